From an optimization exercise on the open Yosys and OpenROAD flow, aimed at small area; shortcuts taken in it are not production practice. RTL that was checked went through simulation tests only; none was proved equivalent to the original. Order is by start time. A run may have started before the one above it ended, and the first run may already hold edits. Some runs may be left out. An edit can pass the tests and still lose a function that they never use. The RTL of run 4 was laid out without a check of its function.

--- design/flow/config.mk ---
export PLATFORM = sky130hd
export DESIGN_NAME = STDPmodel
export DESIGN_NICKNAME = STDPmodel
export VERILOG_FILES = /design/flow/design.v
export SDC_FILE = /design/flow/constraint.sdc
export NUM_CORES = 4
export LEC_CHECK = 0
export CAP_MARGIN = 20
export CORE_MARGIN = 2
export CORE_UTILIZATION = 40
export SLEW_MARGIN = 20
--- design/flow/run.sh ---
#!/bin/bash
# synth_recipe.tcl (not shown) runs the flow's synth.tcl, then flattens the netlist and writes it again
# the make line also repeats each setting of config.mk as NAME=value (left out here)
make -C /OpenROAD-flow-scripts/flow DESIGN_CONFIG=/design/flow/config.mk WORK_HOME=/design/flow/orfs CLKGATE_MAP_FILE= SYNTH_SCRIPT=/design/flow/synth_recipe.tcl finish
--- design/flow/design.v ---
module STDP_multiplier 
#(parameter n = 3)(a, b, result);
        input  [n-1:0]  a;
        input  [n-1:0]  b;
        output [n-1:0] result;
		  wire    [2*n-1:0] res;
           assign res = a * b;
			  assign result = res[n/2 +: n];
 endmodule
module STDPmodel
( reset,clk, T_pre,T_post,W_previous, W_new);   
	parameter buffer_size=32;
	parameter buffer_Time=32;
	parameter A_PLUS      = 16'b0000000000000011;   
	parameter A_MINUS     = 16'b0000000011110000;   
	input reset;
	input clk;
	input [buffer_Time-1:0] T_pre;
	input [buffer_Time-1:0] T_post;	
	input [buffer_size-1:0] W_previous;
   	output [buffer_size-1:0] W_new;
	reg  	[buffer_Time-1:0] DeltaT;
	wire 	[buffer_Time-1:0] DeltaW;
	wire 	[buffer_Time-1:0] DeltaW1;
	reg  	AdaptW;
	wire 	[buffer_size-1:0] W;	
	wire 	[buffer_size-1:0] W_B;	
	wire  	[buffer_size-1:0] Z1;
	wire  	[buffer_size-1:0] Z2;
	wire 	[buffer_size-1:0] res1;
	wire 	[buffer_size-1:0] res2;
	wire 	[buffer_size-1:0] res3;
	wire  	[buffer_size-1:0] DELTA;
	wire [buffer_size-1:0] m_minus   = 32'b00000000000000000000000000011111; 
	wire [buffer_size-1:0] m_plus   = 32'b00000000000000000000000001011100; 
	wire [buffer_size-1:0] margin_t= 32'b00000000001010000000000000000000; 
	wire [buffer_size-1:0] W_min   = 32'b00000000000000000000000000000000; 
	wire [buffer_size-1:0] W_max   = 32'b00000000000000010000000000000000; 
	assign W={{buffer_size/2-1{1'b0}},W_previous[buffer_size-1 -: buffer_size/2],1'b0};
	always @(posedge clk)
		begin	
		if (reset)begin
				DeltaT={buffer_Time{1'b0}};
				AdaptW  =1'b0;
				end
		else
				if (T_pre) begin 
								DeltaT=(T_post)?(T_post-T_pre):{buffer_Time{1'b0}};
								AdaptW  =(T_post)?1'b1:1'b0;
						  end
				else    begin
								DeltaT={buffer_Time{1'b0}};
								AdaptW  =1'b0;
							end
		end
		assign DELTA =AdaptW ?(( DeltaT[buffer_Time-1]) ? (~DeltaT)+32'b00000000000000000000000000000001 : DeltaT ):{buffer_Time{1'b0}}; 
		assign Z1    =AdaptW ?((DeltaT[buffer_Time-1])  ?  W	  : W_max-W ):{buffer_Time{1'b0}}; 
		assign Z2    =AdaptW ?((DeltaT[buffer_Time-1])  ?  m_minus : m_plus   ):{buffer_Time{1'b0}}; 
		assign res1=margin_t-DELTA;
			STDP_multiplier 
			  #(.n(buffer_size))
			  mult1
			 (.a(Z2), 
			  .b(res1),
			  .result(res2));  
	      	STDP_multiplier 
			  #(.n(buffer_size))
			  mult2
			 (.a(Z1), 
			  .b(res2),
			  .result(res3));
			 assign DeltaW1 = (DeltaT[buffer_Time-1]) ? (~res3 +32'b00000000000000000000000000000001) : res3 ;
			 assign DeltaW =  (DeltaT[buffer_Time-1]? (DeltaW1[buffer_Time-1]?DeltaW1:{buffer_Time{1'b0}}): (DeltaW1[buffer_Time-1]?{buffer_Time{1'b0}}:DeltaW1));
   	assign W_B = (AdaptW && Z1>={buffer_size{1'b0}})? (W + DeltaW ): W;
	assign W_new= {W_B[buffer_size/2:0],{buffer_size/2-1{1'b0}}};
endmodule
--- design/flow/constraint.sdc ---
create_clock -name core_clock -period 25.0 [get_ports {clk}]
set_input_delay 5.0000 -clock core_clock [delete_from_list [all_inputs] [get_ports {clk}]]
set_output_delay 5.0000 -clock core_clock [all_outputs]
set_load 0.01 [all_outputs]
==> flow_metrics.tcl, run 1 <==
set metrics [dict create \
    root_buffer "clkbuf_16" \
    cts_tree "yes" \
    clock.fmax_ghz 0.04145 \
    die-area_um2 71760 \
    whs_ns 5.406 \
    vias 22050 \
    worst_setup_path_end_kind "output pin" \
    die_w_um 267.9 \
    maxCapViolations 0 \
    ys_ff_latch 33 \
    start_util_pct 40.54 \
    netlist_instances 3276 \
    finalCritPeriodShare_pct 96.51 \
    clockBufferDepth 2 \
    slew_viol_final 0 \
    grtUsageTotal_pct 22.23 \
    slew_headroom_pct 30.16 \
    setup_violations 0 \
    min_period_ns 24.13 \
    row_count 96 \
    antenna_found_initial 2 \
    grt_max_degree 73 \
    synth_area_per_cell_um2 8.502 \
    final_cell_mix "inv_1, fa_1, nand2_1" \
    hp-class "primary input to flop" \
    async_flop_share_pct 0 \
    synth_edf_count 0 \
    numCtsBuffers 5 \
    wl_per_cell_um 17.50 \
    critPathMaxStageDelay_ns 0.57 \
    ant_nets 0 \
    final_common_cell "inv_1" \
    synth_area_leader_cell "fa_1" \
    dr.pass1.iters 5 \
    clkTransAtPathRegs_ns 0.05 \
    wirelength_um 76580 \
    final-hold-violation-count 0 \
    coreArea_um2 68710 \
    grt_pass1_wl_um 124300 \
    clock_sinks 33 \
    ioPinCount 130 \
    io_buffers 98 \
    rsz0062_at_grt "yes" \
    drtIter0Drc 1461 \
    tightest_slew_ns 1.047 \
    critPathSlowestCell "fa_1" \
    nNetsFinal 4399 \
    cp_data_required_time_ns 20.00 \
    h-tree-depth 2 \
    crit_family "adder cells" \
    crit_arrival_ns 19.13 \
    area_delta_synth_final_pct 12.29 \
    drive_above_1_share_pct 8.745 \
    setup_ws_ns 0.8726 \
    ys_types 102 \
    finalSetupTns_ns 0 \
    vias_per_cell 5.040 \
    drc 0 \
    syn-cell-area_um2 27850 \
    grt_pass1_vias 23090 \
    critPathBufInv 11 \
    grt_remaining_overflow 0 \
    synth.area.top_cells "fa_1, ha_1, inv_1" \
    dp_hpwl_um 65590 \
    synth_seq_area_share_pct 2.372 \
    crit_fanout 7 \
    critPathLaunchType "flop" \
    status "timing/DRC/antenna clean" \
    dpl_worst_slack_ns -0.2688 \
    synth.top_cell.area_share_pct 41.76 \
    critical_path_class "flop to output pin" \
    fp.dieH_um 267.9 \
    ys.flop_type "dfxtp_1" \
    ys_warn_count 1 \
    crit_top_cell "fa_1" \
    routabilityCongestion 0.9216 \
]
## logic make-up (layout without fill, tap and decap cells)
| logic type | Yosys count | count (layout) | share of synthesized area [%] |
|---|---|---|---|
| other cells | 1 | 18 | 0.01346 |
| fa+ha+maj | 860 | 860 | 54.29 |
| xor+xnor | 181 | 181 | 5.809 |
| buf+inv | 831 | 983 | 11.55 |
| mux | 20 | 20 | 0.8266 |
| compound gates | 370 | 370 | 8.940 |
| simple gates | 980 | 980 | 16.19 |
| flops | 33 | 33 | 2.372 |
## cell usage after synthesis, drive strengths merged, types with 7 or more instances
library cell,count
inv,727
fa,581
nand2,384
nor2,284
ha,279
a21oi,99
xnor2,97
xor2,83
clkbuf,78
o21ai,75
and2,69
a21o,55
nor3,41
dfxtp,33
nand2b,31
nand3,29
and3,26
buf,25
nor4,22
or3,19
a211oi,17
nand4,17
nor2b,15
mux2,14
o21a,14
o31ai,13
a31oi,12
o21bai,11
or2,10
nand3b,8
nor3b,7
## final timing paths
path / start / to / slack [ns] / cells past startpoint
worst max-delay path: DeltaT[3] / W_new[30] / 0.87 / 77
worst min-delay path: T_post[0] / DeltaT[0] / 5.41 / 4
## timing repair
action                     CTS  global route
pin swaps                    7            27
setup endpoints to repair    2             6
hold endpoints to repair     0             0
resized for setup           17            69
hold buffers                 0             0
gates cloned                 0             1
buffers inserted             1            15
## stage by stage
stage                     util [%]  cell area, um^2  cells
after floorplan                  -            27900   3290
after CTS                    44.94            30880   4357
after global routing         45.51            31270   4374
after detailed placement     44.53            30600   4348
final                        45.52            31270   4376
after global placement       44.52            30590   4348
## registers in the layout, indices dropped and copies added, names as in the netlist
register and cells:
DeltaT 32, AdaptW 1
## final cells by class
cell class | count | area [um^2]
diodes | 3 | 7.507
clock buffers | 7 | 142.6
clock inverters | 1 | 30.03
fillers | 6930 | 37430
inverters | 728 | 2733
multi-input cells | 2426 | 24400
flip-flops and latches | 33 | 665.6
well taps | 931 | 1165
repair buffers | 247 | 2127
## layer usage
layer	track usage (%)	vias up	routed length, um
met5	0	-	0
met1	31.71	10960	35250
met3	2.969	72	4776
li1	-	10420	-
met2	35.94	604	34450
met4	5.119	0	2110
Power of run 1 is left out: the tool's default activity adds up to more than one toggle a clock period on the data nets, which glitch-free logic cannot reach.
==> run 2: changes to the inputs <==
==> design/flow/design.v (replaced) <==
module FA (a, b, c, s, co);
  input a, b, c;
  output s, co;
  assign s = a ^ b ^ c;
  assign co = (a & b) | (c & (a ^ b));
endmodule
module HA (a, b, s, co);
  input a, b;
  output s, co;
  assign s = a ^ b;
  assign co = a & b;
endmodule
module STDP_multiplier
#(parameter n = 3)(a, b, result);
  input  [n-1:0] a;
  input  [n-1:0] b;
  output [n-1:0] result;
  wire [2*n-1:0] res = a * b;
  assign result = res[n/2 +: n];
endmodule
module STDPmodel (reset, clk, T_pre, T_post, W_previous, W_new);
  input reset;
  input clk;
  input [31:0] T_pre;
  input [31:0] T_post;
  input [31:0] W_previous;
  output [31:0] W_new;
  reg [22:0] r2;
  reg s;
  reg A;
  wire a0 = T_post[0] & ~T_pre[0];
  wire a1 = ~(T_post[0] ^ T_pre[0]);
  wire a2 = T_post[1] & ~T_pre[1];
  wire a3 = ~(T_post[1] ^ T_pre[1]);
  wire a4 = T_post[2] & ~T_pre[2];
  wire a5 = ~(T_post[2] ^ T_pre[2]);
  wire a6 = T_post[3] & ~T_pre[3];
  wire a7 = ~(T_post[3] ^ T_pre[3]);
  wire a8 = T_post[4] & ~T_pre[4];
  wire a9 = ~(T_post[4] ^ T_pre[4]);
  wire a10 = T_post[5] & ~T_pre[5];
  wire a11 = ~(T_post[5] ^ T_pre[5]);
  wire a12 = T_post[6] & ~T_pre[6];
  wire a13 = ~(T_post[6] ^ T_pre[6]);
  wire a14 = T_post[7] & ~T_pre[7];
  wire a15 = ~(T_post[7] ^ T_pre[7]);
  wire a16 = T_post[8] & ~T_pre[8];
  wire a17 = ~(T_post[8] ^ T_pre[8]);
  wire a18 = T_post[9] & ~T_pre[9];
  wire a19 = ~(T_post[9] ^ T_pre[9]);
  wire a20 = T_post[10] & ~T_pre[10];
  wire a21 = ~(T_post[10] ^ T_pre[10]);
  wire a22 = T_post[11] & ~T_pre[11];
  wire a23 = ~(T_post[11] ^ T_pre[11]);
  wire a24 = T_post[12] & ~T_pre[12];
  wire a25 = ~(T_post[12] ^ T_pre[12]);
  wire a26 = T_post[13] & ~T_pre[13];
  wire a27 = ~(T_post[13] ^ T_pre[13]);
  wire a28 = T_post[14] & ~T_pre[14];
  wire a29 = ~(T_post[14] ^ T_pre[14]);
  wire a30 = T_post[15] & ~T_pre[15];
  wire a31 = ~(T_post[15] ^ T_pre[15]);
  wire a32 = T_post[16] & ~T_pre[16];
  wire a33 = ~(T_post[16] ^ T_pre[16]);
  wire a34 = T_post[17] & ~T_pre[17];
  wire a35 = ~(T_post[17] ^ T_pre[17]);
  wire a36 = T_post[18] & ~T_pre[18];
  wire a37 = ~(T_post[18] ^ T_pre[18]);
  wire a38 = T_post[19] & ~T_pre[19];
  wire a39 = ~(T_post[19] ^ T_pre[19]);
  wire a40 = T_post[20] & ~T_pre[20];
  wire a41 = ~(T_post[20] ^ T_pre[20]);
  wire a42 = T_post[21] & ~T_pre[21];
  wire a43 = ~(T_post[21] ^ T_pre[21]);
  wire a44 = T_post[22] & ~T_pre[22];
  wire a45 = ~(T_post[22] ^ T_pre[22]);
  wire a46 = T_post[23] & ~T_pre[23];
  wire a47 = ~(T_post[23] ^ T_pre[23]);
  wire a48 = T_post[24] & ~T_pre[24];
  wire a49 = ~(T_post[24] ^ T_pre[24]);
  wire a50 = T_post[25] & ~T_pre[25];
  wire a51 = ~(T_post[25] ^ T_pre[25]);
  wire a52 = T_post[26] & ~T_pre[26];
  wire a53 = ~(T_post[26] ^ T_pre[26]);
  wire a54 = T_post[27] & ~T_pre[27];
  wire a55 = ~(T_post[27] ^ T_pre[27]);
  wire a56 = T_post[28] & ~T_pre[28];
  wire a57 = ~(T_post[28] ^ T_pre[28]);
  wire a58 = T_post[29] & ~T_pre[29];
  wire a59 = ~(T_post[29] ^ T_pre[29]);
  wire a60 = T_post[30] & ~T_pre[30];
  wire a61 = ~(T_post[30] ^ T_pre[30]);
  wire a62 = T_post[31] & ~T_pre[31];
  wire a63 = ~(T_post[31] ^ T_pre[31]);
  wire a64 = a3 & a0;
  wire a65 = a2 | a64;
  wire a66 = a3 & a1;
  wire a67 = a7 & a4;
  wire a68 = a6 | a67;
  wire a69 = a7 & a5;
  wire a70 = a11 & a8;
  wire a71 = a10 | a70;
  wire a72 = a11 & a9;
  wire a73 = a15 & a12;
  wire a74 = a14 | a73;
  wire a75 = a15 & a13;
  wire a76 = a19 & a16;
  wire a77 = a18 | a76;
  wire a78 = a19 & a17;
  wire a79 = a23 & a20;
  wire a80 = a22 | a79;
  wire a81 = a23 & a21;
  wire a82 = a27 & a24;
  wire a83 = a26 | a82;
  wire a84 = a27 & a25;
  wire a85 = a31 & a28;
  wire a86 = a30 | a85;
  wire a87 = a31 & a29;
  wire a88 = a35 & a32;
  wire a89 = a34 | a88;
  wire a90 = a35 & a33;
  wire a91 = a39 & a36;
  wire a92 = a38 | a91;
  wire a93 = a39 & a37;
  wire a94 = a43 & a40;
  wire a95 = a42 | a94;
  wire a96 = a43 & a41;
  wire a97 = a47 & a44;
  wire a98 = a46 | a97;
  wire a99 = a47 & a45;
  wire a100 = a51 & a48;
  wire a101 = a50 | a100;
  wire a102 = a51 & a49;
  wire a103 = a55 & a52;
  wire a104 = a54 | a103;
  wire a105 = a55 & a53;
  wire a106 = a59 & a56;
  wire a107 = a58 | a106;
  wire a108 = a59 & a57;
  wire a109 = a63 & a60;
  wire a110 = a62 | a109;
  wire a111 = a63 & a61;
  wire a112 = a69 & a65;
  wire a113 = a68 | a112;
  wire a114 = a69 & a66;
  wire a115 = a75 & a71;
  wire a116 = a74 | a115;
  wire a117 = a75 & a72;
  wire a118 = a81 & a77;
  wire a119 = a80 | a118;
  wire a120 = a81 & a78;
  wire a121 = a87 & a83;
  wire a122 = a86 | a121;
  wire a123 = a87 & a84;
  wire a124 = a93 & a89;
  wire a125 = a92 | a124;
  wire a126 = a93 & a90;
  wire a127 = a99 & a95;
  wire a128 = a98 | a127;
  wire a129 = a99 & a96;
  wire a130 = a105 & a101;
  wire a131 = a104 | a130;
  wire a132 = a105 & a102;
  wire a133 = a111 & a107;
  wire a134 = a110 | a133;
  wire a135 = a111 & a108;
  wire a136 = a117 & a113;
  wire a137 = a116 | a136;
  wire a138 = a117 & a114;
  wire a139 = a123 & a119;
  wire a140 = a122 | a139;
  wire a141 = a123 & a120;
  wire a142 = a129 & a125;
  wire a143 = a128 | a142;
  wire a144 = a129 & a126;
  wire a145 = a135 & a131;
  wire a146 = a134 | a145;
  wire a147 = a135 & a132;
  wire a148 = a141 & a137;
  wire a149 = a140 | a148;
  wire a150 = a141 & a138;
  wire a151 = a147 & a143;
  wire a152 = a146 | a151;
  wire a153 = a147 & a144;
  wire a154 = a153 & a149;
  wire a155 = a152 | a154;
  wire a156 = a153 & a150;
  wire a157 = a144 & a149;
  wire a158 = a143 | a157;
  wire a159 = a144 & a150;
  wire a160 = a120 & a137;
  wire a161 = a119 | a160;
  wire a162 = a120 & a138;
  wire a163 = a126 & a149;
  wire a164 = a125 | a163;
  wire a165 = a126 & a150;
  wire a166 = a132 & a158;
  wire a167 = a131 | a166;
  wire a168 = a132 & a159;
  wire a169 = a72 & a113;
  wire a170 = a71 | a169;
  wire a171 = a72 & a114;
  wire a172 = a78 & a137;
  wire a173 = a77 | a172;
  wire a174 = a78 & a138;
  wire a175 = a84 & a161;
  wire a176 = a83 | a175;
  wire a177 = a84 & a162;
  wire a178 = a90 & a149;
  wire a179 = a89 | a178;
  wire a180 = a90 & a150;
  wire a181 = a96 & a164;
  wire a182 = a95 | a181;
  wire a183 = a96 & a165;
  wire a184 = a102 & a158;
  wire a185 = a101 | a184;
  wire a186 = a102 & a159;
  wire a187 = a108 & a167;
  wire a188 = a107 | a187;
  wire a189 = a108 & a168;
  wire a190 = a5 & a65;
  wire a191 = a4 | a190;
  wire a192 = a5 & a66;
  wire a193 = a9 & a113;
  wire a194 = a8 | a193;
  wire a195 = a9 & a114;
  wire a196 = a13 & a170;
  wire a197 = a12 | a196;
  wire a198 = a13 & a171;
  wire a199 = a17 & a137;
  wire a200 = a16 | a199;
  wire a201 = a17 & a138;
  wire a202 = a21 & a173;
  wire a203 = a20 | a202;
  wire a204 = a21 & a174;
  wire a205 = a25 & a161;
  wire a206 = a24 | a205;
  wire a207 = a25 & a162;
  wire a208 = a29 & a176;
  wire a209 = a28 | a208;
  wire a210 = a29 & a177;
  wire a211 = a33 & a149;
  wire a212 = a32 | a211;
  wire a213 = a33 & a150;
  wire a214 = a37 & a179;
  wire a215 = a36 | a214;
  wire a216 = a37 & a180;
  wire a217 = a41 & a164;
  wire a218 = a40 | a217;
  wire a219 = a41 & a165;
  wire a220 = a45 & a182;
  wire a221 = a44 | a220;
  wire a222 = a45 & a183;
  wire a223 = a49 & a158;
  wire a224 = a48 | a223;
  wire a225 = a49 & a159;
  wire a226 = a53 & a185;
  wire a227 = a52 | a226;
  wire a228 = a53 & a186;
  wire a229 = a57 & a167;
  wire a230 = a56 | a229;
  wire a231 = a57 & a168;
  wire a232 = a61 & a188;
  wire a233 = a60 | a232;
  wire a234 = a61 & a189;
  wire a235 = a233 | a234;
  wire a236 = a63 ^ a235;
  wire a237 = ~a236;
  wire a238 = ~a1;
  wire a239 = a0 | a1;
  wire a240 = ~a0;
  wire a241 = a236 ? a239 : a240;
  wire a242 = a3 ^ a241;
  wire a243 = a65 | a66;
  wire a244 = ~a65;
  wire a245 = a236 ? a243 : a244;
  wire a246 = a5 ^ a245;
  wire a247 = a191 | a192;
  wire a248 = ~a191;
  wire a249 = a236 ? a247 : a248;
  wire a250 = a7 ^ a249;
  wire a251 = a113 | a114;
  wire a252 = ~a113;
  wire a253 = a236 ? a251 : a252;
  wire a254 = a9 ^ a253;
  wire a255 = a194 | a195;
  wire a256 = ~a194;
  wire a257 = a236 ? a255 : a256;
  wire a258 = a11 ^ a257;
  wire a259 = a170 | a171;
  wire a260 = ~a170;
  wire a261 = a236 ? a259 : a260;
  wire a262 = a13 ^ a261;
  wire a263 = a197 | a198;
  wire a264 = ~a197;
  wire a265 = a236 ? a263 : a264;
  wire a266 = a15 ^ a265;
  wire a267 = a137 | a138;
  wire a268 = ~a137;
  wire a269 = a236 ? a267 : a268;
  wire a270 = a17 ^ a269;
  wire a271 = a200 | a201;
  wire a272 = ~a200;
  wire a273 = a236 ? a271 : a272;
  wire a274 = a19 ^ a273;
  wire a275 = a173 | a174;
  wire a276 = ~a173;
  wire a277 = a236 ? a275 : a276;
  wire a278 = a21 ^ a277;
  wire a279 = a203 | a204;
  wire a280 = ~a203;
  wire a281 = a236 ? a279 : a280;
  wire a282 = a23 ^ a281;
  wire a283 = a161 | a162;
  wire a284 = ~a161;
  wire a285 = a236 ? a283 : a284;
  wire a286 = a25 ^ a285;
  wire a287 = a206 | a207;
  wire a288 = ~a206;
  wire a289 = a236 ? a287 : a288;
  wire a290 = a27 ^ a289;
  wire a291 = a176 | a177;
  wire a292 = ~a176;
  wire a293 = a236 ? a291 : a292;
  wire a294 = a29 ^ a293;
  wire a295 = a209 | a210;
  wire a296 = ~a209;
  wire a297 = a236 ? a295 : a296;
  wire a298 = a31 ^ a297;
  wire a299 = a149 | a150;
  wire a300 = ~a149;
  wire a301 = a236 ? a299 : a300;
  wire a302 = a33 ^ a301;
  wire a303 = a212 | a213;
  wire a304 = ~a212;
  wire a305 = a236 ? a303 : a304;
  wire a306 = a35 ^ a305;
  wire a307 = a179 | a180;
  wire a308 = ~a179;
  wire a309 = a236 ? a307 : a308;
  wire a310 = a37 ^ a309;
  wire a311 = a215 | a216;
  wire a312 = ~a215;
  wire a313 = a236 ? a311 : a312;
  wire a314 = a39 ^ a313;
  wire a315 = a164 | a165;
  wire a316 = ~a164;
  wire a317 = a236 ? a315 : a316;
  wire a318 = a41 ^ a317;
  wire a319 = a218 | a219;
  wire a320 = ~a218;
  wire a321 = a236 ? a319 : a320;
  wire a322 = a43 ^ a321;
  wire a323 = a182 | a183;
  wire a324 = ~a182;
  wire a325 = a236 ? a323 : a324;
  wire a326 = a45 ^ a325;
  wire a327 = a221 | a222;
  wire a328 = ~a221;
  wire a329 = a236 ? a327 : a328;
  wire a330 = a47 ^ a329;
  wire a331 = a158 | a159;
  wire a332 = ~a158;
  wire a333 = a236 ? a331 : a332;
  wire a334 = a49 ^ a333;
  wire a335 = a224 | a225;
  wire a336 = ~a224;
  wire a337 = a236 ? a335 : a336;
  wire a338 = a51 ^ a337;
  wire a339 = a185 | a186;
  wire a340 = ~a185;
  wire a341 = a236 ? a339 : a340;
  wire a342 = a53 ^ a341;
  wire a343 = a227 | a228;
  wire a344 = ~a227;
  wire a345 = a236 ? a343 : a344;
  wire a346 = a55 ^ a345;
  wire a347 = a167 | a168;
  wire a348 = ~a167;
  wire a349 = a236 ? a347 : a348;
  wire a350 = a57 ^ a349;
  wire a351 = a230 | a231;
  wire a352 = ~a230;
  wire a353 = a236 ? a351 : a352;
  wire a354 = a59 ^ a353;
  wire a355 = a188 | a189;
  wire a356 = ~a188;
  wire a357 = a236 ? a355 : a356;
  wire a358 = a61 ^ a357;
  wire a359 = a233 | a234;
  wire a360 = ~a233;
  wire a361 = a236 ? a359 : a360;
  wire a362 = a63 ^ a361;
  wire a363 = ~a314;
  wire a364;
  wire a365;
  HA aha366 (a318, a314, a364, a365);
  wire a367 = ~(a322 ^ a365);
  wire a368 = a322 | a365;
  wire a369;
  wire a370;
  HA aha371 (a326, a368, a369, a370);
  wire a372;
  wire a373;
  HA aha374 (a330, a370, a372, a373);
  wire a375;
  wire a376;
  HA aha377 (a334, a373, a375, a376);
  wire a378;
  wire a379;
  HA aha380 (a338, a376, a378, a379);
  wire a381;
  wire a382;
  HA aha383 (a342, a379, a381, a382);
  wire a384;
  wire a385;
  HA aha386 (a346, a382, a384, a385);
  wire a387;
  wire a388;
  HA aha389 (a350, a385, a387, a388);
  wire a390;
  wire a391;
  HA aha392 (a354, a388, a390, a391);
  wire a393;
  wire a394;
  HA aha395 (a358, a391, a393, a394);
  wire a396;
  wire a397;
  HA aha398 (a362, a394, a396, a397);
  wire a399 = ~a238;
  wire a400 = a236 & a399;
  wire a401 = ~a242;
  wire a402 = a236 & a401;
  wire a403 = ~a246;
  wire a404 = a236 & a403;
  wire a405 = ~a238;
  wire a406 = a237 & a405;
  wire a407 = ~a250;
  wire a408 = a236 & a407;
  wire a409 = ~a242;
  wire a410 = a237 & a409;
  wire a411 = ~a254;
  wire a412 = a236 & a411;
  wire a413 = ~a246;
  wire a414 = a237 & a413;
  wire a415 = ~a258;
  wire a416 = a236 & a415;
  wire a417 = ~a250;
  wire a418 = a237 & a417;
  wire a419 = ~a262;
  wire a420 = a236 ? a419 : a238;
  wire a421 = ~a254;
  wire a422 = a237 & a421;
  wire a423 = ~a266;
  wire a424 = a236 ? a423 : a242;
  wire a425 = ~a258;
  wire a426 = a237 & a425;
  wire a427 = ~a270;
  wire a428 = a236 ? a427 : a246;
  wire a429 = ~a262;
  wire a430 = a237 & a429;
  wire a431 = ~a274;
  wire a432 = a236 ? a431 : a250;
  wire a433 = ~a266;
  wire a434 = a237 & a433;
  wire a435 = ~a278;
  wire a436 = a236 ? a435 : a254;
  wire a437 = ~a270;
  wire a438 = a237 & a437;
  wire a439 = ~a282;
  wire a440 = a236 ? a439 : a258;
  wire a441 = ~a274;
  wire a442 = a237 & a441;
  wire a443 = ~a286;
  wire a444 = a236 ? a443 : a262;
  wire a445 = ~a278;
  wire a446 = a237 & a445;
  wire a447 = ~a290;
  wire a448 = a236 ? a447 : a266;
  wire a449 = ~a282;
  wire a450 = a237 & a449;
  wire a451 = ~a294;
  wire a452 = a236 ? a451 : a270;
  wire a453 = ~a286;
  wire a454 = a237 & a453;
  wire a455 = ~a298;
  wire a456 = a236 ? a455 : a274;
  wire a457 = ~a290;
  wire a458 = a237 & a457;
  wire a459 = ~a302;
  wire a460 = a236 ? a459 : a278;
  wire a461 = ~a294;
  wire a462 = a237 & a461;
  wire a463 = ~a306;
  wire a464 = a236 ? a463 : a282;
  wire a465 = ~a298;
  wire a466 = a237 & a465;
  wire a467 = ~a310;
  wire a468 = a236 ? a467 : a286;
  wire a469 = ~a302;
  wire a470 = a237 & a469;
  wire a471 = ~a363;
  wire a472 = a236 ? a471 : a290;
  wire a473 = ~a306;
  wire a474 = a237 & a473;
  wire a475 = ~a364;
  wire a476 = a236 ? a475 : a294;
  wire a477 = ~a310;
  wire a478 = a237 & a477;
  wire a479 = ~a367;
  wire a480 = a236 ? a479 : a298;
  wire a481 = ~a363;
  wire a482 = a237 & a481;
  wire a483 = ~a369;
  wire a484 = a236 ? a483 : a302;
  wire a485 = ~a364;
  wire a486 = a237 & a485;
  wire a487 = ~a372;
  wire a488 = a236 ? a487 : a306;
  wire a489 = ~a367;
  wire a490 = a237 & a489;
  wire a491 = ~a375;
  wire a492 = a236 ? a491 : a310;
  wire a493 = ~a369;
  wire a494 = a237 & a493;
  wire a495 = ~a378;
  wire a496 = a236 ? a495 : a363;
  wire a497 = ~a372;
  wire a498 = a237 & a497;
  wire a499 = ~a381;
  wire a500 = a236 ? a499 : a364;
  wire a501 = ~a375;
  wire a502 = a237 & a501;
  wire a503 = ~a384;
  wire a504 = a236 ? a503 : a367;
  wire a505 = ~a378;
  wire a506 = a237 & a505;
  wire a507 = ~a387;
  wire a508 = a236 ? a507 : a369;
  wire a509 = ~a381;
  wire a510 = a237 & a509;
  wire a511 = ~a390;
  wire a512 = a236 ? a511 : a372;
  wire a513 = ~a384;
  wire a514 = a237 & a513;
  wire a515 = ~a393;
  wire a516 = a236 ? a515 : a375;
  wire a517 = ~a387;
  wire a518 = a237 & a517;
  wire a519 = ~a396;
  wire a520 = a236 ? a519 : a378;
  wire a521 = ~a390;
  wire a522 = a237 & a521;
  wire a523 = a236 ? 1'b1 : a381;
  wire a524 = ~a393;
  wire a525 = a237 & a524;
  wire a526 = a236 ? 1'b1 : a384;
  wire a527 = ~a396;
  wire a528 = a237 & a527;
  wire a529 = a236 ? 1'b1 : a387;
  wire a530 = a236 ? 1'b1 : a390;
  wire a531 = a236 ? 1'b1 : a393;
  wire a532 = a236 ? 1'b1 : a396;
  wire a533 = ~(a237 ^ a400);
  wire a534 = a237 | a400;
  wire a535;
  wire a536;
  FA afa537 (a237, a534, a402, a535, a536);
  wire a538;
  wire a539;
  FA afa540 (a406, a404, a536, a538, a539);
  wire a541;
  wire a542;
  FA afa543 (a408, a410, a539, a541, a542);
  wire a544;
  wire a545;
  FA afa546 (a412, a414, a542, a544, a545);
  wire a547;
  wire a548;
  FA afa549 (a238, a416, a418, a547, a548);
  wire a550;
  wire a551;
  FA afa552 (a242, a422, a420, a550, a551);
  wire a553;
  wire a554;
  FA afa555 (a246, a426, a424, a553, a554);
  wire a556;
  wire a557;
  FA afa558 (a250, a430, a428, a556, a557);
  wire a559;
  wire a560;
  FA afa561 (a254, a434, a432, a559, a560);
  wire a562;
  wire a563;
  FA afa564 (a258, a438, a436, a562, a563);
  wire a565;
  wire a566;
  FA afa567 (a262, a442, a440, a565, a566);
  wire a568;
  wire a569;
  FA afa570 (a266, a446, a444, a568, a569);
  wire a571;
  wire a572;
  FA afa573 (a270, a450, a448, a571, a572);
  wire a574;
  wire a575;
  FA afa576 (a274, a454, a452, a574, a575);
  wire a577;
  wire a578;
  FA afa579 (a278, a458, a456, a577, a578);
  wire a580;
  wire a581;
  FA afa582 (a282, a462, a460, a580, a581);
  wire a583;
  wire a584;
  FA afa585 (a286, a466, a464, a583, a584);
  wire a586;
  wire a587;
  FA afa588 (a290, a470, a468, a586, a587);
  wire a589;
  wire a590;
  FA afa591 (a294, a474, a472, a589, a590);
  wire a592;
  wire a593;
  FA afa594 (a298, a478, a476, a592, a593);
  wire a595;
  wire a596;
  FA afa597 (a302, a482, a480, a595, a596);
  wire a598;
  wire a599;
  FA afa600 (a306, a486, a484, a598, a599);
  wire a601;
  wire a602;
  FA afa603 (a310, a490, a488, a601, a602);
  wire a604;
  wire a605;
  FA afa606 (a363, a494, a492, a604, a605);
  wire a607;
  wire a608;
  FA afa609 (a364, a498, a496, a607, a608);
  wire a610;
  wire a611;
  FA afa612 (a367, a502, a500, a610, a611);
  wire a613;
  wire a614;
  FA afa615 (a369, a506, a504, a613, a614);
  wire a616;
  wire a617;
  FA afa618 (a372, a510, a508, a616, a617);
  wire a619;
  wire a620;
  FA afa621 (a375, a514, a512, a619, a620);
  wire a622;
  wire a623;
  FA afa624 (a378, a518, a516, a622, a623);
  wire a625;
  wire a626;
  FA afa627 (a381, a522, a520, a625, a626);
  wire a628;
  wire a629;
  FA afa630 (a384, a523, a525, a628, a629);
  wire a631;
  wire a632;
  FA afa633 (a387, a526, a528, a631, a632);
  wire a634;
  wire a635;
  FA afa636 (a237, a390, a529, a634, a635);
  wire a637;
  wire a638;
  FA afa639 (a237, a393, a530, a637, a638);
  wire a640;
  wire a641;
  FA afa642 (a237, a396, a531, a640, a641);
  wire a643;
  wire a644;
  FA afa645 (a237, a532, a641, a643, a644);
  wire a646;
  wire a647;
  FA afa648 (a236, a237, a644, a646, a647);
  wire a649 = a547 & a545;
  wire a650 = a547 | a545;
  wire a651 = a550 & a548;
  wire a652 = a550 | a548;
  wire a653 = a553 & a551;
  wire a654 = a553 | a551;
  wire a655 = a556 & a554;
  wire a656 = a556 | a554;
  wire a657 = a559 & a557;
  wire a658 = a559 | a557;
  wire a659 = a562 & a560;
  wire a660 = a562 | a560;
  wire a661 = a565 & a563;
  wire a662 = a565 | a563;
  wire a663 = a568 & a566;
  wire a664 = a568 | a566;
  wire a665 = a571 & a569;
  wire a666 = a571 | a569;
  wire a667 = a574 & a572;
  wire a668 = a574 | a572;
  wire a669 = a577 & a575;
  wire a670 = a577 | a575;
  wire a671 = a538 & a535;
  wire a672 = a544 & a541;
  wire a673 = a652 & a649;
  wire a674 = a651 | a673;
  wire a675 = a652 & a650;
  wire a676 = a656 & a653;
  wire a677 = a655 | a676;
  wire a678 = a656 & a654;
  wire a679 = a660 & a657;
  wire a680 = a659 | a679;
  wire a681 = a660 & a658;
  wire a682 = a664 & a661;
  wire a683 = a663 | a682;
  wire a684 = a664 & a662;
  wire a685 = a668 & a665;
  wire a686 = a667 | a685;
  wire a687 = a668 & a666;
  wire a688 = a675 & a672;
  wire a689 = a681 & a677;
  wire a690 = a680 | a689;
  wire a691 = a681 & a678;
  wire a692 = a687 & a683;
  wire a693 = a686 | a692;
  wire a694 = a687 & a684;
  wire a695 = a694 & a690;
  wire a696 = a693 | a695;
  wire a697 = a694 & a691;
  wire a698 = a697 & a674;
  wire a699 = a696 | a698;
  wire a700 = a670 & a699;
  wire a701 = a669 | a700;
  wire a702;
  wire a703;
  FA afa704 (a580, a578, a701, a702, a703);
  wire a705;
  wire a706;
  FA afa707 (a583, a581, a703, a705, a706);
  wire a708;
  wire a709;
  FA afa710 (a586, a584, a706, a708, a709);
  wire a711;
  wire a712;
  FA afa713 (a589, a587, a709, a711, a712);
  wire a714;
  wire a715;
  FA afa716 (a592, a590, a712, a714, a715);
  wire a717;
  wire a718;
  FA afa719 (a595, a593, a715, a717, a718);
  wire a720;
  wire a721;
  FA afa722 (a598, a596, a718, a720, a721);
  wire a723;
  wire a724;
  FA afa725 (a601, a599, a721, a723, a724);
  wire a726;
  wire a727;
  FA afa728 (a604, a602, a724, a726, a727);
  wire a729;
  wire a730;
  FA afa731 (a607, a605, a727, a729, a730);
  wire a732;
  wire a733;
  FA afa734 (a610, a608, a730, a732, a733);
  wire a735;
  wire a736;
  FA afa737 (a613, a611, a733, a735, a736);
  wire a738;
  wire a739;
  FA afa740 (a616, a614, a736, a738, a739);
  wire a741;
  wire a742;
  FA afa743 (a619, a617, a739, a741, a742);
  wire a744;
  wire a745;
  FA afa746 (a622, a620, a742, a744, a745);
  wire a747;
  wire a748;
  FA afa749 (a625, a623, a745, a747, a748);
  wire a750;
  wire a751;
  FA afa752 (a628, a626, a748, a750, a751);
  wire a753;
  wire a754;
  FA afa755 (a631, a629, a751, a753, a754);
  wire a756;
  wire a757;
  FA afa758 (a634, a632, a754, a756, a757);
  wire a759;
  wire a760;
  FA afa761 (a637, a635, a757, a759, a760);
  wire a762;
  wire a763;
  FA afa764 (a640, a638, a760, a762, a763);
  wire a765;
  wire a766;
  HA aha767 (a643, a763, a765, a766);
  wire a768;
  wire a769;
  HA aha770 (a646, a766, a768, a769);
  wire a771 = T_pre[0] | T_pre[1];
  wire a772 = T_pre[2] | T_pre[3];
  wire a773 = T_pre[4] | T_pre[5];
  wire a774 = T_pre[6] | T_pre[7];
  wire a775 = T_pre[8] | T_pre[9];
  wire a776 = T_pre[10] | T_pre[11];
  wire a777 = T_pre[12] | T_pre[13];
  wire a778 = T_pre[14] | T_pre[15];
  wire a779 = T_pre[16] | T_pre[17];
  wire a780 = T_pre[18] | T_pre[19];
  wire a781 = T_pre[20] | T_pre[21];
  wire a782 = T_pre[22] | T_pre[23];
  wire a783 = T_pre[24] | T_pre[25];
  wire a784 = T_pre[26] | T_pre[27];
  wire a785 = T_pre[28] | T_pre[29];
  wire a786 = T_pre[30] | T_pre[31];
  wire a787 = a786 | a785;
  wire a788 = a784 | a783;
  wire a789 = a782 | a781;
  wire a790 = a780 | a779;
  wire a791 = a778 | a777;
  wire a792 = a776 | a775;
  wire a793 = a774 | a773;
  wire a794 = a772 | a771;
  wire a795 = a794 | a793;
  wire a796 = a792 | a791;
  wire a797 = a790 | a789;
  wire a798 = a788 | a787;
  wire a799 = a798 | a797;
  wire a800 = a796 | a795;
  wire a801 = a800 | a799;
  wire a802 = T_post[0] | T_post[1];
  wire a803 = T_post[2] | T_post[3];
  wire a804 = T_post[4] | T_post[5];
  wire a805 = T_post[6] | T_post[7];
  wire a806 = T_post[8] | T_post[9];
  wire a807 = T_post[10] | T_post[11];
  wire a808 = T_post[12] | T_post[13];
  wire a809 = T_post[14] | T_post[15];
  wire a810 = T_post[16] | T_post[17];
  wire a811 = T_post[18] | T_post[19];
  wire a812 = T_post[20] | T_post[21];
  wire a813 = T_post[22] | T_post[23];
  wire a814 = T_post[24] | T_post[25];
  wire a815 = T_post[26] | T_post[27];
  wire a816 = T_post[28] | T_post[29];
  wire a817 = T_post[30] | T_post[31];
  wire a818 = a817 | a816;
  wire a819 = a815 | a814;
  wire a820 = a813 | a812;
  wire a821 = a811 | a810;
  wire a822 = a809 | a808;
  wire a823 = a807 | a806;
  wire a824 = a805 | a804;
  wire a825 = a803 | a802;
  wire a826 = a825 | a824;
  wire a827 = a823 | a822;
  wire a828 = a821 | a820;
  wire a829 = a819 | a818;
  wire a830 = a829 | a828;
  wire a831 = a827 | a826;
  wire a832 = a831 | a830;
  wire a833 = a801 & a832;
  wire [22:0] r2_next = {a768, a765, a762, a759, a756, a753, a750, a747, a744, a741, a738, a735, a732, a729, a726, a723, a720, a717, a714, a711, a708, a705, a702};
  wire s_next = a236;
  wire both = a833;
  always @(posedge clk) begin
    r2 <= r2_next;
    s <= s_next;
    A <= both & ~reset;
  end
  wire b0 = ~s;
  wire b1 = ~(W_previous[16] & r2[0]);
  wire b2 = ~(W_previous[16] & r2[1]);
  wire b3 = ~(W_previous[16] & r2[2]);
  wire b4 = ~(W_previous[16] & r2[3]);
  wire b5 = ~(W_previous[16] & r2[4]);
  wire b6 = ~(W_previous[16] & r2[5]);
  wire b7 = ~(W_previous[16] & r2[6]);
  wire b8 = ~(W_previous[16] & r2[7]);
  wire b9 = ~(W_previous[16] & r2[8]);
  wire b10 = ~(W_previous[16] & r2[9]);
  wire b11 = ~(W_previous[16] & r2[10]);
  wire b12 = ~(W_previous[16] & r2[11]);
  wire b13 = ~(W_previous[16] & r2[12]);
  wire b14 = ~(W_previous[16] & r2[13]);
  wire b15 = ~(W_previous[16] & r2[14]);
  wire b16 = ~(W_previous[16] & r2[15]);
  wire b17 = ~(W_previous[16] & r2[16]);
  wire b18 = ~(W_previous[16] & r2[17]);
  wire b19 = ~(W_previous[16] & r2[18]);
  wire b20 = ~(W_previous[16] & r2[19]);
  wire b21 = ~(W_previous[16] & r2[20]);
  wire b22 = ~(W_previous[16] & r2[21]);
  wire b23 = ~(W_previous[16] & r2[22]);
  wire b24 = ~(W_previous[17] & r2[0]);
  wire b25 = ~(W_previous[17] & r2[1]);
  wire b26 = ~(W_previous[17] & r2[2]);
  wire b27 = ~(W_previous[17] & r2[3]);
  wire b28 = ~(W_previous[17] & r2[4]);
  wire b29 = ~(W_previous[17] & r2[5]);
  wire b30 = ~(W_previous[17] & r2[6]);
  wire b31 = ~(W_previous[17] & r2[7]);
  wire b32 = ~(W_previous[17] & r2[8]);
  wire b33 = ~(W_previous[17] & r2[9]);
  wire b34 = ~(W_previous[17] & r2[10]);
  wire b35 = ~(W_previous[17] & r2[11]);
  wire b36 = ~(W_previous[17] & r2[12]);
  wire b37 = ~(W_previous[17] & r2[13]);
  wire b38 = ~(W_previous[17] & r2[14]);
  wire b39 = ~(W_previous[17] & r2[15]);
  wire b40 = ~(W_previous[17] & r2[16]);
  wire b41 = ~(W_previous[17] & r2[17]);
  wire b42 = ~(W_previous[17] & r2[18]);
  wire b43 = ~(W_previous[17] & r2[19]);
  wire b44 = ~(W_previous[17] & r2[20]);
  wire b45 = ~(W_previous[17] & r2[21]);
  wire b46 = ~(W_previous[17] & r2[22]);
  wire b47 = ~(W_previous[18] & r2[0]);
  wire b48 = ~(W_previous[18] & r2[1]);
  wire b49 = ~(W_previous[18] & r2[2]);
  wire b50 = ~(W_previous[18] & r2[3]);
  wire b51 = ~(W_previous[18] & r2[4]);
  wire b52 = ~(W_previous[18] & r2[5]);
  wire b53 = ~(W_previous[18] & r2[6]);
  wire b54 = ~(W_previous[18] & r2[7]);
  wire b55 = ~(W_previous[18] & r2[8]);
  wire b56 = ~(W_previous[18] & r2[9]);
  wire b57 = ~(W_previous[18] & r2[10]);
  wire b58 = ~(W_previous[18] & r2[11]);
  wire b59 = ~(W_previous[18] & r2[12]);
  wire b60 = ~(W_previous[18] & r2[13]);
  wire b61 = ~(W_previous[18] & r2[14]);
  wire b62 = ~(W_previous[18] & r2[15]);
  wire b63 = ~(W_previous[18] & r2[16]);
  wire b64 = ~(W_previous[18] & r2[17]);
  wire b65 = ~(W_previous[18] & r2[18]);
  wire b66 = ~(W_previous[18] & r2[19]);
  wire b67 = ~(W_previous[18] & r2[20]);
  wire b68 = ~(W_previous[18] & r2[21]);
  wire b69 = ~(W_previous[18] & r2[22]);
  wire b70 = ~(W_previous[19] & r2[0]);
  wire b71 = ~(W_previous[19] & r2[1]);
  wire b72 = ~(W_previous[19] & r2[2]);
  wire b73 = ~(W_previous[19] & r2[3]);
  wire b74 = ~(W_previous[19] & r2[4]);
  wire b75 = ~(W_previous[19] & r2[5]);
  wire b76 = ~(W_previous[19] & r2[6]);
  wire b77 = ~(W_previous[19] & r2[7]);
  wire b78 = ~(W_previous[19] & r2[8]);
  wire b79 = ~(W_previous[19] & r2[9]);
  wire b80 = ~(W_previous[19] & r2[10]);
  wire b81 = ~(W_previous[19] & r2[11]);
  wire b82 = ~(W_previous[19] & r2[12]);
  wire b83 = ~(W_previous[19] & r2[13]);
  wire b84 = ~(W_previous[19] & r2[14]);
  wire b85 = ~(W_previous[19] & r2[15]);
  wire b86 = ~(W_previous[19] & r2[16]);
  wire b87 = ~(W_previous[19] & r2[17]);
  wire b88 = ~(W_previous[19] & r2[18]);
  wire b89 = ~(W_previous[19] & r2[19]);
  wire b90 = ~(W_previous[19] & r2[20]);
  wire b91 = ~(W_previous[19] & r2[21]);
  wire b92 = ~(W_previous[19] & r2[22]);
  wire b93 = ~(W_previous[20] & r2[0]);
  wire b94 = ~(W_previous[20] & r2[1]);
  wire b95 = ~(W_previous[20] & r2[2]);
  wire b96 = ~(W_previous[20] & r2[3]);
  wire b97 = ~(W_previous[20] & r2[4]);
  wire b98 = ~(W_previous[20] & r2[5]);
  wire b99 = ~(W_previous[20] & r2[6]);
  wire b100 = ~(W_previous[20] & r2[7]);
  wire b101 = ~(W_previous[20] & r2[8]);
  wire b102 = ~(W_previous[20] & r2[9]);
  wire b103 = ~(W_previous[20] & r2[10]);
  wire b104 = ~(W_previous[20] & r2[11]);
  wire b105 = ~(W_previous[20] & r2[12]);
  wire b106 = ~(W_previous[20] & r2[13]);
  wire b107 = ~(W_previous[20] & r2[14]);
  wire b108 = ~(W_previous[20] & r2[15]);
  wire b109 = ~(W_previous[20] & r2[16]);
  wire b110 = ~(W_previous[20] & r2[17]);
  wire b111 = ~(W_previous[20] & r2[18]);
  wire b112 = ~(W_previous[20] & r2[19]);
  wire b113 = ~(W_previous[20] & r2[20]);
  wire b114 = ~(W_previous[20] & r2[21]);
  wire b115 = ~(W_previous[20] & r2[22]);
  wire b116 = ~(W_previous[21] & r2[0]);
  wire b117 = ~(W_previous[21] & r2[1]);
  wire b118 = ~(W_previous[21] & r2[2]);
  wire b119 = ~(W_previous[21] & r2[3]);
  wire b120 = ~(W_previous[21] & r2[4]);
  wire b121 = ~(W_previous[21] & r2[5]);
  wire b122 = ~(W_previous[21] & r2[6]);
  wire b123 = ~(W_previous[21] & r2[7]);
  wire b124 = ~(W_previous[21] & r2[8]);
  wire b125 = ~(W_previous[21] & r2[9]);
  wire b126 = ~(W_previous[21] & r2[10]);
  wire b127 = ~(W_previous[21] & r2[11]);
  wire b128 = ~(W_previous[21] & r2[12]);
  wire b129 = ~(W_previous[21] & r2[13]);
  wire b130 = ~(W_previous[21] & r2[14]);
  wire b131 = ~(W_previous[21] & r2[15]);
  wire b132 = ~(W_previous[21] & r2[16]);
  wire b133 = ~(W_previous[21] & r2[17]);
  wire b134 = ~(W_previous[21] & r2[18]);
  wire b135 = ~(W_previous[21] & r2[19]);
  wire b136 = ~(W_previous[21] & r2[20]);
  wire b137 = ~(W_previous[21] & r2[21]);
  wire b138 = ~(W_previous[21] & r2[22]);
  wire b139 = ~(W_previous[22] & r2[0]);
  wire b140 = ~(W_previous[22] & r2[1]);
  wire b141 = ~(W_previous[22] & r2[2]);
  wire b142 = ~(W_previous[22] & r2[3]);
  wire b143 = ~(W_previous[22] & r2[4]);
  wire b144 = ~(W_previous[22] & r2[5]);
  wire b145 = ~(W_previous[22] & r2[6]);
  wire b146 = ~(W_previous[22] & r2[7]);
  wire b147 = ~(W_previous[22] & r2[8]);
  wire b148 = ~(W_previous[22] & r2[9]);
  wire b149 = ~(W_previous[22] & r2[10]);
  wire b150 = ~(W_previous[22] & r2[11]);
  wire b151 = ~(W_previous[22] & r2[12]);
  wire b152 = ~(W_previous[22] & r2[13]);
  wire b153 = ~(W_previous[22] & r2[14]);
  wire b154 = ~(W_previous[22] & r2[15]);
  wire b155 = ~(W_previous[22] & r2[16]);
  wire b156 = ~(W_previous[22] & r2[17]);
  wire b157 = ~(W_previous[22] & r2[18]);
  wire b158 = ~(W_previous[22] & r2[19]);
  wire b159 = ~(W_previous[22] & r2[20]);
  wire b160 = ~(W_previous[22] & r2[21]);
  wire b161 = ~(W_previous[22] & r2[22]);
  wire b162 = ~(W_previous[23] & r2[0]);
  wire b163 = ~(W_previous[23] & r2[1]);
  wire b164 = ~(W_previous[23] & r2[2]);
  wire b165 = ~(W_previous[23] & r2[3]);
  wire b166 = ~(W_previous[23] & r2[4]);
  wire b167 = ~(W_previous[23] & r2[5]);
  wire b168 = ~(W_previous[23] & r2[6]);
  wire b169 = ~(W_previous[23] & r2[7]);
  wire b170 = ~(W_previous[23] & r2[8]);
  wire b171 = ~(W_previous[23] & r2[9]);
  wire b172 = ~(W_previous[23] & r2[10]);
  wire b173 = ~(W_previous[23] & r2[11]);
  wire b174 = ~(W_previous[23] & r2[12]);
  wire b175 = ~(W_previous[23] & r2[13]);
  wire b176 = ~(W_previous[23] & r2[14]);
  wire b177 = ~(W_previous[23] & r2[15]);
  wire b178 = ~(W_previous[23] & r2[16]);
  wire b179 = ~(W_previous[23] & r2[17]);
  wire b180 = ~(W_previous[23] & r2[18]);
  wire b181 = ~(W_previous[23] & r2[19]);
  wire b182 = ~(W_previous[23] & r2[20]);
  wire b183 = ~(W_previous[23] & r2[21]);
  wire b184 = ~(W_previous[23] & r2[22]);
  wire b185 = ~(W_previous[24] & r2[0]);
  wire b186 = ~(W_previous[24] & r2[1]);
  wire b187 = ~(W_previous[24] & r2[2]);
  wire b188 = ~(W_previous[24] & r2[3]);
  wire b189 = ~(W_previous[24] & r2[4]);
  wire b190 = ~(W_previous[24] & r2[5]);
  wire b191 = ~(W_previous[24] & r2[6]);
  wire b192 = ~(W_previous[24] & r2[7]);
  wire b193 = ~(W_previous[24] & r2[8]);
  wire b194 = ~(W_previous[24] & r2[9]);
  wire b195 = ~(W_previous[24] & r2[10]);
  wire b196 = ~(W_previous[24] & r2[11]);
  wire b197 = ~(W_previous[24] & r2[12]);
  wire b198 = ~(W_previous[24] & r2[13]);
  wire b199 = ~(W_previous[24] & r2[14]);
  wire b200 = ~(W_previous[24] & r2[15]);
  wire b201 = ~(W_previous[24] & r2[16]);
  wire b202 = ~(W_previous[24] & r2[17]);
  wire b203 = ~(W_previous[24] & r2[18]);
  wire b204 = ~(W_previous[24] & r2[19]);
  wire b205 = ~(W_previous[24] & r2[20]);
  wire b206 = ~(W_previous[24] & r2[21]);
  wire b207 = ~(W_previous[24] & r2[22]);
  wire b208 = ~(W_previous[25] & r2[0]);
  wire b209 = ~(W_previous[25] & r2[1]);
  wire b210 = ~(W_previous[25] & r2[2]);
  wire b211 = ~(W_previous[25] & r2[3]);
  wire b212 = ~(W_previous[25] & r2[4]);
  wire b213 = ~(W_previous[25] & r2[5]);
  wire b214 = ~(W_previous[25] & r2[6]);
  wire b215 = ~(W_previous[25] & r2[7]);
  wire b216 = ~(W_previous[25] & r2[8]);
  wire b217 = ~(W_previous[25] & r2[9]);
  wire b218 = ~(W_previous[25] & r2[10]);
  wire b219 = ~(W_previous[25] & r2[11]);
  wire b220 = ~(W_previous[25] & r2[12]);
  wire b221 = ~(W_previous[25] & r2[13]);
  wire b222 = ~(W_previous[25] & r2[14]);
  wire b223 = ~(W_previous[25] & r2[15]);
  wire b224 = ~(W_previous[25] & r2[16]);
  wire b225 = ~(W_previous[25] & r2[17]);
  wire b226 = ~(W_previous[25] & r2[18]);
  wire b227 = ~(W_previous[25] & r2[19]);
  wire b228 = ~(W_previous[25] & r2[20]);
  wire b229 = ~(W_previous[25] & r2[21]);
  wire b230 = ~(W_previous[25] & r2[22]);
  wire b231 = ~(W_previous[26] & r2[0]);
  wire b232 = ~(W_previous[26] & r2[1]);
  wire b233 = ~(W_previous[26] & r2[2]);
  wire b234 = ~(W_previous[26] & r2[3]);
  wire b235 = ~(W_previous[26] & r2[4]);
  wire b236 = ~(W_previous[26] & r2[5]);
  wire b237 = ~(W_previous[26] & r2[6]);
  wire b238 = ~(W_previous[26] & r2[7]);
  wire b239 = ~(W_previous[26] & r2[8]);
  wire b240 = ~(W_previous[26] & r2[9]);
  wire b241 = ~(W_previous[26] & r2[10]);
  wire b242 = ~(W_previous[26] & r2[11]);
  wire b243 = ~(W_previous[26] & r2[12]);
  wire b244 = ~(W_previous[26] & r2[13]);
  wire b245 = ~(W_previous[26] & r2[14]);
  wire b246 = ~(W_previous[26] & r2[15]);
  wire b247 = ~(W_previous[26] & r2[16]);
  wire b248 = ~(W_previous[26] & r2[17]);
  wire b249 = ~(W_previous[26] & r2[18]);
  wire b250 = ~(W_previous[26] & r2[19]);
  wire b251 = ~(W_previous[26] & r2[20]);
  wire b252 = ~(W_previous[26] & r2[21]);
  wire b253 = ~(W_previous[26] & r2[22]);
  wire b254 = ~(W_previous[27] & r2[0]);
  wire b255 = ~(W_previous[27] & r2[1]);
  wire b256 = ~(W_previous[27] & r2[2]);
  wire b257 = ~(W_previous[27] & r2[3]);
  wire b258 = ~(W_previous[27] & r2[4]);
  wire b259 = ~(W_previous[27] & r2[5]);
  wire b260 = ~(W_previous[27] & r2[6]);
  wire b261 = ~(W_previous[27] & r2[7]);
  wire b262 = ~(W_previous[27] & r2[8]);
  wire b263 = ~(W_previous[27] & r2[9]);
  wire b264 = ~(W_previous[27] & r2[10]);
  wire b265 = ~(W_previous[27] & r2[11]);
  wire b266 = ~(W_previous[27] & r2[12]);
  wire b267 = ~(W_previous[27] & r2[13]);
  wire b268 = ~(W_previous[27] & r2[14]);
  wire b269 = ~(W_previous[27] & r2[15]);
  wire b270 = ~(W_previous[27] & r2[16]);
  wire b271 = ~(W_previous[27] & r2[17]);
  wire b272 = ~(W_previous[27] & r2[18]);
  wire b273 = ~(W_previous[27] & r2[19]);
  wire b274 = ~(W_previous[27] & r2[20]);
  wire b275 = ~(W_previous[27] & r2[21]);
  wire b276 = ~(W_previous[27] & r2[22]);
  wire b277 = ~(W_previous[28] & r2[0]);
  wire b278 = ~(W_previous[28] & r2[1]);
  wire b279 = ~(W_previous[28] & r2[2]);
  wire b280 = ~(W_previous[28] & r2[3]);
  wire b281 = ~(W_previous[28] & r2[4]);
  wire b282 = ~(W_previous[28] & r2[5]);
  wire b283 = ~(W_previous[28] & r2[6]);
  wire b284 = ~(W_previous[28] & r2[7]);
  wire b285 = ~(W_previous[28] & r2[8]);
  wire b286 = ~(W_previous[28] & r2[9]);
  wire b287 = ~(W_previous[28] & r2[10]);
  wire b288 = ~(W_previous[28] & r2[11]);
  wire b289 = ~(W_previous[28] & r2[12]);
  wire b290 = ~(W_previous[28] & r2[13]);
  wire b291 = ~(W_previous[28] & r2[14]);
  wire b292 = ~(W_previous[28] & r2[15]);
  wire b293 = ~(W_previous[28] & r2[16]);
  wire b294 = ~(W_previous[28] & r2[17]);
  wire b295 = ~(W_previous[28] & r2[18]);
  wire b296 = ~(W_previous[28] & r2[19]);
  wire b297 = ~(W_previous[28] & r2[20]);
  wire b298 = ~(W_previous[28] & r2[21]);
  wire b299 = ~(W_previous[28] & r2[22]);
  wire b300 = ~(W_previous[29] & r2[0]);
  wire b301 = ~(W_previous[29] & r2[1]);
  wire b302 = ~(W_previous[29] & r2[2]);
  wire b303 = ~(W_previous[29] & r2[3]);
  wire b304 = ~(W_previous[29] & r2[4]);
  wire b305 = ~(W_previous[29] & r2[5]);
  wire b306 = ~(W_previous[29] & r2[6]);
  wire b307 = ~(W_previous[29] & r2[7]);
  wire b308 = ~(W_previous[29] & r2[8]);
  wire b309 = ~(W_previous[29] & r2[9]);
  wire b310 = ~(W_previous[29] & r2[10]);
  wire b311 = ~(W_previous[29] & r2[11]);
  wire b312 = ~(W_previous[29] & r2[12]);
  wire b313 = ~(W_previous[29] & r2[13]);
  wire b314 = ~(W_previous[29] & r2[14]);
  wire b315 = ~(W_previous[29] & r2[15]);
  wire b316 = ~(W_previous[29] & r2[16]);
  wire b317 = ~(W_previous[29] & r2[17]);
  wire b318 = ~(W_previous[29] & r2[18]);
  wire b319 = ~(W_previous[29] & r2[19]);
  wire b320 = ~(W_previous[29] & r2[20]);
  wire b321 = ~(W_previous[29] & r2[21]);
  wire b322 = ~(W_previous[29] & r2[22]);
  wire b323 = ~(W_previous[30] & r2[0]);
  wire b324 = ~(W_previous[30] & r2[1]);
  wire b325 = ~(W_previous[30] & r2[2]);
  wire b326 = ~(W_previous[30] & r2[3]);
  wire b327 = ~(W_previous[30] & r2[4]);
  wire b328 = ~(W_previous[30] & r2[5]);
  wire b329 = ~(W_previous[30] & r2[6]);
  wire b330 = ~(W_previous[30] & r2[7]);
  wire b331 = ~(W_previous[30] & r2[8]);
  wire b332 = ~(W_previous[30] & r2[9]);
  wire b333 = ~(W_previous[30] & r2[10]);
  wire b334 = ~(W_previous[30] & r2[11]);
  wire b335 = ~(W_previous[30] & r2[12]);
  wire b336 = ~(W_previous[30] & r2[13]);
  wire b337 = ~(W_previous[30] & r2[14]);
  wire b338 = ~(W_previous[30] & r2[15]);
  wire b339 = ~(W_previous[30] & r2[16]);
  wire b340 = ~(W_previous[30] & r2[17]);
  wire b341 = ~(W_previous[30] & r2[18]);
  wire b342 = ~(W_previous[30] & r2[19]);
  wire b343 = ~(W_previous[30] & r2[20]);
  wire b344 = ~(W_previous[30] & r2[21]);
  wire b345 = ~(W_previous[30] & r2[22]);
  wire b346 = ~W_previous[31];
  wire b347 = b0 & b346;
  wire b348 = s & W_previous[31];
  wire b349 = r2[0] ? b347 : b348;
  wire b350 = r2[1] ? b347 : b348;
  wire b351 = r2[2] ? b347 : b348;
  wire b352 = r2[3] ? b347 : b348;
  wire b353 = r2[4] ? b347 : b348;
  wire b354 = r2[5] ? b347 : b348;
  wire b355 = r2[6] ? b347 : b348;
  wire b356 = r2[7] ? b347 : b348;
  wire b357 = r2[8] ? b347 : b348;
  wire b358 = r2[9] ? b347 : b348;
  wire b359 = r2[10] ? b347 : b348;
  wire b360 = r2[11] ? b347 : b348;
  wire b361 = r2[12] ? b347 : b348;
  wire b362 = r2[13] ? b347 : b348;
  wire b363 = r2[14] ? b347 : b348;
  wire b364 = r2[15] ? b347 : b348;
  wire b365 = r2[16] ? b347 : b348;
  wire b366 = ~(b2 ^ b24);
  wire b367 = b2 | b24;
  wire b368 = ~(b3 ^ b25);
  wire b369 = b3 | b25;
  wire b370;
  wire b371;
  FA bfa372 (b47, b367, b368, b370, b371);
  wire b373 = ~(b4 ^ b26);
  wire b374 = b4 | b26;
  wire b375;
  wire b376;
  FA bfa377 (b48, b70, b369, b375, b376);
  wire b378;
  wire b379;
  FA bfa380 (b373, b375, b371, b378, b379);
  wire b381 = ~(b5 ^ b27);
  wire b382 = b5 | b27;
  wire b383;
  wire b384;
  FA bfa385 (b49, b71, b93, b383, b384);
  wire b386;
  wire b387;
  FA bfa388 (b374, b381, b383, b386, b387);
  wire b389;
  wire b390;
  FA bfa391 (b376, b386, b379, b389, b390);
  wire b392 = ~(b6 ^ b28);
  wire b393 = b6 | b28;
  wire b394;
  wire b395;
  FA bfa396 (b50, b72, b94, b394, b395);
  wire b397;
  wire b398;
  FA bfa399 (b116, b382, b392, b397, b398);
  wire b400;
  wire b401;
  FA bfa402 (b384, b394, b397, b400, b401);
  wire b403;
  wire b404;
  FA bfa405 (b387, b400, b390, b403, b404);
  wire b406 = ~(b7 ^ b29);
  wire b407 = b7 | b29;
  wire b408;
  wire b409;
  FA bfa410 (b51, b73, b95, b408, b409);
  wire b411;
  wire b412;
  FA bfa413 (b117, b139, b393, b411, b412);
  wire b414;
  wire b415;
  FA bfa416 (b406, b395, b408, b414, b415);
  wire b417;
  wire b418;
  FA bfa419 (b411, b398, b414, b417, b418);
  wire b420;
  wire b421;
  FA bfa422 (b401, b417, b404, b420, b421);
  wire b423 = ~(b8 ^ b30);
  wire b424 = b8 | b30;
  wire b425;
  wire b426;
  FA bfa427 (b52, b74, b96, b425, b426);
  wire b428;
  wire b429;
  FA bfa430 (b118, b140, b162, b428, b429);
  wire b431;
  wire b432;
  FA bfa433 (b407, b423, b409, b431, b432);
  wire b434;
  wire b435;
  FA bfa436 (b428, b425, b412, b434, b435);
  wire b437;
  wire b438;
  FA bfa439 (b431, b415, b434, b437, b438);
  wire b440;
  wire b441;
  FA bfa442 (b418, b437, b421, b440, b441);
  wire b443 = ~(b9 ^ b31);
  wire b444 = b9 | b31;
  wire b445;
  wire b446;
  FA bfa447 (b53, b75, b97, b445, b446);
  wire b448;
  wire b449;
  FA bfa450 (b119, b141, b163, b448, b449);
  wire b451;
  wire b452;
  FA bfa453 (b185, b424, b443, b451, b452);
  wire b454;
  wire b455;
  FA bfa456 (b426, b429, b448, b454, b455);
  wire b457;
  wire b458;
  FA bfa459 (b445, b451, b432, b457, b458);
  wire b460;
  wire b461;
  FA bfa462 (b454, b435, b457, b460, b461);
  wire b463;
  wire b464;
  FA bfa465 (b438, b460, b441, b463, b464);
  wire b466 = ~(b10 ^ b32);
  wire b467 = b10 | b32;
  wire b468;
  wire b469;
  FA bfa470 (b54, b76, b98, b468, b469);
  wire b471;
  wire b472;
  FA bfa473 (b120, b142, b164, b471, b472);
  wire b474;
  wire b475;
  FA bfa476 (b186, b208, b444, b474, b475);
  wire b477;
  wire b478;
  FA bfa479 (b466, b446, b449, b477, b478);
  wire b480;
  wire b481;
  FA bfa482 (b471, b468, b474, b480, b481);
  wire b483;
  wire b484;
  FA bfa485 (b452, b455, b477, b483, b484);
  wire b486;
  wire b487;
  FA bfa488 (b480, b458, b483, b486, b487);
  wire b489;
  wire b490;
  FA bfa491 (b461, b486, b464, b489, b490);
  wire b492 = ~(b11 ^ b33);
  wire b493 = b11 | b33;
  wire b494;
  wire b495;
  FA bfa496 (b55, b77, b99, b494, b495);
  wire b497;
  wire b498;
  FA bfa499 (b121, b143, b165, b497, b498);
  wire b500;
  wire b501;
  FA bfa502 (b187, b209, b231, b500, b501);
  wire b503;
  wire b504;
  FA bfa505 (b467, b492, b469, b503, b504);
  wire b506;
  wire b507;
  FA bfa508 (b472, b500, b497, b506, b507);
  wire b509;
  wire b510;
  FA bfa511 (b494, b475, b503, b509, b510);
  wire b512;
  wire b513;
  FA bfa514 (b478, b481, b506, b512, b513);
  wire b515;
  wire b516;
  FA bfa517 (b509, b484, b512, b515, b516);
  wire b518;
  wire b519;
  FA bfa520 (b487, b515, b490, b518, b519);
  wire b521 = ~(b12 ^ b34);
  wire b522 = b12 | b34;
  wire b523;
  wire b524;
  FA bfa525 (b56, b78, b100, b523, b524);
  wire b526;
  wire b527;
  FA bfa528 (b122, b144, b166, b526, b527);
  wire b529;
  wire b530;
  FA bfa531 (b188, b210, b232, b529, b530);
  wire b532;
  wire b533;
  FA bfa534 (b254, b493, b521, b532, b533);
  wire b535;
  wire b536;
  FA bfa537 (b495, b498, b501, b535, b536);
  wire b538;
  wire b539;
  FA bfa540 (b529, b526, b523, b538, b539);
  wire b541;
  wire b542;
  FA bfa543 (b532, b504, b535, b541, b542);
  wire b544;
  wire b545;
  FA bfa546 (b507, b538, b510, b544, b545);
  wire b547;
  wire b548;
  FA bfa549 (b541, b513, b544, b547, b548);
  wire b550;
  wire b551;
  FA bfa552 (b516, b547, b519, b550, b551);
  wire b553 = ~(b13 ^ b35);
  wire b554 = b13 | b35;
  wire b555;
  wire b556;
  FA bfa557 (b57, b79, b101, b555, b556);
  wire b558;
  wire b559;
  FA bfa560 (b123, b145, b167, b558, b559);
  wire b561;
  wire b562;
  FA bfa563 (b189, b211, b233, b561, b562);
  wire b564;
  wire b565;
  FA bfa566 (b255, b277, b522, b564, b565);
  wire b567;
  wire b568;
  FA bfa569 (b553, b524, b527, b567, b568);
  wire b570;
  wire b571;
  FA bfa572 (b530, b561, b558, b570, b571);
  wire b573;
  wire b574;
  FA bfa575 (b555, b564, b533, b573, b574);
  wire b576;
  wire b577;
  FA bfa578 (b536, b567, b539, b576, b577);
  wire b579;
  wire b580;
  FA bfa581 (b570, b573, b542, b579, b580);
  wire b582;
  wire b583;
  FA bfa584 (b576, b545, b579, b582, b583);
  wire b585;
  wire b586;
  FA bfa587 (b548, b582, b551, b585, b586);
  wire b588 = ~(b14 ^ b36);
  wire b589 = b14 | b36;
  wire b590;
  wire b591;
  FA bfa592 (b58, b80, b102, b590, b591);
  wire b593;
  wire b594;
  FA bfa595 (b124, b146, b168, b593, b594);
  wire b596;
  wire b597;
  FA bfa598 (b190, b212, b234, b596, b597);
  wire b599;
  wire b600;
  FA bfa601 (b256, b278, b300, b599, b600);
  wire b602;
  wire b603;
  FA bfa604 (b554, b588, b556, b602, b603);
  wire b605;
  wire b606;
  FA bfa607 (b559, b562, b599, b605, b606);
  wire b608;
  wire b609;
  FA bfa610 (b596, b593, b590, b608, b609);
  wire b611;
  wire b612;
  FA bfa613 (b565, b602, b568, b611, b612);
  wire b614;
  wire b615;
  FA bfa616 (b605, b571, b608, b614, b615);
  wire b617;
  wire b618;
  FA bfa619 (b574, b611, b577, b617, b618);
  wire b620;
  wire b621;
  FA bfa622 (b614, b580, b617, b620, b621);
  wire b623;
  wire b624;
  FA bfa625 (b583, b620, b586, b623, b624);
  wire b626 = ~(b15 ^ b37);
  wire b627 = b15 | b37;
  wire b628;
  wire b629;
  FA bfa630 (b59, b81, b103, b628, b629);
  wire b631;
  wire b632;
  FA bfa633 (b125, b147, b169, b631, b632);
  wire b634;
  wire b635;
  FA bfa636 (b191, b213, b235, b634, b635);
  wire b637;
  wire b638;
  FA bfa639 (b257, b279, b301, b637, b638);
  wire b640;
  wire b641;
  FA bfa642 (b323, b589, b626, b640, b641);
  wire b643;
  wire b644;
  FA bfa645 (b591, b594, b597, b643, b644);
  wire b646;
  wire b647;
  FA bfa648 (b600, b637, b634, b646, b647);
  wire b649;
  wire b650;
  FA bfa651 (b631, b628, b640, b649, b650);
  wire b652;
  wire b653;
  FA bfa654 (b603, b606, b643, b652, b653);
  wire b655;
  wire b656;
  FA bfa657 (b609, b646, b649, b655, b656);
  wire b658;
  wire b659;
  FA bfa660 (b612, b652, b615, b658, b659);
  wire b661;
  wire b662;
  FA bfa663 (b655, b618, b658, b661, b662);
  wire b664;
  wire b665;
  FA bfa666 (b621, b661, b624, b664, b665);
  wire b667;
  wire b668;
  FA bfa669 (s, b16, b38, b667, b668);
  wire b670;
  wire b671;
  FA bfa672 (b60, b82, b104, b670, b671);
  wire b673;
  wire b674;
  FA bfa675 (b126, b148, b170, b673, b674);
  wire b676;
  wire b677;
  FA bfa678 (b192, b214, b236, b676, b677);
  wire b679;
  wire b680;
  FA bfa681 (b258, b280, b302, b679, b680);
  wire b682;
  wire b683;
  FA bfa684 (b324, b348, b627, b682, b683);
  wire b685;
  wire b686;
  FA bfa687 (b629, b632, b635, b685, b686);
  wire b688;
  wire b689;
  FA bfa690 (b638, b679, b676, b688, b689);
  wire b691;
  wire b692;
  FA bfa693 (b673, b670, b667, b691, b692);
  wire b694;
  wire b695;
  FA bfa696 (b349, b682, b641, b694, b695);
  wire b697;
  wire b698;
  FA bfa699 (b644, b685, b647, b697, b698);
  wire b700;
  wire b701;
  FA bfa702 (b691, b688, b650, b700, b701);
  wire b703;
  wire b704;
  FA bfa705 (b694, b653, b697, b703, b704);
  wire b706;
  wire b707;
  FA bfa708 (b656, b700, b659, b706, b707);
  wire b709;
  wire b710;
  FA bfa711 (b703, b706, b662, b709, b710);
  wire b712;
  wire b713;
  FA bfa714 (b17, b39, b61, b712, b713);
  wire b715;
  wire b716;
  FA bfa717 (b83, b105, b127, b715, b716);
  wire b718;
  wire b719;
  FA bfa720 (b149, b171, b193, b718, b719);
  wire b721;
  wire b722;
  FA bfa723 (b215, b237, b259, b721, b722);
  wire b724;
  wire b725;
  FA bfa726 (b281, b303, b325, b724, b725);
  wire b727;
  wire b728;
  FA bfa729 (b668, b671, b674, b727, b728);
  wire b730;
  wire b731;
  FA bfa732 (b677, b680, b724, b730, b731);
  wire b733;
  wire b734;
  FA bfa735 (b721, b718, b715, b733, b734);
  wire b736;
  wire b737;
  FA bfa738 (b712, b350, b683, b736, b737);
  wire b739;
  wire b740;
  FA bfa741 (b686, b730, b727, b739, b740);
  wire b742;
  wire b743;
  FA bfa744 (b689, b692, b736, b742, b743);
  wire b745;
  wire b746;
  FA bfa747 (b733, b695, b698, b745, b746);
  wire b748;
  wire b749;
  FA bfa750 (b742, b739, b701, b748, b749);
  wire b751;
  wire b752;
  FA bfa753 (b745, b704, b748, b751, b752);
  wire b754;
  wire b755;
  FA bfa756 (b707, b751, b710, b754, b755);
  wire b757;
  wire b758;
  FA bfa759 (b18, b40, b62, b757, b758);
  wire b760;
  wire b761;
  FA bfa762 (b84, b106, b128, b760, b761);
  wire b763;
  wire b764;
  FA bfa765 (b150, b172, b194, b763, b764);
  wire b766;
  wire b767;
  FA bfa768 (b216, b238, b260, b766, b767);
  wire b769;
  wire b770;
  FA bfa771 (b282, b304, b326, b769, b770);
  wire b772;
  wire b773;
  FA bfa774 (b713, b716, b719, b772, b773);
  wire b775;
  wire b776;
  FA bfa777 (b722, b725, b769, b775, b776);
  wire b778;
  wire b779;
  FA bfa780 (b766, b763, b760, b778, b779);
  wire b781;
  wire b782;
  FA bfa783 (b757, b351, b728, b781, b782);
  wire b784;
  wire b785;
  FA bfa786 (b731, b775, b772, b784, b785);
  wire b787;
  wire b788;
  FA bfa789 (b734, b737, b778, b787, b788);
  wire b790;
  wire b791;
  FA bfa792 (b781, b740, b743, b790, b791);
  wire b793;
  wire b794;
  FA bfa795 (b784, b787, b746, b793, b794);
  wire b796;
  wire b797;
  FA bfa798 (b790, b749, b793, b796, b797);
  wire b799;
  wire b800;
  FA bfa801 (b752, b796, b755, b799, b800);
  wire b802;
  wire b803;
  FA bfa804 (b19, b41, b63, b802, b803);
  wire b805;
  wire b806;
  FA bfa807 (b85, b107, b129, b805, b806);
  wire b808;
  wire b809;
  FA bfa810 (b151, b173, b195, b808, b809);
  wire b811;
  wire b812;
  FA bfa813 (b217, b239, b261, b811, b812);
  wire b814;
  wire b815;
  FA bfa816 (b283, b305, b327, b814, b815);
  wire b817;
  wire b818;
  FA bfa819 (b758, b761, b764, b817, b818);
  wire b820;
  wire b821;
  FA bfa822 (b767, b770, b814, b820, b821);
  wire b823;
  wire b824;
  FA bfa825 (b811, b808, b805, b823, b824);
  wire b826;
  wire b827;
  FA bfa828 (b802, b352, b773, b826, b827);
  wire b829;
  wire b830;
  FA bfa831 (b776, b820, b817, b829, b830);
  wire b832;
  wire b833;
  FA bfa834 (b779, b823, b782, b832, b833);
  wire b835;
  wire b836;
  FA bfa837 (b826, b785, b788, b835, b836);
  wire b838;
  wire b839;
  FA bfa840 (b829, b832, b791, b838, b839);
  wire b841;
  wire b842;
  FA bfa843 (b835, b794, b838, b841, b842);
  wire b844;
  wire b845;
  FA bfa846 (b797, b841, b800, b844, b845);
  wire b847;
  wire b848;
  FA bfa849 (b20, b42, b64, b847, b848);
  wire b850;
  wire b851;
  FA bfa852 (b86, b108, b130, b850, b851);
  wire b853;
  wire b854;
  FA bfa855 (b152, b174, b196, b853, b854);
  wire b856;
  wire b857;
  FA bfa858 (b218, b240, b262, b856, b857);
  wire b859;
  wire b860;
  FA bfa861 (b284, b306, b328, b859, b860);
  wire b862;
  wire b863;
  FA bfa864 (b803, b806, b809, b862, b863);
  wire b865;
  wire b866;
  FA bfa867 (b812, b815, b859, b865, b866);
  wire b868;
  wire b869;
  FA bfa870 (b856, b853, b850, b868, b869);
  wire b871;
  wire b872;
  FA bfa873 (b847, b353, b818, b871, b872);
  wire b874;
  wire b875;
  FA bfa876 (b821, b865, b862, b874, b875);
  wire b877;
  wire b878;
  FA bfa879 (b824, b868, b827, b877, b878);
  wire b880;
  wire b881;
  FA bfa882 (b871, b830, b874, b880, b881);
  wire b883;
  wire b884;
  FA bfa885 (b833, b877, b836, b883, b884);
  wire b886;
  wire b887;
  FA bfa888 (b880, b839, b883, b886, b887);
  wire b889;
  wire b890;
  FA bfa891 (b842, b886, b845, b889, b890);
  wire b892;
  wire b893;
  FA bfa894 (b21, b43, b65, b892, b893);
  wire b895;
  wire b896;
  FA bfa897 (b87, b109, b131, b895, b896);
  wire b898;
  wire b899;
  FA bfa900 (b153, b175, b197, b898, b899);
  wire b901;
  wire b902;
  FA bfa903 (b219, b241, b263, b901, b902);
  wire b904;
  wire b905;
  FA bfa906 (b285, b307, b329, b904, b905);
  wire b907;
  wire b908;
  FA bfa909 (b848, b851, b854, b907, b908);
  wire b910;
  wire b911;
  FA bfa912 (b857, b860, b904, b910, b911);
  wire b913;
  wire b914;
  FA bfa915 (b901, b898, b895, b913, b914);
  wire b916;
  wire b917;
  FA bfa918 (b892, b354, b863, b916, b917);
  wire b919;
  wire b920;
  FA bfa921 (b866, b910, b907, b919, b920);
  wire b922;
  wire b923;
  FA bfa924 (b869, b913, b872, b922, b923);
  wire b925;
  wire b926;
  FA bfa927 (b916, b875, b919, b925, b926);
  wire b928;
  wire b929;
  FA bfa930 (b878, b922, b881, b928, b929);
  wire b931;
  wire b932;
  FA bfa933 (b925, b884, b928, b931, b932);
  wire b934;
  wire b935;
  FA bfa936 (b887, b931, b890, b934, b935);
  wire b937;
  wire b938;
  FA bfa939 (b22, b44, b66, b937, b938);
  wire b940;
  wire b941;
  FA bfa942 (b88, b110, b132, b940, b941);
  wire b943;
  wire b944;
  FA bfa945 (b154, b176, b198, b943, b944);
  wire b946;
  wire b947;
  FA bfa948 (b220, b242, b264, b946, b947);
  wire b949;
  wire b950;
  FA bfa951 (b286, b308, b330, b949, b950);
  wire b952;
  wire b953;
  FA bfa954 (b893, b896, b899, b952, b953);
  wire b955;
  wire b956;
  FA bfa957 (b902, b905, b949, b955, b956);
  wire b958;
  wire b959;
  FA bfa960 (b946, b943, b940, b958, b959);
  wire b961;
  wire b962;
  FA bfa963 (b937, b355, b908, b961, b962);
  wire b964;
  wire b965;
  FA bfa966 (b911, b955, b952, b964, b965);
  wire b967;
  wire b968;
  FA bfa969 (b914, b958, b917, b967, b968);
  wire b970;
  wire b971;
  FA bfa972 (b961, b920, b964, b970, b971);
  wire b973;
  wire b974;
  FA bfa975 (b923, b967, b926, b973, b974);
  wire b976;
  wire b977;
  FA bfa978 (b970, b929, b973, b976, b977);
  wire b979;
  wire b980;
  FA bfa981 (b932, b976, b935, b979, b980);
  wire b982;
  wire b983;
  FA bfa984 (b23, b45, b67, b982, b983);
  wire b985;
  wire b986;
  FA bfa987 (b89, b111, b133, b985, b986);
  wire b988;
  wire b989;
  FA bfa990 (b155, b177, b199, b988, b989);
  wire b991;
  wire b992;
  FA bfa993 (b221, b243, b265, b991, b992);
  wire b994;
  wire b995;
  FA bfa996 (b287, b309, b331, b994, b995);
  wire b997;
  wire b998;
  FA bfa999 (b938, b941, b944, b997, b998);
  wire b1000;
  wire b1001;
  FA bfa1002 (b947, b950, b994, b1000, b1001);
  wire b1003;
  wire b1004;
  FA bfa1005 (b991, b988, b985, b1003, b1004);
  wire b1006;
  wire b1007;
  FA bfa1008 (b982, b356, b953, b1006, b1007);
  wire b1009;
  wire b1010;
  FA bfa1011 (b956, b1000, b997, b1009, b1010);
  wire b1012;
  wire b1013;
  FA bfa1014 (b959, b1003, b962, b1012, b1013);
  wire b1015;
  wire b1016;
  FA bfa1017 (b1006, b965, b1009, b1015, b1016);
  wire b1018;
  wire b1019;
  FA bfa1020 (b968, b1012, b971, b1018, b1019);
  wire b1021;
  wire b1022;
  FA bfa1023 (b1015, b974, b1018, b1021, b1022);
  wire b1024;
  wire b1025;
  FA bfa1026 (b977, b1021, b980, b1024, b1025);
  wire b1027 = ~(b46 ^ b68);
  wire b1028 = b46 | b68;
  wire b1029;
  wire b1030;
  FA bfa1031 (b90, b112, b134, b1029, b1030);
  wire b1032;
  wire b1033;
  FA bfa1034 (b156, b178, b200, b1032, b1033);
  wire b1035;
  wire b1036;
  FA bfa1037 (b222, b244, b266, b1035, b1036);
  wire b1038;
  wire b1039;
  FA bfa1040 (b288, b310, b332, b1038, b1039);
  wire b1041;
  wire b1042;
  FA bfa1043 (b1027, b983, b986, b1041, b1042);
  wire b1044;
  wire b1045;
  FA bfa1046 (b989, b992, b995, b1044, b1045);
  wire b1047;
  wire b1048;
  FA bfa1049 (b1038, b1035, b1032, b1047, b1048);
  wire b1050;
  wire b1051;
  FA bfa1052 (b1029, b357, b998, b1050, b1051);
  wire b1053;
  wire b1054;
  FA bfa1055 (b1001, b1044, b1041, b1053, b1054);
  wire b1056;
  wire b1057;
  FA bfa1058 (b1004, b1047, b1007, b1056, b1057);
  wire b1059;
  wire b1060;
  FA bfa1061 (b1050, b1010, b1053, b1059, b1060);
  wire b1062;
  wire b1063;
  FA bfa1064 (b1013, b1056, b1016, b1062, b1063);
  wire b1065;
  wire b1066;
  FA bfa1067 (b1059, b1019, b1062, b1065, b1066);
  wire b1068;
  wire b1069;
  FA bfa1070 (b1022, b1065, b1025, b1068, b1069);
  wire b1071;
  wire b1072;
  FA bfa1073 (b69, b91, b113, b1071, b1072);
  wire b1074;
  wire b1075;
  FA bfa1076 (b135, b157, b179, b1074, b1075);
  wire b1077;
  wire b1078;
  FA bfa1079 (b201, b223, b245, b1077, b1078);
  wire b1080;
  wire b1081;
  FA bfa1082 (b267, b289, b311, b1080, b1081);
  wire b1083;
  wire b1084;
  FA bfa1085 (b333, b1028, b1030, b1083, b1084);
  wire b1086;
  wire b1087;
  FA bfa1088 (b1033, b1036, b1039, b1086, b1087);
  wire b1089;
  wire b1090;
  FA bfa1091 (b1080, b1077, b1074, b1089, b1090);
  wire b1092;
  wire b1093;
  FA bfa1094 (b1071, b358, b1083, b1092, b1093);
  wire b1095;
  wire b1096;
  FA bfa1097 (b1042, b1045, b1086, b1095, b1096);
  wire b1098;
  wire b1099;
  FA bfa1100 (b1048, b1089, b1051, b1098, b1099);
  wire b1101;
  wire b1102;
  FA bfa1103 (b1092, b1095, b1054, b1101, b1102);
  wire b1104;
  wire b1105;
  FA bfa1106 (b1057, b1098, b1060, b1104, b1105);
  wire b1107;
  wire b1108;
  FA bfa1109 (b1101, b1063, b1104, b1107, b1108);
  wire b1110;
  wire b1111;
  FA bfa1112 (b1066, b1107, b1069, b1110, b1111);
  wire b1113;
  wire b1114;
  FA bfa1115 (b92, b114, b136, b1113, b1114);
  wire b1116;
  wire b1117;
  FA bfa1118 (b158, b180, b202, b1116, b1117);
  wire b1119;
  wire b1120;
  FA bfa1121 (b224, b246, b268, b1119, b1120);
  wire b1122;
  wire b1123;
  FA bfa1124 (b290, b312, b334, b1122, b1123);
  wire b1125;
  wire b1126;
  FA bfa1127 (b1072, b1075, b1078, b1125, b1126);
  wire b1128;
  wire b1129;
  FA bfa1130 (b1081, b1122, b1119, b1128, b1129);
  wire b1131;
  wire b1132;
  FA bfa1133 (b1116, b1113, b359, b1131, b1132);
  wire b1134;
  wire b1135;
  FA bfa1136 (b1084, b1087, b1125, b1134, b1135);
  wire b1137;
  wire b1138;
  FA bfa1139 (b1090, b1131, b1128, b1137, b1138);
  wire b1140;
  wire b1141;
  FA bfa1142 (b1093, b1096, b1134, b1140, b1141);
  wire b1143;
  wire b1144;
  FA bfa1145 (b1137, b1099, b1102, b1143, b1144);
  wire b1146;
  wire b1147;
  FA bfa1148 (b1140, b1105, b1143, b1146, b1147);
  wire b1149;
  wire b1150;
  FA bfa1151 (b1108, b1146, b1111, b1149, b1150);
  wire b1152;
  wire b1153;
  FA bfa1154 (b115, b137, b159, b1152, b1153);
  wire b1155;
  wire b1156;
  FA bfa1157 (b181, b203, b225, b1155, b1156);
  wire b1158;
  wire b1159;
  FA bfa1160 (b247, b269, b291, b1158, b1159);
  wire b1161;
  wire b1162;
  FA bfa1163 (b313, b335, b1114, b1161, b1162);
  wire b1164;
  wire b1165;
  FA bfa1166 (b1117, b1120, b1123, b1164, b1165);
  wire b1167;
  wire b1168;
  FA bfa1169 (b1158, b1155, b1152, b1167, b1168);
  wire b1170;
  wire b1171;
  FA bfa1172 (b360, b1161, b1126, b1170, b1171);
  wire b1173;
  wire b1174;
  FA bfa1175 (b1164, b1129, b1132, b1173, b1174);
  wire b1176;
  wire b1177;
  FA bfa1178 (b1167, b1135, b1170, b1176, b1177);
  wire b1179;
  wire b1180;
  FA bfa1181 (b1173, b1138, b1141, b1179, b1180);
  wire b1182;
  wire b1183;
  FA bfa1184 (b1176, b1179, b1144, b1182, b1183);
  wire b1185;
  wire b1186;
  FA bfa1187 (b1147, b1182, b1150, b1185, b1186);
  wire b1188;
  wire b1189;
  FA bfa1190 (b138, b160, b182, b1188, b1189);
  wire b1191;
  wire b1192;
  FA bfa1193 (b204, b226, b248, b1191, b1192);
  wire b1194;
  wire b1195;
  FA bfa1196 (b270, b292, b314, b1194, b1195);
  wire b1197;
  wire b1198;
  FA bfa1199 (b336, b1153, b1156, b1197, b1198);
  wire b1200;
  wire b1201;
  FA bfa1202 (b1159, b1194, b1191, b1200, b1201);
  wire b1203;
  wire b1204;
  FA bfa1205 (b1188, b361, b1162, b1203, b1204);
  wire b1206;
  wire b1207;
  FA bfa1208 (b1165, b1197, b1168, b1206, b1207);
  wire b1209;
  wire b1210;
  FA bfa1211 (b1200, b1203, b1171, b1209, b1210);
  wire b1212;
  wire b1213;
  FA bfa1214 (b1174, b1206, b1209, b1212, b1213);
  wire b1215;
  wire b1216;
  FA bfa1217 (b1177, b1180, b1212, b1215, b1216);
  wire b1218;
  wire b1219;
  FA bfa1220 (b1183, b1215, b1186, b1218, b1219);
  wire b1221;
  wire b1222;
  FA bfa1223 (b161, b183, b205, b1221, b1222);
  wire b1224;
  wire b1225;
  FA bfa1226 (b227, b249, b271, b1224, b1225);
  wire b1227;
  wire b1228;
  FA bfa1229 (b293, b315, b337, b1227, b1228);
  wire b1230;
  wire b1231;
  FA bfa1232 (b1189, b1192, b1195, b1230, b1231);
  wire b1233;
  wire b1234;
  FA bfa1235 (b1227, b1224, b1221, b1233, b1234);
  wire b1236;
  wire b1237;
  FA bfa1238 (b362, b1198, b1230, b1236, b1237);
  wire b1239;
  wire b1240;
  FA bfa1241 (b1201, b1233, b1204, b1239, b1240);
  wire b1242;
  wire b1243;
  FA bfa1244 (b1236, b1207, b1239, b1242, b1243);
  wire b1245;
  wire b1246;
  FA bfa1247 (b1210, b1242, b1213, b1245, b1246);
  wire b1248;
  wire b1249;
  FA bfa1250 (b1245, b1216, b1219, b1248, b1249);
  wire b1251;
  wire b1252;
  FA bfa1253 (b184, b206, b228, b1251, b1252);
  wire b1254;
  wire b1255;
  FA bfa1256 (b250, b272, b294, b1254, b1255);
  wire b1257;
  wire b1258;
  FA bfa1259 (b316, b338, b1222, b1257, b1258);
  wire b1260;
  wire b1261;
  FA bfa1262 (b1225, b1228, b1254, b1260, b1261);
  wire b1263;
  wire b1264;
  FA bfa1265 (b1251, b363, b1257, b1263, b1264);
  wire b1266;
  wire b1267;
  FA bfa1268 (b1231, b1260, b1234, b1266, b1267);
  wire b1269;
  wire b1270;
  FA bfa1271 (b1263, b1237, b1266, b1269, b1270);
  wire b1272;
  wire b1273;
  FA bfa1274 (b1240, b1269, b1243, b1272, b1273);
  wire b1275;
  wire b1276;
  FA bfa1277 (b1272, b1246, b1249, b1275, b1276);
  wire b1278;
  wire b1279;
  FA bfa1280 (b207, b229, b251, b1278, b1279);
  wire b1281;
  wire b1282;
  FA bfa1283 (b273, b295, b317, b1281, b1282);
  wire b1284;
  wire b1285;
  FA bfa1286 (b339, b1252, b1255, b1284, b1285);
  wire b1287;
  wire b1288;
  FA bfa1289 (b1281, b1278, b364, b1287, b1288);
  wire b1290;
  wire b1291;
  FA bfa1292 (b1258, b1261, b1284, b1290, b1291);
  wire b1293;
  wire b1294;
  FA bfa1295 (b1287, b1264, b1267, b1293, b1294);
  wire b1296;
  wire b1297;
  FA bfa1298 (b1290, b1293, b1270, b1296, b1297);
  wire b1299;
  wire b1300;
  FA bfa1301 (b1296, b1273, b1276, b1299, b1300);
  wire b1302;
  wire b1303;
  FA bfa1304 (b230, b252, b274, b1302, b1303);
  wire b1305;
  wire b1306;
  FA bfa1307 (b296, b318, b340, b1305, b1306);
  wire b1308;
  wire b1309;
  FA bfa1310 (b1279, b1282, b1305, b1308, b1309);
  wire b1311;
  wire b1312;
  FA bfa1313 (b1302, b365, b1285, b1311, b1312);
  wire b1314;
  wire b1315;
  FA bfa1316 (b1308, b1288, b1311, b1314, b1315);
  wire b1317;
  wire b1318;
  FA bfa1319 (b1291, b1314, b1294, b1317, b1318);
  wire b1320;
  wire b1321;
  FA bfa1322 (b1317, b1297, b1300, b1320, b1321);
  wire b1323;
  wire b1324;
  FA bfa1325 (b253, b275, b297, b1323, b1324);
  wire b1326;
  wire b1327;
  FA bfa1328 (b319, b341, b1303, b1326, b1327);
  wire b1329;
  wire b1330;
  FA bfa1331 (b1306, b1323, b1326, b1329, b1330);
  wire b1332;
  wire b1333;
  FA bfa1334 (b1309, b1312, b1329, b1332, b1333);
  wire b1335;
  wire b1336;
  FA bfa1337 (b1315, b1332, b1318, b1335, b1336);
  wire b1338;
  wire b1339;
  FA bfa1340 (b276, b298, b320, b1338, b1339);
  wire b1341;
  wire b1342;
  FA bfa1343 (b342, b1324, b1338, b1341, b1342);
  wire b1344;
  wire b1345;
  FA bfa1346 (b1327, b1341, b1330, b1344, b1345);
  wire b1347;
  wire b1348;
  FA bfa1349 (b1344, b1333, b1336, b1347, b1348);
  wire b1350;
  wire b1351;
  FA bfa1352 (b299, b321, b343, b1350, b1351);
  wire b1353;
  wire b1354;
  FA bfa1355 (b1339, b1350, b1342, b1353, b1354);
  wire b1356;
  wire b1357;
  FA bfa1358 (b1353, b1345, b1348, b1356, b1357);
  wire b1359;
  wire b1360;
  FA bfa1361 (b322, b344, b1351, b1359, b1360);
  wire b1362;
  wire b1363;
  FA bfa1364 (b1359, b1354, b1357, b1362, b1363);
  wire b1365;
  wire b1366;
  FA bfa1367 (b345, b1360, b1363, b1365, b1366);
  wire b1368 = b1 & b0;
  wire b1369 = b1 | b0;
  wire b1370 = b370 & b366;
  wire b1371 = b389 & b378;
  wire b1372 = b420 & b403;
  wire b1373 = b463 & b440;
  wire b1374 = b518 & b489;
  wire b1375 = b585 & b550;
  wire b1376 = b664 & b623;
  wire b1377 = b1370 & b1368;
  wire b1378 = b1372 & b1371;
  wire b1379 = b1374 & b1373;
  wire b1380 = b1376 & b1375;
  wire b1381 = b1378 & b1377;
  wire b1382 = b1380 & b1379;
  wire b1383 = b1382 & b1381;
  wire b1384;
  wire b1385;
  FA bfa1386 (b709, b665, b1383, b1384, b1385);
  wire b1387;
  wire b1388;
  HA bha1389 (b754, b1385, b1387, b1388);
  wire b1390;
  wire b1391;
  HA bha1392 (b799, b1388, b1390, b1391);
  wire b1393;
  wire b1394;
  HA bha1395 (b844, b1391, b1393, b1394);
  wire b1396;
  wire b1397;
  HA bha1398 (b889, b1394, b1396, b1397);
  wire b1399;
  wire b1400;
  HA bha1401 (b934, b1397, b1399, b1400);
  wire b1402;
  wire b1403;
  HA bha1404 (b979, b1400, b1402, b1403);
  wire b1405;
  wire b1406;
  HA bha1407 (b1024, b1403, b1405, b1406);
  wire b1408;
  wire b1409;
  HA bha1410 (b1068, b1406, b1408, b1409);
  wire b1411;
  wire b1412;
  HA bha1413 (b1110, b1409, b1411, b1412);
  wire b1414;
  wire b1415;
  HA bha1416 (b1149, b1412, b1414, b1415);
  wire b1417;
  wire b1418;
  HA bha1419 (b1185, b1415, b1417, b1418);
  wire b1420;
  wire b1421;
  HA bha1422 (b1218, b1418, b1420, b1421);
  wire b1423;
  wire b1424;
  HA bha1425 (b1248, b1421, b1423, b1424);
  wire b1426;
  wire b1427;
  HA bha1428 (b1275, b1424, b1426, b1427);
  wire b1429;
  wire b1430;
  HA bha1431 (b1299, b1427, b1429, b1430);
  wire b1432;
  wire b1433;
  HA bha1434 (b1320, b1430, b1432, b1433);
  wire b1435;
  wire b1436;
  HA bha1437 (b1335, b1321, b1435, b1436);
  wire b1438;
  wire b1439;
  HA bha1440 (b1347, b1436, b1438, b1439);
  wire b1441;
  wire b1442;
  HA bha1443 (b1356, b1439, b1441, b1442);
  wire b1444;
  wire b1445;
  HA bha1446 (b1362, b1442, b1444, b1445);
  wire b1447;
  wire b1448;
  HA bha1449 (b1365, b1445, b1447, b1448);
  wire b1450;
  wire b1451;
  HA bha1452 (b1366, b1448, b1450, b1451);
  wire b1453 = b1320 & r2[0];
  wire b1454 = b1320 | r2[0];
  wire b1455 = b1435 & r2[1];
  wire b1456 = b1435 | r2[1];
  wire b1457 = b1438 & r2[2];
  wire b1458 = b1438 | r2[2];
  wire b1459 = b1441 & r2[3];
  wire b1460 = b1441 | r2[3];
  wire b1461 = b1444 & r2[4];
  wire b1462 = b1444 | r2[4];
  wire b1463 = b1447 & r2[5];
  wire b1464 = b1447 | r2[5];
  wire b1465 = b1450 & r2[6];
  wire b1466 = b1450 | r2[6];
  wire b1467 = b1456 & b1453;
  wire b1468 = b1455 | b1467;
  wire b1469 = b1456 & b1454;
  wire b1470 = b1458 & b1468;
  wire b1471 = b1457 | b1470;
  wire b1472 = b1458 & b1469;
  wire b1473 = b1460 & b1471;
  wire b1474 = b1459 | b1473;
  wire b1475 = b1460 & b1472;
  wire b1476 = b1462 & b1474;
  wire b1477 = b1461 | b1476;
  wire b1478 = b1462 & b1475;
  wire b1479 = b1464 & b1477;
  wire b1480 = b1463 | b1479;
  wire b1481 = b1464 & b1478;
  wire b1482 = b1466 & b1480;
  wire b1483 = b1465 | b1482;
  wire b1484 = b1466 & b1481;
  wire b1485 = b1430 & b1484;
  wire b1486 = b1483 | b1485;
  wire b1487 = r2[7] | r2[8];
  wire b1488 = r2[9] | r2[10];
  wire b1489 = r2[11] | r2[12];
  wire b1490 = r2[13] | r2[14];
  wire b1491 = b1490 | b1489;
  wire b1492 = b1488 | b1487;
  wire b1493 = b1492 | b1491;
  wire b1494 = b1493 | b1486;
  wire b1495 = W_previous[16] | W_previous[17];
  wire b1496 = W_previous[18] | W_previous[19];
  wire b1497 = W_previous[20] | W_previous[21];
  wire b1498 = W_previous[22] | W_previous[23];
  wire b1499 = W_previous[24] | W_previous[25];
  wire b1500 = W_previous[26] | W_previous[27];
  wire b1501 = W_previous[28] | W_previous[29];
  wire b1502 = W_previous[30] | b1501;
  wire b1503 = b1500 | b1499;
  wire b1504 = b1498 | b1497;
  wire b1505 = b1496 | b1495;
  wire b1506 = b1505 | b1504;
  wire b1507 = b1503 | b1502;
  wire b1508 = b1507 | b1506;
  wire b1509 = r2[15] ^ b1494;
  wire b1510 = b1508 & b1509;
  wire b1511 = ~b1510;
  wire b1512 = b0 & W_previous[31];
  wire b1513 = b1512 & b1511;
  wire b1514 = ~b1513;
  wire b1515 = A & b1514;
  wire b1516 = b0 & W_previous[31];
  wire b1517 = r2[0] & b1516;
  wire b1518 = b1432 ^ b1517;
  wire b1519;
  wire b1520;
  HA bha1521 (W_previous[16], b1387, b1519, b1520);
  wire b1522;
  wire b1523;
  FA bfa1524 (W_previous[17], b1390, b1520, b1522, b1523);
  wire b1525;
  wire b1526;
  FA bfa1527 (W_previous[18], b1393, b1523, b1525, b1526);
  wire b1528;
  wire b1529;
  FA bfa1530 (W_previous[19], b1396, b1526, b1528, b1529);
  wire b1531;
  wire b1532;
  FA bfa1533 (W_previous[20], b1399, b1529, b1531, b1532);
  wire b1534;
  wire b1535;
  FA bfa1536 (W_previous[21], b1402, b1532, b1534, b1535);
  wire b1537;
  wire b1538;
  FA bfa1539 (W_previous[22], b1405, b1535, b1537, b1538);
  wire b1540;
  wire b1541;
  FA bfa1542 (W_previous[23], b1408, b1538, b1540, b1541);
  wire b1543;
  wire b1544;
  FA bfa1545 (W_previous[24], b1411, b1541, b1543, b1544);
  wire b1546;
  wire b1547;
  FA bfa1548 (W_previous[25], b1414, b1544, b1546, b1547);
  wire b1549;
  wire b1550;
  FA bfa1551 (W_previous[26], b1417, b1547, b1549, b1550);
  wire b1552;
  wire b1553;
  FA bfa1554 (W_previous[27], b1420, b1550, b1552, b1553);
  wire b1555;
  wire b1556;
  FA bfa1557 (W_previous[28], b1423, b1553, b1555, b1556);
  wire b1558;
  wire b1559;
  FA bfa1560 (W_previous[29], b1426, b1556, b1558, b1559);
  wire b1561;
  wire b1562;
  FA bfa1563 (W_previous[30], b1429, b1559, b1561, b1562);
  wire b1564;
  wire b1565;
  FA bfa1566 (W_previous[31], b1518, b1562, b1564, b1565);
  wire b1567 = b1515 & b1384;
  wire b1568 = b1515 ? b1519 : W_previous[16];
  wire b1569 = b1515 ? b1522 : W_previous[17];
  wire b1570 = b1515 ? b1525 : W_previous[18];
  wire b1571 = b1515 ? b1528 : W_previous[19];
  wire b1572 = b1515 ? b1531 : W_previous[20];
  wire b1573 = b1515 ? b1534 : W_previous[21];
  wire b1574 = b1515 ? b1537 : W_previous[22];
  wire b1575 = b1515 ? b1540 : W_previous[23];
  wire b1576 = b1515 ? b1543 : W_previous[24];
  wire b1577 = b1515 ? b1546 : W_previous[25];
  wire b1578 = b1515 ? b1549 : W_previous[26];
  wire b1579 = b1515 ? b1552 : W_previous[27];
  wire b1580 = b1515 ? b1555 : W_previous[28];
  wire b1581 = b1515 ? b1558 : W_previous[29];
  wire b1582 = b1515 ? b1561 : W_previous[30];
  wire b1583 = b1515 ? b1564 : W_previous[31];
  assign W_new = {b1583, b1582, b1581, b1580, b1579, b1578, b1577, b1576, b1575, b1574, b1573, b1572, b1571, b1570, b1569, b1568, b1567, 15'd0};
endmodule
--- a/design/flow/config.mk
+++ b/design/flow/config.mk
@@ -7,5 +7,7 @@
 export LEC_CHECK = 0
 export CAP_MARGIN = 20
 export CORE_MARGIN = 2
-export CORE_UTILIZATION = 40
+export CORE_UTILIZATION = 60
 export SLEW_MARGIN = 20
+export SYNTH_HIERARCHICAL = 1
+export SYNTH_MINIMUM_KEEP_SIZE = 0
==> run 2 against run 1 <==
Compared with the run above: wire length decreased by 50%; synthesized cell count down 54%; first-iteration DRC count decreased by 57%; clock-buffer cell count down 4; critical endpoint is now W_new[31].
==> flow_metrics.tcl, run 2 <==
set metrics [dict create \
    numCtsBuffers 3 \
    maxCapViolations 0 \
    routabilityCongestion 0.8597 \
    slew_headroom_pct 40.33 \
    slew_viol_final 0 \
    wl_per_cell_um 20.60 \
    grt_max_degree 61 \
    cts_tree "yes" \
    rsz0062_at_grt "no" \
    dr.max_layer_used "met4" \
    syn-cell-area_um2 14850 \
    clock_sinks 25 \
    drc 0 \
    crit_arrival_ns 19.47 \
    antenna_cells 0 \
    postCtsHoldBufs 0 \
    cp_data_required_time_ns 20.00 \
    critical_path_class "primary input to output pin" \
    crit_cells 40 \
    ioPinCount 130 \
    finalCritPeriodShare_pct 97.88 \
    netlist_instances 1522 \
    grt_pass1_wl_um 63850 \
    finalSetupTns_ns 0 \
    grt_pass1_vias 12340 \
    largest_reg_flops 23 \
    async_flop_share_pct 0 \
    dp_hpwl_um 30450 \
    synth.top_cell.area_share_pct 53.79 \
    crit_family "adder cells" \
    ys_warn_count 7 \
    ys_types 60 \
    start_util_pct 61.06 \
    synth_area_leader_cell "fa_1" \
    dr.pass1.iters 5 \
    wl_met1_um 15260 \
    ys.flop_type "dfxtp_1" \
    h-tree-depth 1 \
    tightest_slew_ns 0.8938 \
    vias 11040 \
    grtUsageTotal_pct 31.38 \
    ant_nets 0 \
    final_cell_mix "fa_1, nand2_1, clkdlybuf4s50_1" \
    coreArea_um2 24320 \
    crit_top_cell "fa_1" \
    synth_seq_area_share_pct 3.370 \
    die-area_um2 26020 \
    grt_remaining_overflow 0 \
    critPathMaxStageDelay_ns 0.64 \
    clock.fmax_ghz 0.04087 \
    nNetsFinal 2121 \
    worstSetupEndpoint "W_new[31]" \
    netlist_top_cells_count "fa_1, nand2_1, inv_1" \
    setup_violations 0 \
    synth_area_per_cell_um2 9.756 \
    fillCellCount 2015 \
    startpoint "W_previous[17]" \
    min_period_ns 24.47 \
    final_common_cell "fa_1" \
    io_buffers 98 \
    status "timing/DRC/antenna clean" \
    ys_ff_latch 25 \
    synth.area.top_cells "fa_1, nand2_1, ha_1" \
    root_buffer "clkbuf_16" \
    antenna_found_initial 0 \
    clkTransAtPathRegs_ns 0.06 \
    row_count 57 \
    clockBufferDepth 2 \
    worst_setup_path_end_kind "output pin" \
    critPathBufInv 4 \
    final-hold-violation-count 0 \
    synth_most_common_cell "fa_1" \
    synth_edf_count 0 \
    drtIter0Drc 629 \
    drive_above_1_share_pct 4.873 \
    critPathLaunchType "primary input" \
    area_delta_synth_final_pct 7.533 \
    crit_fanout 14 \
    wirelength_um 38380 \
    die_w_um 161.3 \
    fp.dieH_um 161.3 \
    hp-class "primary input to flop" \
    wl_met2_um 19020 \
    critPathSlowestCell "clkdlybuf4s50_1" \
    vias_per_cell 5.928 \
    wl_met3_um 2931 \
]
-- run 2: cell count changes after synthesis, sizes merged, moves of 34 or more --
cell / previous run / this run
xnor2: 97 / 41
o21ai: 75 / 35
ha: 279 / 84
xor2: 83 / 21
fa: 581 / 399
a21o: 55 / 21
inv: 727 / 88
a21oi: 99 / 62
nor2: 284 / 47
-- run 2: area by class of cell --
cell class              instances  area, um^2  share of cell area, %
clock buffers                   3       75.07                 0.4701
multi-input cells            1282       13350                  83.61
flip-flops and latches         25       500.5                  3.134
clock inverters                 1       5.005                0.03134
well taps                     324       405.4                  2.539
repair buffers                140        1299                  8.134
inverters                      88       332.8                  2.084
-- run 2: cells by family (layout without fill, tap and decap cells) --
| family | Yosys count | after routing | share of synthesized area, % |
|---|---|---|---|
| other | 1 | 15 | 0.02525 |
| AND/OR/NAND/NOR | 504 | 504 | 14.45 |
| multiplexers | 43 | 43 | 3.042 |
| buffers and inverters | 229 | 232 | 7.086 |
| AO/OA/AOI/OAI | 173 | 173 | 7.364 |
| adder cells (fa/ha/maj) | 485 | 485 | 61.00 |
| XOR/XNOR | 62 | 62 | 3.657 |
| flip-flops | 25 | 25 | 3.370 |
-- run 2: worst min path at each step --
stage	start	end	slack [ns]	cells past startpoint
after floorplan	reset	A	5.08	1
after global placement	reset	A	5.61	2
after detailed placement	reset	A	5.61	2
after CTS	reset	A	5.33	2
after global routing	reset	A	5.36	2
final	reset	A	5.34	2
-- run 2: routing by layer --
layer	track usage (%)	vias to the layer above
li1	-	4821
met1	42.04	5658
met2	54.18	496
met3	4.135	69
met4	8.847	0
met5	0	-
-- run 2: timing repair --
item                       in CTS  in global routing
gates resized for setup         0                  1
setup endpoints to repair       0                  1
setup buffers                   0                  0
-- run 2: metrics by stage --
stage / utilization (%) / area [um^2] / setup WS, ns / std cells / hold WS [ns]
floorplan: - / 14900 / 2.076 / 1536 / 5.079
global placement: 65.32 / 15890 / 0.5795 / 1859 / 5.614
detailed placement: 65.32 / 15890 / 0.4673 / 1859 / 5.609
CTS: 65.65 / 15970 / 0.4611 / 1863 / 5.331
global route: 65.66 / 15970 / 0.08786 / 1863 / 5.356
finish: 65.66 / 15970 / 0.5310 / 1863 / 5.339
-- run 2: per-module statistics from Yosys (local to each module, per instance) --
module | flip-flops and latches | area (um^2)
FA | 0 | 20.02
STDPmodel | 25 | 6411
HA | 0 | 12.51
Power of run 2 is left out for the same reason.
==> run 3: changes to the inputs <==
--- a/design/flow/config.mk
+++ b/design/flow/config.mk
@@ -7,7 +7,7 @@
 export LEC_CHECK = 0
 export CAP_MARGIN = 20
 export CORE_MARGIN = 2
-export CORE_UTILIZATION = 60
+export CORE_UTILIZATION = 40
 export SLEW_MARGIN = 20
 export SYNTH_HIERARCHICAL = 1
 export SYNTH_MINIMUM_KEEP_SIZE = 0
==> run 3 against run 2 <==
Compared with the run above: critical path type unchanged; cell area is 1.1% higher; die area is 49% higher; still clean; fmax hardly changed.
==> flow_metrics.tcl, run 3 <==
set metrics [dict create \
    dp_hpwl_um 30820 \
    setup_ws_ns 0.5434 \
    grt_util_met3_pct 2.173 \
    hp-start "reset" \
    grt_pass1_wl_um 63550 \
    row_count 70 \
    min_period_ns 24.46 \
    crit_top_cell "fa_1" \
    hold_depth 2 \
    drive_above_1_share_pct 4.876 \
    drc 0 \
    ant_nets 0 \
    largest_reg_flops 23 \
    antenna_cells 0 \
    finalCritPeriodShare_pct 97.83 \
    clock_sinks 25 \
    netlist_instances 1522 \
    setup_violations 0 \
    synth_seq_area_share_pct 3.370 \
    ys_ff_latch 25 \
    final_cell_mix "fa_1, nand2_1, clkdlybuf4s50_1" \
    synth.area.top_cells "fa_1, nand2_1, ha_1" \
    hp-class "primary input to flop" \
    instances_no_fill 2006 \
    h-tree-depth 1 \
    coreArea_um2 36610 \
    routabilityCongestion 0.8729 \
    async_flop_share_pct 0 \
    die-area_um2 38680 \
    crit_arrival_ns 19.46 \
    min_to "A" \
    ys.flop_type "dfxtp_1" \
    area_delta_synth_final_pct 8.704 \
    critPathBufInv 3 \
    critPathLaunchType "primary input" \
    post-cts-setup-buffers 0 \
    grt.busiest_layer "met2" \
    seq_area_um2 500.5 \
    use_met2_pct 35.30 \
    fillCellCount 3569 \
    grt_max_degree 61 \
    netlist_top_cells_count "fa_1, nand2_1, inv_1" \
    final_common_cell "fa_1" \
    synth_edf_count 0 \
    drtIter0Drc 752 \
    critPathMaxStageDelay_ns 0.60 \
    final-hold-violation-count 0 \
    crit_family "adder cells" \
    finalSetupTns_ns 0 \
    antenna_found_initial 1 \
    wirelength_um 38540 \
    synth_most_common_cell "fa_1" \
    synth_area_leader_cell "fa_1" \
    root_buffer "clkbuf_16" \
    io_buffers 98 \
    fp.dieH_um 196.7 \
    nNetsFinal 2120 \
    fin_util_pct 44.09 \
    synth.top_cell.area_share_pct 53.79 \
    ioPinCount 130 \
    rsz0062_at_grt "no" \
    clkTransAtPathRegs_ns 0.06 \
    ys_types 60 \
    tightest_slew_ns 0.9521 \
    numCtsBuffers 3 \
    ys_warn_count 7 \
    wl_per_cell_um 19.21 \
    maxCapViolations 0 \
    critPathSlowestCell "clkdlybuf4s50_1" \
    dpl_worst_slack_ns 0.3123 \
    slew_headroom_pct 36.44 \
    synth_area_per_cell_um2 9.756 \
    status "timing/DRC/antenna clean" \
    critical_path_class "primary input to output pin" \
    grt_use_met1_pct 28.96 \
    vias 10850 \
    grtUsageTotal_pct 20.87 \
    slew_viol_final 0 \
    clockBufferDepth 2 \
    grt_pass1_vias 12070 \
    die_w_um 196.7 \
    start_util_pct 40.56 \
    multiInputGateArea_um2 13350 \
    crit_fanout 8 \
    grt_remaining_overflow 0 \
    worst_setup_path_end_kind "output pin" \
    cts_tree "yes" \
    cp_data_required_time_ns 20.00 \
    dr.pass1.iters 5 \
    vias_per_cell 5.407 \
    clock.fmax_ghz 0.04089 \
    place_inst 2002 \
    syn-cell-area_um2 14850 \
]
-- run 3: cell counts after synthesis --
No cell type changed its count.
-- run 3: cell families after synthesis --
kind of cell	count (synthesis)	synth area share (%)
simple gates	504	14.45
fa+ha+maj	485	61.00
buf+inv	229	7.086
compound gates	173	7.364
xor+xnor	62	3.657
mux	43	3.042
flops	25	3.370
other cells	1	0.02525
-- run 3: worst max-delay path by stage --
stage | start | endpoint | slack, ns | cells past startpoint
after floorplan | W_previous[18] | W_new[31] | 2.08 | 38
after global placement | W_previous[17] | W_new[31] | 0.46 | 39
after detailed placement | W_previous[17] | W_new[31] | 0.31 | 39
after CTS | W_previous[17] | W_new[31] | 0.31 | 39
after global routing | W_previous[17] | W_new[31] | 0.04 | 39
final | W_previous[17] | W_new[31] | 0.54 | 39
-- run 3: per-module statistics from Yosys, one instance, submodules excluded --
module     copies in the design  area (um^2)  flip-flops and latches
FA                          399        20.02                       0
HA                           36        12.51                       0
STDPmodel                     1         6411                      25
-- run 3: timing repair --
action | in CTS | in global routing
gates resized for setup | 0 | 2
endpoints found under the hold margin | 0 | 0
hold buffers | 0 | 0
endpoints found under the setup margin | 0 | 1
-- run 3: stage by stage --
| stage | hold slack [ns] | area, um^2 |
|---|---|---|
| after floorplan | 5.079 | 14900 |
| after global placement | 5.620 | 16060 |
| after detailed placement | 5.632 | 16060 |
| after CTS | 5.368 | 16140 |
| after global routing | 5.402 | 16140 |
| final | 5.367 | 16140 |
-- run 3: area by class of cell --
| type | instances | area share [%] |
|---|---|---|
| Sequential cell | 25 | 3.101 |
| Timing Repair Buffer | 139 | 7.984 |
| Clock inverter | 1 | 0.03101 |
| Multi-Input combinational cell | 1282 | 82.73 |
| Clock buffer | 3 | 0.4651 |
| Inverter | 88 | 2.062 |
| Tap cell | 468 | 3.628 |
-- run 3: per-layer routing --
| layer | wire length, um | vias to the layer above |
|---|---|---|
| li1 | - | 4808 |
| met1 | 16590 | 5536 |
| met2 | 18330 | 443 |
| met3 | 2653 | 58 |
| met4 | 957 | 2 |
| met5 | 8 | - |
Power of run 3 is left out for the same reason.
==> run 4: changes to the inputs <==
==> design/flow/design.v (replaced) <==
module FA (a, b, c, s, co);
  input a, b, c;
  output s, co;
  assign s = a ^ b ^ c;
  assign co = (a & b) | (c & (a ^ b));
endmodule
module HA (a, b, s, co);
  input a, b;
  output s, co;
  assign s = a ^ b;
  assign co = a & b;
endmodule
module STDP_multiplier
#(parameter n = 3)(a, b, result);
  input  [n-1:0] a;
  input  [n-1:0] b;
  output [n-1:0] result;
  wire [2*n-1:0] res = a * b;
  assign result = res[n/2 +: n];
endmodule
module STDPmodel (reset, clk, T_pre, T_post, W_previous, W_new);
  input reset;
  input clk;
  input [31:0] T_pre;
  input [31:0] T_post;
  input [31:0] W_previous;
  output [31:0] W_new;
  reg [22:0] r2;
  reg s;
  reg A;
  wire a0 = T_post[0] & ~T_pre[0];
  wire a1 = ~(T_post[0] ^ T_pre[0]);
  wire a2 = T_post[1] & ~T_pre[1];
  wire a3 = ~(T_post[1] ^ T_pre[1]);
  wire a4 = T_post[2] & ~T_pre[2];
  wire a5 = ~(T_post[2] ^ T_pre[2]);
  wire a6 = T_post[3] & ~T_pre[3];
  wire a7 = ~(T_post[3] ^ T_pre[3]);
  wire a8 = T_post[4] & ~T_pre[4];
  wire a9 = ~(T_post[4] ^ T_pre[4]);
  wire a10 = T_post[5] & ~T_pre[5];
  wire a11 = ~(T_post[5] ^ T_pre[5]);
  wire a12 = T_post[6] & ~T_pre[6];
  wire a13 = ~(T_post[6] ^ T_pre[6]);
  wire a14 = T_post[7] & ~T_pre[7];
  wire a15 = ~(T_post[7] ^ T_pre[7]);
  wire a16 = T_post[8] & ~T_pre[8];
  wire a17 = ~(T_post[8] ^ T_pre[8]);
  wire a18 = T_post[9] & ~T_pre[9];
  wire a19 = ~(T_post[9] ^ T_pre[9]);
  wire a20 = T_post[10] & ~T_pre[10];
  wire a21 = ~(T_post[10] ^ T_pre[10]);
  wire a22 = T_post[11] & ~T_pre[11];
  wire a23 = ~(T_post[11] ^ T_pre[11]);
  wire a24 = T_post[12] & ~T_pre[12];
  wire a25 = ~(T_post[12] ^ T_pre[12]);
  wire a26 = T_post[13] & ~T_pre[13];
  wire a27 = ~(T_post[13] ^ T_pre[13]);
  wire a28 = T_post[14] & ~T_pre[14];
  wire a29 = ~(T_post[14] ^ T_pre[14]);
  wire a30 = T_post[15] & ~T_pre[15];
  wire a31 = ~(T_post[15] ^ T_pre[15]);
  wire a32 = T_post[16] & ~T_pre[16];
  wire a33 = ~(T_post[16] ^ T_pre[16]);
  wire a34 = T_post[17] & ~T_pre[17];
  wire a35 = ~(T_post[17] ^ T_pre[17]);
  wire a36 = T_post[18] & ~T_pre[18];
  wire a37 = ~(T_post[18] ^ T_pre[18]);
  wire a38 = T_post[19] & ~T_pre[19];
  wire a39 = ~(T_post[19] ^ T_pre[19]);
  wire a40 = T_post[20] & ~T_pre[20];
  wire a41 = ~(T_post[20] ^ T_pre[20]);
  wire a42 = T_post[21] & ~T_pre[21];
  wire a43 = ~(T_post[21] ^ T_pre[21]);
  wire a44 = T_post[22] & ~T_pre[22];
  wire a45 = ~(T_post[22] ^ T_pre[22]);
  wire a46 = T_post[23] & ~T_pre[23];
  wire a47 = ~(T_post[23] ^ T_pre[23]);
  wire a48 = T_post[24] & ~T_pre[24];
  wire a49 = ~(T_post[24] ^ T_pre[24]);
  wire a50 = T_post[25] & ~T_pre[25];
  wire a51 = ~(T_post[25] ^ T_pre[25]);
  wire a52 = T_post[26] & ~T_pre[26];
  wire a53 = ~(T_post[26] ^ T_pre[26]);
  wire a54 = T_post[27] & ~T_pre[27];
  wire a55 = ~(T_post[27] ^ T_pre[27]);
  wire a56 = T_post[28] & ~T_pre[28];
  wire a57 = ~(T_post[28] ^ T_pre[28]);
  wire a58 = T_post[29] & ~T_pre[29];
  wire a59 = ~(T_post[29] ^ T_pre[29]);
  wire a60 = T_post[30] & ~T_pre[30];
  wire a61 = ~(T_post[30] ^ T_pre[30]);
  wire a62 = T_post[31] & ~T_pre[31];
  wire a63 = ~(T_post[31] ^ T_pre[31]);
  wire a64 = a3 & a0;
  wire a65 = a2 | a64;
  wire a66 = a3 & a1;
  wire a67 = a7 & a4;
  wire a68 = a6 | a67;
  wire a69 = a7 & a5;
  wire a70 = a11 & a8;
  wire a71 = a10 | a70;
  wire a72 = a11 & a9;
  wire a73 = a15 & a12;
  wire a74 = a14 | a73;
  wire a75 = a15 & a13;
  wire a76 = a19 & a16;
  wire a77 = a18 | a76;
  wire a78 = a19 & a17;
  wire a79 = a23 & a20;
  wire a80 = a22 | a79;
  wire a81 = a23 & a21;
  wire a82 = a27 & a24;
  wire a83 = a26 | a82;
  wire a84 = a27 & a25;
  wire a85 = a31 & a28;
  wire a86 = a30 | a85;
  wire a87 = a31 & a29;
  wire a88 = a35 & a32;
  wire a89 = a34 | a88;
  wire a90 = a35 & a33;
  wire a91 = a39 & a36;
  wire a92 = a38 | a91;
  wire a93 = a39 & a37;
  wire a94 = a43 & a40;
  wire a95 = a42 | a94;
  wire a96 = a43 & a41;
  wire a97 = a47 & a44;
  wire a98 = a46 | a97;
  wire a99 = a47 & a45;
  wire a100 = a51 & a48;
  wire a101 = a50 | a100;
  wire a102 = a51 & a49;
  wire a103 = a55 & a52;
  wire a104 = a54 | a103;
  wire a105 = a55 & a53;
  wire a106 = a59 & a56;
  wire a107 = a58 | a106;
  wire a108 = a59 & a57;
  wire a109 = a63 & a60;
  wire a110 = a62 | a109;
  wire a111 = a63 & a61;
  wire a112 = a69 & a65;
  wire a113 = a68 | a112;
  wire a114 = a69 & a66;
  wire a115 = a75 & a71;
  wire a116 = a74 | a115;
  wire a117 = a75 & a72;
  wire a118 = a81 & a77;
  wire a119 = a80 | a118;
  wire a120 = a81 & a78;
  wire a121 = a87 & a83;
  wire a122 = a86 | a121;
  wire a123 = a87 & a84;
  wire a124 = a93 & a89;
  wire a125 = a92 | a124;
  wire a126 = a93 & a90;
  wire a127 = a99 & a95;
  wire a128 = a98 | a127;
  wire a129 = a99 & a96;
  wire a130 = a105 & a101;
  wire a131 = a104 | a130;
  wire a132 = a105 & a102;
  wire a133 = a111 & a107;
  wire a134 = a110 | a133;
  wire a135 = a111 & a108;
  wire a136 = a117 & a113;
  wire a137 = a116 | a136;
  wire a138 = a117 & a114;
  wire a139 = a123 & a119;
  wire a140 = a122 | a139;
  wire a141 = a123 & a120;
  wire a142 = a129 & a125;
  wire a143 = a128 | a142;
  wire a144 = a129 & a126;
  wire a145 = a135 & a131;
  wire a146 = a134 | a145;
  wire a147 = a135 & a132;
  wire a148 = a141 & a137;
  wire a149 = a140 | a148;
  wire a150 = a141 & a138;
  wire a151 = a147 & a143;
  wire a152 = a146 | a151;
  wire a153 = a147 & a144;
  wire a154 = a153 & a149;
  wire a155 = a152 | a154;
  wire a156 = a153 & a150;
  wire a157 = a144 & a149;
  wire a158 = a143 | a157;
  wire a159 = a144 & a150;
  wire a160 = a120 & a137;
  wire a161 = a119 | a160;
  wire a162 = a120 & a138;
  wire a163 = a126 & a149;
  wire a164 = a125 | a163;
  wire a165 = a126 & a150;
  wire a166 = a132 & a158;
  wire a167 = a131 | a166;
  wire a168 = a132 & a159;
  wire a169 = a72 & a113;
  wire a170 = a71 | a169;
  wire a171 = a72 & a114;
  wire a172 = a78 & a137;
  wire a173 = a77 | a172;
  wire a174 = a78 & a138;
  wire a175 = a84 & a161;
  wire a176 = a83 | a175;
  wire a177 = a84 & a162;
  wire a178 = a90 & a149;
  wire a179 = a89 | a178;
  wire a180 = a90 & a150;
  wire a181 = a96 & a164;
  wire a182 = a95 | a181;
  wire a183 = a96 & a165;
  wire a184 = a102 & a158;
  wire a185 = a101 | a184;
  wire a186 = a102 & a159;
  wire a187 = a108 & a167;
  wire a188 = a107 | a187;
  wire a189 = a108 & a168;
  wire a190 = a5 & a65;
  wire a191 = a4 | a190;
  wire a192 = a5 & a66;
  wire a193 = a9 & a113;
  wire a194 = a8 | a193;
  wire a195 = a9 & a114;
  wire a196 = a13 & a170;
  wire a197 = a12 | a196;
  wire a198 = a13 & a171;
  wire a199 = a17 & a137;
  wire a200 = a16 | a199;
  wire a201 = a17 & a138;
  wire a202 = a21 & a173;
  wire a203 = a20 | a202;
  wire a204 = a21 & a174;
  wire a205 = a25 & a161;
  wire a206 = a24 | a205;
  wire a207 = a25 & a162;
  wire a208 = a29 & a176;
  wire a209 = a28 | a208;
  wire a210 = a29 & a177;
  wire a211 = a33 & a149;
  wire a212 = a32 | a211;
  wire a213 = a33 & a150;
  wire a214 = a37 & a179;
  wire a215 = a36 | a214;
  wire a216 = a37 & a180;
  wire a217 = a41 & a164;
  wire a218 = a40 | a217;
  wire a219 = a41 & a165;
  wire a220 = a45 & a182;
  wire a221 = a44 | a220;
  wire a222 = a45 & a183;
  wire a223 = a49 & a158;
  wire a224 = a48 | a223;
  wire a225 = a49 & a159;
  wire a226 = a53 & a185;
  wire a227 = a52 | a226;
  wire a228 = a53 & a186;
  wire a229 = a57 & a167;
  wire a230 = a56 | a229;
  wire a231 = a57 & a168;
  wire a232 = a61 & a188;
  wire a233 = a60 | a232;
  wire a234 = a61 & a189;
  wire a235 = a233 | a234;
  wire a236 = a63 ^ a235;
  wire a237 = ~a236;
  wire a238 = ~a1;
  wire a239 = a0 | a1;
  wire a240 = ~a0;
  wire a241 = a236 ? a239 : a240;
  wire a242 = a3 ^ a241;
  wire a243 = a65 | a66;
  wire a244 = ~a65;
  wire a245 = a236 ? a243 : a244;
  wire a246 = a5 ^ a245;
  wire a247 = a191 | a192;
  wire a248 = ~a191;
  wire a249 = a236 ? a247 : a248;
  wire a250 = a7 ^ a249;
  wire a251 = a113 | a114;
  wire a252 = ~a113;
  wire a253 = a236 ? a251 : a252;
  wire a254 = a9 ^ a253;
  wire a255 = a194 | a195;
  wire a256 = ~a194;
  wire a257 = a236 ? a255 : a256;
  wire a258 = a11 ^ a257;
  wire a259 = a170 | a171;
  wire a260 = ~a170;
  wire a261 = a236 ? a259 : a260;
  wire a262 = a13 ^ a261;
  wire a263 = a197 | a198;
  wire a264 = ~a197;
  wire a265 = a236 ? a263 : a264;
  wire a266 = a15 ^ a265;
  wire a267 = a137 | a138;
  wire a268 = ~a137;
  wire a269 = a236 ? a267 : a268;
  wire a270 = a17 ^ a269;
  wire a271 = a200 | a201;
  wire a272 = ~a200;
  wire a273 = a236 ? a271 : a272;
  wire a274 = a19 ^ a273;
  wire a275 = a173 | a174;
  wire a276 = ~a173;
  wire a277 = a236 ? a275 : a276;
  wire a278 = a21 ^ a277;
  wire a279 = a203 | a204;
  wire a280 = ~a203;
  wire a281 = a236 ? a279 : a280;
  wire a282 = a23 ^ a281;
  wire a283 = a161 | a162;
  wire a284 = ~a161;
  wire a285 = a236 ? a283 : a284;
  wire a286 = a25 ^ a285;
  wire a287 = a206 | a207;
  wire a288 = ~a206;
  wire a289 = a236 ? a287 : a288;
  wire a290 = a27 ^ a289;
  wire a291 = a176 | a177;
  wire a292 = ~a176;
  wire a293 = a236 ? a291 : a292;
  wire a294 = a29 ^ a293;
  wire a295 = a209 | a210;
  wire a296 = ~a209;
  wire a297 = a236 ? a295 : a296;
  wire a298 = a31 ^ a297;
  wire a299 = a149 | a150;
  wire a300 = ~a149;
  wire a301 = a236 ? a299 : a300;
  wire a302 = a33 ^ a301;
  wire a303 = a212 | a213;
  wire a304 = ~a212;
  wire a305 = a236 ? a303 : a304;
  wire a306 = a35 ^ a305;
  wire a307 = a179 | a180;
  wire a308 = ~a179;
  wire a309 = a236 ? a307 : a308;
  wire a310 = a37 ^ a309;
  wire a311 = a215 | a216;
  wire a312 = ~a215;
  wire a313 = a236 ? a311 : a312;
  wire a314 = a39 ^ a313;
  wire a315 = a164 | a165;
  wire a316 = ~a164;
  wire a317 = a236 ? a315 : a316;
  wire a318 = a41 ^ a317;
  wire a319 = a218 | a219;
  wire a320 = ~a218;
  wire a321 = a236 ? a319 : a320;
  wire a322 = a43 ^ a321;
  wire a323 = a182 | a183;
  wire a324 = ~a182;
  wire a325 = a236 ? a323 : a324;
  wire a326 = a45 ^ a325;
  wire a327 = a221 | a222;
  wire a328 = ~a221;
  wire a329 = a236 ? a327 : a328;
  wire a330 = a47 ^ a329;
  wire a331 = a158 | a159;
  wire a332 = ~a158;
  wire a333 = a236 ? a331 : a332;
  wire a334 = a49 ^ a333;
  wire a335 = a224 | a225;
  wire a336 = ~a224;
  wire a337 = a236 ? a335 : a336;
  wire a338 = a51 ^ a337;
  wire a339 = a185 | a186;
  wire a340 = ~a185;
  wire a341 = a236 ? a339 : a340;
  wire a342 = a53 ^ a341;
  wire a343 = a227 | a228;
  wire a344 = ~a227;
  wire a345 = a236 ? a343 : a344;
  wire a346 = a55 ^ a345;
  wire a347 = a167 | a168;
  wire a348 = ~a167;
  wire a349 = a236 ? a347 : a348;
  wire a350 = a57 ^ a349;
  wire a351 = a230 | a231;
  wire a352 = ~a230;
  wire a353 = a236 ? a351 : a352;
  wire a354 = a59 ^ a353;
  wire a355 = a188 | a189;
  wire a356 = ~a188;
  wire a357 = a236 ? a355 : a356;
  wire a358 = a61 ^ a357;
  wire a359 = a233 | a234;
  wire a360 = ~a233;
  wire a361 = a236 ? a359 : a360;
  wire a362 = a63 ^ a361;
  wire a363 = ~a314;
  wire a364;
  wire a365;
  HA aha366 (a318, a314, a364, a365);
  wire a367 = ~(a322 ^ a365);
  wire a368 = a322 | a365;
  wire a369;
  wire a370;
  HA aha371 (a326, a368, a369, a370);
  wire a372;
  wire a373;
  HA aha374 (a330, a370, a372, a373);
  wire a375;
  wire a376;
  HA aha377 (a334, a373, a375, a376);
  wire a378;
  wire a379;
  HA aha380 (a338, a376, a378, a379);
  wire a381;
  wire a382;
  HA aha383 (a342, a379, a381, a382);
  wire a384;
  wire a385;
  HA aha386 (a346, a382, a384, a385);
  wire a387;
  wire a388;
  HA aha389 (a350, a385, a387, a388);
  wire a390;
  wire a391;
  HA aha392 (a354, a388, a390, a391);
  wire a393;
  wire a394;
  HA aha395 (a358, a391, a393, a394);
  wire a396;
  wire a397;
  HA aha398 (a362, a394, a396, a397);
  wire a399 = ~a238;
  wire a400 = a236 & a399;
  wire a401 = ~a242;
  wire a402 = a236 & a401;
  wire a403 = ~a246;
  wire a404 = a236 & a403;
  wire a405 = ~a238;
  wire a406 = a237 & a405;
  wire a407 = ~a250;
  wire a408 = a236 & a407;
  wire a409 = ~a242;
  wire a410 = a237 & a409;
  wire a411 = ~a254;
  wire a412 = a236 & a411;
  wire a413 = ~a246;
  wire a414 = a237 & a413;
  wire a415 = ~a258;
  wire a416 = a236 & a415;
  wire a417 = ~a250;
  wire a418 = a237 & a417;
  wire a419 = ~a262;
  wire a420 = a236 ? a419 : a238;
  wire a421 = ~a254;
  wire a422 = a237 & a421;
  wire a423 = ~a266;
  wire a424 = a236 ? a423 : a242;
  wire a425 = ~a258;
  wire a426 = a237 & a425;
  wire a427 = ~a270;
  wire a428 = a236 ? a427 : a246;
  wire a429 = ~a262;
  wire a430 = a237 & a429;
  wire a431 = ~a274;
  wire a432 = a236 ? a431 : a250;
  wire a433 = ~a266;
  wire a434 = a237 & a433;
  wire a435 = ~a278;
  wire a436 = a236 ? a435 : a254;
  wire a437 = ~a270;
  wire a438 = a237 & a437;
  wire a439 = ~a282;
  wire a440 = a236 ? a439 : a258;
  wire a441 = ~a274;
  wire a442 = a237 & a441;
  wire a443 = ~a286;
  wire a444 = a236 ? a443 : a262;
  wire a445 = ~a278;
  wire a446 = a237 & a445;
  wire a447 = ~a290;
  wire a448 = a236 ? a447 : a266;
  wire a449 = ~a282;
  wire a450 = a237 & a449;
  wire a451 = ~a294;
  wire a452 = a236 ? a451 : a270;
  wire a453 = ~a286;
  wire a454 = a237 & a453;
  wire a455 = ~a298;
  wire a456 = a236 ? a455 : a274;
  wire a457 = ~a290;
  wire a458 = a237 & a457;
  wire a459 = ~a302;
  wire a460 = a236 ? a459 : a278;
  wire a461 = ~a294;
  wire a462 = a237 & a461;
  wire a463 = ~a306;
  wire a464 = a236 ? a463 : a282;
  wire a465 = ~a298;
  wire a466 = a237 & a465;
  wire a467 = ~a310;
  wire a468 = a236 ? a467 : a286;
  wire a469 = ~a302;
  wire a470 = a237 & a469;
  wire a471 = ~a363;
  wire a472 = a236 ? a471 : a290;
  wire a473 = ~a306;
  wire a474 = a237 & a473;
  wire a475 = ~a364;
  wire a476 = a236 ? a475 : a294;
  wire a477 = ~a310;
  wire a478 = a237 & a477;
  wire a479 = ~a367;
  wire a480 = a236 ? a479 : a298;
  wire a481 = ~a363;
  wire a482 = a237 & a481;
  wire a483 = ~a369;
  wire a484 = a236 ? a483 : a302;
  wire a485 = ~a364;
  wire a486 = a237 & a485;
  wire a487 = ~a372;
  wire a488 = a236 ? a487 : a306;
  wire a489 = ~a367;
  wire a490 = a237 & a489;
  wire a491 = ~a375;
  wire a492 = a236 ? a491 : a310;
  wire a493 = ~a369;
  wire a494 = a237 & a493;
  wire a495 = ~a378;
  wire a496 = a236 ? a495 : a363;
  wire a497 = ~a372;
  wire a498 = a237 & a497;
  wire a499 = ~a381;
  wire a500 = a236 ? a499 : a364;
  wire a501 = ~a375;
  wire a502 = a237 & a501;
  wire a503 = ~a384;
  wire a504 = a236 ? a503 : a367;
  wire a505 = ~a378;
  wire a506 = a237 & a505;
  wire a507 = ~a387;
  wire a508 = a236 ? a507 : a369;
  wire a509 = ~a381;
  wire a510 = a237 & a509;
  wire a511 = ~a390;
  wire a512 = a236 ? a511 : a372;
  wire a513 = ~a384;
  wire a514 = a237 & a513;
  wire a515 = ~a393;
  wire a516 = a236 ? a515 : a375;
  wire a517 = ~a387;
  wire a518 = a237 & a517;
  wire a519 = ~a396;
  wire a520 = a236 ? a519 : a378;
  wire a521 = ~a390;
  wire a522 = a237 & a521;
  wire a523 = a236 ? 1'b1 : a381;
  wire a524 = ~a393;
  wire a525 = a237 & a524;
  wire a526 = a236 ? 1'b1 : a384;
  wire a527 = ~a396;
  wire a528 = a237 & a527;
  wire a529 = a236 ? 1'b1 : a387;
  wire a530 = a236 ? 1'b1 : a390;
  wire a531 = a236 ? 1'b1 : a393;
  wire a532 = a236 ? 1'b1 : a396;
  wire a533 = ~a237;
  wire a534;
  wire a535;
  HA aha536 (a237, a402, a534, a535);
  wire a537;
  wire a538;
  HA aha539 (a406, a404, a537, a538);
  wire a540;
  wire a541;
  HA aha542 (a408, a410, a540, a541);
  wire a543;
  wire a544;
  HA aha545 (a412, a414, a543, a544);
  wire a546;
  wire a547;
  FA afa548 (a238, a416, a418, a546, a547);
  wire a549;
  wire a550;
  FA afa551 (a242, a422, a420, a549, a550);
  wire a552;
  wire a553;
  FA afa554 (a246, a426, a424, a552, a553);
  wire a555;
  wire a556;
  FA afa557 (a250, a430, a428, a555, a556);
  wire a558;
  wire a559;
  FA afa560 (a254, a434, a432, a558, a559);
  wire a561;
  wire a562;
  FA afa563 (a258, a438, a436, a561, a562);
  wire a564;
  wire a565;
  FA afa566 (a262, a442, a440, a564, a565);
  wire a567;
  wire a568;
  FA afa569 (a266, a446, a444, a567, a568);
  wire a570;
  wire a571;
  FA afa572 (a270, a450, a448, a570, a571);
  wire a573;
  wire a574;
  FA afa575 (a274, a454, a452, a573, a574);
  wire a576;
  wire a577;
  FA afa578 (a278, a458, a456, a576, a577);
  wire a579;
  wire a580;
  FA afa581 (a282, a462, a460, a579, a580);
  wire a582;
  wire a583;
  FA afa584 (a286, a466, a464, a582, a583);
  wire a585;
  wire a586;
  FA afa587 (a290, a470, a468, a585, a586);
  wire a588;
  wire a589;
  FA afa590 (a294, a474, a472, a588, a589);
  wire a591;
  wire a592;
  FA afa593 (a298, a478, a476, a591, a592);
  wire a594;
  wire a595;
  FA afa596 (a302, a482, a480, a594, a595);
  wire a597;
  wire a598;
  FA afa599 (a306, a486, a484, a597, a598);
  wire a600;
  wire a601;
  FA afa602 (a310, a490, a488, a600, a601);
  wire a603;
  wire a604;
  FA afa605 (a363, a494, a492, a603, a604);
  wire a606;
  wire a607;
  FA afa608 (a364, a498, a496, a606, a607);
  wire a609;
  wire a610;
  FA afa611 (a367, a502, a500, a609, a610);
  wire a612;
  wire a613;
  FA afa614 (a369, a506, a504, a612, a613);
  wire a615;
  wire a616;
  FA afa617 (a372, a510, a508, a615, a616);
  wire a618;
  wire a619;
  FA afa620 (a375, a514, a512, a618, a619);
  wire a621;
  wire a622;
  FA afa623 (a378, a518, a516, a621, a622);
  wire a624;
  wire a625;
  FA afa626 (a381, a522, a520, a624, a625);
  wire a627;
  wire a628;
  FA afa629 (a384, a523, a525, a627, a628);
  wire a630;
  wire a631;
  FA afa632 (a387, a526, a528, a630, a631);
  wire a633;
  wire a634;
  FA afa635 (a237, a390, a529, a633, a634);
  wire a636;
  wire a637;
  FA afa638 (a237, a393, a530, a636, a637);
  wire a639;
  wire a640;
  FA afa641 (a237, a396, a531, a639, a640);
  wire a642;
  wire a643;
  HA aha644 (a237, a532, a642, a643);
  wire a645;
  wire a646;
  HA aha647 (a236, a237, a645, a646);
  wire a648 = a533 & a400;
  wire a649 = a533 | a400;
  wire a650 = a237 & a534;
  wire a651 = a237 | a534;
  wire a652 = a535 & a537;
  wire a653 = a535 | a537;
  wire a654 = a538 & a540;
  wire a655 = a538 | a540;
  wire a656 = a541 & a543;
  wire a657 = a541 | a543;
  wire a658 = a544 & a546;
  wire a659 = a544 | a546;
  wire a660 = a547 & a549;
  wire a661 = a547 | a549;
  wire a662 = a550 & a552;
  wire a663 = a550 | a552;
  wire a664 = a553 & a555;
  wire a665 = a553 | a555;
  wire a666 = a556 & a558;
  wire a667 = a556 | a558;
  wire a668 = a559 & a561;
  wire a669 = a559 | a561;
  wire a670 = a562 & a564;
  wire a671 = a562 | a564;
  wire a672 = a565 & a567;
  wire a673 = a565 | a567;
  wire a674 = a568 & a570;
  wire a675 = a568 | a570;
  wire a676 = a571 & a573;
  wire a677 = a571 | a573;
  wire a678 = a574 & a576;
  wire a679 = a574 | a576;
  wire a680 = a653 & a650;
  wire a681 = a652 | a680;
  wire a682 = a653 & a651;
  wire a683 = a657 & a654;
  wire a684 = a656 | a683;
  wire a685 = a657 & a655;
  wire a686 = a661 & a658;
  wire a687 = a660 | a686;
  wire a688 = a661 & a659;
  wire a689 = a665 & a662;
  wire a690 = a664 | a689;
  wire a691 = a665 & a663;
  wire a692 = a669 & a666;
  wire a693 = a668 | a692;
  wire a694 = a669 & a667;
  wire a695 = a673 & a670;
  wire a696 = a672 | a695;
  wire a697 = a673 & a671;
  wire a698 = a677 & a674;
  wire a699 = a676 | a698;
  wire a700 = a677 & a675;
  wire a701 = a682 & a648;
  wire a702 = a681 | a701;
  wire a703 = a688 & a684;
  wire a704 = a687 | a703;
  wire a705 = a688 & a685;
  wire a706 = a694 & a690;
  wire a707 = a693 | a706;
  wire a708 = a694 & a691;
  wire a709 = a700 & a696;
  wire a710 = a699 | a709;
  wire a711 = a700 & a697;
  wire a712 = a705 & a702;
  wire a713 = a704 | a712;
  wire a714 = a711 & a707;
  wire a715 = a710 | a714;
  wire a716 = a711 & a708;
  wire a717 = a716 & a713;
  wire a718 = a715 | a717;
  wire a719 = a679 & a718;
  wire a720 = a678 | a719;
  wire a721;
  wire a722;
  FA afa723 (a577, a579, a720, a721, a722);
  wire a724;
  wire a725;
  FA afa726 (a580, a582, a722, a724, a725);
  wire a727;
  wire a728;
  FA afa729 (a583, a585, a725, a727, a728);
  wire a730;
  wire a731;
  FA afa732 (a586, a588, a728, a730, a731);
  wire a733;
  wire a734;
  FA afa735 (a589, a591, a731, a733, a734);
  wire a736;
  wire a737;
  FA afa738 (a592, a594, a734, a736, a737);
  wire a739;
  wire a740;
  FA afa741 (a595, a597, a737, a739, a740);
  wire a742;
  wire a743;
  FA afa744 (a598, a600, a740, a742, a743);
  wire a745;
  wire a746;
  FA afa747 (a601, a603, a743, a745, a746);
  wire a748;
  wire a749;
  FA afa750 (a604, a606, a746, a748, a749);
  wire a751;
  wire a752;
  FA afa753 (a607, a609, a749, a751, a752);
  wire a754;
  wire a755;
  FA afa756 (a610, a612, a752, a754, a755);
  wire a757;
  wire a758;
  FA afa759 (a613, a615, a755, a757, a758);
  wire a760;
  wire a761;
  FA afa762 (a616, a618, a758, a760, a761);
  wire a763;
  wire a764;
  FA afa765 (a619, a621, a761, a763, a764);
  wire a766;
  wire a767;
  FA afa768 (a622, a624, a764, a766, a767);
  wire a769;
  wire a770;
  FA afa771 (a625, a627, a767, a769, a770);
  wire a772;
  wire a773;
  FA afa774 (a628, a630, a770, a772, a773);
  wire a775;
  wire a776;
  FA afa777 (a631, a633, a773, a775, a776);
  wire a778;
  wire a779;
  FA afa780 (a634, a636, a776, a778, a779);
  wire a781;
  wire a782;
  FA afa783 (a637, a639, a779, a781, a782);
  wire a784;
  wire a785;
  FA afa786 (a640, a642, a782, a784, a785);
  wire a787;
  wire a788;
  FA afa789 (a643, a645, a785, a787, a788);
  wire a790 = T_pre[0] | T_pre[1];
  wire a791 = T_pre[2] | T_pre[3];
  wire a792 = T_pre[4] | T_pre[5];
  wire a793 = T_pre[6] | T_pre[7];
  wire a794 = T_pre[8] | T_pre[9];
  wire a795 = T_pre[10] | T_pre[11];
  wire a796 = T_pre[12] | T_pre[13];
  wire a797 = T_pre[14] | T_pre[15];
  wire a798 = T_pre[16] | T_pre[17];
  wire a799 = T_pre[18] | T_pre[19];
  wire a800 = T_pre[20] | T_pre[21];
  wire a801 = T_pre[22] | T_pre[23];
  wire a802 = T_pre[24] | T_pre[25];
  wire a803 = T_pre[26] | T_pre[27];
  wire a804 = T_pre[28] | T_pre[29];
  wire a805 = T_pre[30] | T_pre[31];
  wire a806 = a805 | a804;
  wire a807 = a803 | a802;
  wire a808 = a801 | a800;
  wire a809 = a799 | a798;
  wire a810 = a797 | a796;
  wire a811 = a795 | a794;
  wire a812 = a793 | a792;
  wire a813 = a791 | a790;
  wire a814 = a813 | a812;
  wire a815 = a811 | a810;
  wire a816 = a809 | a808;
  wire a817 = a807 | a806;
  wire a818 = a817 | a816;
  wire a819 = a815 | a814;
  wire a820 = a819 | a818;
  wire a821 = T_post[0] | T_post[1];
  wire a822 = T_post[2] | T_post[3];
  wire a823 = T_post[4] | T_post[5];
  wire a824 = T_post[6] | T_post[7];
  wire a825 = T_post[8] | T_post[9];
  wire a826 = T_post[10] | T_post[11];
  wire a827 = T_post[12] | T_post[13];
  wire a828 = T_post[14] | T_post[15];
  wire a829 = T_post[16] | T_post[17];
  wire a830 = T_post[18] | T_post[19];
  wire a831 = T_post[20] | T_post[21];
  wire a832 = T_post[22] | T_post[23];
  wire a833 = T_post[24] | T_post[25];
  wire a834 = T_post[26] | T_post[27];
  wire a835 = T_post[28] | T_post[29];
  wire a836 = T_post[30] | T_post[31];
  wire a837 = a836 | a835;
  wire a838 = a834 | a833;
  wire a839 = a832 | a831;
  wire a840 = a830 | a829;
  wire a841 = a828 | a827;
  wire a842 = a826 | a825;
  wire a843 = a824 | a823;
  wire a844 = a822 | a821;
  wire a845 = a844 | a843;
  wire a846 = a842 | a841;
  wire a847 = a840 | a839;
  wire a848 = a838 | a837;
  wire a849 = a848 | a847;
  wire a850 = a846 | a845;
  wire a851 = a850 | a849;
  wire a852 = a820 & a851;
  wire [22:0] r2_next = {a787, a784, a781, a778, a775, a772, a769, a766, a763, a760, a757, a754, a751, a748, a745, a742, a739, a736, a733, a730, a727, a724, a721};
  wire s_next = a236;
  wire both = a852;
  always @(posedge clk) begin
    r2 <= r2_next;
    s <= s_next;
    A <= both & ~reset;
  end
  wire b0 = ~s;
  wire b1 = ~W_previous[31];
  wire b2 = b0 & b1;
  wire b3 = s & W_previous[31];
  wire b4 = r2[0] ? b2 : b3;
  wire b5 = r2[1] ? b2 : b3;
  wire b6 = r2[2] ? b2 : b3;
  wire b7 = r2[3] ? b2 : b3;
  wire b8 = r2[4] ? b2 : b3;
  wire b9 = r2[5] ? b2 : b3;
  wire b10 = r2[6] ? b2 : b3;
  wire b11 = r2[7] ? b2 : b3;
  wire b12 = r2[8] ? b2 : b3;
  wire b13 = r2[9] ? b2 : b3;
  wire b14 = r2[10] ? b2 : b3;
  wire b15 = r2[11] ? b2 : b3;
  wire b16 = r2[12] ? b2 : b3;
  wire b17 = r2[13] ? b2 : b3;
  wire b18 = r2[14] ? b2 : b3;
  wire b19 = r2[15] ? b2 : b3;
  wire b20 = r2[16] ? b2 : b3;
  wire b21 = ~W_previous[16];
  wire b22 = W_previous[17] & b21;
  wire b23 = ~W_previous[17];
  wire b24 = ~W_previous[17];
  wire b25 = W_previous[16] & r2[0];
  wire b26 = b25 ^ b24;
  wire b27 = W_previous[16] & r2[1];
  wire b28 = b22 & r2[0];
  wire b29 = b27 | b28;
  wire b30 = b29 ^ b24;
  wire b31 = W_previous[16] & r2[2];
  wire b32 = b22 & r2[1];
  wire b33 = b31 | b32;
  wire b34 = b33 ^ b24;
  wire b35 = W_previous[16] & r2[3];
  wire b36 = b22 & r2[2];
  wire b37 = b35 | b36;
  wire b38 = b37 ^ b24;
  wire b39 = W_previous[16] & r2[4];
  wire b40 = b22 & r2[3];
  wire b41 = b39 | b40;
  wire b42 = b41 ^ b24;
  wire b43 = W_previous[16] & r2[5];
  wire b44 = b22 & r2[4];
  wire b45 = b43 | b44;
  wire b46 = b45 ^ b24;
  wire b47 = W_previous[16] & r2[6];
  wire b48 = b22 & r2[5];
  wire b49 = b47 | b48;
  wire b50 = b49 ^ b24;
  wire b51 = W_previous[16] & r2[7];
  wire b52 = b22 & r2[6];
  wire b53 = b51 | b52;
  wire b54 = b53 ^ b24;
  wire b55 = W_previous[16] & r2[8];
  wire b56 = b22 & r2[7];
  wire b57 = b55 | b56;
  wire b58 = b57 ^ b24;
  wire b59 = W_previous[16] & r2[9];
  wire b60 = b22 & r2[8];
  wire b61 = b59 | b60;
  wire b62 = b61 ^ b24;
  wire b63 = W_previous[16] & r2[10];
  wire b64 = b22 & r2[9];
  wire b65 = b63 | b64;
  wire b66 = b65 ^ b24;
  wire b67 = W_previous[16] & r2[11];
  wire b68 = b22 & r2[10];
  wire b69 = b67 | b68;
  wire b70 = b69 ^ b24;
  wire b71 = W_previous[16] & r2[12];
  wire b72 = b22 & r2[11];
  wire b73 = b71 | b72;
  wire b74 = b73 ^ b24;
  wire b75 = W_previous[16] & r2[13];
  wire b76 = b22 & r2[12];
  wire b77 = b75 | b76;
  wire b78 = b77 ^ b24;
  wire b79 = W_previous[16] & r2[14];
  wire b80 = b22 & r2[13];
  wire b81 = b79 | b80;
  wire b82 = b81 ^ b24;
  wire b83 = W_previous[16] & r2[15];
  wire b84 = b22 & r2[14];
  wire b85 = b83 | b84;
  wire b86 = b85 ^ b24;
  wire b87 = W_previous[16] & r2[16];
  wire b88 = b22 & r2[15];
  wire b89 = b87 | b88;
  wire b90 = b89 ^ b24;
  wire b91 = W_previous[16] & r2[17];
  wire b92 = b22 & r2[16];
  wire b93 = b91 | b92;
  wire b94 = b93 ^ b24;
  wire b95 = W_previous[16] & r2[18];
  wire b96 = b22 & r2[17];
  wire b97 = b95 | b96;
  wire b98 = b97 ^ b24;
  wire b99 = W_previous[16] & r2[19];
  wire b100 = b22 & r2[18];
  wire b101 = b99 | b100;
  wire b102 = b101 ^ b24;
  wire b103 = W_previous[16] & r2[20];
  wire b104 = b22 & r2[19];
  wire b105 = b103 | b104;
  wire b106 = b105 ^ b24;
  wire b107 = W_previous[16] & r2[21];
  wire b108 = b22 & r2[20];
  wire b109 = b107 | b108;
  wire b110 = b109 ^ b24;
  wire b111 = W_previous[16] & r2[22];
  wire b112 = b22 & r2[21];
  wire b113 = b111 | b112;
  wire b114 = b113 ^ b24;
  wire b115 = b22 & r2[22];
  wire b116 = b115 ^ b24;
  wire b117 = ~b24;
  wire b118 = W_previous[18] ^ W_previous[17];
  wire b119 = ~W_previous[18];
  wire b120 = ~W_previous[17];
  wire b121 = b119 & b120;
  wire b122 = W_previous[19] & b121;
  wire b123 = ~W_previous[19];
  wire b124 = W_previous[18] & W_previous[17];
  wire b125 = b123 & b124;
  wire b126 = b122 | b125;
  wire b127 = ~W_previous[19];
  wire b128 = b118 & r2[0];
  wire b129 = b128 ^ b127;
  wire b130 = b118 & r2[1];
  wire b131 = b126 & r2[0];
  wire b132 = b130 | b131;
  wire b133 = b132 ^ b127;
  wire b134 = b118 & r2[2];
  wire b135 = b126 & r2[1];
  wire b136 = b134 | b135;
  wire b137 = b136 ^ b127;
  wire b138 = b118 & r2[3];
  wire b139 = b126 & r2[2];
  wire b140 = b138 | b139;
  wire b141 = b140 ^ b127;
  wire b142 = b118 & r2[4];
  wire b143 = b126 & r2[3];
  wire b144 = b142 | b143;
  wire b145 = b144 ^ b127;
  wire b146 = b118 & r2[5];
  wire b147 = b126 & r2[4];
  wire b148 = b146 | b147;
  wire b149 = b148 ^ b127;
  wire b150 = b118 & r2[6];
  wire b151 = b126 & r2[5];
  wire b152 = b150 | b151;
  wire b153 = b152 ^ b127;
  wire b154 = b118 & r2[7];
  wire b155 = b126 & r2[6];
  wire b156 = b154 | b155;
  wire b157 = b156 ^ b127;
  wire b158 = b118 & r2[8];
  wire b159 = b126 & r2[7];
  wire b160 = b158 | b159;
  wire b161 = b160 ^ b127;
  wire b162 = b118 & r2[9];
  wire b163 = b126 & r2[8];
  wire b164 = b162 | b163;
  wire b165 = b164 ^ b127;
  wire b166 = b118 & r2[10];
  wire b167 = b126 & r2[9];
  wire b168 = b166 | b167;
  wire b169 = b168 ^ b127;
  wire b170 = b118 & r2[11];
  wire b171 = b126 & r2[10];
  wire b172 = b170 | b171;
  wire b173 = b172 ^ b127;
  wire b174 = b118 & r2[12];
  wire b175 = b126 & r2[11];
  wire b176 = b174 | b175;
  wire b177 = b176 ^ b127;
  wire b178 = b118 & r2[13];
  wire b179 = b126 & r2[12];
  wire b180 = b178 | b179;
  wire b181 = b180 ^ b127;
  wire b182 = b118 & r2[14];
  wire b183 = b126 & r2[13];
  wire b184 = b182 | b183;
  wire b185 = b184 ^ b127;
  wire b186 = b118 & r2[15];
  wire b187 = b126 & r2[14];
  wire b188 = b186 | b187;
  wire b189 = b188 ^ b127;
  wire b190 = b118 & r2[16];
  wire b191 = b126 & r2[15];
  wire b192 = b190 | b191;
  wire b193 = b192 ^ b127;
  wire b194 = b118 & r2[17];
  wire b195 = b126 & r2[16];
  wire b196 = b194 | b195;
  wire b197 = b196 ^ b127;
  wire b198 = b118 & r2[18];
  wire b199 = b126 & r2[17];
  wire b200 = b198 | b199;
  wire b201 = b200 ^ b127;
  wire b202 = b118 & r2[19];
  wire b203 = b126 & r2[18];
  wire b204 = b202 | b203;
  wire b205 = b204 ^ b127;
  wire b206 = b118 & r2[20];
  wire b207 = b126 & r2[19];
  wire b208 = b206 | b207;
  wire b209 = b208 ^ b127;
  wire b210 = b118 & r2[21];
  wire b211 = b126 & r2[20];
  wire b212 = b210 | b211;
  wire b213 = b212 ^ b127;
  wire b214 = b118 & r2[22];
  wire b215 = b126 & r2[21];
  wire b216 = b214 | b215;
  wire b217 = b216 ^ b127;
  wire b218 = b126 & r2[22];
  wire b219 = b218 ^ b127;
  wire b220 = ~b127;
  wire b221 = W_previous[20] ^ W_previous[19];
  wire b222 = ~W_previous[20];
  wire b223 = ~W_previous[19];
  wire b224 = b222 & b223;
  wire b225 = W_previous[21] & b224;
  wire b226 = ~W_previous[21];
  wire b227 = W_previous[20] & W_previous[19];
  wire b228 = b226 & b227;
  wire b229 = b225 | b228;
  wire b230 = ~W_previous[21];
  wire b231 = b221 & r2[0];
  wire b232 = b231 ^ b230;
  wire b233 = b221 & r2[1];
  wire b234 = b229 & r2[0];
  wire b235 = b233 | b234;
  wire b236 = b235 ^ b230;
  wire b237 = b221 & r2[2];
  wire b238 = b229 & r2[1];
  wire b239 = b237 | b238;
  wire b240 = b239 ^ b230;
  wire b241 = b221 & r2[3];
  wire b242 = b229 & r2[2];
  wire b243 = b241 | b242;
  wire b244 = b243 ^ b230;
  wire b245 = b221 & r2[4];
  wire b246 = b229 & r2[3];
  wire b247 = b245 | b246;
  wire b248 = b247 ^ b230;
  wire b249 = b221 & r2[5];
  wire b250 = b229 & r2[4];
  wire b251 = b249 | b250;
  wire b252 = b251 ^ b230;
  wire b253 = b221 & r2[6];
  wire b254 = b229 & r2[5];
  wire b255 = b253 | b254;
  wire b256 = b255 ^ b230;
  wire b257 = b221 & r2[7];
  wire b258 = b229 & r2[6];
  wire b259 = b257 | b258;
  wire b260 = b259 ^ b230;
  wire b261 = b221 & r2[8];
  wire b262 = b229 & r2[7];
  wire b263 = b261 | b262;
  wire b264 = b263 ^ b230;
  wire b265 = b221 & r2[9];
  wire b266 = b229 & r2[8];
  wire b267 = b265 | b266;
  wire b268 = b267 ^ b230;
  wire b269 = b221 & r2[10];
  wire b270 = b229 & r2[9];
  wire b271 = b269 | b270;
  wire b272 = b271 ^ b230;
  wire b273 = b221 & r2[11];
  wire b274 = b229 & r2[10];
  wire b275 = b273 | b274;
  wire b276 = b275 ^ b230;
  wire b277 = b221 & r2[12];
  wire b278 = b229 & r2[11];
  wire b279 = b277 | b278;
  wire b280 = b279 ^ b230;
  wire b281 = b221 & r2[13];
  wire b282 = b229 & r2[12];
  wire b283 = b281 | b282;
  wire b284 = b283 ^ b230;
  wire b285 = b221 & r2[14];
  wire b286 = b229 & r2[13];
  wire b287 = b285 | b286;
  wire b288 = b287 ^ b230;
  wire b289 = b221 & r2[15];
  wire b290 = b229 & r2[14];
  wire b291 = b289 | b290;
  wire b292 = b291 ^ b230;
  wire b293 = b221 & r2[16];
  wire b294 = b229 & r2[15];
  wire b295 = b293 | b294;
  wire b296 = b295 ^ b230;
  wire b297 = b221 & r2[17];
  wire b298 = b229 & r2[16];
  wire b299 = b297 | b298;
  wire b300 = b299 ^ b230;
  wire b301 = b221 & r2[18];
  wire b302 = b229 & r2[17];
  wire b303 = b301 | b302;
  wire b304 = b303 ^ b230;
  wire b305 = b221 & r2[19];
  wire b306 = b229 & r2[18];
  wire b307 = b305 | b306;
  wire b308 = b307 ^ b230;
  wire b309 = b221 & r2[20];
  wire b310 = b229 & r2[19];
  wire b311 = b309 | b310;
  wire b312 = b311 ^ b230;
  wire b313 = b221 & r2[21];
  wire b314 = b229 & r2[20];
  wire b315 = b313 | b314;
  wire b316 = b315 ^ b230;
  wire b317 = b221 & r2[22];
  wire b318 = b229 & r2[21];
  wire b319 = b317 | b318;
  wire b320 = b319 ^ b230;
  wire b321 = b229 & r2[22];
  wire b322 = b321 ^ b230;
  wire b323 = ~b230;
  wire b324 = W_previous[22] ^ W_previous[21];
  wire b325 = ~W_previous[22];
  wire b326 = ~W_previous[21];
  wire b327 = b325 & b326;
  wire b328 = W_previous[23] & b327;
  wire b329 = ~W_previous[23];
  wire b330 = W_previous[22] & W_previous[21];
  wire b331 = b329 & b330;
  wire b332 = b328 | b331;
  wire b333 = ~W_previous[23];
  wire b334 = b324 & r2[0];
  wire b335 = b334 ^ b333;
  wire b336 = b324 & r2[1];
  wire b337 = b332 & r2[0];
  wire b338 = b336 | b337;
  wire b339 = b338 ^ b333;
  wire b340 = b324 & r2[2];
  wire b341 = b332 & r2[1];
  wire b342 = b340 | b341;
  wire b343 = b342 ^ b333;
  wire b344 = b324 & r2[3];
  wire b345 = b332 & r2[2];
  wire b346 = b344 | b345;
  wire b347 = b346 ^ b333;
  wire b348 = b324 & r2[4];
  wire b349 = b332 & r2[3];
  wire b350 = b348 | b349;
  wire b351 = b350 ^ b333;
  wire b352 = b324 & r2[5];
  wire b353 = b332 & r2[4];
  wire b354 = b352 | b353;
  wire b355 = b354 ^ b333;
  wire b356 = b324 & r2[6];
  wire b357 = b332 & r2[5];
  wire b358 = b356 | b357;
  wire b359 = b358 ^ b333;
  wire b360 = b324 & r2[7];
  wire b361 = b332 & r2[6];
  wire b362 = b360 | b361;
  wire b363 = b362 ^ b333;
  wire b364 = b324 & r2[8];
  wire b365 = b332 & r2[7];
  wire b366 = b364 | b365;
  wire b367 = b366 ^ b333;
  wire b368 = b324 & r2[9];
  wire b369 = b332 & r2[8];
  wire b370 = b368 | b369;
  wire b371 = b370 ^ b333;
  wire b372 = b324 & r2[10];
  wire b373 = b332 & r2[9];
  wire b374 = b372 | b373;
  wire b375 = b374 ^ b333;
  wire b376 = b324 & r2[11];
  wire b377 = b332 & r2[10];
  wire b378 = b376 | b377;
  wire b379 = b378 ^ b333;
  wire b380 = b324 & r2[12];
  wire b381 = b332 & r2[11];
  wire b382 = b380 | b381;
  wire b383 = b382 ^ b333;
  wire b384 = b324 & r2[13];
  wire b385 = b332 & r2[12];
  wire b386 = b384 | b385;
  wire b387 = b386 ^ b333;
  wire b388 = b324 & r2[14];
  wire b389 = b332 & r2[13];
  wire b390 = b388 | b389;
  wire b391 = b390 ^ b333;
  wire b392 = b324 & r2[15];
  wire b393 = b332 & r2[14];
  wire b394 = b392 | b393;
  wire b395 = b394 ^ b333;
  wire b396 = b324 & r2[16];
  wire b397 = b332 & r2[15];
  wire b398 = b396 | b397;
  wire b399 = b398 ^ b333;
  wire b400 = b324 & r2[17];
  wire b401 = b332 & r2[16];
  wire b402 = b400 | b401;
  wire b403 = b402 ^ b333;
  wire b404 = b324 & r2[18];
  wire b405 = b332 & r2[17];
  wire b406 = b404 | b405;
  wire b407 = b406 ^ b333;
  wire b408 = b324 & r2[19];
  wire b409 = b332 & r2[18];
  wire b410 = b408 | b409;
  wire b411 = b410 ^ b333;
  wire b412 = b324 & r2[20];
  wire b413 = b332 & r2[19];
  wire b414 = b412 | b413;
  wire b415 = b414 ^ b333;
  wire b416 = b324 & r2[21];
  wire b417 = b332 & r2[20];
  wire b418 = b416 | b417;
  wire b419 = b418 ^ b333;
  wire b420 = b324 & r2[22];
  wire b421 = b332 & r2[21];
  wire b422 = b420 | b421;
  wire b423 = b422 ^ b333;
  wire b424 = b332 & r2[22];
  wire b425 = b424 ^ b333;
  wire b426 = ~b333;
  wire b427 = W_previous[24] ^ W_previous[23];
  wire b428 = ~W_previous[24];
  wire b429 = ~W_previous[23];
  wire b430 = b428 & b429;
  wire b431 = W_previous[25] & b430;
  wire b432 = ~W_previous[25];
  wire b433 = W_previous[24] & W_previous[23];
  wire b434 = b432 & b433;
  wire b435 = b431 | b434;
  wire b436 = ~W_previous[25];
  wire b437 = b427 & r2[0];
  wire b438 = b437 ^ b436;
  wire b439 = b427 & r2[1];
  wire b440 = b435 & r2[0];
  wire b441 = b439 | b440;
  wire b442 = b441 ^ b436;
  wire b443 = b427 & r2[2];
  wire b444 = b435 & r2[1];
  wire b445 = b443 | b444;
  wire b446 = b445 ^ b436;
  wire b447 = b427 & r2[3];
  wire b448 = b435 & r2[2];
  wire b449 = b447 | b448;
  wire b450 = b449 ^ b436;
  wire b451 = b427 & r2[4];
  wire b452 = b435 & r2[3];
  wire b453 = b451 | b452;
  wire b454 = b453 ^ b436;
  wire b455 = b427 & r2[5];
  wire b456 = b435 & r2[4];
  wire b457 = b455 | b456;
  wire b458 = b457 ^ b436;
  wire b459 = b427 & r2[6];
  wire b460 = b435 & r2[5];
  wire b461 = b459 | b460;
  wire b462 = b461 ^ b436;
  wire b463 = b427 & r2[7];
  wire b464 = b435 & r2[6];
  wire b465 = b463 | b464;
  wire b466 = b465 ^ b436;
  wire b467 = b427 & r2[8];
  wire b468 = b435 & r2[7];
  wire b469 = b467 | b468;
  wire b470 = b469 ^ b436;
  wire b471 = b427 & r2[9];
  wire b472 = b435 & r2[8];
  wire b473 = b471 | b472;
  wire b474 = b473 ^ b436;
  wire b475 = b427 & r2[10];
  wire b476 = b435 & r2[9];
  wire b477 = b475 | b476;
  wire b478 = b477 ^ b436;
  wire b479 = b427 & r2[11];
  wire b480 = b435 & r2[10];
  wire b481 = b479 | b480;
  wire b482 = b481 ^ b436;
  wire b483 = b427 & r2[12];
  wire b484 = b435 & r2[11];
  wire b485 = b483 | b484;
  wire b486 = b485 ^ b436;
  wire b487 = b427 & r2[13];
  wire b488 = b435 & r2[12];
  wire b489 = b487 | b488;
  wire b490 = b489 ^ b436;
  wire b491 = b427 & r2[14];
  wire b492 = b435 & r2[13];
  wire b493 = b491 | b492;
  wire b494 = b493 ^ b436;
  wire b495 = b427 & r2[15];
  wire b496 = b435 & r2[14];
  wire b497 = b495 | b496;
  wire b498 = b497 ^ b436;
  wire b499 = b427 & r2[16];
  wire b500 = b435 & r2[15];
  wire b501 = b499 | b500;
  wire b502 = b501 ^ b436;
  wire b503 = b427 & r2[17];
  wire b504 = b435 & r2[16];
  wire b505 = b503 | b504;
  wire b506 = b505 ^ b436;
  wire b507 = b427 & r2[18];
  wire b508 = b435 & r2[17];
  wire b509 = b507 | b508;
  wire b510 = b509 ^ b436;
  wire b511 = b427 & r2[19];
  wire b512 = b435 & r2[18];
  wire b513 = b511 | b512;
  wire b514 = b513 ^ b436;
  wire b515 = b427 & r2[20];
  wire b516 = b435 & r2[19];
  wire b517 = b515 | b516;
  wire b518 = b517 ^ b436;
  wire b519 = b427 & r2[21];
  wire b520 = b435 & r2[20];
  wire b521 = b519 | b520;
  wire b522 = b521 ^ b436;
  wire b523 = b427 & r2[22];
  wire b524 = b435 & r2[21];
  wire b525 = b523 | b524;
  wire b526 = b525 ^ b436;
  wire b527 = b435 & r2[22];
  wire b528 = b527 ^ b436;
  wire b529 = ~b436;
  wire b530 = W_previous[26] ^ W_previous[25];
  wire b531 = ~W_previous[26];
  wire b532 = ~W_previous[25];
  wire b533 = b531 & b532;
  wire b534 = W_previous[27] & b533;
  wire b535 = ~W_previous[27];
  wire b536 = W_previous[26] & W_previous[25];
  wire b537 = b535 & b536;
  wire b538 = b534 | b537;
  wire b539 = ~W_previous[27];
  wire b540 = b530 & r2[0];
  wire b541 = b540 ^ b539;
  wire b542 = b530 & r2[1];
  wire b543 = b538 & r2[0];
  wire b544 = b542 | b543;
  wire b545 = b544 ^ b539;
  wire b546 = b530 & r2[2];
  wire b547 = b538 & r2[1];
  wire b548 = b546 | b547;
  wire b549 = b548 ^ b539;
  wire b550 = b530 & r2[3];
  wire b551 = b538 & r2[2];
  wire b552 = b550 | b551;
  wire b553 = b552 ^ b539;
  wire b554 = b530 & r2[4];
  wire b555 = b538 & r2[3];
  wire b556 = b554 | b555;
  wire b557 = b556 ^ b539;
  wire b558 = b530 & r2[5];
  wire b559 = b538 & r2[4];
  wire b560 = b558 | b559;
  wire b561 = b560 ^ b539;
  wire b562 = b530 & r2[6];
  wire b563 = b538 & r2[5];
  wire b564 = b562 | b563;
  wire b565 = b564 ^ b539;
  wire b566 = b530 & r2[7];
  wire b567 = b538 & r2[6];
  wire b568 = b566 | b567;
  wire b569 = b568 ^ b539;
  wire b570 = b530 & r2[8];
  wire b571 = b538 & r2[7];
  wire b572 = b570 | b571;
  wire b573 = b572 ^ b539;
  wire b574 = b530 & r2[9];
  wire b575 = b538 & r2[8];
  wire b576 = b574 | b575;
  wire b577 = b576 ^ b539;
  wire b578 = b530 & r2[10];
  wire b579 = b538 & r2[9];
  wire b580 = b578 | b579;
  wire b581 = b580 ^ b539;
  wire b582 = b530 & r2[11];
  wire b583 = b538 & r2[10];
  wire b584 = b582 | b583;
  wire b585 = b584 ^ b539;
  wire b586 = b530 & r2[12];
  wire b587 = b538 & r2[11];
  wire b588 = b586 | b587;
  wire b589 = b588 ^ b539;
  wire b590 = b530 & r2[13];
  wire b591 = b538 & r2[12];
  wire b592 = b590 | b591;
  wire b593 = b592 ^ b539;
  wire b594 = b530 & r2[14];
  wire b595 = b538 & r2[13];
  wire b596 = b594 | b595;
  wire b597 = b596 ^ b539;
  wire b598 = b530 & r2[15];
  wire b599 = b538 & r2[14];
  wire b600 = b598 | b599;
  wire b601 = b600 ^ b539;
  wire b602 = b530 & r2[16];
  wire b603 = b538 & r2[15];
  wire b604 = b602 | b603;
  wire b605 = b604 ^ b539;
  wire b606 = b530 & r2[17];
  wire b607 = b538 & r2[16];
  wire b608 = b606 | b607;
  wire b609 = b608 ^ b539;
  wire b610 = b530 & r2[18];
  wire b611 = b538 & r2[17];
  wire b612 = b610 | b611;
  wire b613 = b612 ^ b539;
  wire b614 = b530 & r2[19];
  wire b615 = b538 & r2[18];
  wire b616 = b614 | b615;
  wire b617 = b616 ^ b539;
  wire b618 = b530 & r2[20];
  wire b619 = b538 & r2[19];
  wire b620 = b618 | b619;
  wire b621 = b620 ^ b539;
  wire b622 = b530 & r2[21];
  wire b623 = b538 & r2[20];
  wire b624 = b622 | b623;
  wire b625 = b624 ^ b539;
  wire b626 = b530 & r2[22];
  wire b627 = b538 & r2[21];
  wire b628 = b626 | b627;
  wire b629 = b628 ^ b539;
  wire b630 = b538 & r2[22];
  wire b631 = b630 ^ b539;
  wire b632 = ~b539;
  wire b633 = W_previous[28] ^ W_previous[27];
  wire b634 = ~W_previous[28];
  wire b635 = ~W_previous[27];
  wire b636 = b634 & b635;
  wire b637 = W_previous[29] & b636;
  wire b638 = ~W_previous[29];
  wire b639 = W_previous[28] & W_previous[27];
  wire b640 = b638 & b639;
  wire b641 = b637 | b640;
  wire b642 = ~W_previous[29];
  wire b643 = b633 & r2[0];
  wire b644 = b643 ^ b642;
  wire b645 = b633 & r2[1];
  wire b646 = b641 & r2[0];
  wire b647 = b645 | b646;
  wire b648 = b647 ^ b642;
  wire b649 = b633 & r2[2];
  wire b650 = b641 & r2[1];
  wire b651 = b649 | b650;
  wire b652 = b651 ^ b642;
  wire b653 = b633 & r2[3];
  wire b654 = b641 & r2[2];
  wire b655 = b653 | b654;
  wire b656 = b655 ^ b642;
  wire b657 = b633 & r2[4];
  wire b658 = b641 & r2[3];
  wire b659 = b657 | b658;
  wire b660 = b659 ^ b642;
  wire b661 = b633 & r2[5];
  wire b662 = b641 & r2[4];
  wire b663 = b661 | b662;
  wire b664 = b663 ^ b642;
  wire b665 = b633 & r2[6];
  wire b666 = b641 & r2[5];
  wire b667 = b665 | b666;
  wire b668 = b667 ^ b642;
  wire b669 = b633 & r2[7];
  wire b670 = b641 & r2[6];
  wire b671 = b669 | b670;
  wire b672 = b671 ^ b642;
  wire b673 = b633 & r2[8];
  wire b674 = b641 & r2[7];
  wire b675 = b673 | b674;
  wire b676 = b675 ^ b642;
  wire b677 = b633 & r2[9];
  wire b678 = b641 & r2[8];
  wire b679 = b677 | b678;
  wire b680 = b679 ^ b642;
  wire b681 = b633 & r2[10];
  wire b682 = b641 & r2[9];
  wire b683 = b681 | b682;
  wire b684 = b683 ^ b642;
  wire b685 = b633 & r2[11];
  wire b686 = b641 & r2[10];
  wire b687 = b685 | b686;
  wire b688 = b687 ^ b642;
  wire b689 = b633 & r2[12];
  wire b690 = b641 & r2[11];
  wire b691 = b689 | b690;
  wire b692 = b691 ^ b642;
  wire b693 = b633 & r2[13];
  wire b694 = b641 & r2[12];
  wire b695 = b693 | b694;
  wire b696 = b695 ^ b642;
  wire b697 = b633 & r2[14];
  wire b698 = b641 & r2[13];
  wire b699 = b697 | b698;
  wire b700 = b699 ^ b642;
  wire b701 = b633 & r2[15];
  wire b702 = b641 & r2[14];
  wire b703 = b701 | b702;
  wire b704 = b703 ^ b642;
  wire b705 = b633 & r2[16];
  wire b706 = b641 & r2[15];
  wire b707 = b705 | b706;
  wire b708 = b707 ^ b642;
  wire b709 = b633 & r2[17];
  wire b710 = b641 & r2[16];
  wire b711 = b709 | b710;
  wire b712 = b711 ^ b642;
  wire b713 = b633 & r2[18];
  wire b714 = b641 & r2[17];
  wire b715 = b713 | b714;
  wire b716 = b715 ^ b642;
  wire b717 = b633 & r2[19];
  wire b718 = b641 & r2[18];
  wire b719 = b717 | b718;
  wire b720 = b719 ^ b642;
  wire b721 = b633 & r2[20];
  wire b722 = b641 & r2[19];
  wire b723 = b721 | b722;
  wire b724 = b723 ^ b642;
  wire b725 = b633 & r2[21];
  wire b726 = b641 & r2[20];
  wire b727 = b725 | b726;
  wire b728 = b727 ^ b642;
  wire b729 = b633 & r2[22];
  wire b730 = b641 & r2[21];
  wire b731 = b729 | b730;
  wire b732 = b731 ^ b642;
  wire b733 = b641 & r2[22];
  wire b734 = b733 ^ b642;
  wire b735 = ~b642;
  wire b736 = W_previous[30] ^ W_previous[29];
  wire b737 = ~W_previous[30];
  wire b738 = ~W_previous[29];
  wire b739 = b737 & b738;
  wire b740 = W_previous[30] & W_previous[29];
  wire b741 = b736 & r2[0];
  wire b742 = ~b741;
  wire b743 = b736 & r2[1];
  wire b744 = b740 & r2[0];
  wire b745 = b743 | b744;
  wire b746 = ~b745;
  wire b747 = b736 & r2[2];
  wire b748 = b740 & r2[1];
  wire b749 = b747 | b748;
  wire b750 = ~b749;
  wire b751 = b736 & r2[3];
  wire b752 = b740 & r2[2];
  wire b753 = b751 | b752;
  wire b754 = ~b753;
  wire b755 = b736 & r2[4];
  wire b756 = b740 & r2[3];
  wire b757 = b755 | b756;
  wire b758 = ~b757;
  wire b759 = b736 & r2[5];
  wire b760 = b740 & r2[4];
  wire b761 = b759 | b760;
  wire b762 = ~b761;
  wire b763 = b736 & r2[6];
  wire b764 = b740 & r2[5];
  wire b765 = b763 | b764;
  wire b766 = ~b765;
  wire b767 = b736 & r2[7];
  wire b768 = b740 & r2[6];
  wire b769 = b767 | b768;
  wire b770 = ~b769;
  wire b771 = b736 & r2[8];
  wire b772 = b740 & r2[7];
  wire b773 = b771 | b772;
  wire b774 = ~b773;
  wire b775 = b736 & r2[9];
  wire b776 = b740 & r2[8];
  wire b777 = b775 | b776;
  wire b778 = ~b777;
  wire b779 = b736 & r2[10];
  wire b780 = b740 & r2[9];
  wire b781 = b779 | b780;
  wire b782 = ~b781;
  wire b783 = b736 & r2[11];
  wire b784 = b740 & r2[10];
  wire b785 = b783 | b784;
  wire b786 = ~b785;
  wire b787 = b736 & r2[12];
  wire b788 = b740 & r2[11];
  wire b789 = b787 | b788;
  wire b790 = ~b789;
  wire b791 = b736 & r2[13];
  wire b792 = b740 & r2[12];
  wire b793 = b791 | b792;
  wire b794 = ~b793;
  wire b795 = b736 & r2[14];
  wire b796 = b740 & r2[13];
  wire b797 = b795 | b796;
  wire b798 = ~b797;
  wire b799 = b736 & r2[15];
  wire b800 = b740 & r2[14];
  wire b801 = b799 | b800;
  wire b802 = ~b801;
  wire b803 = b736 & r2[16];
  wire b804 = b740 & r2[15];
  wire b805 = b803 | b804;
  wire b806 = ~b805;
  wire b807 = b736 & r2[17];
  wire b808 = b740 & r2[16];
  wire b809 = b807 | b808;
  wire b810 = ~b809;
  wire b811 = b736 & r2[18];
  wire b812 = b740 & r2[17];
  wire b813 = b811 | b812;
  wire b814 = ~b813;
  wire b815 = b736 & r2[19];
  wire b816 = b740 & r2[18];
  wire b817 = b815 | b816;
  wire b818 = ~b817;
  wire b819 = b736 & r2[20];
  wire b820 = b740 & r2[19];
  wire b821 = b819 | b820;
  wire b822 = ~b821;
  wire b823 = b736 & r2[21];
  wire b824 = b740 & r2[20];
  wire b825 = b823 | b824;
  wire b826 = ~b825;
  wire b827 = b736 & r2[22];
  wire b828 = b740 & r2[21];
  wire b829 = b827 | b828;
  wire b830 = ~b829;
  wire b831 = b740 & r2[22];
  wire b832 = ~b831;
  wire b833;
  wire b834;
  FA bfa835 (s, b3, b4, b833, b834);
  wire b836;
  wire b837;
  HA bha838 (b5, b750, b836, b837);
  wire b839;
  wire b840;
  HA bha841 (b6, b754, b839, b840);
  wire b842;
  wire b843;
  HA bha844 (b7, b758, b842, b843);
  wire b845;
  wire b846;
  HA bha847 (b8, b762, b845, b846);
  wire b848;
  wire b849;
  HA bha850 (b9, b766, b848, b849);
  wire b851;
  wire b852;
  HA bha853 (b10, b770, b851, b852);
  wire b854;
  wire b855;
  HA bha856 (b11, b774, b854, b855);
  wire b857;
  wire b858;
  HA bha859 (b12, b116, b857, b858);
  wire b860 = ~(b117 ^ b13);
  wire b861 = b117 | b13;
  wire b862 = ~b14;
  wire b863 = ~b436;
  wire b864 = ~b62;
  wire b865 = ~(b539 ^ b541);
  wire b866 = b539 | b541;
  wire b867;
  wire b868;
  HA bha869 (b66, b161, b867, b868);
  wire b870 = ~(b70 ^ b165);
  wire b871 = b70 | b165;
  wire b872;
  wire b873;
  HA bha874 (b260, b355, b872, b873);
  wire b875 = ~(b642 ^ b644);
  wire b876 = b642 | b644;
  wire b877;
  wire b878;
  FA bfa879 (b74, b169, b264, b877, b878);
  wire b880;
  wire b881;
  HA bha882 (b359, b454, b880, b881);
  wire b883 = ~(b78 ^ b173);
  wire b884 = b78 | b173;
  wire b885;
  wire b886;
  FA bfa887 (b268, b363, b458, b885, b886);
  wire b888;
  wire b889;
  HA bha890 (b553, b648, b888, b889);
  wire b891;
  wire b892;
  FA bfa893 (b742, b82, b177, b891, b892);
  wire b894;
  wire b895;
  FA bfa896 (b272, b367, b462, b894, b895);
  wire b897;
  wire b898;
  HA bha899 (b557, b652, b897, b898);
  wire b900;
  wire b901;
  FA bfa902 (b746, b86, b833, b900, b901);
  wire b903;
  wire b904;
  FA bfa905 (b181, b276, b371, b903, b904);
  wire b906;
  wire b907;
  FA bfa908 (b466, b561, b656, b906, b907);
  wire b909;
  wire b910;
  FA bfa911 (b834, b90, b836, b909, b910);
  wire b912;
  wire b913;
  FA bfa914 (b185, b280, b375, b912, b913);
  wire b915;
  wire b916;
  FA bfa917 (b470, b565, b660, b915, b916);
  wire b918;
  wire b919;
  FA bfa920 (b837, b94, b839, b918, b919);
  wire b921;
  wire b922;
  FA bfa923 (b189, b284, b379, b921, b922);
  wire b924;
  wire b925;
  FA bfa926 (b474, b569, b664, b924, b925);
  wire b927;
  wire b928;
  FA bfa929 (b840, b98, b842, b927, b928);
  wire b930;
  wire b931;
  FA bfa932 (b193, b288, b383, b930, b931);
  wire b933;
  wire b934;
  FA bfa935 (b478, b573, b668, b933, b934);
  wire b936;
  wire b937;
  FA bfa938 (b843, b102, b845, b936, b937);
  wire b939;
  wire b940;
  FA bfa941 (b197, b292, b387, b939, b940);
  wire b942;
  wire b943;
  FA bfa944 (b482, b577, b672, b942, b943);
  wire b945;
  wire b946;
  FA bfa947 (b846, b106, b848, b945, b946);
  wire b948;
  wire b949;
  FA bfa950 (b201, b296, b391, b948, b949);
  wire b951;
  wire b952;
  FA bfa953 (b486, b581, b676, b951, b952);
  wire b954;
  wire b955;
  FA bfa956 (b849, b110, b851, b954, b955);
  wire b957;
  wire b958;
  FA bfa959 (b205, b300, b395, b957, b958);
  wire b960;
  wire b961;
  FA bfa962 (b490, b585, b680, b960, b961);
  wire b963;
  wire b964;
  FA bfa965 (b852, b114, b854, b963, b964);
  wire b966;
  wire b967;
  FA bfa968 (b209, b304, b399, b966, b967);
  wire b969;
  wire b970;
  FA bfa971 (b494, b589, b684, b969, b970);
  wire b972;
  wire b973;
  FA bfa974 (b778, b855, b857, b972, b973);
  wire b975;
  wire b976;
  FA bfa977 (b213, b308, b403, b975, b976);
  wire b978;
  wire b979;
  FA bfa980 (b498, b593, b688, b978, b979);
  wire b981;
  wire b982;
  FA bfa983 (b782, b860, b858, b981, b982);
  wire b984;
  wire b985;
  FA bfa986 (b217, b312, b407, b984, b985);
  wire b987;
  wire b988;
  FA bfa989 (b502, b597, b692, b987, b988);
  wire b990;
  wire b991;
  FA bfa992 (b862, b786, b861, b990, b991);
  wire b993;
  wire b994;
  FA bfa995 (b219, b316, b411, b993, b994);
  wire b996;
  wire b997;
  FA bfa998 (b506, b601, b696, b996, b997);
  wire b999;
  wire b1000;
  FA bfa1001 (b220, b14, b15, b999, b1000);
  wire b1002;
  wire b1003;
  FA bfa1004 (b790, b320, b415, b1002, b1003);
  wire b1005;
  wire b1006;
  FA bfa1007 (b510, b605, b700, b1005, b1006);
  wire b1008 = ~(b16 ^ b794);
  wire b1009 = b16 | b794;
  wire b1010;
  wire b1011;
  FA bfa1012 (b322, b419, b514, b1010, b1011);
  wire b1013;
  wire b1014;
  HA bha1015 (b609, b704, b1013, b1014);
  wire b1016;
  wire b1017;
  FA bfa1018 (b323, b17, b798, b1016, b1017);
  wire b1019;
  wire b1020;
  FA bfa1021 (b423, b518, b613, b1019, b1020);
  wire b1022 = ~(b18 ^ b802);
  wire b1023 = b18 | b802;
  wire b1024;
  wire b1025;
  HA bha1026 (b425, b522, b1024, b1025);
  wire b1027;
  wire b1028;
  FA bfa1029 (b426, b19, b806, b1027, b1028);
  wire b1030 = ~b20;
  wire b1031 = ~b230;
  wire b1032 = ~b46;
  wire b1033 = ~(b333 ^ b335);
  wire b1034 = b333 | b335;
  wire b1035;
  wire b1036;
  HA bha1037 (b50, b145, b1035, b1036);
  wire b1038 = ~(b54 ^ b149);
  wire b1039 = b54 | b149;
  wire b1040;
  wire b1041;
  HA bha1042 (b244, b339, b1040, b1041);
  wire b1043;
  wire b1044;
  FA bfa1045 (b863, b438, b58, b1043, b1044);
  wire b1046;
  wire b1047;
  FA bfa1048 (b153, b248, b343, b1046, b1047);
  wire b1049;
  wire b1050;
  FA bfa1051 (b436, b864, b157, b1049, b1050);
  wire b1052;
  wire b1053;
  FA bfa1054 (b252, b347, b442, b1052, b1053);
  wire b1055;
  wire b1056;
  FA bfa1057 (b62, b865, b256, b1055, b1056);
  wire b1058;
  wire b1059;
  FA bfa1060 (b351, b446, b867, b1058, b1059);
  wire b1061;
  wire b1062;
  FA bfa1063 (b866, b450, b545, b1061, b1062);
  wire b1064;
  wire b1065;
  FA bfa1066 (b868, b870, b872, b1064, b1065);
  wire b1067;
  wire b1068;
  FA bfa1069 (b875, b549, b871, b1067, b1068);
  wire b1070;
  wire b1071;
  FA bfa1072 (b873, b880, b877, b1070, b1071);
  wire b1073;
  wire b1074;
  FA bfa1075 (b876, b881, b883, b1073, b1074);
  wire b1076;
  wire b1077;
  FA bfa1078 (b888, b878, b885, b1076, b1077);
  wire b1079;
  wire b1080;
  FA bfa1081 (b884, b889, b897, b1079, b1080);
  wire b1082;
  wire b1083;
  FA bfa1084 (b891, b886, b894, b1082, b1083);
  wire b1085;
  wire b1086;
  FA bfa1087 (b900, b898, b892, b1085, b1086);
  wire b1088;
  wire b1089;
  FA bfa1090 (b895, b903, b906, b1088, b1089);
  wire b1091;
  wire b1092;
  FA bfa1093 (b901, b909, b904, b1091, b1092);
  wire b1094;
  wire b1095;
  FA bfa1096 (b907, b912, b915, b1094, b1095);
  wire b1097;
  wire b1098;
  FA bfa1099 (b910, b918, b913, b1097, b1098);
  wire b1100;
  wire b1101;
  FA bfa1102 (b916, b921, b924, b1100, b1101);
  wire b1103;
  wire b1104;
  FA bfa1105 (b919, b927, b922, b1103, b1104);
  wire b1106;
  wire b1107;
  FA bfa1108 (b925, b930, b933, b1106, b1107);
  wire b1109;
  wire b1110;
  FA bfa1111 (b928, b936, b931, b1109, b1110);
  wire b1112;
  wire b1113;
  FA bfa1114 (b934, b939, b942, b1112, b1113);
  wire b1115;
  wire b1116;
  FA bfa1117 (b937, b945, b940, b1115, b1116);
  wire b1118;
  wire b1119;
  FA bfa1120 (b943, b948, b951, b1118, b1119);
  wire b1121;
  wire b1122;
  FA bfa1123 (b946, b954, b949, b1121, b1122);
  wire b1124;
  wire b1125;
  FA bfa1126 (b952, b957, b960, b1124, b1125);
  wire b1127;
  wire b1128;
  FA bfa1129 (b955, b963, b958, b1127, b1128);
  wire b1130;
  wire b1131;
  FA bfa1132 (b961, b966, b969, b1130, b1131);
  wire b1133;
  wire b1134;
  FA bfa1135 (b964, b972, b967, b1133, b1134);
  wire b1136;
  wire b1137;
  FA bfa1138 (b970, b975, b978, b1136, b1137);
  wire b1139;
  wire b1140;
  FA bfa1141 (b981, b973, b976, b1139, b1140);
  wire b1142;
  wire b1143;
  FA bfa1144 (b979, b984, b987, b1142, b1143);
  wire b1145;
  wire b1146;
  FA bfa1147 (b990, b982, b985, b1145, b1146);
  wire b1148;
  wire b1149;
  FA bfa1150 (b988, b993, b996, b1148, b1149);
  wire b1151;
  wire b1152;
  FA bfa1153 (b999, b991, b994, b1151, b1152);
  wire b1154;
  wire b1155;
  FA bfa1156 (b997, b1002, b1005, b1154, b1155);
  wire b1157;
  wire b1158;
  FA bfa1159 (b1000, b1008, b1013, b1157, b1158);
  wire b1160;
  wire b1161;
  FA bfa1162 (b1003, b1006, b1010, b1160, b1161);
  wire b1163;
  wire b1164;
  FA bfa1165 (b1009, b1016, b708, b1163, b1164);
  wire b1166;
  wire b1167;
  FA bfa1168 (b1014, b1011, b1019, b1166, b1167);
  wire b1169;
  wire b1170;
  FA bfa1171 (b1022, b1017, b617, b1169, b1170);
  wire b1172;
  wire b1173;
  FA bfa1174 (b712, b1024, b1020, b1172, b1173);
  wire b1175;
  wire b1176;
  FA bfa1177 (b1023, b1027, b526, b1175, b1176);
  wire b1178;
  wire b1179;
  FA bfa1180 (b621, b716, b1025, b1178, b1179);
  wire b1181;
  wire b1182;
  FA bfa1183 (b1030, b810, b1028, b1181, b1182);
  wire b1184;
  wire b1185;
  FA bfa1186 (b528, b625, b720, b1184, b1185);
  wire b1187;
  wire b1188;
  FA bfa1189 (b529, b20, b814, b1187, b1188);
  wire b1190;
  wire b1191;
  HA bha1192 (b629, b724, b1190, b1191);
  wire b1193 = ~(b818 ^ b631);
  wire b1194 = b818 | b631;
  wire b1195 = ~b0;
  wire b1196 = ~b127;
  wire b1197 = ~b38;
  wire b1198;
  wire b1199;
  FA bfa1200 (b1031, b232, b42, b1198, b1199);
  wire b1201;
  wire b1202;
  FA bfa1203 (b230, b1032, b141, b1201, b1202);
  wire b1204;
  wire b1205;
  FA bfa1206 (b46, b1033, b240, b1204, b1205);
  wire b1207;
  wire b1208;
  FA bfa1209 (b1034, b1036, b1038, b1207, b1208);
  wire b1210;
  wire b1211;
  FA bfa1212 (b1043, b1039, b1041, b1210, b1211);
  wire b1213;
  wire b1214;
  FA bfa1215 (b1044, b1049, b1047, b1213, b1214);
  wire b1216;
  wire b1217;
  FA bfa1218 (b1050, b1055, b1053, b1216, b1217);
  wire b1219;
  wire b1220;
  FA bfa1221 (b1056, b1061, b1059, b1219, b1220);
  wire b1222;
  wire b1223;
  FA bfa1224 (b1062, b1067, b1065, b1222, b1223);
  wire b1225;
  wire b1226;
  FA bfa1227 (b1068, b1073, b1071, b1225, b1226);
  wire b1228;
  wire b1229;
  FA bfa1230 (b1074, b1079, b1077, b1228, b1229);
  wire b1231;
  wire b1232;
  FA bfa1233 (b1080, b1085, b1083, b1231, b1232);
  wire b1234;
  wire b1235;
  FA bfa1236 (b1086, b1091, b1089, b1234, b1235);
  wire b1237;
  wire b1238;
  FA bfa1239 (b1092, b1097, b1095, b1237, b1238);
  wire b1240;
  wire b1241;
  FA bfa1242 (b1098, b1103, b1101, b1240, b1241);
  wire b1243;
  wire b1244;
  FA bfa1245 (b1104, b1109, b1107, b1243, b1244);
  wire b1246;
  wire b1247;
  FA bfa1248 (b1110, b1115, b1113, b1246, b1247);
  wire b1249;
  wire b1250;
  FA bfa1251 (b1116, b1121, b1119, b1249, b1250);
  wire b1252;
  wire b1253;
  FA bfa1254 (b1122, b1127, b1125, b1252, b1253);
  wire b1255;
  wire b1256;
  FA bfa1257 (b1128, b1133, b1131, b1255, b1256);
  wire b1258;
  wire b1259;
  FA bfa1260 (b1134, b1139, b1137, b1258, b1259);
  wire b1261;
  wire b1262;
  FA bfa1263 (b1140, b1145, b1143, b1261, b1262);
  wire b1264;
  wire b1265;
  FA bfa1266 (b1146, b1151, b1149, b1264, b1265);
  wire b1267;
  wire b1268;
  FA bfa1269 (b1157, b1152, b1155, b1267, b1268);
  wire b1270;
  wire b1271;
  FA bfa1272 (b1163, b1158, b1161, b1270, b1271);
  wire b1273;
  wire b1274;
  FA bfa1275 (b1164, b1169, b1172, b1273, b1274);
  wire b1276;
  wire b1277;
  FA bfa1278 (b1170, b1175, b1178, b1276, b1277);
  wire b1279;
  wire b1280;
  FA bfa1281 (b1181, b1176, b1184, b1279, b1280);
  wire b1282;
  wire b1283;
  FA bfa1284 (b1187, b1182, b1190, b1282, b1283);
  wire b1285;
  wire b1286;
  FA bfa1287 (b1188, b728, b1193, b1285, b1286);
  wire b1288;
  wire b1289;
  FA bfa1290 (b632, b822, b1194, b1288, b1289);
  wire b1291 = ~b826;
  wire b1292;
  wire b1293;
  HA bha1294 (b1195, b24, b1292, b1293);
  wire b1295 = ~(b0 ^ b30);
  wire b1296 = b0 | b30;
  wire b1297;
  wire b1298;
  FA bfa1299 (b1196, b129, b34, b1297, b1298);
  wire b1300;
  wire b1301;
  FA bfa1302 (b127, b1197, b133, b1300, b1301);
  wire b1303;
  wire b1304;
  FA bfa1305 (b38, b1198, b137, b1303, b1304);
  wire b1306;
  wire b1307;
  FA bfa1308 (b1199, b236, b1201, b1306, b1307);
  wire b1309;
  wire b1310;
  FA bfa1311 (b1035, b1202, b1204, b1309, b1310);
  wire b1312;
  wire b1313;
  FA bfa1314 (b1040, b1205, b1207, b1312, b1313);
  wire b1315;
  wire b1316;
  FA bfa1317 (b1046, b1208, b1210, b1315, b1316);
  wire b1318;
  wire b1319;
  FA bfa1320 (b1052, b1211, b1213, b1318, b1319);
  wire b1321;
  wire b1322;
  FA bfa1323 (b1058, b1214, b1216, b1321, b1322);
  wire b1324;
  wire b1325;
  FA bfa1326 (b1064, b1217, b1219, b1324, b1325);
  wire b1327;
  wire b1328;
  FA bfa1329 (b1070, b1220, b1222, b1327, b1328);
  wire b1330;
  wire b1331;
  FA bfa1332 (b1076, b1223, b1225, b1330, b1331);
  wire b1333;
  wire b1334;
  FA bfa1335 (b1082, b1226, b1228, b1333, b1334);
  wire b1336;
  wire b1337;
  FA bfa1338 (b1088, b1229, b1231, b1336, b1337);
  wire b1339;
  wire b1340;
  FA bfa1341 (b1094, b1232, b1234, b1339, b1340);
  wire b1342;
  wire b1343;
  FA bfa1344 (b1100, b1235, b1237, b1342, b1343);
  wire b1345;
  wire b1346;
  FA bfa1347 (b1106, b1238, b1240, b1345, b1346);
  wire b1348;
  wire b1349;
  FA bfa1350 (b1112, b1241, b1243, b1348, b1349);
  wire b1351;
  wire b1352;
  FA bfa1353 (b1118, b1244, b1246, b1351, b1352);
  wire b1354;
  wire b1355;
  FA bfa1356 (b1124, b1247, b1249, b1354, b1355);
  wire b1357;
  wire b1358;
  FA bfa1359 (b1130, b1250, b1252, b1357, b1358);
  wire b1360;
  wire b1361;
  FA bfa1362 (b1136, b1253, b1255, b1360, b1361);
  wire b1363;
  wire b1364;
  FA bfa1365 (b1142, b1256, b1258, b1363, b1364);
  wire b1366;
  wire b1367;
  FA bfa1368 (b1148, b1259, b1261, b1366, b1367);
  wire b1369;
  wire b1370;
  FA bfa1371 (b1154, b1262, b1264, b1369, b1370);
  wire b1372;
  wire b1373;
  FA bfa1374 (b1160, b1265, b1267, b1372, b1373);
  wire b1375;
  wire b1376;
  FA bfa1377 (b1166, b1270, b1268, b1375, b1376);
  wire b1378;
  wire b1379;
  FA bfa1380 (b1167, b1271, b1273, b1378, b1379);
  wire b1381;
  wire b1382;
  FA bfa1383 (b1173, b1276, b1274, b1381, b1382);
  wire b1384;
  wire b1385;
  FA bfa1386 (b1179, b1279, b1277, b1384, b1385);
  wire b1387;
  wire b1388;
  FA bfa1389 (b1185, b1282, b1280, b1387, b1388);
  wire b1390;
  wire b1391;
  FA bfa1392 (b1191, b1285, b1283, b1390, b1391);
  wire b1393;
  wire b1394;
  FA bfa1395 (b732, b1288, b1286, b1393, b1394);
  wire b1396;
  wire b1397;
  FA bfa1398 (b1291, b734, b1289, b1396, b1397);
  wire b1399;
  wire b1400;
  FA bfa1401 (b735, b826, b830, b1399, b1400);
  wire b1402 = ~b832;
  wire b1403 = b1292 & b26;
  wire b1404 = b1292 | b26;
  wire b1405 = b1293 & b1295;
  wire b1406 = b1293 | b1295;
  wire b1407 = b1296 & b1297;
  wire b1408 = b1296 | b1297;
  wire b1409 = b1298 & b1300;
  wire b1410 = b1298 | b1300;
  wire b1411 = b1301 & b1303;
  wire b1412 = b1301 | b1303;
  wire b1413 = b1304 & b1306;
  wire b1414 = b1304 | b1306;
  wire b1415 = b1307 & b1309;
  wire b1416 = b1307 | b1309;
  wire b1417 = b1310 & b1312;
  wire b1418 = b1310 | b1312;
  wire b1419 = b1313 & b1315;
  wire b1420 = b1313 | b1315;
  wire b1421 = b1316 & b1318;
  wire b1422 = b1316 | b1318;
  wire b1423 = b1319 & b1321;
  wire b1424 = b1319 | b1321;
  wire b1425 = b1322 & b1324;
  wire b1426 = b1322 | b1324;
  wire b1427 = b1325 & b1327;
  wire b1428 = b1325 | b1327;
  wire b1429 = b1328 & b1330;
  wire b1430 = b1328 | b1330;
  wire b1431 = b1331 & b1333;
  wire b1432 = b1331 | b1333;
  wire b1433 = b1408 & b1405;
  wire b1434 = b1407 | b1433;
  wire b1435 = b1408 & b1406;
  wire b1436 = b1412 & b1409;
  wire b1437 = b1411 | b1436;
  wire b1438 = b1412 & b1410;
  wire b1439 = b1416 & b1413;
  wire b1440 = b1415 | b1439;
  wire b1441 = b1416 & b1414;
  wire b1442 = b1420 & b1417;
  wire b1443 = b1419 | b1442;
  wire b1444 = b1420 & b1418;
  wire b1445 = b1424 & b1421;
  wire b1446 = b1423 | b1445;
  wire b1447 = b1424 & b1422;
  wire b1448 = b1428 & b1425;
  wire b1449 = b1427 | b1448;
  wire b1450 = b1428 & b1426;
  wire b1451 = b1432 & b1429;
  wire b1452 = b1431 | b1451;
  wire b1453 = b1432 & b1430;
  wire b1454 = b1435 & b1403;
  wire b1455 = b1434 | b1454;
  wire b1456 = b1441 & b1437;
  wire b1457 = b1440 | b1456;
  wire b1458 = b1441 & b1438;
  wire b1459 = b1447 & b1443;
  wire b1460 = b1446 | b1459;
  wire b1461 = b1447 & b1444;
  wire b1462 = b1453 & b1449;
  wire b1463 = b1452 | b1462;
  wire b1464 = b1453 & b1450;
  wire b1465 = b1458 & b1455;
  wire b1466 = b1457 | b1465;
  wire b1467 = b1464 & b1460;
  wire b1468 = b1463 | b1467;
  wire b1469 = b1464 & b1461;
  wire b1470 = b1469 & b1466;
  wire b1471 = b1468 | b1470;
  wire b1472;
  wire b1473;
  FA bfa1474 (b1334, b1336, b1471, b1472, b1473);
  wire b1475;
  wire b1476;
  FA bfa1477 (b1337, b1339, b1473, b1475, b1476);
  wire b1478;
  wire b1479;
  FA bfa1480 (b1340, b1342, b1476, b1478, b1479);
  wire b1481;
  wire b1482;
  FA bfa1483 (b1343, b1345, b1479, b1481, b1482);
  wire b1484;
  wire b1485;
  FA bfa1486 (b1346, b1348, b1482, b1484, b1485);
  wire b1487;
  wire b1488;
  FA bfa1489 (b1349, b1351, b1485, b1487, b1488);
  wire b1490;
  wire b1491;
  FA bfa1492 (b1352, b1354, b1488, b1490, b1491);
  wire b1493;
  wire b1494;
  FA bfa1495 (b1355, b1357, b1491, b1493, b1494);
  wire b1496;
  wire b1497;
  FA bfa1498 (b1358, b1360, b1494, b1496, b1497);
  wire b1499;
  wire b1500;
  FA bfa1501 (b1361, b1363, b1497, b1499, b1500);
  wire b1502;
  wire b1503;
  FA bfa1504 (b1364, b1366, b1500, b1502, b1503);
  wire b1505;
  wire b1506;
  FA bfa1507 (b1367, b1369, b1503, b1505, b1506);
  wire b1508;
  wire b1509;
  FA bfa1510 (b1370, b1372, b1506, b1508, b1509);
  wire b1511;
  wire b1512;
  FA bfa1513 (b1373, b1375, b1509, b1511, b1512);
  wire b1514;
  wire b1515;
  FA bfa1516 (b1376, b1378, b1512, b1514, b1515);
  wire b1517;
  wire b1518;
  FA bfa1519 (b1379, b1381, b1515, b1517, b1518);
  wire b1520;
  wire b1521;
  FA bfa1522 (b1382, b1384, b1518, b1520, b1521);
  wire b1523;
  wire b1524;
  HA bha1525 (b1382, b1384, b1523, b1524);
  wire b1526;
  wire b1527;
  FA bfa1528 (b1385, b1387, b1524, b1526, b1527);
  wire b1529;
  wire b1530;
  FA bfa1531 (b1388, b1390, b1527, b1529, b1530);
  wire b1532;
  wire b1533;
  FA bfa1534 (b1391, b1393, b1530, b1532, b1533);
  wire b1535;
  wire b1536;
  FA bfa1537 (b1394, b1396, b1533, b1535, b1536);
  wire b1538;
  wire b1539;
  FA bfa1540 (b1397, b1399, b1536, b1538, b1539);
  wire b1541;
  wire b1542;
  FA bfa1543 (b1400, b1402, b1539, b1541, b1542);
  wire b1544 = b1523 & r2[0];
  wire b1545 = b1523 | r2[0];
  wire b1546 = b1526 & r2[1];
  wire b1547 = b1526 | r2[1];
  wire b1548 = b1529 & r2[2];
  wire b1549 = b1529 | r2[2];
  wire b1550 = b1532 & r2[3];
  wire b1551 = b1532 | r2[3];
  wire b1552 = b1535 & r2[4];
  wire b1553 = b1535 | r2[4];
  wire b1554 = b1538 & r2[5];
  wire b1555 = b1538 | r2[5];
  wire b1556 = b1541 & r2[6];
  wire b1557 = b1541 | r2[6];
  wire b1558 = b1547 & b1544;
  wire b1559 = b1546 | b1558;
  wire b1560 = b1547 & b1545;
  wire b1561 = b1549 & b1559;
  wire b1562 = b1548 | b1561;
  wire b1563 = b1549 & b1560;
  wire b1564 = b1551 & b1562;
  wire b1565 = b1550 | b1564;
  wire b1566 = b1551 & b1563;
  wire b1567 = b1553 & b1565;
  wire b1568 = b1552 | b1567;
  wire b1569 = b1553 & b1566;
  wire b1570 = b1555 & b1568;
  wire b1571 = b1554 | b1570;
  wire b1572 = b1555 & b1569;
  wire b1573 = b1557 & b1571;
  wire b1574 = b1556 | b1573;
  wire b1575 = b1557 & b1572;
  wire b1576 = b1518 & b1575;
  wire b1577 = b1574 | b1576;
  wire b1578 = r2[7] | r2[8];
  wire b1579 = r2[9] | r2[10];
  wire b1580 = r2[11] | r2[12];
  wire b1581 = r2[13] | r2[14];
  wire b1582 = b1581 | b1580;
  wire b1583 = b1579 | b1578;
  wire b1584 = b1583 | b1582;
  wire b1585 = b1584 | b1577;
  wire b1586 = W_previous[16] | W_previous[17];
  wire b1587 = W_previous[18] | W_previous[19];
  wire b1588 = W_previous[20] | W_previous[21];
  wire b1589 = W_previous[22] | W_previous[23];
  wire b1590 = W_previous[24] | W_previous[25];
  wire b1591 = W_previous[26] | W_previous[27];
  wire b1592 = W_previous[28] | W_previous[29];
  wire b1593 = W_previous[30] | b1592;
  wire b1594 = b1591 | b1590;
  wire b1595 = b1589 | b1588;
  wire b1596 = b1587 | b1586;
  wire b1597 = b1596 | b1595;
  wire b1598 = b1594 | b1593;
  wire b1599 = b1598 | b1597;
  wire b1600 = r2[15] ^ b1585;
  wire b1601 = b1599 & b1600;
  wire b1602 = ~b1601;
  wire b1603 = b0 & W_previous[31];
  wire b1604 = b1603 & b1602;
  wire b1605 = ~b1604;
  wire b1606 = A & b1605;
  wire b1607 = b0 & W_previous[31];
  wire b1608 = r2[0] & b1607;
  wire b1609 = b1520 ^ b1608;
  wire b1610;
  wire b1611;
  HA bha1612 (W_previous[16], b1475, b1610, b1611);
  wire b1613;
  wire b1614;
  FA bfa1615 (W_previous[17], b1478, b1611, b1613, b1614);
  wire b1616;
  wire b1617;
  FA bfa1618 (W_previous[18], b1481, b1614, b1616, b1617);
  wire b1619;
  wire b1620;
  FA bfa1621 (W_previous[19], b1484, b1617, b1619, b1620);
  wire b1622;
  wire b1623;
  FA bfa1624 (W_previous[20], b1487, b1620, b1622, b1623);
  wire b1625;
  wire b1626;
  FA bfa1627 (W_previous[21], b1490, b1623, b1625, b1626);
  wire b1628;
  wire b1629;
  FA bfa1630 (W_previous[22], b1493, b1626, b1628, b1629);
  wire b1631;
  wire b1632;
  FA bfa1633 (W_previous[23], b1496, b1629, b1631, b1632);
  wire b1634;
  wire b1635;
  FA bfa1636 (W_previous[24], b1499, b1632, b1634, b1635);
  wire b1637;
  wire b1638;
  FA bfa1639 (W_previous[25], b1502, b1635, b1637, b1638);
  wire b1640;
  wire b1641;
  FA bfa1642 (W_previous[26], b1505, b1638, b1640, b1641);
  wire b1643;
  wire b1644;
  FA bfa1645 (W_previous[27], b1508, b1641, b1643, b1644);
  wire b1646;
  wire b1647;
  FA bfa1648 (W_previous[28], b1511, b1644, b1646, b1647);
  wire b1649;
  wire b1650;
  FA bfa1651 (W_previous[29], b1514, b1647, b1649, b1650);
  wire b1652;
  wire b1653;
  FA bfa1654 (W_previous[30], b1517, b1650, b1652, b1653);
  wire b1655;
  wire b1656;
  FA bfa1657 (W_previous[31], b1609, b1653, b1655, b1656);
  wire b1658 = b1606 & b1472;
  wire b1659 = b1606 ? b1610 : W_previous[16];
  wire b1660 = b1606 ? b1613 : W_previous[17];
  wire b1661 = b1606 ? b1616 : W_previous[18];
  wire b1662 = b1606 ? b1619 : W_previous[19];
  wire b1663 = b1606 ? b1622 : W_previous[20];
  wire b1664 = b1606 ? b1625 : W_previous[21];
  wire b1665 = b1606 ? b1628 : W_previous[22];
  wire b1666 = b1606 ? b1631 : W_previous[23];
  wire b1667 = b1606 ? b1634 : W_previous[24];
  wire b1668 = b1606 ? b1637 : W_previous[25];
  wire b1669 = b1606 ? b1640 : W_previous[26];
  wire b1670 = b1606 ? b1643 : W_previous[27];
  wire b1671 = b1606 ? b1646 : W_previous[28];
  wire b1672 = b1606 ? b1649 : W_previous[29];
  wire b1673 = b1606 ? b1652 : W_previous[30];
  wire b1674 = b1606 ? b1655 : W_previous[31];
  assign W_new = {b1674, b1673, b1672, b1671, b1670, b1669, b1668, b1667, b1666, b1665, b1664, b1663, b1662, b1661, b1660, b1659, b1658, 15'd0};
endmodule
==> run 4 against run 3 <==
Compared with the run above: critical path type unchanged; cell area down 6.3%; final cell count is 2.8% lower; first-iteration DRC count grew 22%; fmax grew 0.67%; synthesized cell count shrank 1.4%; wire length is 3.3% higher; utilization decreased by 0.086 points; die area down 6.3%; critical path depth up 3; clock-buffer cell count did not move; highest routed layer is now met4; sequential cell count stayed put.
==> flow_metrics.tcl, run 4 <==
set metrics [dict create \
    critPathBufInv 4 \
    synth.area.top_cells "fa_1, xnor2_1, ha_1" \
    largest_reg_flops 23 \
    grt_max_degree 67 \
    antenna_cells 0 \
    root_buffer "clkbuf_16" \
    placed_area_um2 15040 \
    clock_sinks 25 \
    finalCritPeriodShare_pct 97.18 \
    status "timing/DRC/antenna clean" \
    grt_remaining_overflow 0 \
    clock.fmax_ghz 0.04116 \
    synth_area_per_cell_um2 9.255 \
    numCtsBuffers 3 \
    drtIter0Drc 917 \
    fillCellCount 3394 \
    synth_top_family_by_area "adder cells" \
    coreArea_um2 34370 \
    slew_viol_final 0 \
    synth_most_common_cell "fa_1" \
    clockBufferDepth 2 \
    setup_violations 0 \
    netlist_instances 1501 \
    critPathMaxStageDelay_ns 0.74 \
    fp.dieH_um 190.4 \
    min_period_ns 24.29 \
    row_count 68 \
    synth-compound-area-share_pct 19.41 \
    slew_headroom_pct 32.79 \
    whs_ns 5.451 \
    area_delta_synth_final_pct 8.881 \
    critPathSlowestCell "clkdlybuf4s50_1" \
    final_area_um2 15130 \
    finalSetupTns_ns 0 \
    post-cts-setup-buffers 0 \
    crit_family "adder cells" \
    critical_path_class "primary input to output pin" \
    async_flop_share_pct 0 \
    dp_hpwl_um 30700 \
    grtUsageTotal_pct 22.60 \
    netlist_top_cells_count "fa_1, xnor2_1, a22oi_1" \
    dpl_worst_slack_ns 0.6153 \
    syn-cell-area_um2 13890 \
    vias 11330 \
    die_w_um 190.4 \
    worst_setup_path_end_kind "output pin" \
    start_util_pct 40.42 \
    ys.flop_type "dfxtp_1" \
    synth.area.mux_share_pct 2.180 \
    nNetsFinal 1942 \
    ioPinCount 130 \
    drc 0 \
    maxCapViolations 0 \
    synth.top_cell.area_share_pct 36.46 \
    crit_fanout 22 \
    cts_resized 0 \
    vias_per_cell 5.811 \
    cp_data_required_time_ns 20.00 \
    ant_nets 0 \
    synth_area_leader_cell "fa_1" \
    wl_per_cell_um 20.42 \
    synthAdderAreaFrac_pct 45.75 \
    yosys.area_share.simple_pct 7.665 \
    dr.pass1.iters 5 \
    hp-class "primary input to flop" \
    setup_ws_ns 0.7057 \
    crit_top_cell "fa_1" \
    wirelength_um 39820 \
    h-tree-depth 1 \
    drive_above_1_share_pct 6.020 \
    critPathLaunchType "primary input" \
    grt_pass1_vias 11690 \
    postCtsHoldBufs 0 \
    synthXorXnorAreaFrac_pct 13.24 \
    routabilityCongestion 0.8725 \
    synth_edf_count 0 \
    clkTransAtPathRegs_ns 0.06 \
    cts_tree "yes" \
    ys_types 63 \
    rsz0062_at_grt "no" \
    ys_warn_count 7 \
    final-hold-violation-count 0 \
    antenna_found_initial 0 \
    final_common_cell "fa_1" \
    crit_arrival_ns 19.29 \
    synth_seq_area_share_pct 3.603 \
    ys_ff_latch 25 \
    final_cell_mix "fa_1, xnor2_1, a22oi_1" \
    tightest_slew_ns 1.007 \
    die-area_um2 36240 \
    io_buffers 98 \
    grt_pass1_wl_um 64490 \
]
## run 4: modules after synthesis, one instance, submodules excluded
| module | cell area [um^2] | times used | flops+latches | cells inside |
|---|---|---|---|---|
| FA | 20.02 | 253 | 0 | 1 |
| HA | 12.51 | 38 | 0 | 1 |
| STDPmodel | 8352 | 1 | 25 | 1210 |
## run 4: logic make-up (layout without fill, tap and decap cells)
family / Yosys count / after routing
other: 1 / 15
flip-flops: 25 / 25
XOR/XNOR: 210 / 210
adder cells (fa/ha/maj): 358 / 358
AO/OA/AOI/OAI: 397 / 397
multiplexers: 28 / 28
buffers and inverters: 259 / 239
AND/OR/NAND/NOR: 223 / 223
## run 4: through the flow
step                util [%]  std cells
floorplan                  -       1515
global placement       43.76       1946
detailed placement     43.76       1946
CTS                    44.00       1950
global route           44.00       1950
finish                 44.00       1950
## run 4: layout make-up
class                   instances  area (um^2)  share of cell area (%)
clock buffers                   3        75.07                  0.4963
inverters                      91        341.6                   2.258
multi-input cells            1231        12320                   81.42
well taps                     455        569.3                   3.764
repair buffers                144         1319                   8.719
clock inverters                 1        5.005                 0.03309
flip-flops and latches         25        500.5                   3.309
## run 4: metal layers
layer / track usage [%] / vias up / share of wire (%)
li1: - / 5117 / -
met1: 31.41 / 5657 / 44
met2: 37.72 / 503 / 47
met3: 2.816 / 55 / 7.5
met4: 4.890 / 0 / 1.9
met5: 0 / - / 0
## run 4: worst paths after layout
path	slack, ns	endpoint	cells past startpoint	from
worst max-delay path	0.71	W_new[16]	42	W_previous[20]
worst min-delay path	5.45	A	2	reset
Power of run 4 is left out for the same reason.
==> run 5: changes to the inputs <==
--- a/design/flow/design.v
+++ b/design/flow/design.v
@@ -4,6 +4,11 @@
   assign s = a ^ b ^ c;
   assign co = (a & b) | (c & (a ^ b));
 endmodule
+module BPP (one, two, neg, a, b, pp);
+  input one, two, neg, a, b;
+  output pp;
+  assign pp = ((one & a) | (two & b)) ^ neg;
+endmodule
 module HA (a, b, s, co);
   input a, b;
   output s, co;
--- a/design/flow/config.mk
+++ b/design/flow/config.mk
@@ -5,6 +5,7 @@
 export SDC_FILE = /design/flow/constraint.sdc
 export NUM_CORES = 4
 export LEC_CHECK = 0
+export ABC_AREA = 1
 export CAP_MARGIN = 20
 export CORE_MARGIN = 2
 export CORE_UTILIZATION = 40
==> run 5 against run 4 <==
Compared with the run above: sequential share of layout area barely moved; synthesized cell count rose by 9.4%; wire length barely moved; clock-buffer cell count did not move; sequential cell count did not move; area after synthesis fell by 1.1%; critical path depth rose by 4; worst hold slack got worse by 0.11 ns; fmax rose by 3.9%; critical path type unchanged; critical endpoint is now W_new[17]; largest cell class unchanged.
==> flow_metrics.tcl, run 5 <==
set metrics [dict create \
    status "timing/DRC/antenna clean" \
    vias_per_cell 5.593 \
    dp_hpwl_um 31110 \
    wirelength_um 39800 \
    whs_ns 5.343 \
    fillCellCount 3423 \
    netlist_top_cells_count "fa_1, nand2_1, inv_1" \
    synth.area.top_cells "fa_1, xor2_1, ha_1" \
    syn-cell-area_um2 13740 \
    crit_arrival_ns 18.39 \
    wl_per_cell_um 18.87 \
    numCtsBuffers 3 \
    synth.top_cell.area_share_pct 36.87 \
    final-hold-violation-count 0 \
    netlist_instances 1642 \
    hp-class "primary input to flop" \
    min_period_ns 23.39 \
    postCtsHoldBufs 0 \
    synth_area_per_cell_um2 8.367 \
    antenna_cells 0 \
    synth_area_leader_cell "fa_1" \
    coreArea_um2 33700 \
    maxCapViolations 0 \
    grt_pass1_wl_um 65300 \
    nNetsFinal 2108 \
    clockBufferDepth 2 \
    instances_no_fill 2109 \
    clock.fmax_ghz 0.04275 \
    finalSetupTns_ns 0 \
    drive_above_1_share_pct 6.201 \
    ant_nets 0 \
    start_util_pct 40.77 \
    critical_path_class "primary input to output pin" \
    finalCritPeriodShare_pct 93.57 \
    dr.pass1.iters 5 \
    final_cell_mix "fa_1, nand2_1, inv_1" \
    die_w_um 189.3 \
    synth_edf_count 0 \
    crit_cells 46 \
    synth_seq_area_share_pct 3.643 \
    cp_data_required_time_ns 20.00 \
    vias 11800 \
    rsz0062_at_grt "no" \
    h-tree-depth 1 \
    hold_depth 2 \
    crit_top_cell "fa_1" \
    cts_resized 0 \
    place_inst 2105 \
    ys_types 55 \
    ioPinCount 130 \
    antenna_found_initial 0 \
    clkTransAtPathRegs_ns 0.06 \
    tightest_slew_ns 0.8997 \
    critPathLaunchType "primary input" \
    grt_pass1_vias 12480 \
    die-area_um2 35840 \
    crit_family "adder cells" \
    post-cts-setup-buffers 0 \
    async_flop_share_pct 0 \
    worst_setup_path_end_kind "output pin" \
    clock_sinks 25 \
    grt_remaining_overflow 0 \
    ys_warn_count 7 \
    io_buffers 98 \
    drc 0 \
    area_delta_synth_final_pct 9.290 \
    slew_viol_final 0 \
    setup_violations 0 \
    drtIter0Drc 838 \
    routabilityCongestion 0.8911 \
    crit_fanout 16 \
    grt_max_degree 80 \
    synth_most_common_cell "fa_1" \
    slew_headroom_pct 39.83 \
    ys.flop_type "dfxtp_1" \
    largest_reg_flops 23 \
    critPathMaxStageDelay_ns 1.01 \
    root_buffer "clkbuf_16" \
    ys_ff_latch 25 \
    critPathBufInv 5 \
    row_count 67 \
    grtUsageTotal_pct 22.83 \
    critPathSlowestCell "clkdlybuf4s50_1" \
    fp.dieH_um 189.3 \
    cts_tree "yes" \
    final_common_cell "fa_1" \
]
run 5: changes by cell type in the layout (fill, tap and decap cells not counted), moves of 50 or more:
cell	previous run	this run
nand2_1	66	209
nand3_1	11	61
a22oi_1	153	0
o22ai_1	4	179
inv_1	86	182
xor2_1	53	175
xnor2_1	157	6
run 5: layer usage:
layer / vias to the layer above / track usage, % / share of wire [%]
met5: - / 0 / 0
met2: 499 / 39.63 / 48
met4: 0 / 7.185 / 3.4
met1: 5795 / 28.88 / 41
li1: 5397 / - / -
met3: 104 / 4.004 / 7.5
run 5: worst paths after layout:
kind,from,to,slack [ns]
setup / recovery,W_previous[17],W_new[17],1.61
hold / removal,reset,A,5.34
run 5: Yosys stat by module, one instance, submodules excluded:
module     copies in the design  flops+latches  area (um^2)
STDPmodel                     1             25         8198
FA                          253              0        20.02
HA                           38              0        12.51
run 5: kinds of logic (layout without fill, tap and decap cells):
kind of cell	after synthesis	in the layout	synth area share (%)
AND/OR/NAND/NOR	422	422	13.93
XOR/XNOR	185	185	12.01
flip-flops	25	25	3.643
adder cells (fa/ha/maj)	348	348	45.52
other	1	15	0.02730
AO/OA/AOI/OAI	321	321	14.11
buffers and inverters	334	339	10.33
multiplexers	6	6	0.4372
run 5: final cells by class:
class	instances	area [um^2]	share of cell area, %
clock buffers	3	75.07	0.5000
clock inverters	1	5.005	0.03333
inverters	206	773.2	5.150
multi-input cells	1297	11890	79.17
flip-flops and latches	25	500.5	3.333
well taps	448	560.5	3.733
repair buffers	129	1214	8.083
run 5: stage by stage:
stage | utilization [%] | setup WS, ns | cell area, um^2
finish | 44.55 | 1.608 | 15010
global placement | 44.32 | 1.642 | 14930
floorplan | - | 2.979 | 13790
CTS | 44.55 | 1.537 | 15010
global route | 44.55 | 0.7972 | 15010
detailed placement | 44.32 | 1.553 | 14930
Power of run 5 is left out for the same reason.
==> run 6: changes to the inputs <==
--- a/design/flow/design.v
+++ b/design/flow/design.v
@@ -268,627 +268,609 @@
   wire a232 = a61 & a188;
   wire a233 = a60 | a232;
   wire a234 = a61 & a189;
-  wire a235 = a233 | a234;
-  wire a236 = a63 ^ a235;
-  wire a237 = ~a236;
-  wire a238 = ~a1;
-  wire a239 = a0 | a1;
-  wire a240 = ~a0;
-  wire a241 = a236 ? a239 : a240;
-  wire a242 = a3 ^ a241;
-  wire a243 = a65 | a66;
-  wire a244 = ~a65;
-  wire a245 = a236 ? a243 : a244;
-  wire a246 = a5 ^ a245;
-  wire a247 = a191 | a192;
-  wire a248 = ~a191;
-  wire a249 = a236 ? a247 : a248;
-  wire a250 = a7 ^ a249;
-  wire a251 = a113 | a114;
-  wire a252 = ~a113;
-  wire a253 = a236 ? a251 : a252;
-  wire a254 = a9 ^ a253;
-  wire a255 = a194 | a195;
-  wire a256 = ~a194;
-  wire a257 = a236 ? a255 : a256;
-  wire a258 = a11 ^ a257;
-  wire a259 = a170 | a171;
-  wire a260 = ~a170;
-  wire a261 = a236 ? a259 : a260;
-  wire a262 = a13 ^ a261;
-  wire a263 = a197 | a198;
-  wire a264 = ~a197;
-  wire a265 = a236 ? a263 : a264;
-  wire a266 = a15 ^ a265;
-  wire a267 = a137 | a138;
-  wire a268 = ~a137;
-  wire a269 = a236 ? a267 : a268;
-  wire a270 = a17 ^ a269;
-  wire a271 = a200 | a201;
-  wire a272 = ~a200;
-  wire a273 = a236 ? a271 : a272;
-  wire a274 = a19 ^ a273;
-  wire a275 = a173 | a174;
-  wire a276 = ~a173;
-  wire a277 = a236 ? a275 : a276;
-  wire a278 = a21 ^ a277;
-  wire a279 = a203 | a204;
-  wire a280 = ~a203;
-  wire a281 = a236 ? a279 : a280;
-  wire a282 = a23 ^ a281;
-  wire a283 = a161 | a162;
-  wire a284 = ~a161;
-  wire a285 = a236 ? a283 : a284;
-  wire a286 = a25 ^ a285;
-  wire a287 = a206 | a207;
-  wire a288 = ~a206;
-  wire a289 = a236 ? a287 : a288;
-  wire a290 = a27 ^ a289;
-  wire a291 = a176 | a177;
-  wire a292 = ~a176;
-  wire a293 = a236 ? a291 : a292;
-  wire a294 = a29 ^ a293;
-  wire a295 = a209 | a210;
-  wire a296 = ~a209;
-  wire a297 = a236 ? a295 : a296;
-  wire a298 = a31 ^ a297;
-  wire a299 = a149 | a150;
-  wire a300 = ~a149;
-  wire a301 = a236 ? a299 : a300;
-  wire a302 = a33 ^ a301;
-  wire a303 = a212 | a213;
-  wire a304 = ~a212;
-  wire a305 = a236 ? a303 : a304;
-  wire a306 = a35 ^ a305;
-  wire a307 = a179 | a180;
-  wire a308 = ~a179;
-  wire a309 = a236 ? a307 : a308;
-  wire a310 = a37 ^ a309;
-  wire a311 = a215 | a216;
-  wire a312 = ~a215;
-  wire a313 = a236 ? a311 : a312;
-  wire a314 = a39 ^ a313;
-  wire a315 = a164 | a165;
-  wire a316 = ~a164;
-  wire a317 = a236 ? a315 : a316;
-  wire a318 = a41 ^ a317;
-  wire a319 = a218 | a219;
-  wire a320 = ~a218;
-  wire a321 = a236 ? a319 : a320;
-  wire a322 = a43 ^ a321;
-  wire a323 = a182 | a183;
-  wire a324 = ~a182;
-  wire a325 = a236 ? a323 : a324;
-  wire a326 = a45 ^ a325;
-  wire a327 = a221 | a222;
-  wire a328 = ~a221;
-  wire a329 = a236 ? a327 : a328;
-  wire a330 = a47 ^ a329;
-  wire a331 = a158 | a159;
-  wire a332 = ~a158;
-  wire a333 = a236 ? a331 : a332;
-  wire a334 = a49 ^ a333;
-  wire a335 = a224 | a225;
-  wire a336 = ~a224;
-  wire a337 = a236 ? a335 : a336;
-  wire a338 = a51 ^ a337;
-  wire a339 = a185 | a186;
-  wire a340 = ~a185;
-  wire a341 = a236 ? a339 : a340;
-  wire a342 = a53 ^ a341;
-  wire a343 = a227 | a228;
-  wire a344 = ~a227;
-  wire a345 = a236 ? a343 : a344;
-  wire a346 = a55 ^ a345;
-  wire a347 = a167 | a168;
-  wire a348 = ~a167;
-  wire a349 = a236 ? a347 : a348;
-  wire a350 = a57 ^ a349;
-  wire a351 = a230 | a231;
-  wire a352 = ~a230;
-  wire a353 = a236 ? a351 : a352;
-  wire a354 = a59 ^ a353;
-  wire a355 = a188 | a189;
-  wire a356 = ~a188;
-  wire a357 = a236 ? a355 : a356;
-  wire a358 = a61 ^ a357;
-  wire a359 = a233 | a234;
-  wire a360 = ~a233;
-  wire a361 = a236 ? a359 : a360;
-  wire a362 = a63 ^ a361;
-  wire a363 = ~a314;
-  wire a364;
-  wire a365;
-  HA aha366 (a318, a314, a364, a365);
-  wire a367 = ~(a322 ^ a365);
-  wire a368 = a322 | a365;
-  wire a369;
-  wire a370;
-  HA aha371 (a326, a368, a369, a370);
-  wire a372;
-  wire a373;
-  HA aha374 (a330, a370, a372, a373);
-  wire a375;
-  wire a376;
-  HA aha377 (a334, a373, a375, a376);
-  wire a378;
-  wire a379;
-  HA aha380 (a338, a376, a378, a379);
-  wire a381;
-  wire a382;
-  HA aha383 (a342, a379, a381, a382);
-  wire a384;
-  wire a385;
-  HA aha386 (a346, a382, a384, a385);
-  wire a387;
-  wire a388;
-  HA aha389 (a350, a385, a387, a388);
-  wire a390;
-  wire a391;
-  HA aha392 (a354, a388, a390, a391);
-  wire a393;
-  wire a394;
-  HA aha395 (a358, a391, a393, a394);
-  wire a396;
-  wire a397;
-  HA aha398 (a362, a394, a396, a397);
-  wire a399 = ~a238;
-  wire a400 = a236 & a399;
-  wire a401 = ~a242;
-  wire a402 = a236 & a401;
-  wire a403 = ~a246;
-  wire a404 = a236 & a403;
-  wire a405 = ~a238;
-  wire a406 = a237 & a405;
-  wire a407 = ~a250;
-  wire a408 = a236 & a407;
-  wire a409 = ~a242;
-  wire a410 = a237 & a409;
-  wire a411 = ~a254;
-  wire a412 = a236 & a411;
-  wire a413 = ~a246;
-  wire a414 = a237 & a413;
-  wire a415 = ~a258;
-  wire a416 = a236 & a415;
-  wire a417 = ~a250;
-  wire a418 = a237 & a417;
-  wire a419 = ~a262;
-  wire a420 = a236 ? a419 : a238;
-  wire a421 = ~a254;
-  wire a422 = a237 & a421;
-  wire a423 = ~a266;
-  wire a424 = a236 ? a423 : a242;
-  wire a425 = ~a258;
-  wire a426 = a237 & a425;
-  wire a427 = ~a270;
-  wire a428 = a236 ? a427 : a246;
-  wire a429 = ~a262;
-  wire a430 = a237 & a429;
-  wire a431 = ~a274;
-  wire a432 = a236 ? a431 : a250;
-  wire a433 = ~a266;
-  wire a434 = a237 & a433;
-  wire a435 = ~a278;
-  wire a436 = a236 ? a435 : a254;
-  wire a437 = ~a270;
-  wire a438 = a237 & a437;
-  wire a439 = ~a282;
-  wire a440 = a236 ? a439 : a258;
-  wire a441 = ~a274;
-  wire a442 = a237 & a441;
-  wire a443 = ~a286;
-  wire a444 = a236 ? a443 : a262;
-  wire a445 = ~a278;
-  wire a446 = a237 & a445;
-  wire a447 = ~a290;
-  wire a448 = a236 ? a447 : a266;
-  wire a449 = ~a282;
-  wire a450 = a237 & a449;
-  wire a451 = ~a294;
-  wire a452 = a236 ? a451 : a270;
-  wire a453 = ~a286;
-  wire a454 = a237 & a453;
-  wire a455 = ~a298;
-  wire a456 = a236 ? a455 : a274;
-  wire a457 = ~a290;
-  wire a458 = a237 & a457;
-  wire a459 = ~a302;
-  wire a460 = a236 ? a459 : a278;
-  wire a461 = ~a294;
-  wire a462 = a237 & a461;
-  wire a463 = ~a306;
-  wire a464 = a236 ? a463 : a282;
-  wire a465 = ~a298;
-  wire a466 = a237 & a465;
-  wire a467 = ~a310;
-  wire a468 = a236 ? a467 : a286;
-  wire a469 = ~a302;
-  wire a470 = a237 & a469;
-  wire a471 = ~a363;
-  wire a472 = a236 ? a471 : a290;
-  wire a473 = ~a306;
-  wire a474 = a237 & a473;
-  wire a475 = ~a364;
-  wire a476 = a236 ? a475 : a294;
-  wire a477 = ~a310;
-  wire a478 = a237 & a477;
-  wire a479 = ~a367;
-  wire a480 = a236 ? a479 : a298;
-  wire a481 = ~a363;
-  wire a482 = a237 & a481;
-  wire a483 = ~a369;
-  wire a484 = a236 ? a483 : a302;
-  wire a485 = ~a364;
-  wire a486 = a237 & a485;
-  wire a487 = ~a372;
-  wire a488 = a236 ? a487 : a306;
-  wire a489 = ~a367;
-  wire a490 = a237 & a489;
-  wire a491 = ~a375;
-  wire a492 = a236 ? a491 : a310;
-  wire a493 = ~a369;
-  wire a494 = a237 & a493;
-  wire a495 = ~a378;
-  wire a496 = a236 ? a495 : a363;
-  wire a497 = ~a372;
-  wire a498 = a237 & a497;
-  wire a499 = ~a381;
-  wire a500 = a236 ? a499 : a364;
-  wire a501 = ~a375;
-  wire a502 = a237 & a501;
-  wire a503 = ~a384;
-  wire a504 = a236 ? a503 : a367;
-  wire a505 = ~a378;
-  wire a506 = a237 & a505;
-  wire a507 = ~a387;
-  wire a508 = a236 ? a507 : a369;
-  wire a509 = ~a381;
-  wire a510 = a237 & a509;
-  wire a511 = ~a390;
-  wire a512 = a236 ? a511 : a372;
-  wire a513 = ~a384;
-  wire a514 = a237 & a513;
-  wire a515 = ~a393;
-  wire a516 = a236 ? a515 : a375;
-  wire a517 = ~a387;
-  wire a518 = a237 & a517;
-  wire a519 = ~a396;
-  wire a520 = a236 ? a519 : a378;
-  wire a521 = ~a390;
-  wire a522 = a237 & a521;
-  wire a523 = a236 ? 1'b1 : a381;
-  wire a524 = ~a393;
-  wire a525 = a237 & a524;
-  wire a526 = a236 ? 1'b1 : a384;
-  wire a527 = ~a396;
-  wire a528 = a237 & a527;
-  wire a529 = a236 ? 1'b1 : a387;
-  wire a530 = a236 ? 1'b1 : a390;
-  wire a531 = a236 ? 1'b1 : a393;
-  wire a532 = a236 ? 1'b1 : a396;
-  wire a533 = ~a237;
+  wire a235 = a0 | a1;
+  wire a236 = a5 & a2;
+  wire a237 = a4 | a236;
+  wire a238 = a5 & a3;
+  wire a239 = a9 & a6;
+  wire a240 = a8 | a239;
+  wire a241 = a9 & a7;
+  wire a242 = a13 & a10;
+  wire a243 = a12 | a242;
+  wire a244 = a13 & a11;
+  wire a245 = a17 & a14;
+  wire a246 = a16 | a245;
+  wire a247 = a17 & a15;
+  wire a248 = a21 & a18;
+  wire a249 = a20 | a248;
+  wire a250 = a21 & a19;
+  wire a251 = a25 & a22;
+  wire a252 = a24 | a251;
+  wire a253 = a25 & a23;
+  wire a254 = a29 & a26;
+  wire a255 = a28 | a254;
+  wire a256 = a29 & a27;
+  wire a257 = a33 & a30;
+  wire a258 = a32 | a257;
+  wire a259 = a33 & a31;
+  wire a260 = a37 & a34;
+  wire a261 = a36 | a260;
+  wire a262 = a37 & a35;
+  wire a263 = a41 & a38;
+  wire a264 = a40 | a263;
+  wire a265 = a41 & a39;
+  wire a266 = a45 & a42;
+  wire a267 = a44 | a266;
+  wire a268 = a45 & a43;
+  wire a269 = a49 & a46;
+  wire a270 = a48 | a269;
+  wire a271 = a49 & a47;
+  wire a272 = a53 & a50;
+  wire a273 = a52 | a272;
+  wire a274 = a53 & a51;
+  wire a275 = a57 & a54;
+  wire a276 = a56 | a275;
+  wire a277 = a57 & a55;
+  wire a278 = a61 & a58;
+  wire a279 = a60 | a278;
+  wire a280 = a61 & a59;
+  wire a281 = a238 & a235;
+  wire a282 = a237 | a281;
+  wire a283 = a244 & a240;
+  wire a284 = a243 | a283;
+  wire a285 = a244 & a241;
+  wire a286 = a250 & a246;
+  wire a287 = a249 | a286;
+  wire a288 = a250 & a247;
+  wire a289 = a256 & a252;
+  wire a290 = a255 | a289;
+  wire a291 = a256 & a253;
+  wire a292 = a262 & a258;
+  wire a293 = a261 | a292;
+  wire a294 = a262 & a259;
+  wire a295 = a268 & a264;
+  wire a296 = a267 | a295;
+  wire a297 = a268 & a265;
+  wire a298 = a274 & a270;
+  wire a299 = a273 | a298;
+  wire a300 = a274 & a271;
+  wire a301 = a280 & a276;
+  wire a302 = a279 | a301;
+  wire a303 = a280 & a277;
+  wire a304 = a285 & a282;
+  wire a305 = a284 | a304;
+  wire a306 = a291 & a287;
+  wire a307 = a290 | a306;
+  wire a308 = a291 & a288;
+  wire a309 = a297 & a293;
+  wire a310 = a296 | a309;
+  wire a311 = a297 & a294;
+  wire a312 = a303 & a299;
+  wire a313 = a302 | a312;
+  wire a314 = a303 & a300;
+  wire a315 = a308 & a305;
+  wire a316 = a307 | a315;
+  wire a317 = a314 & a310;
+  wire a318 = a313 | a317;
+  wire a319 = a314 & a311;
+  wire a320 = a319 & a316;
+  wire a321 = a318 | a320;
+  wire a322 = a311 & a316;
+  wire a323 = a310 | a322;
+  wire a324 = a288 & a305;
+  wire a325 = a287 | a324;
+  wire a326 = a294 & a316;
+  wire a327 = a293 | a326;
+  wire a328 = a300 & a323;
+  wire a329 = a299 | a328;
+  wire a330 = a241 & a282;
+  wire a331 = a240 | a330;
+  wire a332 = a247 & a305;
+  wire a333 = a246 | a332;
+  wire a334 = a253 & a325;
+  wire a335 = a252 | a334;
+  wire a336 = a259 & a316;
+  wire a337 = a258 | a336;
+  wire a338 = a265 & a327;
+  wire a339 = a264 | a338;
+  wire a340 = a271 & a323;
+  wire a341 = a270 | a340;
+  wire a342 = a277 & a329;
+  wire a343 = a276 | a342;
+  wire a344 = a3 & a235;
+  wire a345 = a2 | a344;
+  wire a346 = a7 & a282;
+  wire a347 = a6 | a346;
+  wire a348 = a11 & a331;
+  wire a349 = a10 | a348;
+  wire a350 = a15 & a305;
+  wire a351 = a14 | a350;
+  wire a352 = a19 & a333;
+  wire a353 = a18 | a352;
+  wire a354 = a23 & a325;
+  wire a355 = a22 | a354;
+  wire a356 = a27 & a335;
+  wire a357 = a26 | a356;
+  wire a358 = a31 & a316;
+  wire a359 = a30 | a358;
+  wire a360 = a35 & a337;
+  wire a361 = a34 | a360;
+  wire a362 = a39 & a327;
+  wire a363 = a38 | a362;
+  wire a364 = a43 & a339;
+  wire a365 = a42 | a364;
+  wire a366 = a47 & a323;
+  wire a367 = a46 | a366;
+  wire a368 = a51 & a341;
+  wire a369 = a50 | a368;
+  wire a370 = a55 & a329;
+  wire a371 = a54 | a370;
+  wire a372 = a59 & a343;
+  wire a373 = a58 | a372;
+  wire a374 = a63 & a321;
+  wire a375 = a62 | a374;
+  wire a376 = ~a1;
+  wire a377 = a3 ^ a235;
+  wire a378 = a5 ^ a345;
+  wire a379 = a7 ^ a282;
+  wire a380 = a9 ^ a347;
+  wire a381 = a11 ^ a331;
+  wire a382 = a13 ^ a349;
+  wire a383 = a15 ^ a305;
+  wire a384 = a17 ^ a351;
+  wire a385 = a19 ^ a333;
+  wire a386 = a21 ^ a353;
+  wire a387 = a23 ^ a325;
+  wire a388 = a25 ^ a355;
+  wire a389 = a27 ^ a335;
+  wire a390 = a29 ^ a357;
+  wire a391 = a31 ^ a316;
+  wire a392 = a33 ^ a359;
+  wire a393 = a35 ^ a337;
+  wire a394 = a37 ^ a361;
+  wire a395 = a39 ^ a327;
+  wire a396 = a41 ^ a363;
+  wire a397 = a43 ^ a339;
+  wire a398 = a45 ^ a365;
+  wire a399 = a47 ^ a323;
+  wire a400 = a49 ^ a367;
+  wire a401 = a51 ^ a341;
+  wire a402 = a53 ^ a369;
+  wire a403 = a55 ^ a329;
+  wire a404 = a57 ^ a371;
+  wire a405 = a59 ^ a343;
+  wire a406 = a61 ^ a373;
+  wire a407 = a63 ^ a321;
+  wire a408 = ~a407;
+  wire a409 = a407 ? ({a407, a406, a405, a404, a403, a402, a401, a400, a399, a398, a397, a396, a395, a394, a393, a392, a391, a390, a389, a388, a387, a386, a385, a384, a383, a382, a381, a380, a379, a378, a377, a376} < 32'hFFD80000) : ({a407, a406, a405, a404, a403, a402, a401, a400, a399, a398, a397, a396, a395, a394, a393, a392, a391, a390, a389, a388, a387, a386, a385, a384, a383, a382, a381, a380, a379, a378, a377, a376} > 32'h00280000);
+  wire a410 = a407 & a376;
+  wire a411 = ~a410;
+  wire a412 = a407 & a377;
+  wire a413 = ~a412;
+  wire a414 = a407 & a378;
+  wire a415 = ~a414;
+  wire a416 = a408 & a376;
+  wire a417 = a407 & a379;
+  wire a418 = ~a417;
+  wire a419 = a408 & a377;
+  wire a420 = a407 & a380;
+  wire a421 = ~a420;
+  wire a422 = a408 & a378;
+  wire a423 = a407 & a381;
+  wire a424 = ~a423;
+  wire a425 = a408 & a379;
+  wire a426 = a407 & a382;
+  wire a427 = ~a426;
+  wire a428 = a408 & a380;
+  wire a429 = a407 ? a383 : a376;
+  wire a430 = ~a429;
+  wire a431 = a408 & a381;
+  wire a432 = a407 ? a384 : a377;
+  wire a433 = ~a432;
+  wire a434 = a408 & a382;
+  wire a435 = a407 ? a385 : a378;
+  wire a436 = ~a435;
+  wire a437 = a408 & a383;
+  wire a438 = a407 ? a386 : a379;
+  wire a439 = ~a438;
+  wire a440 = a408 & a384;
+  wire a441 = a407 ? a387 : a380;
+  wire a442 = ~a441;
+  wire a443 = a408 & a385;
+  wire a444 = a407 ? a388 : a381;
+  wire a445 = ~a444;
+  wire a446 = a408 & a386;
+  wire a447 = a407 ? a389 : a382;
+  wire a448 = ~a447;
+  wire a449 = a408 & a387;
+  wire a450 = a407 ? a390 : a383;
+  wire a451 = ~a450;
+  wire a452 = a408 & a388;
+  wire a453 = a407 ? a391 : a384;
+  wire a454 = ~a453;
+  wire a455 = a408 & a389;
+  wire a456 = a407 ? a392 : a385;
+  wire a457 = ~a456;
+  wire a458 = a408 & a390;
+  wire a459 = a407 ? a393 : a386;
+  wire a460 = ~a459;
+  wire a461 = a408 & a391;
+  wire a462 = a407 ? a394 : a387;
+  wire a463 = ~a462;
+  wire a464 = a408 & a392;
+  wire a465 = a407 ? a395 : a388;
+  wire a466 = ~a465;
+  wire a467 = a408 & a393;
+  wire a468 = a407 ? a396 : a389;
+  wire a469 = ~a468;
+  wire a470 = a408 & a394;
+  wire a471 = a407 ? a397 : a390;
+  wire a472 = ~a471;
+  wire a473 = a408 & a395;
+  wire a474 = a407 ? a398 : a391;
+  wire a475 = ~a474;
+  wire a476 = a408 & a396;
+  wire a477 = a407 ? a399 : a392;
+  wire a478 = ~a477;
+  wire a479 = a408 & a397;
+  wire a480 = a407 ? a400 : a393;
+  wire a481 = ~a480;
+  wire a482 = a408 & a398;
+  wire a483 = a407 ? a401 : a394;
+  wire a484 = ~a483;
+  wire a485 = a408 & a399;
+  wire a486 = a407 ? a402 : a395;
+  wire a487 = ~a486;
+  wire a488 = a408 & a400;
+  wire a489 = a407 ? a403 : a396;
+  wire a490 = ~a489;
+  wire a491 = a408 & a401;
+  wire a492 = a407 ? a404 : a397;
+  wire a493 = ~a492;
+  wire a494 = a408 & a402;
+  wire a495 = a407 ? a405 : a398;
+  wire a496 = ~a495;
+  wire a497 = a408 & a403;
+  wire a498 = a407 ? a406 : a399;
+  wire a499 = ~a498;
+  wire a500 = a408 & a404;
+  wire a501 = a407 ? a407 : a400;
+  wire a502 = ~a501;
+  wire a503 = a408 & a405;
+  wire a504 = ~a401;
+  wire a505 = a407 | a504;
+  wire a506 = a408 & a406;
+  wire a507 = ~a402;
+  wire a508 = a407 | a507;
+  wire a509 = a408 & a407;
+  wire a510 = ~a403;
+  wire a511 = a407 | a510;
+  wire a512 = ~a404;
+  wire a513 = a407 | a512;
+  wire a514 = ~a405;
+  wire a515 = a407 | a514;
+  wire a516 = ~a406;
+  wire a517 = a407 | a516;
+  wire a518 = ~a407;
+  wire a519 = a407 | a518;
+  wire a520 = ~a409;
+  wire a521 = a407 & a520;
+  wire a522 = a408 & a409;
+  wire a523 = a408 & a409;
+  wire a524 = a408 & a409;
+  wire a525 = ~a409;
+  wire a526 = a407 & a525;
+  wire a527 = ~a409;
+  wire a528 = a407 & a527;
+  wire a529 = a408 & a409;
+  wire a530 = a528 | a529;
+  wire a531;
+  wire a532;
+  HA aha533 (a407, a467, a531, a532);
   wire a534;
   wire a535;
-  HA aha536 (a237, a402, a534, a535);
+  FA afa536 (a391, a407, a470, a534, a535);
   wire a537;
   wire a538;
-  HA aha539 (a406, a404, a537, a538);
-  wire a540;
-  wire a541;
-  HA aha542 (a408, a410, a540, a541);
+  FA afa539 (a392, a408, a473, a537, a538);
+  wire a540 = ~(a393 ^ a476);
+  wire a541 = a393 | a476;
+  wire a542;
   wire a543;
-  wire a544;
-  HA aha545 (a412, a414, a543, a544);
+  FA afa544 (a407, a478, a394, a542, a543);
+  wire a545;
   wire a546;
-  wire a547;
-  FA afa548 (a238, a416, a418, a546, a547);
+  HA aha547 (a395, a481, a545, a546);
+  wire a548;
   wire a549;
-  wire a550;
-  FA afa551 (a242, a422, a420, a549, a550);
-  wire a552;
+  FA afa550 (a408, a485, a396, a548, a549);
+  wire a551 = ~(a397 ^ a488);
+  wire a552 = a397 | a488;
   wire a553;
-  FA afa554 (a246, a426, a424, a552, a553);
-  wire a555;
+  wire a554;
+  FA afa555 (a408, a491, a490, a553, a554);
   wire a556;
-  FA afa557 (a250, a430, a428, a555, a556);
-  wire a558;
+  wire a557;
+  HA aha558 (a399, a494, a556, a557);
   wire a559;
-  FA afa560 (a254, a434, a432, a558, a559);
-  wire a561;
+  wire a560;
+  HA aha561 (a400, a497, a559, a560);
   wire a562;
-  FA afa563 (a258, a438, a436, a561, a562);
-  wire a564;
+  wire a563;
+  HA aha564 (a401, a500, a562, a563);
   wire a565;
-  FA afa566 (a262, a442, a440, a564, a565);
-  wire a567;
+  wire a566;
+  HA aha567 (a502, a402, a565, a566);
   wire a568;
-  FA afa569 (a266, a446, a444, a567, a568);
-  wire a570;
+  wire a569;
+  FA afa570 (a403, a505, a521, a568, a569);
   wire a571;
-  FA afa572 (a270, a450, a448, a570, a571);
-  wire a573;
+  wire a572;
+  HA aha573 (a509, a404, a571, a572);
   wire a574;
-  FA afa575 (a274, a454, a452, a573, a574);
-  wire a576;
+  wire a575;
+  HA aha576 (a511, a405, a574, a575);
   wire a577;
-  FA afa578 (a278, a458, a456, a576, a577);
-  wire a579;
+  wire a578;
+  HA aha579 (a513, a523, a577, a578);
   wire a580;
-  FA afa581 (a282, a462, a460, a579, a580);
-  wire a582;
+  wire a581;
+  HA aha582 (a407, a515, a580, a581);
   wire a583;
-  FA afa584 (a286, a466, a464, a582, a583);
-  wire a585;
+  wire a584;
+  HA aha585 (a376, a424, a583, a584);
   wire a586;
-  FA afa587 (a290, a470, a468, a585, a586);
-  wire a588;
+  wire a587;
+  FA afa588 (a377, a427, a428, a586, a587);
   wire a589;
-  FA afa590 (a294, a474, a472, a588, a589);
-  wire a591;
+  wire a590;
+  FA afa591 (a378, a431, a430, a589, a590);
   wire a592;
-  FA afa593 (a298, a478, a476, a591, a592);
-  wire a594;
+  wire a593;
+  FA afa594 (a379, a434, a433, a592, a593);
   wire a595;
-  FA afa596 (a302, a482, a480, a594, a595);
-  wire a597;
+  wire a596;
+  FA afa597 (a380, a437, a436, a595, a596);
   wire a598;
-  FA afa599 (a306, a486, a484, a597, a598);
-  wire a600;
+  wire a599;
+  FA afa600 (a381, a440, a439, a598, a599);
   wire a601;
-  FA afa602 (a310, a490, a488, a600, a601);
-  wire a603;
+  wire a602;
+  FA afa603 (a382, a443, a442, a601, a602);
   wire a604;
-  FA afa605 (a363, a494, a492, a603, a604);
-  wire a606;
+  wire a605;
+  FA afa606 (a383, a446, a445, a604, a605);
   wire a607;
-  FA afa608 (a364, a498, a496, a606, a607);
-  wire a609;
+  wire a608;
+  FA afa609 (a384, a449, a448, a607, a608);
   wire a610;
-  FA afa611 (a367, a502, a500, a609, a610);
-  wire a612;
+  wire a611;
+  FA afa612 (a385, a452, a451, a610, a611);
   wire a613;
-  FA afa614 (a369, a506, a504, a612, a613);
-  wire a615;
+  wire a614;
+  FA afa615 (a386, a455, a454, a613, a614);
   wire a616;
-  FA afa617 (a372, a510, a508, a615, a616);
-  wire a618;
+  wire a617;
+  FA afa618 (a387, a457, a458, a616, a617);
   wire a619;
-  FA afa620 (a375, a514, a512, a618, a619);
-  wire a621;
+  wire a620;
+  FA afa621 (a388, a461, a460, a619, a620);
   wire a622;
-  FA afa623 (a378, a518, a516, a621, a622);
-  wire a624;
+  wire a623;
+  FA afa624 (a389, a464, a463, a622, a623);
   wire a625;
-  FA afa626 (a381, a522, a520, a624, a625);
-  wire a627;
+  wire a626;
+  FA afa627 (a466, a390, a531, a625, a626);
   wire a628;
-  FA afa629 (a384, a523, a525, a627, a628);
-  wire a630;
+  wire a629;
+  FA afa630 (a532, a469, a534, a628, a629);
   wire a631;
-  FA afa632 (a387, a526, a528, a630, a631);
-  wire a633;
+  wire a632;
+  FA afa633 (a537, a472, a535, a631, a632);
   wire a634;
-  FA afa635 (a237, a390, a529, a633, a634);
-  wire a636;
+  wire a635;
+  FA afa636 (a538, a540, a475, a634, a635);
   wire a637;
-  FA afa638 (a237, a393, a530, a636, a637);
-  wire a639;
+  wire a638;
+  FA afa639 (a479, a541, a542, a637, a638);
   wire a640;
-  FA afa641 (a237, a396, a531, a639, a640);
-  wire a642;
+  wire a641;
+  FA afa642 (a543, a482, a545, a640, a641);
   wire a643;
-  HA aha644 (a237, a532, a642, a643);
-  wire a645;
+  wire a644;
+  FA afa645 (a548, a484, a546, a643, a644);
   wire a646;
-  HA aha647 (a236, a237, a645, a646);
-  wire a648 = a533 & a400;
-  wire a649 = a533 | a400;
-  wire a650 = a237 & a534;
-  wire a651 = a237 | a534;
-  wire a652 = a535 & a537;
-  wire a653 = a535 | a537;
-  wire a654 = a538 & a540;
-  wire a655 = a538 | a540;
-  wire a656 = a541 & a543;
-  wire a657 = a541 | a543;
-  wire a658 = a544 & a546;
-  wire a659 = a544 | a546;
-  wire a660 = a547 & a549;
-  wire a661 = a547 | a549;
-  wire a662 = a550 & a552;
-  wire a663 = a550 | a552;
-  wire a664 = a553 & a555;
-  wire a665 = a553 | a555;
-  wire a666 = a556 & a558;
-  wire a667 = a556 | a558;
-  wire a668 = a559 & a561;
-  wire a669 = a559 | a561;
-  wire a670 = a562 & a564;
-  wire a671 = a562 | a564;
-  wire a672 = a565 & a567;
-  wire a673 = a565 | a567;
-  wire a674 = a568 & a570;
-  wire a675 = a568 | a570;
-  wire a676 = a571 & a573;
-  wire a677 = a571 | a573;
-  wire a678 = a574 & a576;
-  wire a679 = a574 | a576;
-  wire a680 = a653 & a650;
-  wire a681 = a652 | a680;
-  wire a682 = a653 & a651;
-  wire a683 = a657 & a654;
-  wire a684 = a656 | a683;
-  wire a685 = a657 & a655;
-  wire a686 = a661 & a658;
-  wire a687 = a660 | a686;
-  wire a688 = a661 & a659;
-  wire a689 = a665 & a662;
-  wire a690 = a664 | a689;
-  wire a691 = a665 & a663;
-  wire a692 = a669 & a666;
-  wire a693 = a668 | a692;
-  wire a694 = a669 & a667;
-  wire a695 = a673 & a670;
-  wire a696 = a672 | a695;
-  wire a697 = a673 & a671;
-  wire a698 = a677 & a674;
-  wire a699 = a676 | a698;
-  wire a700 = a677 & a675;
-  wire a701 = a682 & a648;
-  wire a702 = a681 | a701;
-  wire a703 = a688 & a684;
-  wire a704 = a687 | a703;
-  wire a705 = a688 & a685;
-  wire a706 = a694 & a690;
-  wire a707 = a693 | a706;
-  wire a708 = a694 & a691;
-  wire a709 = a700 & a696;
-  wire a710 = a699 | a709;
-  wire a711 = a700 & a697;
-  wire a712 = a705 & a702;
-  wire a713 = a704 | a712;
-  wire a714 = a711 & a707;
-  wire a715 = a710 | a714;
-  wire a716 = a711 & a708;
-  wire a717 = a716 & a713;
-  wire a718 = a715 | a717;
-  wire a719 = a679 & a718;
-  wire a720 = a678 | a719;
+  wire a647;
+  FA afa648 (a549, a551, a487, a646, a647);
+  wire a649;
+  wire a650;
+  FA afa651 (a552, a398, a553, a649, a650);
+  wire a652;
+  wire a653;
+  FA afa654 (a554, a493, a556, a652, a653);
+  wire a655;
+  wire a656;
+  FA afa657 (a559, a496, a557, a655, a656);
+  wire a658;
+  wire a659;
+  FA afa660 (a560, a562, a499, a658, a659);
+  wire a661;
+  wire a662;
+  FA afa663 (a503, a565, a563, a661, a662);
+  wire a664;
+  wire a665;
+  FA afa666 (a566, a506, a568, a664, a665);
+  wire a667;
+  wire a668;
+  FA afa669 (a571, a508, a569, a667, a668);
+  wire a670;
+  wire a671;
+  FA afa672 (a572, a574, a522, a670, a671);
+  wire a673;
+  wire a674;
+  FA afa675 (a575, a406, a577, a673, a674);
+  wire a676;
+  wire a677;
+  FA afa678 (a524, a578, a580, a676, a677);
+  wire a679;
+  wire a680;
+  FA afa681 (a526, a581, a517, a679, a680);
+  wire a682;
+  wire a683;
+  HA aha684 (a519, a530, a682, a683);
+  wire a685 = ~a411;
+  wire a686;
+  wire a687;
+  HA aha688 (a413, a411, a686, a687);
+  wire a689 = (a415 & a416) | (a687 & (a415 | a416));
+  wire a690 = (a418 & a419) | (a689 & (a418 | a419));
+  wire a691 = (a421 & a422) | (a690 & (a421 | a422));
+  wire a692 = (a583 & a425) | (a691 & (a583 | a425));
+  wire a693 = (a584 & a586) | (a692 & (a584 | a586));
+  wire a694 = (a587 & a589) | (a693 & (a587 | a589));
+  wire a695 = (a590 & a592) | (a694 & (a590 | a592));
+  wire a696 = (a593 & a595) | (a695 & (a593 | a595));
+  wire a697 = (a596 & a598) | (a696 & (a596 | a598));
+  wire a698 = (a599 & a601) | (a697 & (a599 | a601));
+  wire a699 = (a602 & a604) | (a698 & (a602 | a604));
+  wire a700 = (a605 & a607) | (a699 & (a605 | a607));
+  wire a701 = (a608 & a610) | (a700 & (a608 | a610));
+  wire a702 = (a611 & a613) | (a701 & (a611 | a613));
+  wire a703;
+  wire a704;
+  FA afa705 (a614, a616, a702, a703, a704);
+  wire a706;
+  wire a707;
+  FA afa708 (a617, a619, a704, a706, a707);
+  wire a709;
+  wire a710;
+  FA afa711 (a620, a622, a707, a709, a710);
+  wire a712;
+  wire a713;
+  FA afa714 (a623, a625, a710, a712, a713);
+  wire a715;
+  wire a716;
+  FA afa717 (a626, a628, a713, a715, a716);
+  wire a718;
+  wire a719;
+  FA afa720 (a629, a631, a716, a718, a719);
   wire a721;
   wire a722;
-  FA afa723 (a577, a579, a720, a721, a722);
+  FA afa723 (a632, a634, a719, a721, a722);
   wire a724;
   wire a725;
-  FA afa726 (a580, a582, a722, a724, a725);
+  FA afa726 (a635, a637, a722, a724, a725);
   wire a727;
   wire a728;
-  FA afa729 (a583, a585, a725, a727, a728);
+  FA afa729 (a638, a640, a725, a727, a728);
   wire a730;
   wire a731;
-  FA afa732 (a586, a588, a728, a730, a731);
+  FA afa732 (a641, a643, a728, a730, a731);
   wire a733;
   wire a734;
-  FA afa735 (a589, a591, a731, a733, a734);
+  FA afa735 (a644, a646, a731, a733, a734);
   wire a736;
   wire a737;
-  FA afa738 (a592, a594, a734, a736, a737);
+  FA afa738 (a647, a649, a734, a736, a737);
   wire a739;
   wire a740;
-  FA afa741 (a595, a597, a737, a739, a740);
+  FA afa741 (a650, a652, a737, a739, a740);
   wire a742;
   wire a743;
-  FA afa744 (a598, a600, a740, a742, a743);
+  FA afa744 (a653, a655, a740, a742, a743);
   wire a745;
   wire a746;
-  FA afa747 (a601, a603, a743, a745, a746);
+  FA afa747 (a656, a658, a743, a745, a746);
   wire a748;
   wire a749;
-  FA afa750 (a604, a606, a746, a748, a749);
+  FA afa750 (a659, a661, a746, a748, a749);
   wire a751;
   wire a752;
-  FA afa753 (a607, a609, a749, a751, a752);
+  FA afa753 (a662, a664, a749, a751, a752);
   wire a754;
   wire a755;
-  FA afa756 (a610, a612, a752, a754, a755);
+  FA afa756 (a665, a667, a752, a754, a755);
   wire a757;
   wire a758;
-  FA afa759 (a613, a615, a755, a757, a758);
+  FA afa759 (a668, a670, a755, a757, a758);
   wire a760;
   wire a761;
-  FA afa762 (a616, a618, a758, a760, a761);
+  FA afa762 (a671, a673, a758, a760, a761);
   wire a763;
   wire a764;
-  FA afa765 (a619, a621, a761, a763, a764);
+  FA afa765 (a674, a676, a761, a763, a764);
   wire a766;
   wire a767;
-  FA afa768 (a622, a624, a764, a766, a767);
+  FA afa768 (a677, a679, a764, a766, a767);
   wire a769;
   wire a770;
-  FA afa771 (a625, a627, a767, a769, a770);
-  wire a772;
-  wire a773;
-  FA afa774 (a628, a630, a770, a772, a773);
-  wire a775;
-  wire a776;
-  FA afa777 (a631, a633, a773, a775, a776);
-  wire a778;
-  wire a779;
-  FA afa780 (a634, a636, a776, a778, a779);
-  wire a781;
-  wire a782;
-  FA afa783 (a637, a639, a779, a781, a782);
-  wire a784;
-  wire a785;
-  FA afa786 (a640, a642, a782, a784, a785);
-  wire a787;
-  wire a788;
-  FA afa789 (a643, a645, a785, a787, a788);
-  wire a790 = T_pre[0] | T_pre[1];
-  wire a791 = T_pre[2] | T_pre[3];
-  wire a792 = T_pre[4] | T_pre[5];
-  wire a793 = T_pre[6] | T_pre[7];
-  wire a794 = T_pre[8] | T_pre[9];
-  wire a795 = T_pre[10] | T_pre[11];
-  wire a796 = T_pre[12] | T_pre[13];
-  wire a797 = T_pre[14] | T_pre[15];
-  wire a798 = T_pre[16] | T_pre[17];
-  wire a799 = T_pre[18] | T_pre[19];
-  wire a800 = T_pre[20] | T_pre[21];
-  wire a801 = T_pre[22] | T_pre[23];
-  wire a802 = T_pre[24] | T_pre[25];
-  wire a803 = T_pre[26] | T_pre[27];
-  wire a804 = T_pre[28] | T_pre[29];
-  wire a805 = T_pre[30] | T_pre[31];
-  wire a806 = a805 | a804;
-  wire a807 = a803 | a802;
-  wire a808 = a801 | a800;
-  wire a809 = a799 | a798;
-  wire a810 = a797 | a796;
-  wire a811 = a795 | a794;
-  wire a812 = a793 | a792;
-  wire a813 = a791 | a790;
-  wire a814 = a813 | a812;
-  wire a815 = a811 | a810;
-  wire a816 = a809 | a808;
-  wire a817 = a807 | a806;
-  wire a818 = a817 | a816;
-  wire a819 = a815 | a814;
-  wire a820 = a819 | a818;
-  wire a821 = T_post[0] | T_post[1];
-  wire a822 = T_post[2] | T_post[3];
-  wire a823 = T_post[4] | T_post[5];
-  wire a824 = T_post[6] | T_post[7];
-  wire a825 = T_post[8] | T_post[9];
-  wire a826 = T_post[10] | T_post[11];
-  wire a827 = T_post[12] | T_post[13];
-  wire a828 = T_post[14] | T_post[15];
-  wire a829 = T_post[16] | T_post[17];
-  wire a830 = T_post[18] | T_post[19];
-  wire a831 = T_post[20] | T_post[21];
-  wire a832 = T_post[22] | T_post[23];
-  wire a833 = T_post[24] | T_post[25];
-  wire a834 = T_post[26] | T_post[27];
-  wire a835 = T_post[28] | T_post[29];
-  wire a836 = T_post[30] | T_post[31];
-  wire a837 = a836 | a835;
-  wire a838 = a834 | a833;
-  wire a839 = a832 | a831;
-  wire a840 = a830 | a829;
-  wire a841 = a828 | a827;
-  wire a842 = a826 | a825;
-  wire a843 = a824 | a823;
-  wire a844 = a822 | a821;
-  wire a845 = a844 | a843;
-  wire a846 = a842 | a841;
-  wire a847 = a840 | a839;
-  wire a848 = a838 | a837;
-  wire a849 = a848 | a847;
-  wire a850 = a846 | a845;
-  wire a851 = a850 | a849;
-  wire a852 = a820 & a851;
-  wire [22:0] r2_next = {a787, a784, a781, a778, a775, a772, a769, a766, a763, a760, a757, a754, a751, a748, a745, a742, a739, a736, a733, a730, a727, a724, a721};
-  wire s_next = a236;
-  wire both = a852;
+  FA afa771 (a680, a682, a767, a769, a770);
+  wire a772 = T_pre[0] | T_pre[1];
+  wire a773 = T_pre[2] | T_pre[3];
+  wire a774 = T_pre[4] | T_pre[5];
+  wire a775 = T_pre[6] | T_pre[7];
+  wire a776 = T_pre[8] | T_pre[9];
+  wire a777 = T_pre[10] | T_pre[11];
+  wire a778 = T_pre[12] | T_pre[13];
+  wire a779 = T_pre[14] | T_pre[15];
+  wire a780 = T_pre[16] | T_pre[17];
+  wire a781 = T_pre[18] | T_pre[19];
+  wire a782 = T_pre[20] | T_pre[21];
+  wire a783 = T_pre[22] | T_pre[23];
+  wire a784 = T_pre[24] | T_pre[25];
+  wire a785 = T_pre[26] | T_pre[27];
+  wire a786 = T_pre[28] | T_pre[29];
+  wire a787 = T_pre[30] | T_pre[31];
+  wire a788 = a787 | a786;
+  wire a789 = a785 | a784;
+  wire a790 = a783 | a782;
+  wire a791 = a781 | a780;
+  wire a792 = a779 | a778;
+  wire a793 = a777 | a776;
+  wire a794 = a775 | a774;
+  wire a795 = a773 | a772;
+  wire a796 = a795 | a794;
+  wire a797 = a793 | a792;
+  wire a798 = a791 | a790;
+  wire a799 = a789 | a788;
+  wire a800 = a799 | a798;
+  wire a801 = a797 | a796;
+  wire a802 = a801 | a800;
+  wire a803 = T_post[0] | T_post[1];
+  wire a804 = T_post[2] | T_post[3];
+  wire a805 = T_post[4] | T_post[5];
+  wire a806 = T_post[6] | T_post[7];
+  wire a807 = T_post[8] | T_post[9];
+  wire a808 = T_post[10] | T_post[11];
+  wire a809 = T_post[12] | T_post[13];
+  wire a810 = T_post[14] | T_post[15];
+  wire a811 = T_post[16] | T_post[17];
+  wire a812 = T_post[18] | T_post[19];
+  wire a813 = T_post[20] | T_post[21];
+  wire a814 = T_post[22] | T_post[23];
+  wire a815 = T_post[24] | T_post[25];
+  wire a816 = T_post[26] | T_post[27];
+  wire a817 = T_post[28] | T_post[29];
+  wire a818 = T_post[30] | T_post[31];
+  wire a819 = a818 | a817;
+  wire a820 = a816 | a815;
+  wire a821 = a814 | a813;
+  wire a822 = a812 | a811;
+  wire a823 = a810 | a809;
+  wire a824 = a808 | a807;
+  wire a825 = a806 | a805;
+  wire a826 = a804 | a803;
+  wire a827 = a826 | a825;
+  wire a828 = a824 | a823;
+  wire a829 = a822 | a821;
+  wire a830 = a820 | a819;
+  wire a831 = a830 | a829;
+  wire a832 = a828 | a827;
+  wire a833 = a832 | a831;
+  wire a834 = a802 & a833;
+  wire [22:0] r2_next = {a769, a766, a763, a760, a757, a754, a751, a748, a745, a742, a739, a736, a733, a730, a727, a724, a721, a718, a715, a712, a709, a706, a703};
+  wire s_next = a407;
+  wire both = a834;
   always @(posedge clk) begin
     r2 <= r2_next;
     s <= s_next;
==> run 6 against run 5 <==
Compared with the run above: worst hold slack got worse by 0.0012 ns; non-clock buffer count rose by 3; sequential cell count did not move; cell area fell by 3.0%; critical path depth rose by 3; first-iteration DRC count fell by 6.7%; fmax rose by 0.55%; via count fell by 8.1%; synthesized cell count fell by 9.7%; utilization rose by 0.20 points; critical path type unchanged; highest routed layer unchanged.
==> flow_metrics.tcl, run 6 <==
set metrics [dict create \
    io_buffers 98 \
    critPathSlowestCell "clkdlybuf4s50_1" \
    async_flop_share_pct 0 \
    grtUsageTotal_pct 22.80 \
    coreArea_um2 32540 \
    antenna_found_initial 0 \
    cts_tree "yes" \
    die-area_um2 34460 \
    status "timing/DRC/antenna clean" \
    finalSetupTns_ns 0 \
    finalCritPeriodShare_pct 93.05 \
    clkTransAtPathRegs_ns 0.06 \
    final_area_um2 14560 \
    netlist_instances 1483 \
    postCtsHoldBufs 0 \
    nNetsFinal 1980 \
    critPathLaunchType "primary input" \
    whs_ns 5.342 \
    tightest_slew_ns 0.9210 \
    synth.top_cell.area_share_pct 41.57 \
    crit_top_cell "fa_1" \
    ant_nets 0 \
    drtIter0Drc 782 \
    grt_pass1_wl_um 61210 \
    post-cts-setup-buffers 0 \
    startpoint "W_previous[17]" \
    seq_area_um2 500.5 \
    synth.area.top_cells "fa_1, xor2_1, ha_1" \
    fp.dieH_um 185.6 \
    dp_hpwl_um 30340 \
    synth_seq_area_share_pct 3.793 \
    ioPinCount 130 \
    die_w_um 185.6 \
    critical_path_class "primary input to output pin" \
    clock.fmax_ghz 0.04299 \
    final-hold-violation-count 0 \
    cts_resized 0 \
    row_count 66 \
    h-tree-depth 1 \
    crit_fanout 16 \
    grt_remaining_overflow 0 \
    ys_warn_count 7 \
    synth_most_common_cell "fa_1" \
    critPathMaxStageDelay_ns 0.68 \
    fillCellCount 3258 \
    min_period_ns 23.26 \
    grt_max_degree 58 \
    area_delta_synth_final_pct 10.35 \
    largest_reg_flops 23 \
    synth_area_leader_cell "fa_1" \
    start_util_pct 40.56 \
    numCtsBuffers 3 \
    syn-cell-area_um2 13200 \
    setup_violations 0 \
    fin_util_pct 44.75 \
    ys_ff_latch 25 \
    maxCapViolations 0 \
    wl_per_cell_um 19.43 \
    vias_per_cell 5.539 \
    wirelength_um 38010 \
    rsz0062_at_grt "no" \
    routabilityCongestion 0.8676 \
    dr.pass1.iters 5 \
    placed_area_um2 14480 \
    ys_types 47 \
    antenna_cells 0 \
    slew_viol_final 0 \
    slew_headroom_pct 38.51 \
    drive_above_1_share_pct 5.020 \
    vias 10830 \
    final_common_cell "fa_1" \
    netlist_top_cells_count "fa_1, inv_1, o22ai_1" \
    ys.flop_type "dfxtp_1" \
    crit_arrival_ns 18.26 \
    synth_area_per_cell_um2 8.898 \
    final_cell_mix "fa_1, inv_1, o22ai_1" \
    clock_sinks 25 \
    synth_edf_count 0 \
    root_buffer "clkbuf_16" \
    hp-class "primary input to flop" \
    worst_setup_path_end_kind "output pin" \
    worstSetupEndpoint "W_new[30]" \
    multiInputGateArea_um2 11420 \
    clockBufferDepth 2 \
    drc 0 \
    cp_data_required_time_ns 20.00 \
    grt_pass1_vias 11450 \
]
## run 6: cell count changes in the layout (fill, tap and decap cells not counted), sizes merged, moves of 4 or more
cell | previous run | this run
nor2 | 81 | 65
nand2 | 231 | 167
xnor2 | 9 | 17
clkinv | 8 | 4
fa | 253 | 274
a21oi | 59 | 34
xor2 | 176 | 166
nand3 | 62 | 30
a31o | 0 | 7
or2 | 14 | 2
o21ai | 53 | 29
nor4 | 14 | 25
## run 6: worst max-delay path: cells and delay by family
family / cells / cell delay, ns
AOI/OAI and AO/OA: 9 / 1.02
xor gates and xnor gates: 1 / 0.18
adders and majority gates: 21 / 8.51
buffers and inverters: 5 / 1.94
muxes: 1 / 0.47
and+or+nand+nor: 12 / 1.10
## run 6: through the flow
| step | cells | worst slack [ns] |
|---|---|---|
| after detailed placement | 1952 | 1.761 |
| after floorplan | 1498 | 3.047 |
| final | 1956 | 1.737 |
| after global placement | 1952 | 1.804 |
| after CTS | 1956 | 1.722 |
| after global routing | 1956 | 1.218 |
## run 6: cells by family after synthesis
logic type      count (synthesis)  synth area share [%]
fa+ha+maj                     367                 50.39
buf+inv                       325                 10.26
simple gates                  305                 10.14
compound gates                270                 12.76
xor+xnor                      183                 12.15
flops                          25                 3.793
mux                             6                0.4552
other cells                     2               0.05691
## run 6: cell type report
type	instances	share of cell area, %
Multi-Input combinational cell	1148	78.42
Clock inverter	1	0.05156
Timing Repair Buffer	132	8.489
Inverter	205	5.284
Tap cell	442	3.798
Sequential cell	25	3.437
Clock buffer	3	0.5156
## run 6: how the worst min path moves through the flow
| stage | from | endpoint | slack (ns) | cells after the start |
|---|---|---|---|---|
| after floorplan | reset | A | 5.08 | 1 |
| after global placement | reset | A | 5.62 | 2 |
| after detailed placement | reset | A | 5.62 | 2 |
| after CTS | reset | A | 5.34 | 2 |
| after global routing | reset | A | 5.34 | 2 |
| final | reset | A | 5.34 | 2 |
## run 6: per-module statistics from Yosys (local to each module, per instance)
module     times used  flops+latches  area, um^2  cells
HA                 34              0       12.51      1
STDPmodel           1             25        7585   1190
FA                259              0       20.02      1
## run 6: routing by layer
metal	part of all wire (%)	wire [um]	global-route usage [%]
met1	42	15910	29.99
met5	0	0	0
met4	4.4	1674	9.890
met3	6.6	2511	2.485
met2	47	17910	38.15
Power of run 6 is left out for the same reason.
==> run 7: changes to the inputs <==
==> design/flow/flow/run.sh (new file) <==
#!/bin/bash
set -euo pipefail
export BUFFER_PORTS_ARGS="-buffer_cell sky130_fd_sc_hd__buf_1"
bash standard.sh finish > flow_make.log 2>&1 || { tail -50 flow_make.log; exit 1; }
tail -5 flow_make.log
==> design/flow/standard.sh (new file) <==
#!/bin/bash
# synth_recipe.tcl (not shown) runs the flow's synth.tcl, then flattens the netlist and writes it again
# the make line also repeats each setting of config.mk as NAME=value (left out here)
make -C /OpenROAD-flow-scripts/flow DESIGN_CONFIG=/design/flow/config.mk WORK_HOME=/design/flow/orfs CLKGATE_MAP_FILE= SYNTH_SCRIPT=/design/flow/synth_recipe.tcl "${@:-finish}"
removed: design/flow/run.sh
==> run 7 against run 6 <==
Compared with the run above: via count shrank 0.86%; worst setup slack gained 0.10 ns; critical path type unchanged; synthesized cell count is the same; global-route usage shrank 0.71 points; non-clock buffer count shrank 2; area after synthesis is the same; sequential cell count is the same; fmax grew 0.45%; highest routed layer unchanged; first-iteration DRC count grew 20%; wire length shrank 2.1%; final cell count shrank 0.10%.
==> flow_metrics.tcl, run 7 <==
set metrics [dict create \
    status "timing/DRC/antenna clean" \
    async_flop_share_pct 0 \
    routabilityCongestion 0.8704 \
    min_period_ns 23.16 \
    drtIter0Drc 939 \
    antenna_cells 0 \
    grt_remaining_overflow 0 \
    postCtsHoldBufs 0 \
    dp_hpwl_um 29540 \
    hp-class "primary input to flop" \
    hp-start "reset" \
    netlist_top_cells_count "fa_1, inv_1, o22ai_1" \
    numCtsBuffers 3 \
    die_w_um 185.6 \
    die-area_um2 34460 \
    finalSetupTns_ns 0 \
    crit_top_cell "fa_1" \
    critical_path_class "primary input to output pin" \
    synth_most_common_cell "fa_1" \
    grt_pass1_wl_um 59630 \
    worst_setup_path_end_kind "output pin" \
    netlist_instances 1483 \
    drc 0 \
    rsz0062_at_grt "no" \
    syn-cell-area_um2 13200 \
    nNetsFinal 1978 \
    critPathMaxStageDelay_ns 0.85 \
    ys_warn_count 7 \
    clkTransAtPathRegs_ns 0.06 \
    largest_reg_flops 23 \
    critPathSlowestCell "nand2_1" \
    wl_per_cell_um 19.05 \
    grt_pass1_vias 11290 \
    seq_area_um2 500.5 \
    post-cts-setup-buffers 0 \
    start_util_pct 40.56 \
    hold_depth 2 \
    fp.dieH_um 185.6 \
    clock_sinks 25 \
    wirelength_um 37230 \
    h-tree-depth 1 \
    ys.flop_type "dfxtp_1" \
    ant_nets 0 \
    setup_violations 0 \
    cts_tree "yes" \
    grtUsageTotal_pct 22.09 \
    synth_edf_count 0 \
    slew_viol_final 0 \
    crit_fanout 24 \
    vias_per_cell 5.497 \
    vias 10740 \
    critPathLaunchType "primary input" \
    ys_types 47 \
    clock.fmax_ghz 0.04318 \
    ioPinCount 130 \
    grt_max_degree 58 \
    cts_resized 0 \
    fillCellCount 3279 \
    coreArea_um2 32540 \
    synth.area.top_cells "fa_1, xor2_1, ha_1" \
    final-hold-violation-count 0 \
    cp_data_required_time_ns 20.00 \
    area_delta_synth_final_pct 5.604 \
    drive_above_1_share_pct 4.894 \
    placed_area_um2 13850 \
    final_area_um2 13930 \
    finalCritPeriodShare_pct 92.64 \
    synth_seq_area_share_pct 3.793 \
    antenna_found_initial 0 \
    dr.pass1.iters 5 \
    crit_arrival_ns 18.16 \
    synth_area_per_cell_um2 8.898 \
    min_to "A" \
    synth.top_cell.area_share_pct 41.57 \
    maxCapViolations 0 \
    multiInputGateArea_um2 11420 \
    root_buffer "clkbuf_16" \
    ys_ff_latch 25 \
    final_cell_mix "fa_1, inv_1, o22ai_1" \
    final_common_cell "fa_1" \
    clockBufferDepth 2 \
    slew_headroom_pct 34.57 \
    synth_area_leader_cell "fa_1" \
    io_buffers 98 \
    row_count 66 \
    tightest_slew_ns 0.9814 \
]
[run 7: cell counts after synthesis]
Identical to the previous run, type by type.
[run 7: routing by layer]
layer / vias up / wire length (um) / track usage [%]
met1: 5341 / 15510 / 28.30
met2: 450 / 18040 / 38.78
met3: 78 / 2606 / 2.817
met4: 0 / 1073 / 6.961
li1: 4872 / - / -
met5: - / 0 / 0
[run 7: stage by stage]
step | setup slack, ns | hold slack (ns) | utilization, % | instances
after detailed placement | 1.923 | 5.220 | 42.57 | 1950
after global routing | 1.286 | 4.986 | 42.83 | 1954
after floorplan | 3.047 | 5.079 | - | 1498
after global placement | 1.987 | 5.246 | 42.57 | 1950
final | 1.841 | 4.963 | 42.83 | 1954
after CTS | 1.878 | 4.952 | 42.83 | 1954
[run 7: per-module statistics from Yosys, one instance, submodules excluded]
module / cell area (um^2) / flops+latches
STDPmodel: 7585 / 25
HA: 12.51 / 0
FA: 20.02 / 0
[run 7: final cells by class]
| type | count | area share [%] |
|---|---|---|
| multi-input combinational | 1148 | 81.95 |
| inverter | 205 | 5.522 |
| timing repair buffer | 130 | 4.364 |
| tap | 442 | 3.969 |
| sequential | 25 | 3.592 |
| clock buffer | 3 | 0.5387 |
| clock inverter | 1 | 0.06285 |
[run 7: worst max path at each step]
stage | from | endpoint | slack, ns | depth (start not counted)
finish | W_previous[16] | W_new[21] | 1.84 | 46
global route | W_previous[16] | W_new[19] | 1.29 | 46
CTS | W_previous[16] | W_new[20] | 1.88 | 46
detailed placement | W_previous[16] | W_new[20] | 1.92 | 46
global placement | W_previous[16] | W_new[21] | 1.99 | 46
floorplan | W_previous[17] | W_new[19] | 3.05 | 52
[run 7: cells by family (layout without fill, tap and decap cells)]
kind of cell / after synthesis / after routing / synth area share [%]
compound gates: 270 / 270 / 12.76
fa+ha+maj: 367 / 367 / 50.39
xor+xnor: 183 / 183 / 12.15
mux: 6 / 6 / 0.4552
simple gates: 305 / 305 / 10.14
flops: 25 / 25 / 3.793
buf+inv: 325 / 339 / 10.26
other cells: 2 / 17 / 0.05691
[run 7: critical path, delay by kind of cell]
family | cells | cell delay (ns)
simple gates | 13 | 2.30
buf+inv | 3 | 1.07
xor+xnor | 1 | 0.24
compound gates | 9 | 1.27
fa+ha+maj | 20 | 8.28
Power of run 7 is left out for the same reason.
==> run 8: changes to the inputs <==
--- a/design/flow/config.mk
+++ b/design/flow/config.mk
@@ -9,6 +9,7 @@
 export CAP_MARGIN = 20
 export CORE_MARGIN = 2
 export CORE_UTILIZATION = 40
+export CTS_BUF_LIST = sky130_fd_sc_hd__clkbuf_8
 export SLEW_MARGIN = 20
 export SYNTH_HIERARCHICAL = 1
 export SYNTH_MINIMUM_KEEP_SIZE = 0
==> run 8 against run 7 <==
Compared with the run above: sequential cell count is the same; area after synthesis is the same; die area stayed put; critical endpoint unchanged; clock-buffer cell count unchanged; fmax is essentially flat; wire length fell by 0.43%; utilization down 0.10 points; global-route usage about the same; worst setup slack improved by 0.0056 ns.
==> flow_metrics.tcl, run 8 <==
set metrics [dict create \
    status "timing/DRC/antenna clean" \
    drtIter0Drc 911 \
    crit_top_cell "fa_1" \
    critPathMaxStageDelay_ns 0.84 \
    synth.top_cell.area_share_pct 41.57 \
    antenna_cells 0 \
    synth_area_per_cell_um2 8.898 \
    fillCellCount 3282 \
    wl_per_cell_um 18.97 \
    grt_max_degree 58 \
    dr.pass1.iters 5 \
    setup_violations 0 \
    synth_most_common_cell "fa_1" \
    synth_area_leader_cell "fa_1" \
    antenna_found_initial 0 \
    drive_above_1_share_pct 4.894 \
    grt_pass1_vias 11270 \
    nNetsFinal 1978 \
    clock.fmax_ghz 0.04319 \
    grtUsageTotal_pct 22.05 \
    ys_ff_latch 25 \
    largest_reg_flops 23 \
    async_flop_share_pct 0 \
    cp_data_required_time_ns 20.00 \
    wirelength_um 37070 \
    die-area_um2 34460 \
    drc 0 \
    synth.area.top_cells "fa_1, xor2_1, ha_1" \
    area_delta_synth_final_pct 5.348 \
    final_cell_mix "fa_1, inv_1, o22ai_1" \
    worstSetupEndpoint "W_new[21]" \
    finalSetupTns_ns 0 \
    syn-cell-area_um2 13200 \
    vias_per_cell 5.475 \
    maxCapViolations 0 \
    postCtsHoldBufs 0 \
    synthXorXnorAreaFrac_pct 12.15 \
    routabilityCongestion 0.8704 \
    fp.dieH_um 185.6 \
    synth_seq_area_share_pct 3.793 \
    clock_sinks 25 \
    grt_remaining_overflow 0 \
    synth_edf_count 0 \
    synth_top_family_by_area "adder cells" \
    synthAdderAreaFrac_pct 50.39 \
    row_count 66 \
    synth-compound-area-share_pct 12.76 \
    startpoint "W_previous[16]" \
    critPathLaunchType "primary input" \
    ys.flop_type "dfxtp_1" \
    hp-class "primary input to flop" \
    ys_types 47 \
    yosys.area_share.simple_pct 10.14 \
    crit_arrival_ns 18.15 \
    critical_path_class "primary input to output pin" \
    final-hold-violation-count 0 \
    cts_tree "yes" \
    dp_hpwl_um 29540 \
    start_util_pct 40.56 \
    io_buffers 98 \
    rsz0062_at_grt "no" \
    netlist_instances 1483 \
    slew_headroom_pct 35.66 \
    cts_resized 0 \
    finalCritPeriodShare_pct 92.61 \
    worst_setup_path_end_kind "output pin" \
    slew_viol_final 0 \
    grt_pass1_wl_um 59530 \
    numCtsBuffers 3 \
    clkTransAtPathRegs_ns 0.08 \
    h-tree-depth 1 \
    ys_warn_count 7 \
    post-cts-setup-buffers 0 \
    coreArea_um2 32540 \
    netlist_top_cells_count "fa_1, inv_1, o22ai_1" \
    ant_nets 0 \
    clockBufferDepth 2 \
    synth.area.mux_share_pct 0.4551 \
    root_buffer "clkbuf_8" \
    tightest_slew_ns 0.9627 \
    die_w_um 185.6 \
    final_common_cell "fa_1" \
    ioPinCount 130 \
    crit_fanout 24 \
    min_period_ns 23.15 \
    critPathSlowestCell "nand2_1" \
    vias 10700 \
]
run 8: cells by family after synthesis:
logic type	count (synthesis)
xor+xnor	183
other cells	2
mux	6
fa+ha+maj	367
flops	25
buf+inv	325
simple gates	305
compound gates	270
run 8: layout make-up:
type | instances | area [um^2] | area share, %
multi-input cells | 1148 | 11420 | 82.15
clock inverters | 1 | 8.758 | 0.06301
repair buffers | 130 | 608.1 | 4.374
well taps | 442 | 553.0 | 3.978
flip-flops and latches | 25 | 500.5 | 3.600
clock buffers | 3 | 41.29 | 0.2970
inverters | 205 | 769.5 | 5.536
run 8: critical path, delay by kind of cell:
kind / cells / cell delay [ns]
adders and majority gates: 20 / 8.26
xor gates and xnor gates: 1 / 0.24
buffers and inverters: 3 / 1.09
and+or+nand+nor: 13 / 2.28
AOI/OAI and AO/OA: 9 / 1.27
run 8: per-stage QoR:
stage	instance area, um^2	setup WS [ns]	util, %	hold WS (ns)	std cells
3_3_place_gp	13850	1.987	42.57	5.246	1950
2_1_floorplan	13250	3.047	-	5.079	1498
4_1_cts	13900	1.878	42.72	4.934	1954
3_5_place_dp	13850	1.923	42.57	5.220	1950
6_report	13900	1.847	42.72	4.949	1954
5_1_grt	13900	1.286	42.72	4.964	1954
run 8: worst min-delay path by stage:
stage | startpoint | endpoint | slack, ns | cells after the start
after floorplan | reset | A | 5.08 | 1
after global placement | reset | A | 5.25 | 2
after detailed placement | reset | A | 5.22 | 2
after CTS | reset | A | 4.93 | 2
after global routing | reset | A | 4.96 | 2
final | reset | A | 4.95 | 2
run 8: layer usage:
metal	vias to the layer above	global-route usage, %	wire (um)
met4	0	6.866	1094
met3	78	3.013	2572
met1	5324	28.20	15380
met2	426	38.66	18020
met5	-	0	0
li1	4871	-	-
run 8: per-module statistics from Yosys (local to each module, per instance):
module,cells,cell area [um^2],flops+latches,copies in the design
HA,1,12.51,0,34
FA,1,20.02,0,259
STDPmodel,1190,7585,25,1
Power of run 8 is left out for the same reason.
==> run 9: changes to the inputs <==
--- a/design/flow/config.mk
+++ b/design/flow/config.mk
@@ -6,10 +6,10 @@
 export NUM_CORES = 4
 export LEC_CHECK = 0
 export ABC_AREA = 1
-export CAP_MARGIN = 20
+export CAP_MARGIN = 0
 export CORE_MARGIN = 2
 export CORE_UTILIZATION = 40
 export CTS_BUF_LIST = sky130_fd_sc_hd__clkbuf_8
-export SLEW_MARGIN = 20
+export SLEW_MARGIN = 0
 export SYNTH_HIERARCHICAL = 1
 export SYNTH_MINIMUM_KEEP_SIZE = 0
==> run 9 against run 8 <==
Compared with the run above: sequential share of layout area unchanged; critical path depth unchanged; die area unchanged; utilization unchanged; first-iteration DRC count unchanged; still clean on timing, DRC and antenna; via count unchanged; wire length unchanged; fmax unchanged; area after synthesis unchanged; cell area unchanged; clock-buffer cell count unchanged; worst hold slack unchanged.
==> flow_metrics.tcl, run 9 <==
set metrics [dict create \
    status "timing/DRC/antenna clean" \
    critical_path_class "primary input to output pin" \
    slew_viol_final 0 \
    wl_per_cell_um 18.97 \
    root_buffer "clkbuf_8" \
    finalCritPeriodShare_pct 92.61 \
    final-hold-violation-count 0 \
    final_common_cell "fa_1" \
    ant_nets 0 \
    grtUsageTotal_pct 22.05 \
    grt_max_degree 58 \
    vias_per_cell 5.475 \
    area_delta_synth_final_pct 5.348 \
    min_to "A" \
    crit_top_cell "fa_1" \
    critPathBufInv 3 \
    maxCapViolations 0 \
    setup_violations 0 \
    dpl_worst_slack_ns 1.923 \
    drtIter0Drc 911 \
    clkTransAtPathRegs_ns 0.08 \
    synth_area_leader_cell "fa_1" \
    postCtsHoldBufs 0 \
    grt_pass1_wl_um 59530 \
    synth.area.top_cells "fa_1, xor2_1, ha_1" \
    critPathSlowestCell "nand2_1" \
    dp_hpwl_um 29540 \
    critPathMaxStageDelay_ns 0.84 \
    crit_family "adder cells" \
    synth.top_cell.area_share_pct 41.57 \
    critPathLaunchType "primary input" \
    cts_resized 0 \
    coreArea_um2 32540 \
    drc 0 \
    die_w_um 185.6 \
    post-cts-setup-buffers 0 \
    ys_ff_latch 25 \
    fp.dieH_um 185.6 \
    row_count 66 \
    final_cell_mix "fa_1, inv_1, o22ai_1" \
    finalSetupTns_ns 0 \
    h-tree-depth 1 \
    crit_fanout 24 \
    numCtsBuffers 3 \
    antenna_found_initial 0 \
    antenna_cells 0 \
    rsz0062_at_grt "no" \
    clock.fmax_ghz 0.04319 \
    tightest_slew_ns 0.9627 \
    netlist_instances 1483 \
    synth_area_per_cell_um2 8.898 \
    drive_above_1_share_pct 4.894 \
    routabilityCongestion 0.8704 \
    min_period_ns 23.15 \
    hold_depth 2 \
    ys_types 47 \
    setup_ws_ns 1.847 \
    slew_headroom_pct 35.66 \
    ys_warn_count 7 \
    start_util_pct 40.56 \
    cp_data_required_time_ns 20.00 \
    largest_reg_flops 23 \
    grt_remaining_overflow 0 \
    clock_sinks 25 \
    clockBufferDepth 2 \
    synth_most_common_cell "fa_1" \
    cts_tree "yes" \
    async_flop_share_pct 0 \
    ioPinCount 130 \
    die-area_um2 34460 \
    wirelength_um 37070 \
    crit_arrival_ns 18.15 \
    hp-class "primary input to flop" \
    dr.pass1.iters 5 \
    synth_edf_count 0 \
    syn-cell-area_um2 13200 \
    ys.flop_type "dfxtp_1" \
    nNetsFinal 1978 \
    hp-start "reset" \
    io_buffers 98 \
    worst_setup_path_end_kind "output pin" \
    vias 10700 \
    netlist_top_cells_count "fa_1, inv_1, o22ai_1" \
    grt_pass1_vias 11270 \
    synth_seq_area_share_pct 3.793 \
]
run 9: cell counts after synthesis:
Identical to the previous run, type by type.
run 9: worst max-delay path by stage:
stage,depth (start not counted),slack (ns),start,endpoint
final,46,1.85,W_previous[16],W_new[21]
after global placement,46,1.99,W_previous[16],W_new[21]
after floorplan,52,3.05,W_previous[17],W_new[19]
after detailed placement,46,1.92,W_previous[16],W_new[20]
after global routing,46,1.29,W_previous[16],W_new[19]
after CTS,46,1.88,W_previous[16],W_new[20]
run 9: kinds of logic (layout without fill, tap and decap cells):
family	count (synthesis)	count (layout)	synth area share, %
AO/OA/AOI/OAI	270	270	12.76
XOR/XNOR	183	183	12.15
adder cells (fa/ha/maj)	367	367	50.39
buffers and inverters	325	339	10.26
flip-flops	25	25	3.793
multiplexers	6	6	0.4552
other	2	17	0.05691
AND/OR/NAND/NOR	305	305	10.14
run 9: per-stage QoR:
stage | hold WS, ns | utilization [%] | cells | instance area, um^2
after detailed placement | 5.220 | 42.57 | 1950 | 13850
after global placement | 5.246 | 42.57 | 1950 | 13850
after global routing | 4.964 | 42.72 | 1954 | 13900
after CTS | 4.934 | 42.72 | 1954 | 13900
after floorplan | 5.079 | - | 1498 | 13250
final | 4.949 | 42.72 | 1954 | 13900
run 9: per-module statistics from Yosys, one instance, submodules excluded:
module / area (um^2) / flops+latches / copies in the design
HA: 12.51 / 0 / 34
FA: 20.02 / 0 / 259
STDPmodel: 7585 / 25 / 1
run 9: cell type report:
cell class / instances / area (um^2)
fill: 3282 / 18640
multi-input combinational: 1148 / 11420
inverter: 205 / 769.5
timing repair buffer: 130 / 608.1
tap: 442 / 553.0
sequential: 25 / 500.5
clock buffer: 3 / 41.29
clock inverter: 1 / 8.758
run 9: routing by layer:
layer / vias to the layer above / GRT usage [%] / routed length (um)
li1: 4871 / - / -
met1: 5324 / 28.20 / 15380
met2: 426 / 38.66 / 18020
met3: 78 / 3.013 / 2572
met4: 0 / 6.866 / 1094
met5: - / 0 / 0
Power of run 9 is left out for the same reason.

what the ideal ports hide:
The results above use ideal ports. As a check the final layouts listed here were re-extracted and re-timed, cells and wires unchanged. Step 1 assumes that a clkbuf_16 drives the clock port and a buf_2 every other input. Step 2 times the ports against the registers' clock, not the clock port: input delays grow and output delays shrink by t, the midpoint of the rising clock arrivals with the driver on. Slacks: ideal / step 1 / step 2; pairs: ideal / step 1.
run	t (ns)	slack for setup (ns)	clock arrival spread, ns	worst data-port slew with drivers (ns)
run 1	0.302	0.873 / 0.842 / 0.861	0.005 / 0.005	0.11
run 2	0.294	0.531 / 0.508 / 0.508	0.001 / 0.002	0.06
run 3	0.290	0.543 / 0.520 / 0.520	0.005 / 0.005	0.04
run 4	0.289	0.706 / 0.679 / 0.679	0.003 / 0.003	0.04
run 5	0.293	1.608 / 1.584 / 1.584	0.003 / 0.003	0.05
run 6	0.290	1.737 / 1.708 / 1.708	0.005 / 0.005	0.04
run 7	0.287	1.841 / 1.816 / 1.816	0.008 / 0.007	0.03
run 8	0.292	1.847 / 1.822 / 1.822	0.010 / 0.009	0.03
run 9	0.292	1.847 / 1.822 / 1.822	0.010 / 0.009	0.03
After both steps setup and hold are still met in every run listed. The setup slack of run 6, which loses most, moves by -0.029 ns with the drivers and by -0.029 ns with both steps.
